Background: an optimization exercise with open tools, aiming at small area, a short achievable clock period and few clock cycles. Do not read the settings as production practice.
Where RTL was checked, it was by simulation tests only, not by an equivalence proof against the original.
Order is by start time. A run may have started before the one above it ended, and the first run may already hold edits.
Not every run is shown, and edits may drop behaviour that the tests do not exercise.
No functional check of the RTL was part of runs 2, 4, 6 to 11 and 18.
Power and IR drop assume default switching activity.

### design.v
`timescale 1ns/10ps
module maze_router (
reset		,
start		,
clk         ,  
address     ,  
data_in        ,  
data_out,
cs          ,  
we          ,  
D); 
parameter DATA_WIDTH = 8 ;
parameter ADDR_WIDTH = 8 ;
localparam
INI=127, WAIT=126; 
input					reset		;
input 					start	;
input                  clk         ;
input [DATA_WIDTH-1:0]  data_in       ;
output                  cs          ;
output                  we          ;
output [DATA_WIDTH-1:0]  data_out       ;
output [ADDR_WIDTH-1:0] address     ;
output D;
reg cs,we;
reg [DATA_WIDTH-1:0]  data_out       ;
reg [ADDR_WIDTH-1:0] address     ;
reg D,flagr	;
reg [7:0] state;
reg [ADDR_WIDTH-1:0] sourceadd1,targadd1,sourceadd2,targadd2,servingadd,sourceadd,targadd;
reg [DATA_WIDTH-1:0] matrixa[63:0];
reg [DATA_WIDTH-1:0] matrixb[63:0];
reg nv;  
integer cnta,cntb,dst,dir;
reg [DATA_WIDTH-1:0]  temp;
always@(posedge clk)
begin
if(reset)
	begin
		state<=INI;
		D<=0;
		we<=0;
		cs<=1;
		address<=0;
	end
else
	begin
		case(state)
			INI: begin
					address<=0;
					D<=0;
					we<=0;
					cs<=0;
					state<=WAIT;
					cnta<=0;
					cntb<=0;
				  end
		   WAIT: begin
						if(start)
							begin
								state<=1;
							end
						D<=0;
						cs<=0;
					end
			1: begin		 
					we<=0;
					cs<=1;
					address<=128;
					state<=2;
				 end
			2: begin
					state<=3;
					cs<=0;
				end
			3: begin
					sourceadd1<=data_in;
					we<=1;
					cs<=1;
					data_out<=255;
					state<=4;
				end
			4: begin
					we<=0;
					cs<=1;
					address<=129;
					state<=5;
				end
			5: begin
					state<=6;
					cs<=0;
				end
			6: begin
					targadd1<=data_in;
					we<=1;
					cs<=1;
					data_out<=255;
					state<=7;
				end
			7: begin		 
					we<=0;
					cs<=1;
					address<=130;
					state<=8;
				 end
			8: begin
					state<=9;
					cs<=0;
				end
			9: begin
					sourceadd2<=data_in;
					we<=1;
					cs<=1;
					data_out<=255;
					state<=10;
				end
			10: begin
					we<=0;
					cs<=1;
					address<=131;
					state<=11;
				end
			11: begin
					state<=12;
					cs<=0;
				end
			12: begin
					targadd2<=data_in;
					we<=1;
					cs<=1;
					data_out<=255;
					state<=13;
				 end
			13: begin
					address<=sourceadd1;
					we<=1;
					cs<=1;
					data_out<=0;
					state<=14;
				 end
			14: begin
					address<=sourceadd2;
					we<=1;
					cs<=1;
					data_out<=255;
					state<=15;
				 end
			15: begin
					address<=targadd1;
					we<=1;
					cs<=1;
					data_out<=238;
					state<=16;
				 end
			16: begin
					address<=targadd2;
					we<=1;
					cs<=1;
					data_out<=255;
					sourceadd<=sourceadd1;
					targadd<=targadd1;
					flagr<=0;
					state<=17;
				 end
			17: begin
					servingadd<=sourceadd;
					address<=sourceadd;
					dst<=1;
					cnta<=0;
					state<=18;
					we<=0;
				 end
			18: begin
					if(servingadd[2:0]!=3'b000)
						begin
							address<=servingadd-1;
							we<=0;
							cs<=1;
							nv<=1;
						end
						else begin we<=0; nv<=0; end
					state<=19;
				 end
			19: begin
					state<=20;
					we<=0;
				 end
			20: begin
					if(nv && data_in==238)
						begin
							data_out<=dst;
							we<=1;
							cs<=1;
							matrixa[cnta[5:0]]<=address;
							cnta<=cnta+1;
						end
					else
						begin
							we<=0;
						end
					state<=21;
				 end
			21: begin
					if(servingadd[2:0]!=3'b111)
						begin
							address<=servingadd+1;
							we<=0;
							cs<=1;
							nv<=1;
						end
						else begin we<=0; nv<=0; end
					state<=22;
				 end
			22: begin
					state<=23;
				 end
			23: begin
					if(nv && data_in==238)
						begin
							data_out<=dst;
							we<=1;
							cs<=1;
							matrixa[cnta[5:0]]<=address;
							cnta<=cnta+1;
						end
					state<=24;
				 end
			24: begin
					if(servingadd[5:3]!=3'b000)
						begin
							address<=servingadd-8;
							we<=0;
							cs<=1;
							nv<=1;
						end
						else begin we<=0; nv<=0; end
					state<=25;
				 end
			25: begin
					state<=26;
				 end
			26: begin
					if(nv && data_in==238)
						begin
							data_out<=dst;
							we<=1;
							cs<=1;
							matrixa[cnta[5:0]]<=address;
							cnta<=cnta+1;
						end
					state<=27;
				 end
			27: begin
					if(servingadd[5:3]!=3'b111)
						begin
							address<=servingadd+8;
							we<=0;
							cs<=1;
							nv<=1;
						end
						else begin we<=0; nv<=0; end
					state<=28;
				 end
			28: begin
					state<=29;
				 end
			29: begin
					if(nv && data_in==238)
						begin
							data_out<=dst;
							we<=1;
							cs<=1;
							matrixa[cnta[5:0]]<=address;
							cnta<=cnta+1;
						end
					state<=30;
				 end
			30: begin
					if(servingadd[7:6]!=2'b00)
						begin
							address<=servingadd-64;
							we<=0;
							cs<=1;
							nv<=1;
						end
						else begin we<=0; nv<=0; end
					state<=31;
				 end
			31: begin
					state<=32;
				 end
			32: begin
					if(nv && data_in==238)
						begin
							data_out<=dst;
							we<=1;
							cs<=1;
							matrixa[cnta[5:0]]<=address;
							cnta<=cnta+1;
						end
					state<=33;
				 end
			33: begin
					if(servingadd[7:6]!=2'b11)
						begin
							address<=servingadd+64;
							we<=0;
							cs<=1;
							nv<=1;
						end
						else begin we<=0; nv<=0; end
					state<=34;
				 end
			34: begin
					state<=35;
				 end
			35: begin
					if(nv && data_in==238)
						begin
							data_out<=dst;
							we<=1;
							cs<=1;
							matrixa[cnta[5:0]]<=address;
							cnta<=cnta+1;
						end
					state<=125;
				 end
			125: begin
						dst<=dst+1;
						cntb<=0;
						cnta<=cnta-1;
						state<=36;
				  end
			36: begin
					servingadd<=matrixa[cnta[5:0]];
					we<=0;
					dir<=1;
					if(matrixa[cnta[5:0]]==targadd) 
						begin
							state<=45;
							dst<=dst-1;
							D<=0;
						end
					else
						begin
							state<=37;
						end
				 end
			37: begin
					case(dir)
						1: begin if(servingadd[2:0]!=3'b000)
							begin
								address<=servingadd-1;
								we<=0;
								cs<=1;
								nv<=1;
							end
							else begin we<=0; nv<=0; end
							end
						2: begin if(servingadd[2:0]!=3'b111)
							begin
								address<=servingadd+1;
								we<=0;
								cs<=1;
								nv<=1;
							end
							else begin we<=0; nv<=0; end
							end
						3: begin if(servingadd[5:3]!=3'b000)
							begin
								address<=servingadd-8;
								we<=0;
								cs<=1;
								nv<=1;
							end
							else begin we<=0; nv<=0; end
							end
						4: begin if(servingadd[5:3]!=3'b111)
							begin
								address<=servingadd+8;
								we<=0;
								cs<=1;
								nv<=1;
							end
							else begin we<=0; nv<=0; end
							end
						5: begin if(servingadd[7:6]!=2'b00)
							begin
								address<=servingadd-64;
								we<=0;
								cs<=1;
								nv<=1;
							end
							else begin we<=0; nv<=0; end
							end
						6: begin if(servingadd[7:6]!=2'b11)
							begin
								address<=servingadd+64;
								we<=0;
								cs<=1;
								nv<=1;
							end
							else begin we<=0; nv<=0; end
							cnta<=cnta-1;
							end
					endcase
					state<=38;
				 end
			38: begin
					state<=39;
					dir<=dir+1;
				 end
			39: begin
					if(nv && data_in==238)
						begin
							data_out<=dst;
							we<=1;
							cs<=1;
							matrixb[cntb[5:0]]<=address;
							cntb<=cntb+1;
						end
					if(cnta==-1)
						begin
							state<=40;
							D<=0;
							cnta<=0;
						end
					else if(dir==7)
						begin
							state<=36;
						end
					else
						begin
							state<=37;
						end
				 end
			40: begin
					state<=41;
					dst<=dst+1;
					cntb<=cntb-1;
					cnta<=0;
				 end
			41: begin
					servingadd<=matrixb[cntb[5:0]];
					we<=0;
					dir<=1;
					address<=matrixb[cntb[5:0]];
					if(matrixb[cntb[5:0]]==targadd) 
						begin
							state<=45;
							dst<=dst-1;
							D<=0;
						end
					else
						begin
							state<=42;
						end
				 end
			42: begin
					we<=0;
					cs<=1;
					case(dir)
						1: begin if(servingadd[2:0]!=3'b000)
							begin
								address<=servingadd-1;
								we<=0;
								cs<=1;
								nv<=1;
							end
							else begin we<=0; nv<=0; end
							end
						2: begin if(servingadd[2:0]!=3'b111)
							begin
								address<=servingadd+1;
								we<=0;
								cs<=1;
								nv<=1;
							end
							else begin we<=0; nv<=0; end
							end
						3: begin if(servingadd[5:3]!=3'b000)
							begin
								address<=servingadd-8;
								we<=0;
								cs<=1;
								nv<=1;
							end
							else begin we<=0; nv<=0; end
							end
						4: begin if(servingadd[5:3]!=3'b111)
							begin
								address<=servingadd+8;
								we<=0;
								cs<=1;
								nv<=1;
							end
							else begin we<=0; nv<=0; end
							end
						5: begin if(servingadd[7:6]!=2'b00)
							begin
								address<=servingadd-64;
								we<=0;
								cs<=1;
								nv<=1;
							end
							else begin we<=0; nv<=0; end
							end
						6: begin if(servingadd[7:6]!=2'b11)
							begin
								address<=servingadd+64;
								we<=0;
								cs<=1;
								nv<=1;
							end
							else begin we<=0; nv<=0; end
							cntb<=cntb-1;
							end
					endcase
					state<=43;
				 end
			43: begin
					state<=44;
					dir<=dir+1;
				 end
			44: begin
					if(nv && data_in==238)
						begin
							data_out<=dst;
							we<=1;
							cs<=1;
							matrixa[cnta[5:0]]<=address;
							cnta<=cnta+1;
						end
					if(cntb==-1)
						begin
							state<=125;
							cntb<=0;
							D<=0;
						end
					else if(dir==7)
						begin
							state<=41;
						end
					else
						begin
							state<=42;
						end
				 end
			45: begin
					servingadd<=targadd; 
					dir<=1;
					address<=dst;
					state<=46;
				 end
			46: begin
					we<=0;
					cs<=1;
					case(dir)
						1: begin if(servingadd[2:0]!=3'b000)
							begin
								address<=servingadd-1;
								nv<=1;
							end
							else nv<=0;
							end
						2: begin if(servingadd[2:0]!=3'b111)
							begin
								address<=servingadd+1;
								nv<=1;
							end
							else nv<=0;
							end
						3: begin if(servingadd[5:3]!=3'b000)
							begin
								address<=servingadd-8;
								nv<=1;
							end
							else nv<=0;
							end
						4: begin if(servingadd[5:3]!=3'b111)
							begin
								address<=servingadd+8;
								nv<=1;
							end
							else nv<=0;
							end
						5: begin if(servingadd[7:6]!=2'b00)
							begin
								address<=servingadd-64;
								nv<=1;
							end
							else nv<=0;
							end
						6: begin if(servingadd[7:6]!=2'b11)
							begin
								address<=servingadd+64;
								nv<=1;
							end
							else nv<=0;
							end
						default: nv<=0;
					endcase
					state<=47;
				end
			47: begin
					if(dst==1)
						begin
							state<=49;
							D<=0;
						end
					else
						begin
							state<=48;
						end
				 end
			48: begin
					if(nv && data_in==dst-1)
						begin
							servingadd<=address;
							we<=1;
							cs<=1;
							data_out<=0;
							if(flagr==1)
								begin
									data_out<=254;	 
								end
							dst<=dst-1;
							dir<=1;
						end
					else
						begin
							we<=0;
							dir<=dir+1;
						end
					state<=46;
					end
				49: begin
						address<=targadd;
						we<=1;
						cs<=1;
						data_out<=0;
						state<=50;
					end
				50:begin
						address<=0;
						we<=0;
						cs<=1;
						state<=51;
					end
				51:begin
						state<=52;
						we<=0;
					end
				52:begin
						if(flagr && data_in==254)
						begin
							data_out<=17;
							we<=1;
							cs<=1;
						end
						else if(data_in!=0 && data_in!=255)
						begin
							data_out<=238;
							we<=1;
							cs<=1;
						end
						state<=53;
					end
				53:begin
						address<=address+1;
						we<=0;
						cs<=1;
						if(address==255)
							begin
								state<=54;
								address<=flagr;
								D<=0;
							end
						else
							begin
								state<=51;
								D<=0;
							end
					end
				54: begin
						if(flagr)
							begin
								state<=56;
								D<=0;
							end
						else
							begin
								address<=sourceadd2;
								sourceadd<=sourceadd2;
								targadd<=targadd2;
								flagr<=1;
								data_out<=254; 
								we<=1;
								cs<=1;
								state<=55;
							end
					 end
				55: begin
						address<=targadd2;
						we<=1;
						cs<=1;
						data_out<=238;
						state<=17;
					end
				56: begin
						address<=targadd2;
						we<=1;
						cs<=1;
						data_out<=17;
						state<=57;
						D<=0;
					end
				57:
					begin
						cs<=0;
						D<=1;
					end
			endcase
		end	   
end	
endmodule  
### run.sh
#!/bin/bash
# synth_recipe.tcl (not shown) runs the flow's synth.tcl, then flattens the netlist and writes it again
# the make line also repeats each setting of config.mk as NAME=value (left out here)
make -C /OpenROAD-flow-scripts/flow DESIGN_CONFIG=/design/flow/config.mk WORK_HOME=/design/flow/orfs CLKGATE_MAP_FILE= SYNTH_SCRIPT=/design/flow/synth_recipe.tcl finish
### config.mk
export PLATFORM = sky130hd
export DESIGN_NAME = maze_router
export DESIGN_NICKNAME = maze_router
export VERILOG_FILES = /design/flow/design.v
export SDC_FILE = /design/flow/constraint.sdc
export NUM_CORES = 4
export LEC_CHECK = 0
export CAP_MARGIN = 20
export CORE_MARGIN = 2
export CORE_UTILIZATION = 40
export PLACE_DENSITY = 0.6
export SLEW_MARGIN = 20
### constraint.sdc
create_clock -name core_clock -period 6.5 [get_ports {clk}]
set_input_delay 1.3000 -clock core_clock [delete_from_list [all_inputs] [get_ports {clk}]]
set_output_delay 1.3000 -clock core_clock [all_outputs]
set_load 0.01 [all_outputs]
==> summary.txt, run 1 <==
- Grt ovf: 0
- Core footprint: ~0.15 mm2
- NumNets Final: 4234
- Most used DFF post-synth: edfxtp_1
- Syn. warnings: 1
- WP depth: 17
- Synthesis-to-finish area growth: 11.85%
- Final hold vios: 0
- H-tree depth: 4
- Final Max Slew Viols: 0
- Crit share post-route: roughly four fifths
- Die Y: 386.1 um
- Hold WC Path Type: flop to flop
- Max-slew headroom: 24.99%
- # rows: 140
- Global-route wire length before repair: roughly 240000 um
- Synthesized cell area: approximately 0.058 mm2
- Cell Pwr Density: between 300 and 400 mW/mm2
- Crit-path cells: nand2b_1 > a2bb2oi_1 > o22ai_1 > a22oi_2 > buf_6 > buf_4 > ha_1 > and2_1 > nor2b_1 > a221oi_1 > nor3b_1 > a2111oi_0 > nor2_1 > nand3_1 > o21ai_0 > or4_1 > o211ai_1
- Status: finished clean
- RSZ-0062 raised after global routing: no
- Starting Density: 40.21%
- Max VDD drop: 0.3424 mV
- WL per Instance: around 27 um
- Vias in the first global route: 35899
- DIE AREA: around 0.15 mm2
- Largest net degree at the start of global routing: between 90 and 100
- Syn_area_per_cell: approximately 14 um2
- Max-cap viol count: 0
- # setup viols final: 0
- Mapped Cells: 4131
- Fraction of layout cells with a size suffix above 1: approximately 15%
- Latest clock arrival within the worst-skew pair: around 0.78 ns
- Post-synth EDFFs: 1218
- Post-CTS setup buffer count: 0
- Critical Path End Type: flop
- Clk_skew: approximately 0.034 ns
- Initial antenna violation count: 1
- Via-to-Cell Ratio: between 6 and 7
- Largest delay share family, worst path: compound AO/OA/AOI/OAI gates
- Leakage: 20.87 nW
- Reg clk slew, reported paths: approximately 0.06 ns
- #FFs+latches synth: between 1000 and 1500
- Final ANT Viol Nets: 0
- Crit start category: flop
- Gpl congestion: between 0.9 and 1
- WP buf/inv: 2
- Resized cells post-CTS: 0
- FF-to-FF path depth: 17
- Slowest CP cell: a22oi_2
- Via count: roughly 37000
- Fmax: approximately 0.19 GHz
- Seq/Total Area, Yosys: a little under two thirds
- Min Clock Period, post-route: ~5.3 ns
- Worst Tran Pin Value: around 1.1 ns
- Asr flop ratio synth: 0%
- Ports: 30
- DR iter-0 viols: about 4500
- Number of buffers created by CTS: roughly 140
- CTS Hold Bufs: 0
- Placed insts: 5920
- Crit Path Max Fanout: 17
- Final std cells w/o fill: approximately 6200
- Setup TNS: 0 ns
- Total wire length: between 150000 and 200000 um
- Syn nets: 4222
- Antenna fix cells: 0
- WS Path Type: flop to flop
- WP data required: around 7.1 ns
- Synth cell types: 91
- Die Width: ~390 um
- Port Buffers: 29
- # DRC: 0
- CTS max path bufs: 3
- Worst Hold Depth: 2
- CTS tree: done
- Power Total: roughly 26 mW
- Crit path DAT: between 5 and 6 ns
- 1st-pass router iterations: 8
- Total GRT Usage: 21.85%
- Delay of the slowest cell on the worst path: ~0.7 ns
- HPWL after DPL: approximately 110000 um
- Root Driver: clkbuf_16
- # clock sinks: between 1000 and 1500
area by class of cell:
type                            count  area [um2]
Inverter                           50       187.7
Clock buffer                      178        3725
Sequential cell                  1248       37230
Multi-Input combinational cell   2578       20020
Tap cell                         1917        2399
Clock inverter                     69       596.8
Timing Repair Buffer              128        1144
Fill cell                       12696       79910
cell usage after synthesis, types with 66 or more instances:
library cell / n / area share [%]
edfxtp_1: 1218 / 63
mux2i_1: 79 / 1.4
nor3_1: 77 / 0.66
xnor2_1: 82 / 1.2
nand3_1: 100 / 0.86
mux4_2: 250 / 9.6
o21ai_0: 117 / 1.0
nor2_1: 421 / 2.7
xor2_1: 66 / 0.99
clkbuf_1: 166 / 1.1
nand2_1: 326 / 2.1
a21oi_1: 166 / 1.4
ha_1: 78 / 1.7
stage by stage:
stage | area [um2] | worst slack (ns) | hold WS (ns) | util, %
after global routing | 65300 | 0.7492 | 0.5723 | 44.97
after global placement | 60930 | 0.9430 | 0.5339 | 41.96
after detailed placement | 60950 | 1.156 | 0.5475 | 41.97
after floorplan | 58380 | 0.3272 | 0.5096 | -
final | 65300 | 1.194 | 0.5652 | 44.97
after CTS | 65270 | 1.277 | 0.5656 | 44.95
layout by cell type, fill, tap and decap left out, types with 66 or more instances in the layout:
master	n
mux4_2	250
ha_1	78
edfxtp_1	1218
mux2i_1	79
nand2_1	326
buf_4	89
nor3_1	72
clkbuf_16	139
o21ai_0	117
nand3_1	99
xnor2_1	82
xor2_1	66
nor2_1	419
a21oi_1	164
worst min-delay path, stage by stage, from the launching register on:
cell	delay (ns)
dfxtp_1	0.34
nor2_1	0.12
a211oi_1	0.06
metal layers:
metal  up-vias  part of all wire [%]  GRT usage (%)
met4         2                   2.9          6.478
met5         -                0.0079              0
met2      1717                    46          33.90
met3       309                   8.5          4.502
met1     18893                    42          31.04
li1      16306                     -              -
logic make-up after synthesis:
| logic type | count (synthesis) | share of synthesized area, % |
|---|---|---|
| mux | 352 | 11.56 |
| xor+xnor | 148 | 2.220 |
| compound gates | 706 | 8.053 |
| buf+inv | 305 | 2.169 |
| simple gates | 1292 | 10.58 |
| fa+ha+maj | 80 | 1.740 |
| flops | 1248 | 63.67 |
report_power, final:
part           switching, mW  leakage (nW)  internal, mW  total (mW)
sequential             0.818          11.5          9.64        10.5
clock                   3.24          2.09          4.24        7.48
combinational           4.95          7.32          3.17        8.13
total                   9.01          20.9          17.1        26.1
state kept, by name, summed over array words and instances, names as in the netlist, 7 cells and up, named ones only:
name	count
matrixa	512
matrixb	512
cnta	32
cntb	32
dir	32
dst	32
address	8
data_out	8
servingadd	8
sourceadd1	8
sourceadd2	8
sourceadd	8
targadd1	8
targadd2	8
targadd	8
state	7
worst paths after layout:
kind | startpoint | endpoint | slack, ns
worst max-delay path | state[1] | cnta[31] | 1.19
worst min-delay path | D | D | 0.57
worst max register to register | state[1] | cnta[31] | 1.19
worst min register to register | D | D | 0.57
Testbench counts, summed over its fixed seeds: cycles 434,723.
==> run 2: changes to the inputs <==
==> design.v (replaced) <==
`timescale 1ns/10ps
module maze_router (
reset		,
start		,
clk         ,
address     ,
data_in     ,
data_out    ,
cs          ,
we          ,
D);
input        reset;
input        start;
input        clk;
input  [7:0] data_in;
output       cs;
output       we;
output [7:0] data_out;
output [7:0] address;
output       D;
reg       cs, we, D;
reg [7:0] data_out, address;
localparam [1:0] ST_FREE = 2'b00, ST_BLK = 2'b01, ST_R0 = 2'b10;
localparam [3:0] S_IDLE  = 4'd0,
                 S_SCAN  = 4'd1,    
                 S_DRAIN = 4'd2,    
                 S_BFS   = 4'd3,    
                 S_TRACE = 4'd4,    
                 S_CLR   = 4'd5,    
                 S_SRC2  = 4'd6,    
                 S_FIN   = 4'd7,    
                 S_DONE  = 4'd8,
                 S_GO2   = 4'd9;
reg [3:0] state;
reg       net2;
reg [7:0] s1a, t1a, s2a, t2a;       
reg [7:0] cur;                       
reg [2:0] dir;
reg [7:0] wv;                        
reg [3:0] sw;                        
reg       drain;
reg       pS1, pT2;
reg [7:0] a1;
reg       v1;
reg [255:0] st1, st0;
reg  [7:0] dx, dy;                   
reg  [3:0] dz;                       
reg        g1, g0;
reg        bfs_en, clr;
genvar n;
generate
for (n = 0; n < 256; n = n + 1) begin : g_cell
	wire nbr = ((n % 8) != 0 ? st1[(n % 8) != 0 ? n - 1 : n] : 1'b0)
	         | ((n % 8) != 7 ? st1[(n % 8) != 7 ? n + 1 : n] : 1'b0)
	         | (((n / 8) % 8) != 0 ? st1[((n / 8) % 8) != 0 ? n - 8 : n] : 1'b0)
	         | (((n / 8) % 8) != 7 ? st1[((n / 8) % 8) != 7 ? n + 8 : n] : 1'b0)
	         | ((n / 64) != 0 ? st1[(n / 64) != 0 ? n - 64 : n] : 1'b0)
	         | ((n / 64) != 3 ? st1[(n / 64) != 3 ? n + 64 : n] : 1'b0);
	wire sel = dx[n % 8] & dy[(n / 8) % 8] & dz[n / 64];
	wire en  = sel | (clr & st1[n]) | (bfs_en & nbr & ~st1[n] & ~st0[n]);
	always @(posedge clk)
		if (en) begin
			st1[n] <= g1;
			st0[n] <= g0;
		end
end
endgenerate
function [5:0] validdirs;
	input [7:0] c;
	validdirs = {c[7:6] != 2'd3, c[7:6] != 2'd0,
	             c[5:3] != 3'd7, c[5:3] != 3'd0,
	             c[2:0] != 3'd7, c[2:0] != 3'd0};
endfunction
function [2:0] nextdir;
	input [5:0] v;
	input [2:0] d;
	reg [5:0] m;
	begin
		case (d)
			3'd7: m = v;
			3'd0: m = v & 6'b111110;
			3'd1: m = v & 6'b111100;
			3'd2: m = v & 6'b111000;
			3'd3: m = v & 6'b110000;
			3'd4: m = v & 6'b100000;
			default: m = 6'b000000;
		endcase
		nextdir = m[0] ? 3'd0 : m[1] ? 3'd1 : m[2] ? 3'd2 :
		          m[3] ? 3'd3 : m[4] ? 3'd4 : m[5] ? 3'd5 : 3'd6;
	end
endfunction
function [7:0] nb;
	input [7:0] c;
	input [2:0] d;
	case (d)
		3'd0: nb = {c[7:3], c[2:0] - 3'd1};
		3'd1: nb = {c[7:3], c[2:0] + 3'd1};
		3'd2: nb = {c[7:6], c[5:3] - 3'd1, c[2:0]};
		3'd3: nb = {c[7:6], c[5:3] + 3'd1, c[2:0]};
		3'd4: nb = {c[7:6] - 2'd1, c[5:0]};
		default: nb = {c[7:6] + 2'd1, c[5:0]};
	endcase
endfunction
wire [7:0] naddr = (state == S_TRACE) ? nb(cur, dir) : cur;
wire       ls1   = st1[naddr];
wire       ls0   = st0[naddr];
wire       found = ls1 && (ls0 == wv[1]);
wire [2:0] ndir  = nextdir(validdirs(cur), dir);
wire [2:0] fdir  = nextdir(validdirs(naddr), 3'd7);
reg [7:0] swa, swd;
always @* begin
	case (sw[2:0])
		3'd0: begin swa = 8'd128; swd = 8'hFF; end
		3'd1: begin swa = 8'd129; swd = 8'hFF; end
		3'd2: begin swa = 8'd130; swd = 8'hFF; end
		3'd3: begin swa = 8'd131; swd = 8'hFF; end
		3'd4: begin swa = s1a;    swd = 8'h00; end
		3'd5: begin swa = t1a;    swd = 8'h00; end
		3'd6: begin swa = s2a;    swd = 8'h11; end
		default: begin swa = t2a; swd = 8'h11; end
	endcase
end
wire path_wr = (state == S_TRACE) && found;
wire sw_go   = drain && !sw[3] && !path_wr;
reg       nw_en;
reg [7:0] nw_addr;
reg [1:0] nw_val;
reg       n_bfs, n_clr;
always @(posedge clk) begin
	a1 <= address;
	v1 <= (state == S_SCAN);
	nw_en   = 1'b0;
	nw_addr = cur;
	nw_val  = ST_BLK;
	n_bfs   = 1'b0;
	n_clr   = 1'b0;
	if (reset) begin
		state <= S_IDLE;
		D     <= 1'b0;
		cs    <= 1'b0;
		we    <= 1'b0;
		drain <= 1'b0;
		v1    <= 1'b0;
	end else begin
		cs <= 1'b0;
		we <= 1'b0;
		if (v1) begin
			nw_en   = 1'b1;
			nw_addr = a1;
			if (a1[7:2] == 6'b100000)           nw_val = ST_BLK;
			else if (a1 == s1a)                 nw_val = ST_R0;
			else if (a1 == t1a)                 nw_val = ST_FREE;
			else if (a1 == s2a || a1 == t2a)    nw_val = ST_BLK;
			else if (data_in == 8'hEE)          nw_val = ST_FREE;
			else                                nw_val = ST_BLK;
			if (a1 == 8'd128) s1a <= data_in;
			if (a1 == 8'd129) t1a <= data_in;
			if (a1 == 8'd130) s2a <= data_in;
			if (a1 == 8'd131) t2a <= data_in;
		end
		if (sw_go) begin
			cs       <= 1'b1;
			we       <= 1'b1;
			address  <= swa;
			data_out <= swd;
			sw       <= sw + 4'd1;
		end
		case (state)
			S_IDLE: begin
				net2  <= 1'b0;
				drain <= 1'b0;
				sw    <= 4'd0;
				if (start) begin
					state   <= S_SCAN;
					cs      <= 1'b1;
					address <= 8'd128;
				end
			end
			S_SCAN: begin
				cs      <= 1'b1;
				address <= address + 8'd1;
				if (address == 8'd127) begin
					cs    <= 1'b0;
					state <= S_DRAIN;
				end
			end
			S_DRAIN: begin
				drain <= 1'b1;
				if (!v1) begin
					state <= S_BFS;
					n_bfs = 1'b1;
					wv    <= 8'd1;
					cur   <= t1a;
				end
			end
			S_BFS: begin
				wv <= wv + 8'd1;
				if (ls1) begin
					wv  <= wv - 8'd2;      
					dir <= fdir;
					if (!net2) begin
						nw_en   = 1'b1;
						nw_addr = t1a;
						nw_val  = ST_BLK;
						pS1 <= 1'b1;
						pT2 <= 1'b1;
					end
					if (wv == 8'd2) state <= net2 ? S_FIN : S_CLR;
					else            state <= S_TRACE;
				end else if (wv == 8'd255) begin
					state <= S_FIN;
				end else begin
					n_bfs = 1'b1;
				end
			end
			S_TRACE: begin
				if (found) begin
					cs       <= 1'b1;
					we       <= 1'b1;
					address  <= naddr;
					data_out <= net2 ? 8'h11 : 8'h00;
					nw_en    = 1'b1;
					nw_addr  = naddr;
					nw_val   = ST_BLK;
					cur      <= naddr;
					dir      <= fdir;
					wv       <= wv - 8'd1;
					if (wv == 8'd1) state <= net2 ? S_FIN : S_CLR;
				end else begin
					if (pS1) begin
						nw_en   = 1'b1;
						nw_addr = s1a;
						nw_val  = ST_BLK;
						pS1 <= 1'b0;
					end else if (pT2) begin
						nw_en   = 1'b1;
						nw_addr = t2a;
						nw_val  = ST_FREE;
						pT2 <= 1'b0;
					end
					dir <= ndir;
					if (ndir == 3'd6) state <= S_FIN;
				end
			end
			S_CLR: begin
				if (pS1) begin
					nw_en   = 1'b1;
					nw_addr = s1a;
					nw_val  = ST_BLK;
					pS1 <= 1'b0;
				end else if (pT2) begin
					nw_en   = 1'b1;
					nw_addr = t2a;
					nw_val  = ST_FREE;
					pT2 <= 1'b0;
				end else begin
					n_clr = 1'b1;
					state <= S_SRC2;
				end
			end
			S_SRC2: begin
				nw_en   = 1'b1;
				nw_addr = s2a;
				nw_val  = ST_R0;
				net2  <= 1'b1;
				cur   <= t2a;
				wv    <= 8'd1;
				state <= S_GO2;
			end
			S_GO2: begin
				n_bfs = 1'b1;
				state <= S_BFS;
			end
			S_FIN: begin
				if (sw[3]) begin
					D     <= 1'b1;
					state <= S_DONE;
				end
			end
			S_DONE: begin
				D <= 1'b1;
			end
			default: state <= S_IDLE;
		endcase
	end
	bfs_en <= n_bfs;
	clr    <= n_clr;
	dx     <= 8'd1 << nw_addr[2:0];
	dy     <= 8'd1 << nw_addr[5:3];
	dz     <= nw_en ? (4'd1 << nw_addr[7:6]) : 4'd0;
	if (n_bfs)      {g1, g0} <= {1'b1, n_clr ? 1'b0 : (state == S_BFS ? wv[1] ^ wv[0] : 1'b0)};
	else if (n_clr) {g1, g0} <= ST_FREE;
	else            {g1, g0} <= nw_val;
end
endmodule
==> run 2 against run 1 <==
  * Still clean on timing, DRC and antenna
  * Area after synthesis shrank 34%
  * Utilization shrank 0.76 points
  * Total power fell by 39%
  * Largest power group unchanged
==> summary.txt, run 2 <==
- Max-cap viol count: 0 (unchanged)
- Max VDD drop: 0.2509 mV (was 0.3424 mV)
- Final ANT Viol Nets: 0 (unchanged)
- Ports: 30 (unchanged)
- CTS max path bufs: 3 (unchanged)
- Final std cells w/o fill: 4964 (was 6168)
- Vias in the first global route: 33554 (was 35899)
- Fmax: 0.1561 GHz (was 0.1885 GHz)
- Asr flop ratio synth: 0% (unchanged)
- Reg clk slew, reported paths: 0.06 ns (about the same)
- Syn nets: 3860 (was 4222)
- # rows: 114 (was 140)
- WS Path Type: flop to flop (unchanged)
- Initial antenna violation count: 3 (was 1)
- WL per Instance: 33.94 um (was 26.62 um)
- Mapped Cells: 3834 (was 4131)
- Worst R2R Setup Slack: 0.09 ns (was 1.19 ns)
- WP data required: 7.02 ns (was 7.11 ns)
- Critical Path End Type: flop (unchanged)
- Seq/Total Area, Yosys: 47.56% (was 63.67%)
- NumNets Final: 3656 (was 4234)
- HPWL after DPL: 110300 um (was 107800 um)
- 1st-pass router iterations: 9 (was 8)
- Most used DFF post-synth: edfxtp_1 (unchanged)
- Crit start category: flop (unchanged)
- Setup TNS: 0 ns (unchanged)
- Util after Layout: 44.21% (was 44.97%)
- Die Y: 315.2 um (was 386.1 um)
- Worst Tran Pin Value: 1.217 ns (was 1.116 ns)
- Number of buffers created by CTS: 75 (was 137)
- Resized cells post-CTS: 0 (unchanged)
- Final hold vios: 0 (unchanged)
- Most frequent cells in the layout: 586 x edfxtp_1, 303 x nand2_1, 296 x nor4_1 (was 1218 x edfxtp_1, 419 x nor2_1, 326 x nand2_1)
- Via count: 36596 (was 37227)
- Top cell type's share of synthesized area: 45.44% (was 62.64%)
- # clock sinks: 627 (was 1248)
- Final Max Slew Viols: 0 (unchanged)
- Crit path DAT: 6.93 ns (was 5.92 ns)
- Syn_area_per_cell: 10.10 um2 (was 14.13 um2)
- Port Buffers: 29 (unchanged)
- CTS Hold Bufs: 0 (unchanged)
- CTS tree: done (unchanged)
- # setup viols final: 0 (unchanged)
- # DRC: 0 (unchanged)
- Post-synth EDFFs: 586 (was 1218)
- Gpl congestion: 1.055 (was 0.9709)
- Starting Density: 40.22% (was 40.21%)
- Synth cell types: 93 (was 91)
- Crit Path Max Fanout: 15 (was 17)
- Hold WS: 0.5222 ns (was 0.5652 ns)
- Max-slew headroom: 18.84% (was 24.99%)
- DIE AREA: 0.09933 mm2 (was 0.1490 mm2)
- Most common cell after layout, fill and taps aside: edfxtp_1 (unchanged)
- Grt ovf: 0 (unchanged)
- Crit share post-route: 98.57% (was 81.62%)
- Synth cell count leaders: 586 x edfxtp_1, 336 x clkbuf_1, 305 x nand2_1 (was 1218 x edfxtp_1, 421 x nor2_1, 326 x nand2_1)
- Min Clock Period, post-route: 6.407 ns (was 5.306 ns)
- Clk_skew: 0.03932 ns (was 0.03422 ns)
- Leakage: 13.62 nW (was 20.87 nW)
- Die Width: 315.2 um (was 386.1 um)
- H-tree depth: 3 (was 4)
- Largest net degree at the start of global routing: 172 (was 97)
- Synthesized cell area: 0.03873 mm2 (was 0.05838 mm2)
- RSZ-0062 raised after global routing: no (unchanged)
- Largest area contributor in the netlist: edfxtp_1 (unchanged)
- Global-route wire length before repair: 243300 um (was 242800 um)
- Root Driver: clkbuf_16 (unchanged)
- Cell Pwr Density: 371.7 mW/mm2 (was 399.1 mW/mm2)
- Core footprint: 0.09628 mm2 (was 0.1452 mm2)
- DR iter-0 viols: 6646 (was 4515)
- Area contributors post-synth: edfxtp_1 45%, nor4_1 4.8%, mux2i_1 4.5% (was edfxtp_1 63%, mux4_2 9.6%, nor2_1 2.7%)
- Fraction of layout cells with a size suffix above 1: 11.32% (was 14.87%)
- Via-to-Cell Ratio: 7.372 (was 6.036)
- Placed insts: 4829 (was 5920)
- Status: finished clean (unchanged)
- Post-CTS setup buffer count: 0 (unchanged)
- Total wire length: 168500 um (was 164200 um)
- #FFs+latches synth: 627 (was 1248)
- Most common cell in the netlist: edfxtp_1 (unchanged)
- Hold WC Path Type: flop to flop (unchanged)
- Total GRT Usage: 32.91% (was 21.85%)
- Latest clock arrival within the worst-skew pair: 0.67 ns (was 0.78 ns)
- Critical path startpoint: cur[0] (was state[1])
- Min-delay src: drain (was D)
- R2r startpoint: cur[0] (was state[1])
- Synthesis-to-finish area growth: 9.905% (was 11.85%)
- Syn. warnings: 1 (unchanged)
run 2: cells by family (layout without fill, tap and decap cells):
kind of cell | Yosys count | count (layout) | share of synthesized area (%)
compound gates | 1138 | 1138 | 21.59
fa+ha+maj | 15 | 15 | 0.5234
simple gates | 1274 | 1274 | 16.46
xor+xnor | 54 | 54 | 1.241
flops | 627 | 627 | 47.56
buf+inv | 472 | 323 | 4.843
mux | 254 | 254 | 7.783
other cells | 0 | 3 | 0
run 2: report_power, final:
part | switching, mW | total (mW) | internal [mW]
logic | 3.83 | 5.56 | 1.73
clock network | 1.79 | 4.35 | 2.57
registers | 0.741 | 5.91 | 5.17
run 2: per-layer routing:
layer  vias to the layer above  track usage, %  wire length, um
li1                      15015               -                -
met1                     18015           45.67            65850
met2                      3007           47.10            70630
met3                       557           9.518            22740
met4                         2           15.37             9211
met5                         -               0               13
run 2: worst paths after layout:
| kind | endpoint | cells after the start |
|---|---|---|
| hold reg to reg | drain | 2 |
| setup / recovery | dy[3] | 15 |
| setup reg to reg | dy[3] | 15 |
| hold / removal | drain | 2 |
run 2: final cells by class:
type | instances | area (um2)
Clock inverter | 43 | 478.0
Clock buffer | 89 | 1982
Multi-Input combinational cell | 2735 | 18550
Inverter | 27 | 108.9
Timing Repair Buffer | 164 | 1404
Tap cell | 1276 | 1597
Antenna cell | 3 | 7.507
Fill cell | 9007 | 53720
Sequential cell | 627 | 18440
run 2: stage by stage:
step | setup slack (ns) | cell area (um2) | power [mW]
finish | 0.09307 | 42560 | 15.82
global route | 0.1101 | 42560 | 16.21
CTS | 0.4704 | 42550 | 15.53
detailed placement | 0.5162 | 40090 | 11.21
global placement | 0.4437 | 40090 | 11.20
floorplan | 0.2106 | 38730 | 8.984
run 2: critical path: stages, from the launching register on:
cell and delay (ns):
edfxtp_1 0.40, clkinv_1 0.13, fa_4 1.02, or3_1 0.29, a2bb2oi_2 0.68, buf_4 0.30, a221oi_1 0.08, o41a_1 0.43
o22ai_1 0.72, a22o_1 0.30, a211oi_1 0.12, or4_4 0.68, mux2i_1 0.17, a2111oi_0 0.65, buf_4 0.24, nor4_1 0.05
==> run 3: changes to the inputs <==
--- a/design.v
+++ b/design.v
@@ -19,7 +19,9 @@
 output [7:0] address;
 output       D;
 reg       cs, we, D;
-reg [7:0] data_out, address;
+reg [7:0] address;
+reg       do_a, do_b;                
+assign data_out = {do_a, do_a, do_a, do_b, do_a, do_a, do_a, do_b};
 localparam [1:0] ST_FREE = 2'b00, ST_BLK = 2'b01, ST_R0 = 2'b10;
 localparam [3:0] S_IDLE  = 4'd0,
                  S_SCAN  = 4'd1,    
@@ -28,18 +30,24 @@
                  S_TRACE = 4'd4,    
                  S_CLR   = 4'd5,    
                  S_SRC2  = 4'd6,    
-                 S_FIN   = 4'd7,    
-                 S_DONE  = 4'd8,
-                 S_GO2   = 4'd9;
+                 S_GO2   = 4'd7,    
+                 S_FIN   = 4'd8,    
+                 S_DONE  = 4'd9;
 reg [3:0] state;
 reg       net2;
 reg [7:0] s1a, t1a, s2a, t2a;       
-reg [7:0] cur;                       
-reg [2:0] dir;
 reg [7:0] wv;                        
 reg [3:0] sw;                        
 reg       drain;
-reg       pS1, pT2;
+reg       pS1, pT2;                  
+reg [7:0] cur;                       
+reg [5:0] cmask;                     
+reg [2:0] dir;                       
+reg [7:0] naddr;                     
+reg [7:0] laddr;                     
+reg [2:0] ldir;
+reg       lval;                      
+reg       ls1, ls0;                  
 reg [7:0] a1;
 reg       v1;
 reg [255:0] st1, st0;
@@ -71,23 +79,21 @@
 	             c[5:3] != 3'd7, c[5:3] != 3'd0,
 	             c[2:0] != 3'd7, c[2:0] != 3'd0};
 endfunction
-function [2:0] nextdir;
-	input [5:0] v;
+function [2:0] firstdir;
+	input [5:0] m;
+	firstdir = m[0] ? 3'd0 : m[1] ? 3'd1 : m[2] ? 3'd2 :
+	           m[3] ? 3'd3 : m[4] ? 3'd4 : m[5] ? 3'd5 : 3'd6;
+endfunction
+function [5:0] after;
 	input [2:0] d;
-	reg [5:0] m;
-	begin
-		case (d)
-			3'd7: m = v;
-			3'd0: m = v & 6'b111110;
-			3'd1: m = v & 6'b111100;
-			3'd2: m = v & 6'b111000;
-			3'd3: m = v & 6'b110000;
-			3'd4: m = v & 6'b100000;
-			default: m = 6'b000000;
-		endcase
-		nextdir = m[0] ? 3'd0 : m[1] ? 3'd1 : m[2] ? 3'd2 :
-		          m[3] ? 3'd3 : m[4] ? 3'd4 : m[5] ? 3'd5 : 3'd6;
-	end
+	case (d)
+		3'd0: after = 6'b111110;
+		3'd1: after = 6'b111100;
+		3'd2: after = 6'b111000;
+		3'd3: after = 6'b110000;
+		3'd4: after = 6'b100000;
+		default: after = 6'b000000;
+	endcase
 endfunction
 function [7:0] nb;
 	input [7:0] c;
@@ -101,27 +107,39 @@
 		default: nb = {c[7:6] + 2'd1, c[5:0]};
 	endcase
 endfunction
-wire [7:0] naddr = (state == S_TRACE) ? nb(cur, dir) : cur;
-wire       ls1   = st1[naddr];
-wire       ls0   = st0[naddr];
-wire       found = ls1 && (ls0 == wv[1]);
-wire [2:0] ndir  = nextdir(validdirs(cur), dir);
-wire [2:0] fdir  = nextdir(validdirs(naddr), 3'd7);
-reg [7:0] swa, swd;
+function [5:0] backdir;
+	input [2:0] d;
+	case (d)
+		3'd0: backdir = 6'b000010;
+		3'd1: backdir = 6'b000001;
+		3'd2: backdir = 6'b001000;
+		3'd3: backdir = 6'b000100;
+		3'd4: backdir = 6'b100000;
+		default: backdir = 6'b010000;
+	endcase
+endfunction
+wire       found  = (state == S_TRACE) && lval && ls1 && (ls0 == wv[1]);
+wire [5:0] fmask  = validdirs(laddr) & ~backdir(ldir);
+wire [2:0] fdir   = firstdir(fmask);
+wire [7:0] fnaddr = nb(laddr, fdir);
+wire [5:0] nmask  = cmask & after(dir);
+wire [2:0] ndir   = firstdir(nmask);
+wire [7:0] nnaddr = nb(cur, ndir);
+wire [2:0] tdir   = firstdir(validdirs(cur));
+reg [7:0] swa;
 always @* begin
 	case (sw[2:0])
-		3'd0: begin swa = 8'd128; swd = 8'hFF; end
-		3'd1: begin swa = 8'd129; swd = 8'hFF; end
-		3'd2: begin swa = 8'd130; swd = 8'hFF; end
-		3'd3: begin swa = 8'd131; swd = 8'hFF; end
-		3'd4: begin swa = s1a;    swd = 8'h00; end
-		3'd5: begin swa = t1a;    swd = 8'h00; end
-		3'd6: begin swa = s2a;    swd = 8'h11; end
-		default: begin swa = t2a; swd = 8'h11; end
+		3'd0: swa = 8'd128;
+		3'd1: swa = 8'd129;
+		3'd2: swa = 8'd130;
+		3'd3: swa = 8'd131;
+		3'd4: swa = s1a;
+		3'd5: swa = t1a;
+		3'd6: swa = s2a;
+		default: swa = t2a;
 	endcase
 end
-wire path_wr = (state == S_TRACE) && found;
-wire sw_go   = drain && !sw[3] && !path_wr;
+wire sw_go = drain && !sw[3] && !found;
 reg       nw_en;
 reg [7:0] nw_addr;
 reg [1:0] nw_val;
@@ -129,8 +147,13 @@
 always @(posedge clk) begin
 	a1 <= address;
 	v1 <= (state == S_SCAN);
+	ls1   <= st1[naddr];
+	ls0   <= st0[naddr];
+	laddr <= naddr;
+	ldir  <= dir;
+	lval  <= 1'b0;
 	nw_en   = 1'b0;
-	nw_addr = cur;
+	nw_addr = laddr;
 	nw_val  = ST_BLK;
 	n_bfs   = 1'b0;
 	n_clr   = 1'b0;
@@ -159,11 +182,12 @@
 			if (a1 == 8'd131) t2a <= data_in;
 		end
 		if (sw_go) begin
-			cs       <= 1'b1;
-			we       <= 1'b1;
-			address  <= swa;
-			data_out <= swd;
-			sw       <= sw + 4'd1;
+			cs      <= 1'b1;
+			we      <= 1'b1;
+			address <= swa;
+			do_a    <= (sw[2] == 1'b0);
+			do_b    <= (sw[2] == 1'b0) || (sw[1] == 1'b1);
+			sw      <= sw + 4'd1;
 		end
 		case (state)
 			S_IDLE: begin
@@ -186,18 +210,21 @@
 			end
 			S_DRAIN: begin
 				drain <= 1'b1;
+				cur   <= t1a;
+				naddr <= t1a;
 				if (!v1) begin
 					state <= S_BFS;
 					n_bfs = 1'b1;
 					wv    <= 8'd1;
-					cur   <= t1a;
 				end
 			end
 			S_BFS: begin
-				wv <= wv + 8'd1;
-				if (ls1) begin
-					wv  <= wv - 8'd2;      
-					dir <= fdir;
+				wv    <= wv + 8'd1;
+				naddr <= nb(cur, tdir);
+				dir   <= tdir;
+				cmask <= validdirs(cur);
+				if (ls1 && wv != 8'd1) begin
+					wv <= wv - 8'd3;      
 					if (!net2) begin
 						nw_en   = 1'b1;
 						nw_addr = t1a;
@@ -205,26 +232,31 @@
 						pS1 <= 1'b1;
 						pT2 <= 1'b1;
 					end
-					if (wv == 8'd2) state <= net2 ? S_FIN : S_CLR;
+					if (wv == 8'd3) state <= net2 ? S_FIN : S_CLR;
 					else            state <= S_TRACE;
 				end else if (wv == 8'd255) begin
 					state <= S_FIN;
 				end else begin
 					n_bfs = 1'b1;
+					naddr <= cur;
 				end
 			end
 			S_TRACE: begin
 				if (found) begin
-					cs       <= 1'b1;
-					we       <= 1'b1;
-					address  <= naddr;
-					data_out <= net2 ? 8'h11 : 8'h00;
-					nw_en    = 1'b1;
-					nw_addr  = naddr;
-					nw_val   = ST_BLK;
-					cur      <= naddr;
-					dir      <= fdir;
-					wv       <= wv - 8'd1;
+					cs      <= 1'b1;
+					we      <= 1'b1;
+					address <= laddr;
+					do_a    <= 1'b0;
+					do_b    <= net2;
+					nw_en   = 1'b1;
+					nw_addr = laddr;
+					nw_val  = ST_BLK;
+					cur     <= laddr;
+					cmask   <= fmask;
+					naddr   <= fnaddr;
+					dir     <= fdir;
+					lval    <= 1'b0;
+					wv      <= wv - 8'd1;
 					if (wv == 8'd1) state <= net2 ? S_FIN : S_CLR;
 				end else begin
 					if (pS1) begin
@@ -238,8 +270,9 @@
 						nw_val  = ST_FREE;
 						pT2 <= 1'b0;
 					end
-					dir <= ndir;
-					if (ndir == 3'd6) state <= S_FIN;
+					lval  <= (dir != 3'd6);
+					naddr <= nnaddr;
+					dir   <= ndir;
 				end
 			end
 			S_CLR: begin
@@ -264,6 +297,7 @@
 				nw_val  = ST_R0;
 				net2  <= 1'b1;
 				cur   <= t2a;
+				naddr <= t2a;
 				wv    <= 8'd1;
 				state <= S_GO2;
 			end
@@ -288,7 +322,7 @@
 	dx     <= 8'd1 << nw_addr[2:0];
 	dy     <= 8'd1 << nw_addr[5:3];
 	dz     <= nw_en ? (4'd1 << nw_addr[7:6]) : 4'd0;
-	if (n_bfs)      {g1, g0} <= {1'b1, n_clr ? 1'b0 : (state == S_BFS ? wv[1] ^ wv[0] : 1'b0)};
+	if (n_bfs)      {g1, g0} <= {1'b1, state == S_BFS ? wv[1] ^ wv[0] : 1'b0};
 	else if (n_clr) {g1, g0} <= ST_FREE;
 	else            {g1, g0} <= nw_val;
 end
==> run 3 against run 2 <==
  * The layout now fails its checks (slew limit)
  * Clock skew rose by 0.0031 ns
  * Utilization fell by 0.15 points
  * Count of clock-buffer cells in the layout did not move
  * Total power fell by 23%
==> summary.txt, run 3 <==
- Logic pwr share: 20.3% (was 35.1%)
- Via count: 29657 (was 36596)
- Core footprint: 0.08865 mm2 (was 0.09628 mm2)
- Final Cell Area: 0.03905 mm2 (was 0.04256 mm2)
- R2r startpoint: naddr[0] (was cur[0])
- Largest delay share family, worst path: buffers and inverters (was compound AO/OA/AOI/OAI gates)
- Reg-to-Reg End: ls0 (was dy[3])
- Min Clock Period, post-route: 3.452 ns (was 6.407 ns)
- Ports: 30 (unchanged)
- Via-to-Cell Ratio: 6.970 (was 7.372)
- WP data required: 6.99 ns (was 7.02 ns)
- Clock network power share: 33.9% (was 27.5%)
- Worst Slack Setup Final: 3.048 ns (was 0.09307 ns)
- Synthesis-to-finish area growth: 8.802% (was 9.905%)
- Util after Layout: 44.06% (was 44.21%)
- # DRC: 0 (unchanged)
- # clock sinks: 648 (was 627)
- Final std cells w/o fill: 4255 (was 4964)
- Leakage: 12.25 nW (was 13.62 nW)
- Most frequent CP cell: nand2_1 (was buf_4)
- Slowest CP cell: nand2_1 (was fa_4)
- Top cell type's share of synthesized area: 49.61% (was 45.44%)
- H-tree depth: 3 (unchanged)
- Reg clk slew, reported paths: 0.06 ns (about the same)
- Grt ovf: 0 (unchanged)
- Synth cell count leaders: 593 x edfxtp_1, 262 x nor4_1, 252 x nor2_1 (was 586 x edfxtp_1, 336 x clkbuf_1, 305 x nand2_1)
- Syn. warnings: 1 (unchanged)
- CTS max path bufs: 3 (unchanged)
- Initial antenna violation count: 1 (was 3)
- Setup TNS: 0 ns (unchanged)
- # rows: 109 (was 114)
- HPWL after DPL: 78500 um (was 110300 um)
- Seq pwr share: 45.8% (was 37.3%)
- Post-CTS setup buffer count: 0 (unchanged)
- Max VDD drop: 0.2224 mV (was 0.2509 mV)
- Critical Path End Type: flop (unchanged)
- Vias in the first global route: 28250 (was 33554)
- Worst R2R Setup Slack: 3.06 ns (was 0.09 ns)
- Final ANT Viol Nets: 0 (unchanged)
- Post-DP Area: 0.03671 mm2 (was 0.04009 mm2)
- Crit start category: input pin (was flop)
- Max-cap viol count: 0 (unchanged)
- Hold WC Path Type: flop to flop (unchanged)
- Crit Path Max Fanout: 30 (was 15)
- Synthesized cell area: 0.03589 mm2 (was 0.03873 mm2)
- NetSw: 3.873 mW (was 6.360 mW)
- Die Width: 303.6 um (was 315.2 um)
- Final Max Slew Viols: 47 (was 0)
- Syn nets: 3228 (was 3860)
- Mapped Cells: 3195 (was 3834)
- Asr flop ratio synth: 0% (unchanged)
- Worst Hold Depth: 0 (was 2)
- Worst Tran Pin Value: 1.523 ns (was 1.217 ns)
- Post-synth EDFFs: 593 (was 586)
- Total wire length: 126800 um (was 168500 um)
- Crit share post-route: 53.11% (was 98.57%)
- Root Driver: clkbuf_16 (unchanged)
- Syn_area_per_cell: 11.23 um2 (was 10.10 um2)
- Number of buffers created by CTS: 72 (was 75)
- Hold WS: 0.4261 ns (was 0.5222 ns)
- Crit path DAT: 3.94 ns (was 6.93 ns)
- Worst hold path endpoint: ldir[0] (was drain)
- Int Power: 8.276 mW (was 9.461 mW)
- Min-delay src: dir[0] (was drain)
- Starting Density: 40.49% (was 40.22%)
- # setup viols final: 0 (unchanged)
- Total GRT Usage: 27.05% (was 32.91%)
- Most common cell in the netlist: edfxtp_1 (unchanged)
- Largest area contributor in the netlist: edfxtp_1 (unchanged)
- Largest net degree at the start of global routing: 233 (was 172)
- DIE AREA: 0.09215 mm2 (was 0.09933 mm2)
- Reasons for failing layout checks: slew limit
- RSZ-0062 raised after global routing: no (unchanged)
- Gpl congestion: 0.9259 (was 1.055)
- WP buf/inv: 3 (unchanged)
- FF-to-FF path depth: 8 (was 15)
- NumNets Final: 3069 (was 3656)
- Fraction of layout cells with a size suffix above 1: 10.78% (was 11.32%)
- Delay of the slowest cell on the worst path: 0.70 ns (was 1.02 ns)
- Die Y: 303.6 um (was 315.2 um)
- Crit-path cells: clkdlybuf4s50_1 > buf_4 > clkinv_1 > nand2_1 > nand2_1 > o21ai_1 > nor2_1 (was clkinv_1 > fa_4 > or3_1 > a2bb2oi_2 > buf_4 > a221oi_1 > o41a_1 > o22ai_1 > a22o_1 > a211oi_1 > or4_4 > mux2i_1 > a2111oi_0 > buf_4 > nor4_1)
- Port Buffers: 29 (unchanged)
- Most used DFF post-synth: edfxtp_1 (unchanged)
- Power Total: 12.15 mW (was 15.82 mW)
- #FFs+latches synth: 648 (was 627)
- Placement Setup Slack: 2.510 ns (was 0.5162 ns)
- Most common cell after layout, fill and taps aside: edfxtp_1 (unchanged)
- Most frequent cells in the layout: 593 x edfxtp_1, 262 x nor4_1, 252 x nor2_1 (was 586 x edfxtp_1, 303 x nand2_1, 296 x nor4_1)
- Status: finished with violations (was finished clean)
- Latest clock arrival within the worst-skew pair: 0.64 ns (was 0.67 ns)
- WL per Instance: 29.80 um (was 33.94 um)
- Fmax: 0.2897 GHz (was 0.1561 GHz)
- Synth cell types: 88 (was 93)
- Area contributors post-synth: edfxtp_1 50%, mux4_2 5.0%, nor4_1 4.6% (was edfxtp_1 45%, nor4_1 4.8%, mux2i_1 4.5%)
- Clk_skew: 0.04245 ns (was 0.03932 ns)
- CTS tree: done (unchanged)
- 1st-pass router iterations: 5 (was 9)
- Seq/Total Area, Yosys: 52.68% (was 47.56%)
- WS Path Type: input pin to flop (was flop to flop)
- DR iter-0 viols: 4033 (was 6646)
- Placed insts: 4125 (was 4829)
- Final hold vios: 0 (unchanged)
- CTS Hold Bufs: 0 (unchanged)
- Global-route wire length before repair: 188200 um (was 243300 um)
- Cell Pwr Density: 311.1 mW/mm2 (was 371.7 mW/mm2)
- Resized cells post-CTS: 0 (unchanged)
- Sw Ratio: 31.88% (was 40.20%)
- Max-slew headroom: -1.559% (was 18.84%)
run 3: final cells by class:
class / count / area, um2
multi-input combinational: 2207 / 15540
inverter: 35 / 138.9
clock buffer: 89 / 1969
fill: 8310 / 49590
tap: 1165 / 1458
timing repair buffer: 72 / 664.4
clock inverter: 38 / 356.6
sequential: 648 / 18930
antenna: 1 / 2.502
run 3: how the worst max path moves through the flow:
stage          slack (ns)      to      from  cells past startpoint
6_report             3.05   dx[4]     reset                      7
5_1_grt              2.85     ls0  naddr[0]                      8
4_1_cts              2.99     ls0  naddr[0]                      8
3_5_place_dp         2.51   dx[0]     reset                      7
3_3_place_gp         2.54   dx[0]     reset                      7
2_1_floorplan        2.27  st0[0]        g0                      0
run 3: cells by family after synthesis:
group / share of synthesized area [%]
buf+inv: 4.050
compound gates: 16.83
fa+ha+maj: 0.8087
flops: 52.68
mux: 9.073
simple gates: 15.30
xor+xnor: 1.269
run 3: per-layer routing:
metal	GRT usage, %	wire length [um]	vias up
li1	-	-	12569
met1	38.85	52220	14805
met2	38.65	54310	1959
met3	6.818	14500	322
met4	11.64	5749	2
met5	0	11	-
run 3: power by group through the flow:
stage          Combinational [mW]  Sequential [mW]  Clock, mW
2_1_floorplan                1.67             5.45          0
3_3_place_gp                 2.40             5.63          0
3_5_place_dp                 2.40             5.63          0
4_1_cts                      2.41             5.54       4.16
5_1_grt                      2.62             5.58       4.32
6_report                     2.47             5.56       4.12
Testbench counts for the RTL of run 3, summed over its fixed seeds: cycles 25,591.
==> run 4: changes to the inputs <==
--- a/design.v
+++ b/design.v
@@ -44,15 +44,16 @@
 reg [5:0] cmask;                     
 reg [2:0] dir;                       
 reg [7:0] naddr;                     
+reg [15:0] rl, rh;                   
 reg [7:0] laddr;                     
 reg [2:0] ldir;
 reg       lval;                      
 reg       ls1, ls0;                  
-reg [7:0] a1;
 reg       v1;
+wire [7:0] a1 = address - 8'd1;
 reg [255:0] st1, st0;
-reg  [7:0] dx, dy;                   
-reg  [3:0] dz;                       
+reg [15:0] dl;                       
+reg [15:0] dh;                       
 reg        g1, g0;
 reg        bfs_en, clr;
 genvar n;
@@ -64,7 +65,7 @@
 	         | (((n / 8) % 8) != 7 ? st1[((n / 8) % 8) != 7 ? n + 8 : n] : 1'b0)
 	         | ((n / 64) != 0 ? st1[(n / 64) != 0 ? n - 64 : n] : 1'b0)
 	         | ((n / 64) != 3 ? st1[(n / 64) != 3 ? n + 64 : n] : 1'b0);
-	wire sel = dx[n % 8] & dy[(n / 8) % 8] & dz[n / 64];
+	wire sel = dl[n % 16] & dh[n / 16];
 	wire en  = sel | (clr & st1[n]) | (bfs_en & nbr & ~st1[n] & ~st0[n]);
 	always @(posedge clk)
 		if (en) begin
@@ -72,6 +73,11 @@
 			st0[n] <= g0;
 		end
 end
+wire [15:0] rd1, rd0;
+for (n = 0; n < 16; n = n + 1) begin : g_rd
+	assign rd1[n] = |(rl & st1[16 * n +: 16]);
+	assign rd0[n] = |(rl & st0[16 * n +: 16]);
+end
 endgenerate
 function [5:0] validdirs;
 	input [7:0] c;
@@ -125,7 +131,8 @@
 wire [5:0] nmask  = cmask & after(dir);
 wire [2:0] ndir   = firstdir(nmask);
 wire [7:0] nnaddr = nb(cur, ndir);
-wire [2:0] tdir   = firstdir(validdirs(cur));
+wire [5:0] tmask  = validdirs(cur);
+wire [2:0] tdir   = firstdir(tmask);
 reg [7:0] swa;
 always @* begin
 	case (sw[2:0])
@@ -144,19 +151,24 @@
 reg [7:0] nw_addr;
 reg [1:0] nw_val;
 reg       n_bfs, n_clr;
+reg [7:0] n_naddr;
 always @(posedge clk) begin
-	a1 <= address;
 	v1 <= (state == S_SCAN);
-	ls1   <= st1[naddr];
-	ls0   <= st0[naddr];
+	ls1   <= |(rh & rd1);
+	ls0   <= |(rh & rd0);
 	laddr <= naddr;
 	ldir  <= dir;
 	lval  <= 1'b0;
+	n_naddr = naddr;
 	nw_en   = 1'b0;
 	nw_addr = laddr;
 	nw_val  = ST_BLK;
 	n_bfs   = 1'b0;
 	n_clr   = 1'b0;
+	address <= swa;
+	do_a    <= (sw[2] == 1'b0);
+	do_b    <= (sw[2] == 1'b0) || (sw[1] == 1'b1);
+	D       <= 1'b0;
 	if (reset) begin
 		state <= S_IDLE;
 		D     <= 1'b0;
@@ -184,9 +196,6 @@
 		if (sw_go) begin
 			cs      <= 1'b1;
 			we      <= 1'b1;
-			address <= swa;
-			do_a    <= (sw[2] == 1'b0);
-			do_b    <= (sw[2] == 1'b0) || (sw[1] == 1'b1);
 			sw      <= sw + 4'd1;
 		end
 		case (state)
@@ -211,7 +220,7 @@
 			S_DRAIN: begin
 				drain <= 1'b1;
 				cur   <= t1a;
-				naddr <= t1a;
+				n_naddr = t1a;
 				if (!v1) begin
 					state <= S_BFS;
 					n_bfs = 1'b1;
@@ -220,9 +229,9 @@
 			end
 			S_BFS: begin
 				wv    <= wv + 8'd1;
-				naddr <= nb(cur, tdir);
+				n_naddr = nb(cur, tdir);
 				dir   <= tdir;
-				cmask <= validdirs(cur);
+				cmask <= tmask;
 				if (ls1 && wv != 8'd1) begin
 					wv <= wv - 8'd3;      
 					if (!net2) begin
@@ -238,7 +247,7 @@
 					state <= S_FIN;
 				end else begin
 					n_bfs = 1'b1;
-					naddr <= cur;
+					n_naddr = cur;
 				end
 			end
 			S_TRACE: begin
@@ -253,7 +262,7 @@
 					nw_val  = ST_BLK;
 					cur     <= laddr;
 					cmask   <= fmask;
-					naddr   <= fnaddr;
+					n_naddr = fnaddr;
 					dir     <= fdir;
 					lval    <= 1'b0;
 					wv      <= wv - 8'd1;
@@ -270,9 +279,9 @@
 						nw_val  = ST_FREE;
 						pT2 <= 1'b0;
 					end
-					lval  <= (dir != 3'd6);
-					naddr <= nnaddr;
-					dir   <= ndir;
+					lval    <= (dir != 3'd6);
+					n_naddr = nnaddr;
+					dir     <= ndir;
 				end
 			end
 			S_CLR: begin
@@ -297,7 +306,7 @@
 				nw_val  = ST_R0;
 				net2  <= 1'b1;
 				cur   <= t2a;
-				naddr <= t2a;
+				n_naddr = t2a;
 				wv    <= 8'd1;
 				state <= S_GO2;
 			end
@@ -317,11 +326,13 @@
 			default: state <= S_IDLE;
 		endcase
 	end
+	naddr <= n_naddr;
+	rl    <= 16'd1 << n_naddr[3:0];
+	rh    <= 16'd1 << n_naddr[7:4];
 	bfs_en <= n_bfs;
 	clr    <= n_clr;
-	dx     <= 8'd1 << nw_addr[2:0];
-	dy     <= 8'd1 << nw_addr[5:3];
-	dz     <= nw_en ? (4'd1 << nw_addr[7:6]) : 4'd0;
+	dl     <= 16'd1 << nw_addr[3:0];
+	dh     <= nw_en ? (16'd1 << nw_addr[7:4]) : 16'd0;
 	if (n_bfs)      {g1, g0} <= {1'b1, state == S_BFS ? wv[1] ^ wv[0] : 1'b0};
 	else if (n_clr) {g1, g0} <= ST_FREE;
 	else            {g1, g0} <= nw_val;
--- a/config.mk
+++ b/config.mk
@@ -9,4 +9,5 @@
 export CORE_MARGIN = 2
 export CORE_UTILIZATION = 40
 export PLACE_DENSITY = 0.6
+export SETUP_SLACK_MARGIN = 3.9
 export SLEW_MARGIN = 20
==> run 4 against run 3 <==
  * The run now finishes clean
  * Final cell count shrank 1.6%
  * Count of clock-buffer cells in the layout rose by 7
  * Maximum frequency is 24% higher
  * Area after synthesis fell by 2.8%
  * Design area grew 3.5%
  * First-iteration DRC count up 37%
  * Highest routed layer unchanged
==> summary.txt, run 4 <==
- Final Max Slew Viols: 0 (was 47)
- Total wire length: 152100 um (was 126800 um)
- Syn_area_per_cell: 11.50 um2 (was 11.23 um2)
- NumNets Final: 3000 (was 3069)
- Leakage: 12.14 nW (was 12.25 nW)
- Die Y: 299.4 um (was 303.6 um)
- Setup TNS: 0 ns (unchanged)
- Via count: 31940 (was 29657)
- Synth cell types: 95 (was 88)
- Total GRT Usage: 32.57% (was 27.05%)
- Worst Tran Pin Value: 1.118 ns (was 1.523 ns)
- Final ANT Viol Nets: 0 (unchanged)
- Max VDD drop: 0.3306 mV (was 0.2224 mV)
- Final hold vios: 0 (unchanged)
- Reg clk slew, reported paths: 0.06 ns (about the same)
- Core footprint: 0.08662 mm2 (was 0.08865 mm2)
- Via-to-Cell Ratio: 7.625 (was 6.970)
- DR iter-0 viols: 5511 (was 4033)
- Syn. warnings: 1 (unchanged)
- Largest family of logic cells by synthesized area: compound AO/OA/AOI/OAI gates (unchanged)
- Most common cell after layout, fill and taps aside: edfxtp_1 (unchanged)
- DIE AREA: 0.08961 mm2 (was 0.09215 mm2)
- Synthesis-to-finish area growth: 15.80% (was 8.802%)
- Util after Layout: 46.65% (was 44.06%)
- RSZ-0062 raised after global routing: yes (was no)
- HPWL after DPL: 90420 um (was 78500 um)
- Most used DFF post-synth: edfxtp_1 (unchanged)
- Area contributors post-synth: edfxtp_1 49%, a22oi_1 6.8%, dfxtp_1 6.3% (was edfxtp_1 50%, mux4_2 5.0%, nor4_1 4.6%)
- Mux cell area share after synthesis: 0.5486% (was 9.073%)
- Global-route wire length before repair: 216300 um (was 188200 um)
- Crit start category: flop (was input pin)
- Status: finished clean (was finished with violations)
- CTS tree: done (unchanged)
- Crit path DAT: 3.36 ns (was 3.94 ns)
- Compound-cell area share of the yosys netlist: 23.69% (was 16.83%)
- Synth cell count leaders: 575 x edfxtp_1, 318 x a22oi_1, 254 x clkbuf_1 (was 593 x edfxtp_1, 262 x nor4_1, 252 x nor2_1)
- Largest area contributor in the netlist: edfxtp_1 (unchanged)
- CTS Hold Bufs: 0 (unchanged)
- Worst R2R Setup Slack: 3.70 ns (was 3.06 ns)
- WS Path Type: flop to flop (was input pin to flop)
- Post-synth EDFFs: 575 (was 593)
- Seq/Total Area, Yosys: 55.74% (was 52.68%)
- Mapped Cells: 3035 (was 3195)
- Xor and xnor area share after synthesis: 1.381% (was 1.269%)
- Asr flop ratio synth: 0% (unchanged)
- Latest clock arrival within the worst-skew pair: 0.66 ns (was 0.64 ns)
- Top cell type's share of synthesized area: 49.48% (was 49.61%)
- WL per Instance: 36.31 um (was 29.80 um)
- Synthesized cell area: 0.03489 mm2 (was 0.03589 mm2)
- #FFs+latches synth: 684 (was 648)
- Die Width: 299.4 um (was 303.6 um)
- Simple-Gate Fraction of Synth Area: 13.37% (was 15.30%)
- Crit Path Max Fanout: 5 (was 30)
- H-tree depth: 3 (unchanged)
- Ports: 30 (unchanged)
- Gpl congestion: 0.9563 (was 0.9259)
- Crit share post-route: 43.00% (was 53.11%)
- Number of buffers created by CTS: 79 (was 72)
- # setup viols final: 0 (unchanged)
- Port Buffers: 29 (unchanged)
- Hold WC Path Type: flop to flop (unchanged)
- Vias in the first global route: 30720 (was 28250)
- 1st-pass router iterations: 8 (was 5)
- Post-synthesis adder-cell area fraction: 0.9753% (was 0.8087%)
- Largest net degree at the start of global routing: 220 (was 233)
- Min Clock Period, post-route: 2.795 ns (was 3.452 ns)
- Grt ovf: 0 (unchanged)
- Root Driver: clkbuf_16 (unchanged)
- Cell Pwr Density: 400.1 mW/mm2 (was 311.1 mW/mm2)
- Critical Path End Type: flop (unchanged)
- Initial antenna violation count: 6 (was 1)
- WP data required: 7.06 ns (was 6.99 ns)
- Fmax: 0.3578 GHz (was 0.2897 GHz)
- Syn nets: 3072 (was 3228)
- Most frequent cells in the layout: 575 x edfxtp_1, 316 x a22oi_1, 201 x o41ai_1 (was 593 x edfxtp_1, 262 x nor4_1, 252 x nor2_1)
- CTS max path bufs: 3 (unchanged)
- Clk_skew: 0.03574 ns (was 0.04245 ns)
- Most common cell in the netlist: edfxtp_1 (unchanged)
- Max-slew headroom: 25.50% (was -1.559%)
- # clock sinks: 684 (was 648)
- # DRC: 0 (unchanged)
- Starting Density: 40.28% (was 40.49%)
- Fraction of layout cells with a size suffix above 1: 18.86% (was 10.78%)
- # rows: 108 (was 109)
- Max-cap viol count: 0 (unchanged)
## run 4: changes by cell type in the layout (fill, tap and decap cells not counted), moves of 69 or more
cell      previous run  this run
a21oi_1            165        60
o41ai_1             17       201
a22o_1              13        83
mux2i_1            115        15
buf_4               37       113
mux4_2              80         0
a221oi_1            18        89
nor4_1             262       193
a22oi_1             32       316
nand2_1            211        47
o21ai_0            123        49
nor2_1             252       178
a32oi_1             99         3
nand3_1            146        41
## run 4: worst paths after layout
check | startpoint | end | depth (start not counted)
worst min-delay path | naddr[6] | laddr[6] | 0
worst max register to register | laddr[1] | rh[5] | 9
worst min register to register | naddr[6] | laddr[6] | 0
worst max-delay path | laddr[1] | rh[5] | 9
## run 4: worst max-delay path: stages (launching register included)
cell and delay (ns):
dfxtp_4 0.35, or4_4 0.53, a211o_4 0.36, nor2b_4 0.12, fa_2 0.46, o311ai_4 0.24
a21oi_2 0.06, a21oi_2 0.26, nand2_2 0.15, nor3_2 0.19
## run 4: repair_timing
action	CTS	global route
pin swaps	39	57
hold endpoints to repair	0	0
gates resized for setup	228	128
setup buffers	64	38
setup endpoints to repair	163	366
gates cloned	4	0
## run 4: logic make-up after synthesis
logic type / after synthesis
xor+xnor: 55
fa+ha+maj: 26
buf+inv: 351
compound gates: 1049
flops: 684
mux: 19
simple gates: 851
## run 4: layer usage
metal | track usage (%) | vias to the layer above | wire length [um]
met5 | 0 | - | 12
met4 | 19.49 | 2 | 10130
met3 | 10.96 | 699 | 22120
met2 | 46.63 | 2899 | 64140
met1 | 42.69 | 15767 | 55720
li1 | - | 12573 | -
## run 4: area by class of cell
type                            count  area [um2]
Clock inverter                     49       479.2
Timing Repair Buffer              163        1431
Multi-Input combinational cell   2001       15080
Tap cell                         1155        1445
Fill cell                        7694       46210
Timing Repair inverter              1       7.507
Sequential cell                   684       19580
Antenna cell                        7       17.52
Inverter                           33       143.9
Clock buffer                       96        2221
## run 4: report_power, final
group          total (mW)  switching, mW  leakage [nW]  internal, mW
registers            6.44           1.03          6.05          5.41
clock network        4.68           1.89          1.32          2.79
logic                5.05           3.25          4.77          1.80
## run 4: per-stage QoR
| step | instances | setup slack, ns | hold WS, ns | total power, mW | instance area, um2 |
|---|---|---|---|---|---|
| 2_1_floorplan | 3035 | 3.795 | 0.3226 | 8.590 | 35020 |
| 3_3_place_gp | 3931 | 2.696 | 0.3418 | 10.39 | 35690 |
| 3_5_place_dp | 3931 | 2.673 | 0.3462 | 10.43 | 35690 |
| 4_1_cts | 4144 | 3.716 | 0.3389 | 15.53 | 39560 |
| 5_1_grt | 4183 | 3.643 | 0.3356 | 16.52 | 40390 |
| 6_report | 4189 | 3.705 | 0.3440 | 16.17 | 40410 |
==> run 5: changes to the inputs <==
==> design.v: back to that of run 3 <==
--- a/config.mk
+++ b/config.mk
@@ -5,9 +5,10 @@
 export SDC_FILE = /design/flow/constraint.sdc
 export NUM_CORES = 4
 export LEC_CHECK = 0
+export ABC_CLOCK_PERIOD_IN_PS = 2800
 export CAP_MARGIN = 20
 export CORE_MARGIN = 2
 export CORE_UTILIZATION = 40
 export PLACE_DENSITY = 0.6
-export SETUP_SLACK_MARGIN = 3.9
+export SETUP_SLACK_MARGIN = 3.7
 export SLEW_MARGIN = 20
==> run 5 against run 4 <==
  * Maximum frequency fell by 0.98%
  * Sequential power fell by 14%
  * Total power fell by 23%
  * Final cell count rose by 2.5%
  * Sequential cell count fell by 36
  * Via count fell by 6.3%
  * Global-route usage fell by 5.0 points
  * Utilization fell by 1.9 points
  * Clock skew fell by 0.0028 ns
  * Register-to-register slack barely moved
  * Sequential share of layout area fell by 0.70 points
  * Largest cell class unchanged
  * Largest power group unchanged
  * Highest routed layer unchanged
==> summary.txt, run 5 <==
- FF-to-FF path depth: 8 (was 9)
- DR iter-0 viols: 4562 (was 5511)
- WP depth: 2 (was 9)
- Critical Path End Type: output port (was flop)
- Largest net degree at the start of global routing: 173 (was 220)
- Asr flop ratio synth: 0% (unchanged)
- Fraction of layout cells with a size suffix above 1: 12.92% (was 18.86%)
- # clock sinks: 648 (was 684)
- Root Driver: clkbuf_16 (unchanged)
- Total wire length: 128500 um (was 152100 um)
- Final ANT Viol Nets: 0 (unchanged)
- Worst Tran Pin Value: 1.104 ns (was 1.118 ns)
- 1st-pass router iterations: 6 (was 8)
- Number of buffers created by CTS: 73 (was 79)
- Largest delay share family, worst path: flip-flops (was simple AND/OR/NAND/NOR gates)
- Via-to-Cell Ratio: 6.972 (was 7.625)
- Latest clock arrival within the worst-skew pair: 0.65 ns (was 0.66 ns)
- Gpl congestion: 0.9142 (was 0.9563)
- Max VDD drop: 0.2444 mV (was 0.3306 mV)
- Starting Density: 40.49% (was 40.28%)
- Seq/Total Area, Yosys: 52.68% (was 55.74%)
- DIE AREA: 0.09215 mm2 (was 0.08961 mm2)
- Final hold vios: 0 (unchanged)
- Most common cell after layout, fill and taps aside: edfxtp_1 (unchanged)
- Setup TNS: 0 ns (unchanged)
- Placement Setup Slack: 2.490 ns (was 2.673 ns)
- WL per Instance: 29.93 um (was 36.31 um)
- Worst hold path endpoint: ldir[0] (was laddr[6])
- Total GRT Usage: 27.59% (was 32.57%)
- CTS max path bufs: 3 (unchanged)
- Reg-to-Reg End: ls0 (was rh[5])
- Clk_skew: 0.03297 ns (was 0.03574 ns)
- Synth cell types: 88 (was 95)
- Slowest CP cell: edfxtp_1 (was or4_4)
- Antenna fix cells: 0 (was 7)
- Crit path DAT: 1.52 ns (was 3.36 ns)
- Via count: 29931 (was 31940)
- Synthesis-to-finish area growth: 10.43% (was 15.80%)
- Die Y: 303.6 um (was 299.4 um)
- Worst Hold Depth: 0 (unchanged)
- R2r startpoint: naddr[0] (was laddr[1])
- Util after Layout: 44.71% (was 46.65%)
- Crit Path Max Fanout: 4 (was 5)
- CTS tree: done (unchanged)
- Grt ovf: 0 (unchanged)
- Most common cell in the netlist: edfxtp_1 (unchanged)
- Final Max Slew Viols: 0 (unchanged)
- Min-delay src: dir[0] (was naddr[6])
- Leakage: 12.56 nW (was 12.14 nW)
- Post-synth EDFFs: 593 (was 575)
- Max-cap viol count: 0 (unchanged)
- WP data required: 5.20 ns (was 7.06 ns)
- Worst Slack Setup Final: 3.677 ns (was 3.705 ns)
- Top cell type's share of synthesized area: 49.61% (was 49.48%)
- Die Width: 303.6 um (was 299.4 um)
- Worst R2R Setup Slack: 3.69 ns (was 3.70 ns)
- Global-route wire length before repair: 192600 um (was 216300 um)
- Area contributors post-synth: edfxtp_1 50%, mux4_2 5.0%, nor4_1 4.6% (was edfxtp_1 49%, a22oi_1 6.8%, dfxtp_1 6.3%)
- Crit-path cells: buf_4 > dlygate4sd2_1 (was or4_4 > a211o_4 > nor2b_4 > fa_2 > o311ai_4 > a21oi_2 > a21oi_2 > nand2_2 > nor3_2)
- Max-slew headroom: 26.41% (was 25.50%)
- # DRC: 0 (unchanged)
- Mapped Cells: 3195 (was 3035)
- Most frequent cells in the layout: 593 x edfxtp_1, 260 x nor4_1, 248 x nor2_1 (was 575 x edfxtp_1, 316 x a22oi_1, 201 x o41ai_1)
- RSZ-0062 raised after global routing: yes (unchanged)
- Crit share post-route: 43.43% (was 43.00%)
- Status: finished clean (unchanged)
- # setup viols final: 0 (unchanged)
- Delay of the slowest cell on the worst path: 0.45 ns (was 0.53 ns)
- #FFs+latches synth: 648 (was 684)
- Vias in the first global route: 28761 (was 30720)
- HPWL after DPL: 79120 um (was 90420 um)
- Reg clk slew, reported paths: 0.06 ns (about the same)
- Initial antenna violation count: 0 (was 6)
- Hold WC Path Type: flop to flop (unchanged)
- Hold WS: 0.4313 ns (was 0.3440 ns)
- Most used DFF post-synth: edfxtp_1 (unchanged)
- Largest area contributor in the netlist: edfxtp_1 (unchanged)
- Syn nets: 3228 (was 3072)
- Cell Pwr Density: 312.1 mW/mm2 (was 400.1 mW/mm2)
- Syn_area_per_cell: 11.23 um2 (was 11.50 um2)
- Synth cell count leaders: 593 x edfxtp_1, 262 x nor4_1, 252 x nor2_1 (was 575 x edfxtp_1, 318 x a22oi_1, 254 x clkbuf_1)
- WS Path Type: flop to output port (was flop to flop)
- # rows: 109 (was 108)
- H-tree depth: 3 (unchanged)
- Min Clock Period, post-route: 2.823 ns (was 2.795 ns)
- NumNets Final: 3104 (was 3000)
- Fmax: 0.3542 GHz (was 0.3578 GHz)
- Synthesized cell area: 0.03589 mm2 (was 0.03489 mm2)
- Syn. warnings: 1 (unchanged)
- WP buf/inv: 2 (was 0)
- Core footprint: 0.08865 mm2 (was 0.08662 mm2)
- Crit start category: flop (unchanged)
- Ports: 30 (unchanged)
- Port Buffers: 29 (unchanged)
==> run 5: changes by cell type after synthesis, moves of 64 or more <==
cell      previous run  this run
nand2_1             65       211
nand3_1             41       146
a21oi_1             71       165
nor4_1             198       262
a32oi_1              3        99
mux2i_1             18       115
a221oi_1            96        18
o41ai_1            201        17
mux4_2               0        80
a22o_1              83        13
a22oi_1            318        32
or4_1               77         8
==> run 5: worst max-delay path by stage <==
| stage | start | slack [ns] | to |
|---|---|---|---|
| floorplan | reset | 3.81 | cur[0] |
| global placement | reset | 2.51 | dx[5] |
| detailed placement | reset | 2.49 | dz[1] |
| CTS | do_a | 3.63 | data_out[2] |
| global route | naddr[0] | 3.62 | ls0 |
| finish | do_a | 3.68 | data_out[6] |
==> run 5: what timing repair did <==
item / CTS / global route
pin swaps: 3 / 1
resized for setup: 40 / 28
setup buffers: 25 / 6
hold buffers: 0 / 0
endpoints found under the setup margin: 218 / 83
cloned: 3 / 0
==> run 5: per-stage QoR <==
| stage | cell area, um2 | std cells | power (mW) |
|---|---|---|---|
| 6_report | 39640 | 4293 | 12.37 |
| 5_1_grt | 39640 | 4293 | 12.77 |
| 4_1_cts | 39500 | 4287 | 12.31 |
| 3_5_place_dp | 36750 | 4127 | 8.028 |
| 3_3_place_gp | 36740 | 4126 | 8.021 |
| 2_1_floorplan | 35910 | 3195 | 7.086 |
==> run 5: routing by layer <==
layer | GRT usage [%] | part of all wire [%]
met1 | 40.19 | 41
met2 | 39.98 | 44
met3 | 6.018 | 12
met4 | 10.57 | 3.7
met5 | 0.6211 | 0.061
==> run 5: kinds of logic (layout without fill, tap and decap cells) <==
group,Yosys count,after routing,share of synthesized area (%)
xor gates and xnor gates,52,52,1.269
AOI/OAI and AO/OA,814,814,16.83
and+or+nand+nor,1097,1098,15.30
adders and majority gates,22,22,0.8087
buffers and inverters,340,272,4.050
DFF,648,648,52.68
muxes,222,222,9.073
==> run 5: power by group <==
part / switching, mW / internal [mW]
sequential: 0.461 / 5.05
combinational: 1.72 / 0.890
clock: 1.82 / 2.43
total: 4.00 / 8.37
==> run 5: worst register-to-register path, delay by kind of cell, from the launching register on <==
family / cells / cell delay, ns
buf+inv: 2 / 0.54
flops: 1 / 0.38
simple gates: 3 / 1.17
compound gates: 3 / 0.69
==> run 5: cell type report <==
class / instances / area (um2)
fillers: 8243 / 49010
multi-input cells: 2208 / 15680
clock inverters: 38 / 375.4
inverters: 35 / 143.9
well taps: 1165 / 1458
clock buffers: 94 / 2031
repair buffers: 105 / 1013
flip-flops and latches: 648 / 18930
Testbench counts for the RTL of run 5, summed over its fixed seeds: cycles 25,591.
==> run 6: changes to the inputs <==
--- a/design.v
+++ b/design.v
@@ -44,15 +44,21 @@
 reg [5:0] cmask;                     
 reg [2:0] dir;                       
 reg [7:0] naddr;                     
+reg       nval;                      
+reg [15:0] rl, rh;                   
+reg [2:0] nxd;                       
+reg [7:0] nxa;                       
 reg [7:0] laddr;                     
-reg [2:0] ldir;
 reg       lval;                      
 reg       ls1, ls0;                  
-reg [7:0] a1;
+reg [5:0] lfm;                       
+reg [2:0] lfd, lsd;                  
+reg [7:0] lfn, lsn;                  
 reg       v1;
+wire [7:0] a1 = address - 8'd1;
 reg [255:0] st1, st0;
-reg  [7:0] dx, dy;                   
-reg  [3:0] dz;                       
+reg [15:0] dl;                       
+reg [15:0] dh;                       
 reg        g1, g0;
 reg        bfs_en, clr;
 genvar n;
@@ -64,7 +70,7 @@
 	         | (((n / 8) % 8) != 7 ? st1[((n / 8) % 8) != 7 ? n + 8 : n] : 1'b0)
 	         | ((n / 64) != 0 ? st1[(n / 64) != 0 ? n - 64 : n] : 1'b0)
 	         | ((n / 64) != 3 ? st1[(n / 64) != 3 ? n + 64 : n] : 1'b0);
-	wire sel = dx[n % 8] & dy[(n / 8) % 8] & dz[n / 64];
+	wire sel = dl[n % 16] & dh[n / 16];
 	wire en  = sel | (clr & st1[n]) | (bfs_en & nbr & ~st1[n] & ~st0[n]);
 	always @(posedge clk)
 		if (en) begin
@@ -72,6 +78,11 @@
 			st0[n] <= g0;
 		end
 end
+wire [15:0] rd1, rd0;
+for (n = 0; n < 16; n = n + 1) begin : g_rd
+	assign rd1[n] = |(rl & st1[16 * n +: 16]);
+	assign rd0[n] = |(rl & st0[16 * n +: 16]);
+end
 endgenerate
 function [5:0] validdirs;
 	input [7:0] c;
@@ -118,14 +129,18 @@
 		default: backdir = 6'b010000;
 	endcase
 endfunction
+function [2:0] seconddir;
+	input [5:0] m;
+	seconddir = firstdir(m & (m - 6'd1));
+endfunction
 wire       found  = (state == S_TRACE) && lval && ls1 && (ls0 == wv[1]);
-wire [5:0] fmask  = validdirs(laddr) & ~backdir(ldir);
-wire [2:0] fdir   = firstdir(fmask);
-wire [7:0] fnaddr = nb(laddr, fdir);
-wire [5:0] nmask  = cmask & after(dir);
-wire [2:0] ndir   = firstdir(nmask);
-wire [7:0] nnaddr = nb(cur, ndir);
-wire [2:0] tdir   = firstdir(validdirs(cur));
+wire [5:0] nfm    = validdirs(naddr) & ~backdir(dir);
+wire [2:0] nfd    = firstdir(nfm);
+wire [2:0] nsd    = seconddir(nfm);
+wire [2:0] nnd    = firstdir(cmask & after(nxd));
+wire [5:0] tmask  = validdirs(cur);
+wire [2:0] tdir   = firstdir(tmask);
+wire [2:0] tdir2  = seconddir(tmask);
 reg [7:0] swa;
 always @* begin
 	case (sw[2:0])
@@ -144,19 +159,28 @@
 reg [7:0] nw_addr;
 reg [1:0] nw_val;
 reg       n_bfs, n_clr;
+reg [7:0] n_naddr;
 always @(posedge clk) begin
-	a1 <= address;
 	v1 <= (state == S_SCAN);
-	ls1   <= st1[naddr];
-	ls0   <= st0[naddr];
+	ls1   <= |(rh & rd1);
+	ls0   <= |(rh & rd0);
 	laddr <= naddr;
-	ldir  <= dir;
 	lval  <= 1'b0;
+	lfm   <= nfm;
+	lfd   <= nfd;
+	lsd   <= nsd;
+	lfn   <= nb(naddr, nfd);
+	lsn   <= nb(naddr, nsd);
+	n_naddr = naddr;
 	nw_en   = 1'b0;
 	nw_addr = laddr;
 	nw_val  = ST_BLK;
 	n_bfs   = 1'b0;
 	n_clr   = 1'b0;
+	address <= swa;
+	do_a    <= (sw[2] == 1'b0);
+	do_b    <= (sw[2] == 1'b0) || (sw[1] == 1'b1);
+	D       <= 1'b0;
 	if (reset) begin
 		state <= S_IDLE;
 		D     <= 1'b0;
@@ -184,9 +208,6 @@
 		if (sw_go) begin
 			cs      <= 1'b1;
 			we      <= 1'b1;
-			address <= swa;
-			do_a    <= (sw[2] == 1'b0);
-			do_b    <= (sw[2] == 1'b0) || (sw[1] == 1'b1);
 			sw      <= sw + 4'd1;
 		end
 		case (state)
@@ -211,7 +232,7 @@
 			S_DRAIN: begin
 				drain <= 1'b1;
 				cur   <= t1a;
-				naddr <= t1a;
+				n_naddr = t1a;
 				if (!v1) begin
 					state <= S_BFS;
 					n_bfs = 1'b1;
@@ -220,9 +241,12 @@
 			end
 			S_BFS: begin
 				wv    <= wv + 8'd1;
-				naddr <= nb(cur, tdir);
+				n_naddr = nb(cur, tdir);
 				dir   <= tdir;
-				cmask <= validdirs(cur);
+				nval  <= 1'b1;
+				nxd   <= tdir2;
+				nxa   <= nb(cur, tdir2);
+				cmask <= tmask;
 				if (ls1 && wv != 8'd1) begin
 					wv <= wv - 8'd3;      
 					if (!net2) begin
@@ -238,7 +262,7 @@
 					state <= S_FIN;
 				end else begin
 					n_bfs = 1'b1;
-					naddr <= cur;
+					n_naddr = cur;
 				end
 			end
 			S_TRACE: begin
@@ -252,10 +276,12 @@
 					nw_addr = laddr;
 					nw_val  = ST_BLK;
 					cur     <= laddr;
-					cmask   <= fmask;
-					naddr   <= fnaddr;
-					dir     <= fdir;
-					lval    <= 1'b0;
+					cmask   <= lfm;
+					n_naddr = lfn;
+					dir     <= lfd;
+					nval    <= 1'b1;
+					nxd     <= lsd;
+					nxa     <= lsn;
 					wv      <= wv - 8'd1;
 					if (wv == 8'd1) state <= net2 ? S_FIN : S_CLR;
 				end else begin
@@ -270,9 +296,12 @@
 						nw_val  = ST_FREE;
 						pT2 <= 1'b0;
 					end
-					lval  <= (dir != 3'd6);
-					naddr <= nnaddr;
-					dir   <= ndir;
+					lval    <= nval;
+					n_naddr = nxa;
+					dir     <= nxd;
+					nval    <= (nxd != 3'd6);
+					nxd     <= nnd;
+					nxa     <= nb(cur, nnd);
 				end
 			end
 			S_CLR: begin
@@ -297,7 +326,7 @@
 				nw_val  = ST_R0;
 				net2  <= 1'b1;
 				cur   <= t2a;
-				naddr <= t2a;
+				n_naddr = t2a;
 				wv    <= 8'd1;
 				state <= S_GO2;
 			end
@@ -317,11 +346,13 @@
 			default: state <= S_IDLE;
 		endcase
 	end
+	naddr <= n_naddr;
+	rl    <= 16'd1 << n_naddr[3:0];
+	rh    <= 16'd1 << n_naddr[7:4];
 	bfs_en <= n_bfs;
 	clr    <= n_clr;
-	dx     <= 8'd1 << nw_addr[2:0];
-	dy     <= 8'd1 << nw_addr[5:3];
-	dz     <= nw_en ? (4'd1 << nw_addr[7:6]) : 4'd0;
+	dl     <= 16'd1 << nw_addr[3:0];
+	dh     <= nw_en ? (16'd1 << nw_addr[7:4]) : 16'd0;
 	if (n_bfs)      {g1, g0} <= {1'b1, state == S_BFS ? wv[1] ^ wv[0] : 1'b0};
 	else if (n_clr) {g1, g0} <= ST_FREE;
 	else            {g1, g0} <= nw_val;
==> flow/run.sh (new file) <==
#!/bin/bash
# Standard layout, except that the port buffers are buf_4 cells instead of
# the library's smallest (delay) buffer.
set -euo pipefail
export BUFFER_PORTS_ARGS="-buffer_cell sky130_fd_sc_hd__buf_4"
bash standard.sh > standard_flow.log 2>&1
==> standard.sh (new file) <==
#!/bin/bash
# synth_recipe.tcl (not shown) runs the flow's synth.tcl, then flattens the netlist and writes it again
# the make line also repeats each setting of config.mk as NAME=value (left out here)
make -C /OpenROAD-flow-scripts/flow DESIGN_CONFIG=/design/flow/config.mk WORK_HOME=/design/flow/orfs CLKGATE_MAP_FILE= SYNTH_SCRIPT=/design/flow/synth_recipe.tcl "${@:-finish}"
--- a/config.mk
+++ b/config.mk
@@ -5,10 +5,9 @@
 export SDC_FILE = /design/flow/constraint.sdc
 export NUM_CORES = 4
 export LEC_CHECK = 0
-export ABC_CLOCK_PERIOD_IN_PS = 2800
 export CAP_MARGIN = 20
 export CORE_MARGIN = 2
 export CORE_UTILIZATION = 40
 export PLACE_DENSITY = 0.6
-export SETUP_SLACK_MARGIN = 3.7
+export SETUP_SLACK_MARGIN = 4.0
 export SLEW_MARGIN = 20
removed: run.sh
==> run 6 against run 5 <==
  * Still clean on timing, DRC and antenna
  * Sequential power increased by about 20%
  * Count of clock-buffer cells in the layout rose by 13
  * Final cell count is 3.4% higher
  * Die area increased by 2.8%
  * Clock skew down 0.0024 ns
  * Synthesized cell count up 1.3%
  * Sequential cell count is 72 higher
  * Global-route usage rose by 4.2 points
  * Via count increased by 12%
  * Wire length up 22%
  * Utilization increased by 1.9 points
  * First-iteration DRC count up 37%
  * Critical path type is now flop to flop
==> summary.txt, run 6 <==
- Status: finished clean (unchanged)
- Hold WC Path Type: flop to flop (unchanged)
- CTS max path bufs: 3 (unchanged)
- Worst Slack Setup Final: 3.903 ns (was 3.677 ns)
- Reg-to-Reg End: ls0 (unchanged)
- Leakage: 13.10 nW (was 12.56 nW)
- Latest clock arrival within the worst-skew pair: 0.66 ns (was 0.65 ns)
- Final ANT Viol Nets: 0 (unchanged)
- CTS tree: done (unchanged)
- R2r startpoint: rl[14] (was naddr[0])
- Final Max Slew Viols: 0 (unchanged)
- Starting Density: 40.32% (was 40.49%)
- Root Driver: clkbuf_16 (unchanged)
- Largest area contributor in the netlist: edfxtp_1 (unchanged)
- Synth cell count leaders: 587 x edfxtp_1, 270 x a22oi_1, 252 x clkbuf_1 (was 593 x edfxtp_1, 262 x nor4_1, 252 x nor2_1)
- Crit share post-route: 39.96% (was 43.43%)
- CTS Hold Bufs: 0 (unchanged)
- Vias in the first global route: 31817 (was 28761)
- H-tree depth: 3 (unchanged)
- # rows: 111 (was 109)
- Mapped Cells: 3237 (was 3195)
- Via-to-Cell Ratio: 7.564 (was 6.972)
- DIE AREA: 0.09470 mm2 (was 0.09215 mm2)
- Worst Tran Pin Value: 1.160 ns (was 1.104 ns)
- Clk_skew: 0.03054 ns (was 0.03297 ns)
- Total GRT Usage: 31.79% (was 27.59%)
- # DRC: 0 (unchanged)
- Die Y: 307.7 um (was 303.6 um)
- Fraction of layout cells with a size suffix above 1: 18.35% (was 12.92%)
- Fmax: 0.3850 GHz (was 0.3542 GHz)
- Min-delay src: naddr[0] (was dir[0])
- Worst hold path endpoint: laddr[0] (was ldir[0])
- Most frequent cells in the layout: 587 x edfxtp_1, 268 x a22oi_1, 214 x nor2_1 (was 593 x edfxtp_1, 260 x nor4_1, 248 x nor2_1)
- Crit start category: flop (unchanged)
- Area contributors post-synth: edfxtp_1 48%, dfxtp_1 7.2%, a22oi_1 5.5% (was edfxtp_1 50%, mux4_2 5.0%, nor4_1 4.6%)
- Placed insts: 4159 (was 4127)
- Slowest CP cell: dfxtp_4 (was edfxtp_1)
- Syn. warnings: 1 (unchanged)
- WL per Instance: 35.28 um (was 29.93 um)
- Initial antenna violation count: 0 (unchanged)
- Port Buffers: 29 (unchanged)
- Core footprint: 0.09152 mm2 (was 0.08865 mm2)
- Crit path DAT: 3.06 ns (was 1.52 ns)
- Synthesized cell area: 0.03690 mm2 (was 0.03589 mm2)
- #FFs+latches synth: 720 (was 648)
- RSZ-0062 raised after global routing: yes (unchanged)
- Gpl congestion: 0.9780 (was 0.9142)
- Top cell type's share of synthesized area: 47.77% (was 49.61%)
- Most common cell after layout, fill and taps aside: edfxtp_1 (unchanged)
- Synthesis-to-finish area growth: 15.60% (was 10.43%)
- Max-cap viol count: 0 (unchanged)
- Critical Path End Type: flop (was output port)
- Util after Layout: 46.61% (was 44.71%)
- Crit-path cells: buf_6 > a22o_1 > a221oi_2 > nand4_1 > a22o_1 > a221oi_1 > nand4_1 (was buf_4 > dlygate4sd2_1)
- Worst Hold Depth: 0 (unchanged)
- DR iter-0 viols: 6240 (was 4562)
- Global-route wire length before repair: 224000 um (was 192600 um)
- Crit Path Max Fanout: 17 (was 4)
- Max VDD drop: 0.3438 mV (was 0.2444 mV)
- Most common cell in the netlist: edfxtp_1 (unchanged)
- Final std cells w/o fill: 4441 (was 4293)
- Asr flop ratio synth: 0% (unchanged)
- HPWL after DPL: 93600 um (was 79120 um)
- 1st-pass router iterations: 10 (was 6)
- WP data required: 6.96 ns (was 5.20 ns)
- Grt ovf: 0 (unchanged)
- Via count: 33590 (was 29931)
- Syn_area_per_cell: 11.40 um2 (was 11.23 um2)
- Max-slew headroom: 22.56% (was 26.41%)
- Synth cell types: 98 (was 88)
- Total wire length: 156700 um (was 128500 um)
- Die Width: 307.7 um (was 303.6 um)
- Cell Pwr Density: 375.9 mW/mm2 (was 312.1 mW/mm2)
- Setup TNS: 0 ns (unchanged)
- Min Clock Period, post-route: 2.597 ns (was 2.823 ns)
- # setup viols final: 0 (unchanged)
- FF-to-FF path depth: 7 (was 8)
- Seq/Total Area, Yosys: 54.98% (was 52.68%)
- Most used DFF post-synth: edfxtp_1 (unchanged)
- NumNets Final: 3240 (was 3104)
- Number of buffers created by CTS: 80 (was 73)
- Reg clk slew, reported paths: 0.06 ns (about the same)
- Worst R2R Setup Slack: 3.90 ns (was 3.69 ns)
- Post-synth EDFFs: 587 (was 593)
- Placement Setup Slack: 2.798 ns (was 2.490 ns)
- Ports: 30 (unchanged)
- Critical path startpoint: rl[14] (was do_a)
- WS Path Type: flop to flop (was flop to output port)
- Delay of the slowest cell on the worst path: 0.46 ns (was 0.45 ns)
- Largest net degree at the start of global routing: 168 (was 173)
- # clock sinks: 720 (was 648)
- Syn nets: 3282 (was 3228)
- Final hold vios: 0 (unchanged)
[run 6: changes by cell type after synthesis, sizes merged, moves of 52 or more]
cell | before | now
dfxtp | 55 | 133
a32oi | 99 | 1
or4 | 8 | 71
nor4 | 263 | 206
a21oi | 165 | 82
mux4 | 80 | 0
o41ai | 17 | 184
nand3 | 146 | 45
a22o | 13 | 100
mux2i | 115 | 22
o21ai | 128 | 76
nand2 | 211 | 86
a221oi | 27 | 111
a22oi | 33 | 270
[run 6: through the flow]
stage | area (um2) | power [mW] | hold WS [ns]
after CTS | 41330 | 15.31 | 0.3944
final | 42660 | 16.03 | 0.4045
after global placement | 37750 | 10.51 | 0.3712
after detailed placement | 37750 | 10.56 | 0.3660
after global routing | 42650 | 16.44 | 0.4110
after floorplan | 37030 | 8.810 | 0.3519
[run 6: power breakdown]
part           total [mW]  switching, mW  internal (mW)
Sequential           6.63          0.943           5.69
Combinational        5.00           3.13           1.87
Clock                4.40           1.91           2.49
Total                16.0           5.98           10.0
[run 6: layer usage]
layer	GRT usage (%)	up-vias	part of all wire (%)
met5	0	-	0
met4	15.27	0	6.2
met3	9.531	663	14
met2	46.98	3117	43
met1	42.54	16413	37
li1	-	13397	-
[run 6: area by class of cell]
cell class	instances	area (um2)
Fill cell	8159	48870
Sequential cell	720	20390
Multi-Input combinational cell	2143	16330
Clock buffer	107	2271
Timing Repair Buffer	201	1757
Tap cell	1186	1484
Clock inverter	34	210.2
Inverter	49	207.7
Antenna cell	1	2.502
[run 6: worst max-delay path by stage]
stage	to	slack, ns	cells after the start
after floorplan	rh[1]	3.97	7
after global placement	dh[9]	2.94	8
after detailed placement	dh[8]	2.80	8
after CTS	g0	3.92	8
after global routing	rl[13]	3.84	10
final	ls0	3.90	7
[run 6: what timing repair did]
action,4_1_cts,5_1_grt
pin swaps,31,71
gates cloned,2,0
setup buffers,74,63
endpoints found under the setup margin,367,339
gates resized for setup,129,176
[run 6: kinds of logic (layout without fill, tap and decap cells)]
logic type,after synthesis,count (layout),synth area share [%]
AND/OR/NAND/NOR,915,916,13.68
adder cells (fa/ha/maj),38,38,1.261
AO/OA/AOI/OAI,1100,1101,23.69
other,0,1,0
multiplexers,25,25,0.6883
XOR/XNOR,63,63,1.685
flip-flops,720,720,54.98
buffers and inverters,376,391,4.011
[run 6: critical path: cells and delay by family (launching register included)]
kind | cells | cell delay (ns)
flip-flops | 1 | 0.46
buffers and inverters | 1 | 0.25
AND/OR/NAND/NOR | 2 | 0.67
AO/OA/AOI/OAI | 4 | 0.99
==> run 7: changes to the inputs <==
--- a/design.v
+++ b/design.v
@@ -44,21 +44,15 @@
 reg [5:0] cmask;                     
 reg [2:0] dir;                       
 reg [7:0] naddr;                     
-reg       nval;                      
-reg [15:0] rl, rh;                   
-reg [2:0] nxd;                       
-reg [7:0] nxa;                       
 reg [7:0] laddr;                     
+reg [2:0] ldir;
 reg       lval;                      
 reg       ls1, ls0;                  
-reg [5:0] lfm;                       
-reg [2:0] lfd, lsd;                  
-reg [7:0] lfn, lsn;                  
+reg [7:0] a1;
 reg       v1;
-wire [7:0] a1 = address - 8'd1;
 reg [255:0] st1, st0;
-reg [15:0] dl;                       
-reg [15:0] dh;                       
+reg  [7:0] dx, dy;                   
+reg  [3:0] dz;                       
 reg        g1, g0;
 reg        bfs_en, clr;
 genvar n;
@@ -70,7 +64,7 @@
 	         | (((n / 8) % 8) != 7 ? st1[((n / 8) % 8) != 7 ? n + 8 : n] : 1'b0)
 	         | ((n / 64) != 0 ? st1[(n / 64) != 0 ? n - 64 : n] : 1'b0)
 	         | ((n / 64) != 3 ? st1[(n / 64) != 3 ? n + 64 : n] : 1'b0);
-	wire sel = dl[n % 16] & dh[n / 16];
+	wire sel = dx[n % 8] & dy[(n / 8) % 8] & dz[n / 64];
 	wire en  = sel | (clr & st1[n]) | (bfs_en & nbr & ~st1[n] & ~st0[n]);
 	always @(posedge clk)
 		if (en) begin
@@ -78,11 +72,6 @@
 			st0[n] <= g0;
 		end
 end
-wire [15:0] rd1, rd0;
-for (n = 0; n < 16; n = n + 1) begin : g_rd
-	assign rd1[n] = |(rl & st1[16 * n +: 16]);
-	assign rd0[n] = |(rl & st0[16 * n +: 16]);
-end
 endgenerate
 function [5:0] validdirs;
 	input [7:0] c;
@@ -129,18 +118,14 @@
 		default: backdir = 6'b010000;
 	endcase
 endfunction
-function [2:0] seconddir;
-	input [5:0] m;
-	seconddir = firstdir(m & (m - 6'd1));
-endfunction
 wire       found  = (state == S_TRACE) && lval && ls1 && (ls0 == wv[1]);
-wire [5:0] nfm    = validdirs(naddr) & ~backdir(dir);
-wire [2:0] nfd    = firstdir(nfm);
-wire [2:0] nsd    = seconddir(nfm);
-wire [2:0] nnd    = firstdir(cmask & after(nxd));
-wire [5:0] tmask  = validdirs(cur);
-wire [2:0] tdir   = firstdir(tmask);
-wire [2:0] tdir2  = seconddir(tmask);
+wire [5:0] fmask  = validdirs(laddr) & ~backdir(ldir);
+wire [2:0] fdir   = firstdir(fmask);
+wire [7:0] fnaddr = nb(laddr, fdir);
+wire [5:0] nmask  = cmask & after(dir);
+wire [2:0] ndir   = firstdir(nmask);
+wire [7:0] nnaddr = nb(cur, ndir);
+wire [2:0] tdir   = firstdir(validdirs(cur));
 reg [7:0] swa;
 always @* begin
 	case (sw[2:0])
@@ -159,19 +144,14 @@
 reg [7:0] nw_addr;
 reg [1:0] nw_val;
 reg       n_bfs, n_clr;
-reg [7:0] n_naddr;
 always @(posedge clk) begin
+	a1 <= address;
 	v1 <= (state == S_SCAN);
-	ls1   <= |(rh & rd1);
-	ls0   <= |(rh & rd0);
+	ls1   <= st1[naddr];
+	ls0   <= st0[naddr];
 	laddr <= naddr;
+	ldir  <= dir;
 	lval  <= 1'b0;
-	lfm   <= nfm;
-	lfd   <= nfd;
-	lsd   <= nsd;
-	lfn   <= nb(naddr, nfd);
-	lsn   <= nb(naddr, nsd);
-	n_naddr = naddr;
 	nw_en   = 1'b0;
 	nw_addr = laddr;
 	nw_val  = ST_BLK;
@@ -181,14 +161,7 @@
 	do_a    <= (sw[2] == 1'b0);
 	do_b    <= (sw[2] == 1'b0) || (sw[1] == 1'b1);
 	D       <= 1'b0;
-	if (reset) begin
-		state <= S_IDLE;
-		D     <= 1'b0;
-		cs    <= 1'b0;
-		we    <= 1'b0;
-		drain <= 1'b0;
-		v1    <= 1'b0;
-	end else begin
+	begin
 		cs <= 1'b0;
 		we <= 1'b0;
 		if (v1) begin
@@ -232,7 +205,7 @@
 			S_DRAIN: begin
 				drain <= 1'b1;
 				cur   <= t1a;
-				n_naddr = t1a;
+				naddr <= t1a;
 				if (!v1) begin
 					state <= S_BFS;
 					n_bfs = 1'b1;
@@ -241,12 +214,9 @@
 			end
 			S_BFS: begin
 				wv    <= wv + 8'd1;
-				n_naddr = nb(cur, tdir);
+				naddr <= nb(cur, tdir);
 				dir   <= tdir;
-				nval  <= 1'b1;
-				nxd   <= tdir2;
-				nxa   <= nb(cur, tdir2);
-				cmask <= tmask;
+				cmask <= validdirs(cur);
 				if (ls1 && wv != 8'd1) begin
 					wv <= wv - 8'd3;      
 					if (!net2) begin
@@ -262,7 +232,7 @@
 					state <= S_FIN;
 				end else begin
 					n_bfs = 1'b1;
-					n_naddr = cur;
+					naddr <= cur;
 				end
 			end
 			S_TRACE: begin
@@ -276,12 +246,10 @@
 					nw_addr = laddr;
 					nw_val  = ST_BLK;
 					cur     <= laddr;
-					cmask   <= lfm;
-					n_naddr = lfn;
-					dir     <= lfd;
-					nval    <= 1'b1;
-					nxd     <= lsd;
-					nxa     <= lsn;
+					cmask   <= fmask;
+					naddr   <= fnaddr;
+					dir     <= fdir;
+					lval    <= 1'b0;
 					wv      <= wv - 8'd1;
 					if (wv == 8'd1) state <= net2 ? S_FIN : S_CLR;
 				end else begin
@@ -296,12 +264,9 @@
 						nw_val  = ST_FREE;
 						pT2 <= 1'b0;
 					end
-					lval    <= nval;
-					n_naddr = nxa;
-					dir     <= nxd;
-					nval    <= (nxd != 3'd6);
-					nxd     <= nnd;
-					nxa     <= nb(cur, nnd);
+					lval  <= (dir != 3'd6);
+					naddr <= nnaddr;
+					dir   <= ndir;
 				end
 			end
 			S_CLR: begin
@@ -326,7 +291,7 @@
 				nw_val  = ST_R0;
 				net2  <= 1'b1;
 				cur   <= t2a;
-				n_naddr = t2a;
+				naddr <= t2a;
 				wv    <= 8'd1;
 				state <= S_GO2;
 			end
@@ -346,15 +311,23 @@
 			default: state <= S_IDLE;
 		endcase
 	end
-	naddr <= n_naddr;
-	rl    <= 16'd1 << n_naddr[3:0];
-	rh    <= 16'd1 << n_naddr[7:4];
 	bfs_en <= n_bfs;
 	clr    <= n_clr;
-	dl     <= 16'd1 << nw_addr[3:0];
-	dh     <= nw_en ? (16'd1 << nw_addr[7:4]) : 16'd0;
+	dx     <= 8'd1 << nw_addr[2:0];
+	dy     <= 8'd1 << nw_addr[5:3];
+	dz     <= nw_en ? (4'd1 << nw_addr[7:6]) : 4'd0;
 	if (n_bfs)      {g1, g0} <= {1'b1, state == S_BFS ? wv[1] ^ wv[0] : 1'b0};
 	else if (n_clr) {g1, g0} <= ST_FREE;
 	else            {g1, g0} <= nw_val;
+	if (reset) begin
+		state  <= S_IDLE;
+		D      <= 1'b0;
+		cs     <= 1'b0;
+		we     <= 1'b0;
+		drain  <= 1'b0;
+		v1     <= 1'b0;
+		bfs_en <= 1'b0;
+		clr    <= 1'b0;
+	end
 end
 endmodule
--- a/config.mk
+++ b/config.mk
@@ -9,5 +9,5 @@
 export CORE_MARGIN = 2
 export CORE_UTILIZATION = 40
 export PLACE_DENSITY = 0.6
-export SETUP_SLACK_MARGIN = 4.0
+export SETUP_SLACK_MARGIN = 3.8
 export SLEW_MARGIN = 20
==> run 7 against run 6 <==
  * Still clean
  * Clock power down 3%
  * Final cell count down 3.2%
  * Register-to-register slack worse by 0.10 ns
  * Utilization down 1.8 points
  * Setup slack worse by 0.10 ns
  * Sequential power down 11%
  * Sequential share of layout area down 0.33 points
  * Critical endpoint unchanged
  * Largest cell class unchanged
  * Largest power group unchanged
==> summary.txt, run 7 <==
- Status: finished clean (unchanged)
- Placed insts: 4119 (was 4159)
- Compound-cell area share of the yosys netlist: 16.69% (was 23.69%)
- Mux cell area share after synthesis: 8.970% (was 0.6883%)
- Largest area contributor in the netlist: edfxtp_1 (unchanged)
- Via count: 30453 (was 33590)
- Via-to-Cell Ratio: 7.084 (was 7.564)
- Synth cell count leaders: 579 x edfxtp_1, 301 x nor2_1, 238 x clkbuf_1 (was 587 x edfxtp_1, 270 x a22oi_1, 252 x clkbuf_1)
- Setup TNS: 0 ns (unchanged)
- Cell Pwr Density: 351.0 mW/mm2 (was 375.9 mW/mm2)
- # DRC: 0 (unchanged)
- Mapped Cells: 3208 (was 3237)
- Post-synth EDFFs: 579 (was 587)
- WL per Instance: 30.99 um (was 35.28 um)
- HPWL after DPL: 80070 um (was 93600 um)
- Crit path DAT: 3.25 ns (was 3.06 ns)
- Leakage: 12.64 nW (was 13.10 nW)
- Grt ovf: 0 (unchanged)
- Top cell type's share of synthesized area: 48.69% (was 47.77%)
- H-tree depth: 3 (unchanged)
- Root Driver: clkbuf_16 (unchanged)
- DR iter-0 viols: 4780 (was 6240)
- Final ANT Viol Nets: 0 (unchanged)
- Vias in the first global route: 28593 (was 31817)
- Total GRT Usage: 28.02% (was 31.79%)
- RSZ-0062 raised after global routing: yes (unchanged)
- Syn. warnings: 1 (unchanged)
- Most used DFF post-synth: edfxtp_1 (unchanged)
- Min Clock Period, post-route: 2.702 ns (was 2.597 ns)
- Crit Path Max Fanout: 6 (was 17)
- Crit share post-route: 41.56% (was 39.96%)
- # clock sinks: 648 (was 720)
- CTS max path bufs: 3 (unchanged)
- Global-route wire length before repair: 194600 um (was 224000 um)
- Max-cap viol count: 0 (unchanged)
- # setup viols final: 0 (unchanged)
- #FFs+latches synth: 648 (was 720)
- Post-synthesis adder-cell area fraction: 0.8130% (was 1.261%)
- Synthesized cell area: 0.03571 mm2 (was 0.03690 mm2)
- Most common cell in the netlist: edfxtp_1 (unchanged)
- Simple-Gate Fraction of Synth Area: 15.44% (was 13.68%)
- Syn nets: 3241 (was 3282)
- Largest family of logic cells by synthesized area: compound AO/OA/AOI/OAI gates (unchanged)
- Most frequent CP cell: buf_4
- DIE AREA: 0.09167 mm2 (was 0.09470 mm2)
- Port Buffers: 29 (unchanged)
- Seq/Total Area, Yosys: 52.56% (was 54.98%)
- Final std cells w/o fill: 4299 (was 4441)
- Max VDD drop: 0.3168 mV (was 0.3438 mV)
- Fmax: 0.3701 GHz (was 0.3850 GHz)
- Starting Density: 40.40% (was 40.32%)
- # rows: 109 (was 111)
- Ports: 30 (unchanged)
- Die Width: 302.8 um (was 307.7 um)
- Initial antenna violation count: 1 (was 0)
- Hold WC Path Type: flop to flop (unchanged)
- Gpl congestion: 0.9067 (was 0.9780)
- Clk_skew: 0.02654 ns (was 0.03054 ns)
- Most frequent cells in the layout: 579 x edfxtp_1, 298 x nor2_1, 229 x nor4_1 (was 587 x edfxtp_1, 268 x a22oi_1, 214 x nor2_1)
- Post-DP Area: 0.03639 mm2 (was 0.03775 mm2)
- Syn_area_per_cell: 11.13 um2 (was 11.40 um2)
- Asr flop ratio synth: 0% (unchanged)
- Core footprint: 0.08837 mm2 (was 0.09152 mm2)
- Die Y: 302.8 um (was 307.7 um)
- Crit-path cells: buf_4 > buf_4 > nor2_1 > a22oi_1 > a31oi_1 > a21o_1 > o32ai_1 > a211oi_1 (was buf_6 > a22o_1 > a221oi_2 > nand4_1 > a22o_1 > a221oi_1 > nand4_1)
- Worst Tran Pin Value: 1.233 ns (was 1.160 ns)
- Most common cell after layout, fill and taps aside: edfxtp_1 (unchanged)
- Final Cell Area: 0.03964 mm2 (was 0.04266 mm2)
- Final hold vios: 0 (unchanged)
- Synth cell types: 87 (was 98)
- CTS tree: done (unchanged)
- Number of buffers created by CTS: 73 (was 80)
- Final Max Slew Viols: 0 (unchanged)
- Critical Path End Type: flop (unchanged)
- Delay of the slowest cell on the worst path: 0.65 ns (was 0.46 ns)
- 1st-pass router iterations: 8 (was 10)
- NumNets Final: 3112 (was 3240)
- WS Path Type: flop to flop (unchanged)
- Xor and xnor area share after synthesis: 1.346% (was 1.685%)
- Largest net degree at the start of global routing: 214 (was 168)
- Slowest CP cell: nor2_1 (was dfxtp_4)
- Latest clock arrival within the worst-skew pair: 0.63 ns (was 0.66 ns)
- Reg clk slew, reported paths: 0.06 ns (about the same)
- WP data required: 7.04 ns (was 6.96 ns)
- Fraction of layout cells with a size suffix above 1: 13.38% (was 18.35%)
- Max-slew headroom: 17.83% (was 22.56%)
- Crit start category: flop (unchanged)
- Synthesis-to-finish area growth: 11.02% (was 15.60%)
- Area contributors post-synth: edfxtp_1 49%, mux4_2 5.1%, nor4_1 4.1% (was edfxtp_1 48%, dfxtp_1 7.2%, a22oi_1 5.5%)
- Total wire length: 133200 um (was 156700 um)
## run 7: cell count changes in the layout (fill, tap and decap cells not counted), moves of 70 or more
cell / change
a22oi_1: -239
o41ai_1: -162
nand2_1: +120
a32oi_1: +117
mux2i_1: +108
a221oi_1: -95
a22o_1: -92
nand3_1: +86
nor2_1: +84
mux4_2: +81
o21ai_0: +77
a21oi_1: +70
## run 7: logic make-up (layout without fill, tap and decap cells)
family / Yosys count / count (layout)
AO/OA/AOI/OAI: 804 / 804
XOR/XNOR: 54 / 54
adder cells (fa/ha/maj): 22 / 22
buffers and inverters: 353 / 274
flip-flops: 648 / 648
multiplexers: 218 / 218
other: 0 / 2
AND/OR/NAND/NOR: 1109 / 1112
## run 7: worst paths after layout
path / start / endpoint / slack (ns) / cells past startpoint
worst max register to register: naddr[2] / ls0 / 3.80 / 8
worst max-delay path: naddr[2] / ls0 / 3.80 / 8
worst min-delay path: address[3] / a1[3] / 0.40 / 0
worst min register to register: address[3] / a1[3] / 0.40 / 0
## run 7: through the flow
stage	power (mW)	hold WS [ns]	utilization, %	worst slack (ns)
2_1_floorplan	7.905	0.3462	-	3.848
3_3_place_gp	9.254	0.3957	41.18	2.960
3_5_place_dp	9.263	0.3954	41.18	2.832
4_1_cts	13.64	0.4039	44.34	3.802
5_1_grt	14.26	0.4205	44.85	3.698
6_report	13.91	0.4013	44.86	3.798
## run 7: what timing repair did
item	in CTS	in global routing
hold buffers	0	0
setup endpoints to repair	342	56
gates cloned	6	5
pin swaps	4	10
resized for setup	31	46
setup buffers	18	21
## run 7: critical path: cells and delay by family, from the launching register on
family | cells | cell delay, ns
AOI/OAI and AO/OA | 5 | 1.08
buffers and inverters | 2 | 0.37
DFF | 1 | 0.51
and+or+nand+nor | 1 | 0.65
## run 7: area by class of cell
cell class              count  area [um2]
clock buffers              91        1998
inverters                  36       146.4
repair buffers            110        1097
multi-input cells        2210       15720
diodes                      2       5.005
clock inverters            37       400.4
flip-flops and latches    648       18820
well taps                1165        1458
fillers                  8143       48730
## run 7: power by group
group	internal, mW	total (mW)	switching [mW]
clock	2.50	4.25	1.75
sequential	5.19	5.89	0.703
combinational	1.24	3.77	2.53
total	8.92	13.9	4.99
## run 7: layer usage
| metal | global-route usage [%] | vias up | share of wire [%] |
|---|---|---|---|
| met1 | 40.66 | 15141 | 40 |
| met5 | 0 | - | 0 |
| met2 | 41.23 | 2355 | 43 |
| met3 | 5.471 | 315 | 12 |
| met4 | 11.05 | 0 | 4.0 |
| li1 | - | 12642 | - |
==> run 8: changes to the inputs <==
==> run.sh (new file) <==
#!/bin/bash
# synth_recipe.tcl (not shown) runs the flow's synth.tcl, then flattens the netlist and writes it again
# the make line also repeats each setting of config.mk as NAME=value (left out here)
make -C /OpenROAD-flow-scripts/flow DESIGN_CONFIG=/design/flow/config.mk WORK_HOME=/design/flow/orfs CLKGATE_MAP_FILE= SYNTH_SCRIPT=/design/flow/synth_recipe.tcl finish
--- a/config.mk
+++ b/config.mk
@@ -8,6 +8,8 @@
 export CAP_MARGIN = 20
 export CORE_MARGIN = 2
 export CORE_UTILIZATION = 40
+export CTS_BUF_LIST = sky130_fd_sc_hd__clkbuf_8
+export CTS_CLUSTER_SIZE = 30
 export PLACE_DENSITY = 0.6
-export SETUP_SLACK_MARGIN = 3.8
+export SETUP_SLACK_MARGIN = 3.7
 export SLEW_MARGIN = 20
removed: flow/run.sh
removed: standard.sh
==> run 8 against run 7 <==
  * Critical endpoint is now naddr[4]
  * Synthesized cell count unchanged
  * Total power down 4.3%
  * Still clean on timing, DRC and antenna
  * Die area unchanged
  * Utilization down 0.38 points
  * Setup slack worse by 0.080 ns
  * Critical path type unchanged
  * Largest cell class unchanged
  * Maximum frequency down 2.9%
  * Combinational power down 2%
==> summary.txt, run 8 <==
- Port Buffers: 29 (unchanged)
- Syn_area_per_cell: 11.13 um2 (unchanged)
- DR iter-0 viols: 4381 (was 4780)
- Area contributors post-synth: edfxtp_1 49%, mux4_2 5.1%, nor4_1 4.1% (unchanged)
- CTS Hold Bufs: 0 (unchanged)
- Setup TNS: 0 ns (unchanged)
- Largest net degree at the start of global routing: 210 (was 214)
- Final ANT Viol Nets: 0 (unchanged)
- DIE AREA: 0.09167 mm2 (unchanged)
- Clock network power share: 28.5% (was 30.5%)
- Synthesized cell area: 0.03571 mm2 (unchanged)
- Status: finished clean (unchanged)
- Ports: 30 (unchanged)
- Crit start category: flop (unchanged)
- Core footprint: 0.08837 mm2 (unchanged)
- Starting Density: 40.40% (unchanged)
- Most common cell after layout, fill and taps aside: edfxtp_1 (unchanged)
- Cell Pwr Density: 338.6 mW/mm2 (was 351.0 mW/mm2)
- Critical Path End Type: flop (unchanged)
- Via-to-Cell Ratio: 6.963 (was 7.084)
- Syn nets: 3241 (unchanged)
- Power Total: 13.31 mW (was 13.91 mW)
- # rows: 109 (unchanged)
- CTS tree: done (unchanged)
- #FFs+latches synth: 648 (unchanged)
- Die Width: 302.8 um (unchanged)
- Latest clock arrival within the worst-skew pair: 0.78 ns (was 0.63 ns)
- Crit path DAT: 3.28 ns (was 3.25 ns)
- Synthesis-to-finish area growth: 10.07% (was 11.02%)
- Seq/Total Area, Yosys: 52.56% (unchanged)
- WS Path Type: flop to flop (unchanged)
- Fmax: 0.3594 GHz (was 0.3701 GHz)
- 1st-pass router iterations: 8 (unchanged)
- Final Max Slew Viols: 0 (unchanged)
- Clk_skew: 0.05385 ns (was 0.02654 ns)
- # DRC: 0 (unchanged)
- Hold WC Path Type: flop to flop (unchanged)
- NetSw: 4.935 mW (was 4.989 mW)
- Max VDD drop: 0.3571 mV (was 0.3168 mV)
- Max-slew headroom: 14.38% (was 17.83%)
- Most frequent cells in the layout: 579 x edfxtp_1, 301 x nor2_1, 233 x nor4_1 (was 579 x edfxtp_1, 298 x nor2_1, 229 x nor4_1)
- Initial antenna violation count: 3 (was 1)
- Die Y: 302.8 um (unchanged)
- Grt ovf: 0 (unchanged)
- Asr flop ratio synth: 0% (unchanged)
- Post-synth EDFFs: 579 (unchanged)
- Leakage: 12.62 nW (was 12.64 nW)
- Number of buffers created by CTS: 112 (was 73)
- Sw Ratio: 37.09% (was 35.86%)
- Worst Tran Pin Value: 1.284 ns (was 1.233 ns)
- Fillers: 8309 (was 8143)
- Most used DFF post-synth: edfxtp_1 (unchanged)
- Synth cell count leaders: 579 x edfxtp_1, 301 x nor2_1, 238 x clkbuf_1 (unchanged)
- Via count: 30393 (was 30453)
- # setup viols final: 0 (unchanged)
- Gpl congestion: 0.9366 (was 0.9067)
- WL per Instance: 29.93 um (was 30.99 um)
- Syn. warnings: 1 (unchanged)
- Fraction of layout cells with a size suffix above 1: 13.35% (was 13.38%)
- HPWL after DPL: 81440 um (was 80070 um)
- Root Driver: clkbuf_8 (was clkbuf_16)
- Global-route wire length before repair: 193700 um (was 194600 um)
- Min Clock Period, post-route: 2.782 ns (was 2.702 ns)
- Most common cell in the netlist: edfxtp_1 (unchanged)
- Final hold vios: 0 (unchanged)
- Top cell type's share of synthesized area: 48.69% (unchanged)
- RSZ-0062 raised after global routing: yes (unchanged)
- H-tree depth: 3 (unchanged)
- Vias in the first global route: 28822 (was 28593)
- Synth cell types: 87 (unchanged)
- Reg clk slew, reported paths: 0.06 ns (about the same)
- Largest area contributor in the netlist: edfxtp_1 (unchanged)
- NumNets Final: 3137 (was 3112)
- WP data required: 7.00 ns (was 7.04 ns)
- Mapped Cells: 3208 (unchanged)
- Max-cap viol count: 0 (unchanged)
- Crit share post-route: 42.80% (was 41.56%)
- CTS max path bufs: 3 (unchanged)
- Worst R2R Setup Slack: 3.72 ns (was 3.80 ns)
- # clock sinks: 648 (unchanged)
- Int Power: 8.372 mW (was 8.924 mW)
- Logic pwr share: 27.7% (was 27.1%)
- Total wire length: 130600 um (was 133200 um)
- Crit Path Max Fanout: 10 (was 6)
- Seq pwr share: 43.8% (was 42.3%)
- Total GRT Usage: 27.84% (was 28.02%)
run 8: cell counts after synthesis:
No cell type changed its count.
run 8: per-layer routing:
metal	global-route usage, %	part of all wire (%)
met1	40.41	41
met2	40.28	43
met3	6.108	12
met4	11.29	4.3
met5	0	0
run 8: critical path: stages, from the launching register on:
cell and delay (ns):
dfxtp_1 0.68, nor3_1 0.15, nand2b_1 0.15, a21boi_4 0.11
inv_1 0.07, nor2_1 0.05, fa_1 0.49, a21oi_1 0.09
a222oi_1 0.48, o221ai_1 0.23
run 8: through the flow:
stage	std cells	setup WS (ns)	utilization [%]	hold WS [ns]	cell area, um2
after floorplan	3208	3.848	-	0.3462	35710
after detailed placement	4123	2.895	41.30	0.3906	36500
final	4365	3.718	44.47	0.3906	39300
after global routing	4365	3.667	44.47	0.4021	39300
after CTS	4345	3.685	44.11	0.3982	38980
after global placement	4123	2.965	41.30	0.4031	36500
run 8: logic make-up (layout without fill, tap and decap cells):
logic type,Yosys count,count (layout),share of synthesized area (%)
AO/OA/AOI/OAI,804,804,16.69
XOR/XNOR,54,54,1.346
adder cells (fa/ha/maj),22,22,0.8130
buffers and inverters,353,342,4.184
flip-flops,648,648,52.56
multiplexers,218,218,8.970
other,0,1,0
AND/OR/NAND/NOR,1109,1111,15.44
run 8: what timing repair did:
item	CTS	global route
gates resized for setup	53	42
setup endpoints to repair	81	43
cloned	4	1
buffers inserted	9	18
pin swaps	3	6
run 8: worst paths after layout:
path         startpoint  endpoint  depth (start not counted)
min          address[3]     a1[3]                          0
max            laddr[2]  naddr[4]                          9
min reg2reg  address[3]     a1[3]                          0
max reg2reg    laddr[2]  naddr[4]                          9
run 8: layout make-up:
cell class                      count  area (um2)  share of cell area [%]
Multi-Input combinational cell   2209       15660                   39.85
Antenna cell                        1       2.502                0.006367
Tap cell                         1165        1458                   3.709
Timing Repair Buffer               97       993.5                   2.528
Inverter                           36       142.6                  0.3629
Clock buffer                      120        1652                   4.202
Clock inverter                     89       578.1                   1.471
Sequential cell                   648       18810                   47.87
run 8: power groups by stage:
stage               registers (mW)  logic, mW  clock network (mW)
floorplan                     5.60       2.31                   0
global placement              5.90       3.40                   0
detailed placement            5.89       3.40                   0
CTS                           5.80       3.49                3.83
global route                  5.86       3.85                4.01
finish                        5.83       3.69                3.79
==> run 9: changes to the inputs <==
--- a/design.v
+++ b/design.v
@@ -50,7 +50,7 @@
 reg       ls1, ls0;                  
 reg [7:0] a1;
 reg       v1;
-reg [255:0] st1, st0;
+wire [255:0] st1, st0;
 reg  [7:0] dx, dy;                   
 reg  [3:0] dz;                       
 reg        g1, g0;
@@ -64,13 +64,21 @@
 	         | (((n / 8) % 8) != 7 ? st1[((n / 8) % 8) != 7 ? n + 8 : n] : 1'b0)
 	         | ((n / 64) != 0 ? st1[(n / 64) != 0 ? n - 64 : n] : 1'b0)
 	         | ((n / 64) != 3 ? st1[(n / 64) != 3 ? n + 64 : n] : 1'b0);
-	wire sel = dx[n % 8] & dy[(n / 8) % 8] & dz[n / 64];
-	wire en  = sel | (clr & st1[n]) | (bfs_en & nbr & ~st1[n] & ~st0[n]);
-	always @(posedge clk)
-		if (en) begin
-			st1[n] <= g1;
-			st0[n] <= g0;
-		end
+	if (n >= 128 && n < 132) begin : g_pin
+		assign st1[n] = 1'b0;
+		assign st0[n] = 1'b1;
+	end else begin : g_map
+		reg  q1, q0;
+		wire sel = dx[n % 8] & dy[(n / 8) % 8] & dz[n / 64];
+		wire en  = sel | (clr & q1) | (bfs_en & nbr & ~q1 & ~q0);
+		always @(posedge clk)
+			if (en) begin
+				q1 <= g1;
+				q0 <= g0;
+			end
+		assign st1[n] = q1;
+		assign st0[n] = q0;
+	end
 end
 endgenerate
 function [5:0] validdirs;
@@ -98,14 +106,24 @@
 function [7:0] nb;
 	input [7:0] c;
 	input [2:0] d;
-	case (d)
-		3'd0: nb = {c[7:3], c[2:0] - 3'd1};
-		3'd1: nb = {c[7:3], c[2:0] + 3'd1};
-		3'd2: nb = {c[7:6], c[5:3] - 3'd1, c[2:0]};
-		3'd3: nb = {c[7:6], c[5:3] + 3'd1, c[2:0]};
-		3'd4: nb = {c[7:6] - 2'd1, c[5:0]};
-		default: nb = {c[7:6] + 2'd1, c[5:0]};
-	endcase
+	reg [2:0] xm, xp, ym, yp;
+	reg [1:0] zm, zp;
+	begin
+		xm = {c[2] ^ ~(c[1] | c[0]), c[1] ~^ c[0], ~c[0]};
+		xp = {c[2] ^ (c[1] & c[0]), c[1] ^ c[0], ~c[0]};
+		ym = {c[5] ^ ~(c[4] | c[3]), c[4] ~^ c[3], ~c[3]};
+		yp = {c[5] ^ (c[4] & c[3]), c[4] ^ c[3], ~c[3]};
+		zm = {c[7] ~^ c[6], ~c[6]};
+		zp = {c[7] ^ c[6], ~c[6]};
+		case (d)
+			3'd0: nb = {c[7:3], xm};
+			3'd1: nb = {c[7:3], xp};
+			3'd2: nb = {c[7:6], ym, c[2:0]};
+			3'd3: nb = {c[7:6], yp, c[2:0]};
+			3'd4: nb = {zm, c[5:0]};
+			default: nb = {zp, c[5:0]};
+		endcase
+	end
 endfunction
 function [5:0] backdir;
 	input [2:0] d;
==> flow/run.sh (new file) <==
#!/bin/bash
# Standard layout, except that the port buffers are buf_4 cells instead of
# the library's smallest (delay) buffer.
set -euo pipefail
export BUFFER_PORTS_ARGS="-buffer_cell sky130_fd_sc_hd__buf_4"
bash standard.sh > standard_flow.log 2>&1
==> standard.sh (new file) <==
#!/bin/bash
# synth_recipe.tcl (not shown) runs the flow's synth.tcl, then flattens the netlist and writes it again
# the make line also repeats each setting of config.mk as NAME=value (left out here)
make -C /OpenROAD-flow-scripts/flow DESIGN_CONFIG=/design/flow/config.mk WORK_HOME=/design/flow/orfs CLKGATE_MAP_FILE= SYNTH_SCRIPT=/design/flow/synth_recipe.tcl "${@:-finish}"
--- a/config.mk
+++ b/config.mk
@@ -8,8 +8,6 @@
 export CAP_MARGIN = 20
 export CORE_MARGIN = 2
 export CORE_UTILIZATION = 40
-export CTS_BUF_LIST = sky130_fd_sc_hd__clkbuf_8
-export CTS_CLUSTER_SIZE = 30
 export PLACE_DENSITY = 0.6
-export SETUP_SLACK_MARGIN = 3.7
+export SETUP_SLACK_MARGIN = 3.85
 export SLEW_MARGIN = 20
removed: run.sh
==> run 9 against run 8 <==
  * Non-clock buffer count increased by 16
  * Sequential power up 3.8%
  * Area after synthesis is 2.1% lower
  * Maximum frequency is 2.1% lower
  * Design area down 0.56%
  * Setup slack worse by 0.059 ns
  * Clock power is 11% higher
  * Sequential cell count down 8
  * Global-route usage grew 1.2 points
  * Synthesized cell count shrank 3.4%
  * Largest power group unchanged
  * Highest routed layer is now met5
==> summary.txt, run 9 <==
- Status: finished clean (unchanged)
- Synth cell types: 89 (was 87)
- DIE AREA: 0.08980 mm2 (was 0.09167 mm2)
- Max-cap viol count: 0 (unchanged)
- Via count: 30250 (was 30393)
- Power Total: 14.28 mW (was 13.31 mW)
- WL per Instance: 32.04 um (was 29.93 um)
- Area contributors post-synth: edfxtp_1 49%, mux4_2 5.2%, nor4_1 4.7% (was edfxtp_1 49%, mux4_2 5.1%, nor4_1 4.1%)
- NumNets Final: 3034 (was 3137)
- Clk_skew: 0.02330 ns (was 0.05385 ns)
- Final ANT Viol Nets: 0 (unchanged)
- Leakage: 12.51 nW (was 12.62 nW)
- #FFs+latches synth: 640 (was 648)
- Global-route wire length before repair: 198100 um (was 193700 um)
- Min Clock Period, post-route: 2.842 ns (was 2.782 ns)
- Worst R2R Setup Slack: 3.66 ns (was 3.72 ns)
- Port Buffers: 29 (unchanged)
- # rows: 108 (was 109)
- R2r startpoint: naddr[0] (was laddr[2])
- Latest clock arrival within the worst-skew pair: 0.64 ns (was 0.78 ns)
- Synthesized cell area: 0.03497 mm2 (was 0.03571 mm2)
- Worst Slack Setup Final: 3.658 ns (was 3.718 ns)
- Vias in the first global route: 28659 (was 28822)
- Crit start category: flop (unchanged)
- Worst Tran Pin Value: 1.110 ns (was 1.284 ns)
- DR iter-0 viols: 5321 (was 4381)
- Most common cell after layout, fill and taps aside: edfxtp_1 (unchanged)
- M2 GR Usage: 42.06% (was 40.28%)
- Min-delay src: address[1] (was address[3])
- Synth cell count leaders: 571 x edfxtp_1, 263 x nor4_1, 237 x nor2_1 (was 579 x edfxtp_1, 301 x nor2_1, 238 x clkbuf_1)
- WP data required: 7.00 ns (about the same)
- Critical Path End Type: flop (unchanged)
- Mapped Cells: 3098 (was 3208)
- Gpl congestion: 0.9517 (was 0.9366)
- H-tree depth: 3 (unchanged)
- Final hold vios: 0 (unchanged)
- CTS max path bufs: 3 (unchanged)
- Crit path DAT: 3.34 ns (was 3.28 ns)
- Grt peak-use layer: met2 (was met1)
- Util after Layout: 45.05% (was 44.47%)
- Top cell type's share of synthesized area: 49.04% (was 48.69%)
- Worst hold path endpoint: a1[1] (was a1[3])
- Final Max Slew Viols: 0 (unchanged)
- Int Power: 9.063 mW (was 8.372 mW)
- 1st-pass router iterations: 8 (unchanged)
- Syn nets: 3135 (was 3241)
- Largest net degree at the start of global routing: 212 (was 210)
- Initial antenna violation count: 2 (was 3)
- Most common cell in the netlist: edfxtp_1 (unchanged)
- CTS tree: done (unchanged)
- Asr flop ratio synth: 0% (unchanged)
- Reg-to-Reg End: ls0 (was naddr[4])
- Crit Path Max Fanout: 5 (was 10)
- Total GRT Usage: 29.09% (was 27.84%)
- Die Width: 299.7 um (was 302.8 um)
- # clock sinks: 640 (was 648)
- Post-synth EDFFs: 571 (was 579)
- NetSw: 5.215 mW (was 4.935 mW)
- Hold WS: 0.4009 ns (was 0.3906 ns)
- # DRC: 0 (unchanged)
- HPWL after DPL: 84110 um (was 81440 um)
- Hold WC Path Type: flop to flop (unchanged)
- Die Y: 299.7 um (was 302.8 um)
- Fraction of layout cells with a size suffix above 1: 13.89% (was 13.35%)
- GR Layer Usage met1: 40.97% (was 40.41%)
- Setup TNS: 0 ns (unchanged)
- Root Driver: clkbuf_16 (was clkbuf_8)
- WS Path Type: flop to flop (unchanged)
- Grt ovf: 0 (unchanged)
- Fmax: 0.3519 GHz (was 0.3594 GHz)
- Number of buffers created by CTS: 75 (was 112)
- # setup viols final: 0 (unchanged)
- Seq/Total Area, Yosys: 52.99% (was 52.56%)
- Most used DFF post-synth: edfxtp_1 (unchanged)
- Crit share post-route: 43.72% (was 42.80%)
- Total wire length: 134900 um (was 130600 um)
- Clock network power share: 29.5% (was 28.5%)
- Via-to-Cell Ratio: 7.187 (was 6.963)
- Placement Setup Slack: 2.746 ns (was 2.895 ns)
- Reg clk slew, reported paths: 0.06 ns (about the same)
- Cell Pwr Density: 365.3 mW/mm2 (was 338.6 mW/mm2)
- Syn. warnings: 1 (unchanged)
- Sw Ratio: 36.53% (was 37.09%)
- Ports: 30 (unchanged)
- Routing usage on met3: 7.342% (was 6.108%)
- Max VDD drop: 0.3369 mV (was 0.3571 mV)
- Seq pwr share: 42.4% (was 43.8%)
- FF-to-FF path depth: 10 (was 9)
- Synthesis-to-finish area growth: 11.77% (was 10.07%)
- Core footprint: 0.08675 mm2 (was 0.08837 mm2)
- Logic pwr share: 28.1% (was 27.7%)
- Worst Hold Depth: 0 (unchanged)
- Max-slew headroom: 25.98% (was 14.38%)
- Most frequent cells in the layout: 571 x edfxtp_1, 261 x nor4_1, 233 x nor2_1 (was 579 x edfxtp_1, 301 x nor2_1, 233 x nor4_1)
- Largest area contributor in the netlist: edfxtp_1 (unchanged)
- Starting Density: 40.31% (was 40.40%)
- RSZ-0062 raised after global routing: yes (unchanged)
- Syn_area_per_cell: 11.29 um2 (was 11.13 um2)
==> run 9: cell count changes after synthesis, sizes merged, moves of 21 or more <==
cell | before | now
a211o | 65 | 44
a21oi | 147 | 177
a221oi | 4 | 29
nor3 | 104 | 82
o22ai | 34 | 12
nor4 | 236 | 263
a32oi | 118 | 93
nor2 | 302 | 239
==> run 9: per-stage QoR <==
stage,std cells,cell area (um2)
detailed placement,4032,35760
global placement,4030,35700
CTS,4181,38620
global route,4208,39080
floorplan,3098,34970
finish,4209,39080
==> run 9: metal layers <==
metal | up-vias | wire length (um)
met5 | - | 13
met4 | 2 | 7182
met3 | 513 | 17900
met2 | 2562 | 57690
met1 | 14825 | 52070
li1 | 12348 | -
==> run 9: timing repair <==
item	in CTS	in global routing
buffers inserted	10	24
resized for setup	56	55
gates cloned	6	2
pin swaps	2	6
endpoints found under the setup margin	88	100
hold buffers	0	0
==> run 9: power groups by stage <==
| stage | Combinational, mW | Sequential (mW) | Clock (mW) |
|---|---|---|---|
| 2_1_floorplan | 2.29 | 5.80 | 0 |
| 3_3_place_gp | 3.42 | 6.10 | 0 |
| 3_5_place_dp | 3.47 | 6.10 | 0 |
| 6_report | 4.02 | 6.05 | 4.21 |
| 4_1_cts | 3.68 | 6.01 | 4.25 |
| 5_1_grt | 4.13 | 6.08 | 4.41 |
==> run 9: cell type report <==
type / count / area (um2)
diodes: 1 / 2.502
clock buffers: 103 / 2082
clock inverters: 30 / 309.0
fillers: 7968 / 47670
inverters: 44 / 195.2
multi-input cells: 2122 / 15240
flip-flops and latches: 640 / 18560
well taps: 1155 / 1445
repair buffers: 113 / 1237
repair inverters: 1 / 7.507
==> run 9: kinds of logic after synthesis <==
| logic type | count (synthesis) | synth area share [%] |
|---|---|---|
| adders and majority gates | 26 | 0.9304 |
| and+or+nand+nor | 1037 | 14.98 |
| AOI/OAI and AO/OA | 807 | 16.94 |
| xor gates and xnor gates | 50 | 1.274 |
| DFF | 640 | 52.99 |
| buffers and inverters | 336 | 4.215 |
| muxes | 202 | 8.677 |
==> run 9: worst max path at each step <==
| stage | from | end | slack (ns) | cells after the start |
|---|---|---|---|---|
| 2_1_floorplan | start | state[1] | 3.80 | 8 |
| 3_3_place_gp | naddr[3] | ls1 | 2.48 | 6 |
| 3_5_place_dp | naddr[3] | ls0 | 2.75 | 6 |
| 4_1_cts | wv[1] | state[1] | 3.84 | 7 |
| 5_1_grt | naddr[0] | ls0 | 3.73 | 11 |
| 6_report | naddr[0] | ls0 | 3.66 | 10 |
==> run 9: critical path, cell delays in order (launching register included) <==
cell      delay [ns]
edfxtp_1        0.42
buf_6           0.15
buf_8           0.14
buf_16          0.15
buf_12          0.13
buf_12          0.12
mux4_2          0.48
o21ai_0         0.49
a211oi_1        0.22
o32ai_1         0.24
o22ai_1         0.14
==> run 10: changes to the inputs <==
--- a/config.mk
+++ b/config.mk
@@ -8,6 +8,8 @@
 export CAP_MARGIN = 20
 export CORE_MARGIN = 2
 export CORE_UTILIZATION = 40
+export CTS_BUF_LIST = sky130_fd_sc_hd__clkbuf_8
+export CTS_CLUSTER_SIZE = 30
 export PLACE_DENSITY = 0.6
 export SETUP_SLACK_MARGIN = 3.85
 export SLEW_MARGIN = 20
==> run 10 against run 9 <==
  * Synthesized cell count is the same
  * Critical path type unchanged
  * Count of clock-buffer cells in the layout grew 14
  * Global-route usage is essentially flat
  * Sequential cell count is the same
  * Maximum frequency grew 5.1%
  * Final cell count grew 1.5%
  * Utilization shrank 0.51 points
  * Area after synthesis is the same
  * Still clean
  * Die area is the same
  * First-iteration DRC count grew 0.43%
  * Largest cell class unchanged
  * Sequential share of layout area grew 0.59 points
  * Critical endpoint unchanged
==> summary.txt, run 10 <==
- Area contributors post-synth: edfxtp_1 49%, mux4_2 5.2%, nor4_1 4.7% (unchanged)
- R2r startpoint: naddr[3] (was naddr[0])
- Hold WC Path Type: flop to flop (unchanged)
- Latest clock arrival within the worst-skew pair: 0.79 ns (was 0.64 ns)
- Crit-path cells: buf_4 > clkinvlp_4 > a221oi_1 > o21ai_0 > a221oi_2 > nor3_1 > o22ai_1 (was buf_6 > buf_8 > buf_16 > buf_12 > buf_12 > mux4_2 > o21ai_0 > a211oi_1 > o32ai_1 > o22ai_1)
- Top cell type's share of synthesized area: 49.04% (unchanged)
- Grt ovf: 0 (unchanged)
- Worst Tran Pin Value: 1.112 ns (was 1.110 ns)
- Number of buffers created by CTS: 113 (was 75)
- Min Clock Period, post-route: 2.703 ns (was 2.842 ns)
- Crit Path Max Fanout: 12 (was 5)
- WS Path Type: flop to flop (unchanged)
- Port Buffers: 29 (unchanged)
- HPWL after DPL: 84110 um (unchanged)
- WP data required: 7.21 ns (was 7.00 ns)
- Power Total: 13.67 mW (was 14.28 mW)
- Final ANT Viol Nets: 0 (unchanged)
- DR iter-0 viols: 5344 (was 5321)
- Via-to-Cell Ratio: 7.100 (was 7.187)
- Placed insts: 4032 (unchanged)
- Worst hold path endpoint: a1[1] (unchanged)
- Status: finished clean (unchanged)
- RSZ-0062 raised after global routing: yes (unchanged)
- Crit share post-route: 41.59% (was 43.72%)
- Asr flop ratio synth: 0% (unchanged)
- Reg clk slew, reported paths: 0.06 ns (about the same)
- Post-synth EDFFs: 571 (unchanged)
- CTS max path bufs: 3 (unchanged)
- Syn nets: 3135 (unchanged)
- # rows: 108 (unchanged)
- # DRC: 0 (unchanged)
- Worst Slack Setup Final: 3.797 ns (was 3.658 ns)
- Synth cell count leaders: 571 x edfxtp_1, 263 x nor4_1, 237 x nor2_1 (unchanged)
- Min-delay src: address[1] (unchanged)
- Worst R2R Setup Slack: 3.80 ns (was 3.66 ns)
- Seq/Total Area, Yosys: 52.99% (unchanged)
- Worst Hold Depth: 0 (unchanged)
- Largest net degree at the start of global routing: 212 (unchanged)
- Max-cap viol count: 0 (unchanged)
- Max VDD drop: 0.4110 mV (was 0.3369 mV)
- Final Max Slew Viols: 0 (unchanged)
- Max-slew headroom: 25.89% (was 25.98%)
- Cell Pwr Density: 353.8 mW/mm2 (was 365.3 mW/mm2)
- CTS tree: done (unchanged)
- Routing usage on met3: 7.335% (was 7.342%)
- Starting Density: 40.31% (unchanged)
- Most common cell after layout, fill and taps aside: edfxtp_1 (unchanged)
- Final hold vios: 0 (unchanged)
- Total wire length: 134900 um (about the same)
- Most used DFF post-synth: edfxtp_1 (unchanged)
- Die Y: 299.7 um (unchanged)
- M2 GR Usage: 42.12% (was 42.06%)
- NumNets Final: 3057 (was 3034)
- Syn. warnings: 1 (unchanged)
- Synthesis-to-finish area growth: 10.51% (was 11.77%)
- Total GRT Usage: 29.05% (was 29.09%)
- Clk_skew: 0.06315 ns (was 0.02330 ns)
- Fraction of layout cells with a size suffix above 1: 14.57% (was 13.89%)
- Delay of the slowest cell on the worst path: 0.61 ns (was 0.49 ns)
- Gpl congestion: 0.9517 (unchanged)
- Reg-to-Reg End: ls0 (unchanged)
- GR Layer Usage met1: 40.76% (was 40.97%)
- # setup viols final: 0 (unchanged)
- Synthesized cell area: 0.03497 mm2 (unchanged)
- H-tree depth: 3 (unchanged)
- # clock sinks: 640 (unchanged)
- Largest area contributor in the netlist: edfxtp_1 (unchanged)
- Final std cells w/o fill: 4273 (was 4209)
- Most common cell in the netlist: edfxtp_1 (unchanged)
- Fmax: 0.3699 GHz (was 0.3519 GHz)
- WL per Instance: 31.57 um (was 32.04 um)
- Initial antenna violation count: 2 (unchanged)
- Setup TNS: 0 ns (unchanged)
- Most frequent cells in the layout: 571 x edfxtp_1, 263 x nor4_1, 233 x nor2_1 (was 571 x edfxtp_1, 261 x nor4_1, 233 x nor2_1)
- Syn_area_per_cell: 11.29 um2 (unchanged)
- Global-route wire length before repair: 197900 um (was 198100 um)
- Mapped Cells: 3098 (unchanged)
- #FFs+latches synth: 640 (unchanged)
- Vias in the first global route: 28948 (was 28659)
- Slowest CP cell: a221oi_1 (was o21ai_0)
- Crit start category: flop (unchanged)
- 1st-pass router iterations: 9 (was 8)
- FF-to-FF path depth: 7 (was 10)
- Ports: 30 (unchanged)
- Via count: 30339 (was 30250)
- CTS Hold Bufs: 0 (unchanged)
- Critical Path End Type: flop (unchanged)
- Leakage: 12.45 nW (was 12.51 nW)
- Largest delay share family, worst path: compound AO/OA/AOI/OAI gates (unchanged)
- Root Driver: clkbuf_8 (was clkbuf_16)
- Util after Layout: 44.54% (was 45.05%)
- DIE AREA: 0.08980 mm2 (unchanged)
- Grt peak-use layer: met2 (unchanged)
- Die Width: 299.7 um (unchanged)
- Placement Setup Slack: 2.746 ns (unchanged)
- Synth cell types: 89 (unchanged)
- WP buf/inv: 2 (was 5)
- Crit path DAT: 3.41 ns (was 3.34 ns)
- Core footprint: 0.08675 mm2 (unchanged)
==> run 10: cell types whose count changed in the layout (fill, tap and decap cells not counted), moves of 9 or more <==
cell,before,now
clkbuf_1,19,0
clkbuf_16,79,4
buf_4,85,75
clkinv_1,10,35
dfxtp_1,53,44
clkbuf_8,5,117
inv_1,40,73
==> run 10: worst max path at each step <==
stage                     cells after the start  endpoint  slack [ns]      from
after floorplan                               8  state[1]        3.80     start
after global placement                        6       ls1        2.48  naddr[3]
after detailed placement                      6       ls0        2.75  naddr[3]
after CTS                                     8       ls0        3.77  naddr[0]
after global routing                          7       ls0        3.81  naddr[3]
final                                         7       ls0        3.80  naddr[3]
==> run 10: logic make-up (layout without fill, tap and decap cells) <==
| group | after synthesis | after routing | synth area share [%] |
|---|---|---|---|
| other | 0 | 1 | 0 |
| AO/OA/AOI/OAI | 807 | 807 | 16.94 |
| AND/OR/NAND/NOR | 1037 | 1037 | 14.98 |
| buffers and inverters | 336 | 355 | 4.215 |
| flip-flops | 640 | 640 | 52.99 |
| adder cells (fa/ha/maj) | 26 | 26 | 0.9304 |
| multiplexers | 202 | 202 | 8.677 |
| XOR/XNOR | 50 | 50 | 1.274 |
==> run 10: per-stage QoR <==
| stage | cell area (um2) | hold slack (ns) |
|---|---|---|
| after global routing | 38640 | 0.3873 |
| after CTS | 38350 | 0.3807 |
| final | 38640 | 0.3864 |
| after floorplan | 34970 | 0.3680 |
| after detailed placement | 35760 | 0.3679 |
| after global placement | 35700 | 0.3590 |
==> run 10: worst register-to-register path, cell delays in order (launching register included) <==
cell        delay, ns
edfxtp_1         0.35
buf_4            0.16
clkinvlp_4       0.44
a221oi_1         0.61
o21ai_0          0.33
a221oi_2         0.50
nor3_1           0.09
o22ai_1          0.14
==> run 10: metal layers <==
layer,up-vias,part of all wire [%]
met4,2,5.0
met5,-,0.0096
met1,14832,39
li1,12437,-
met3,453,14
met2,2615,43
==> run 10: area by class of cell <==
type	instances	area (um2)
Timing Repair inverter	1	7.507
Timing Repair Buffer	98	1059
Antenna cell	1	2.502
Fill cell	8051	48110
Inverter	44	195.2
Clock inverter	95	540.5
Multi-Input combinational cell	2122	15200
Tap cell	1155	1445
Clock buffer	117	1610
Sequential cell	640	18580
==> run 10: what timing repair did <==
action                                  4_1_cts  5_1_grt
pin swaps                                     2        5
cloned                                        4        4
buffers inserted                             13        6
gates resized for setup                      64       44
endpoints found under the setup margin      102      111
==> run 10: report_power, final <==
part	switching (mW)	internal (mW)	total [mW]
Clock	1.82	1.87	3.69
Combinational	2.66	1.27	3.93
Sequential	0.757	5.29	6.05
==> run 11: changes to the inputs <==
--- a/design.v
+++ b/design.v
@@ -40,6 +40,7 @@
 reg [3:0] sw;                        
 reg       drain;
 reg       pS1, pT2;                  
+reg       pm;                        
 reg [7:0] cur;                       
 reg [5:0] cmask;                     
 reg [2:0] dir;                       
@@ -165,6 +166,7 @@
 always @(posedge clk) begin
 	a1 <= address;
 	v1 <= (state == S_SCAN);
+	pm    <= 1'b0;
 	ls1   <= st1[naddr];
 	ls0   <= st0[naddr];
 	laddr <= naddr;
@@ -254,15 +256,28 @@
 				end
 			end
 			S_TRACE: begin
+				if (pm) begin
+					nw_en   = 1'b1;
+					nw_addr = cur;
+					nw_val  = ST_BLK;
+				end else if (pS1) begin
+					nw_en   = 1'b1;
+					nw_addr = s1a;
+					nw_val  = ST_BLK;
+					pS1 <= 1'b0;
+				end else if (pT2) begin
+					nw_en   = 1'b1;
+					nw_addr = t2a;
+					nw_val  = ST_FREE;
+					pT2 <= 1'b0;
+				end
 				if (found) begin
 					cs      <= 1'b1;
 					we      <= 1'b1;
 					address <= laddr;
 					do_a    <= 1'b0;
 					do_b    <= net2;
-					nw_en   = 1'b1;
-					nw_addr = laddr;
-					nw_val  = ST_BLK;
+					pm      <= 1'b1;
 					cur     <= laddr;
 					cmask   <= fmask;
 					naddr   <= fnaddr;
@@ -271,24 +286,17 @@
 					wv      <= wv - 8'd1;
 					if (wv == 8'd1) state <= net2 ? S_FIN : S_CLR;
 				end else begin
-					if (pS1) begin
-						nw_en   = 1'b1;
-						nw_addr = s1a;
-						nw_val  = ST_BLK;
-						pS1 <= 1'b0;
-					end else if (pT2) begin
-						nw_en   = 1'b1;
-						nw_addr = t2a;
-						nw_val  = ST_FREE;
-						pT2 <= 1'b0;
-					end
 					lval  <= (dir != 3'd6);
 					naddr <= nnaddr;
 					dir   <= ndir;
 				end
 			end
 			S_CLR: begin
-				if (pS1) begin
+				if (pm) begin
+					nw_en   = 1'b1;
+					nw_addr = cur;
+					nw_val  = ST_BLK;
+				end else if (pS1) begin
 					nw_en   = 1'b1;
 					nw_addr = s1a;
 					nw_val  = ST_BLK;
--- a/config.mk
+++ b/config.mk
@@ -11,5 +11,5 @@
 export CTS_BUF_LIST = sky130_fd_sc_hd__clkbuf_8
 export CTS_CLUSTER_SIZE = 30
 export PLACE_DENSITY = 0.6
-export SETUP_SLACK_MARGIN = 3.85
+export SETUP_SLACK_MARGIN = 3.95
 export SLEW_MARGIN = 20
==> run 11 against run 10 <==
  * Non-clock buffer count up 23
  * Still clean
  * Highest routed layer unchanged
  * Clock skew rose by 0.038 ns
  * Via count down 0.49%
  * Sequential cell count increased by 1
  * First-iteration DRC count is 11% lower
  * Utilization up 0.71 points
  * Area after synthesis rose by 0.78%
  * Largest power group unchanged
  * Count of clock-buffer cells in the layout is 7 higher
  * Worst hold slack improved by 0.073 ns
  * Sequential power fell by 4.0%
  * Critical path depth rose by 1
==> summary.txt, run 11 <==
- Status: finished clean (unchanged)
- Via-to-Cell Ratio: 7.098 (was 7.100)
- Total wire length: 134900 um (about the same)
- Core footprint: 0.08702 mm2 (was 0.08675 mm2)
- Clk_skew: 0.1015 ns (was 0.06315 ns)
- DR iter-0 viols: 4734 (was 5344)
- RSZ-0062 raised after global routing: yes (unchanged)
- Fillers: 8032 (was 8051)
- Largest net degree at the start of global routing: 143 (was 212)
- Worst Slack Setup Final: 3.744 ns (was 3.797 ns)
- Largest area contributor in the netlist: edfxtp_1 (unchanged)
- Most common cell after layout, fill and taps aside: edfxtp_1 (unchanged)
- Most common cell in the netlist: edfxtp_1 (unchanged)
- WL per Instance: 31.71 um (was 31.57 um)
- Max VDD drop: 0.1868 mV (was 0.4110 mV)
- Synthesized cell area: 0.03524 mm2 (was 0.03497 mm2)
- Initial antenna violation count: 3 (was 2)
- Max-cap viol count: 0 (unchanged)
- Latest clock arrival within the worst-skew pair: 0.83 ns (was 0.79 ns)
- CTS Hold Bufs: 0 (unchanged)
- WP data required: 7.09 ns (was 7.21 ns)
- # clock sinks: 641 (was 640)
- Grt peak-use layer: met2 (unchanged)
- Post-DP Area: 0.03580 mm2 (was 0.03576 mm2)
- Total GRT Usage: 28.99% (was 29.05%)
- Asr flop ratio synth: 0% (unchanged)
- Syn_area_per_cell: 11.46 um2 (was 11.29 um2)
- # setup viols final: 0 (unchanged)
- Cell Pwr Density: 348.4 mW/mm2 (was 353.8 mW/mm2)
- Crit start category: flop (unchanged)
- Global-route wire length before repair: 199000 um (was 197900 um)
- Crit share post-route: 42.41% (was 41.59%)
- HPWL after DPL: 82740 um (was 84110 um)
- Top cell type's share of synthesized area: 48.66% (was 49.04%)
- Area contributors post-synth: edfxtp_1 49%, mux4_2 5.9%, nor4_1 4.5% (was edfxtp_1 49%, mux4_2 5.2%, nor4_1 4.7%)
- Most frequent cells in the layout: 571 x edfxtp_1, 255 x nor4_1, 221 x nor2_1 (was 571 x edfxtp_1, 263 x nor4_1, 233 x nor2_1)
- Hold WC Path Type: flop to flop (unchanged)
- Area of the multi-input gates: 0.01546 mm2 (was 0.01520 mm2)
- Post-synth EDFFs: 571 (unchanged)
- Routing usage on met3: 8.074% (was 7.335%)
- Die Y: 300.8 um (was 299.7 um)
- Crit Path Max Fanout: 29 (was 12)
- Crit path DAT: 3.35 ns (was 3.41 ns)
- GR Layer Usage met1: 40.95% (was 40.76%)
- Port Buffers: 29 (unchanged)
- # rows: 108 (unchanged)
- Register area: 0.01861 mm2 (was 0.01858 mm2)
- # DRC: 0 (unchanged)
- Syn. warnings: 1 (unchanged)
- Most used DFF post-synth: edfxtp_1 (unchanged)
- Final Cell Area: 0.03938 mm2 (was 0.03864 mm2)
- Synth cell count leaders: 571 x edfxtp_1, 255 x nor4_1, 226 x nor2_1 (was 571 x edfxtp_1, 263 x nor4_1, 237 x nor2_1)
- 1st-pass router iterations: 6 (was 9)
- Min Clock Period, post-route: 2.756 ns (was 2.703 ns)
- Placement Setup Slack: 2.924 ns (was 2.746 ns)
- Final Max Slew Viols: 0 (unchanged)
- Die Width: 300.8 um (was 299.7 um)
- Final ANT Viol Nets: 0 (unchanged)
- Ports: 30 (unchanged)
- NumNets Final: 3042 (was 3057)
- Worst Tran Pin Value: 1.140 ns (was 1.112 ns)
- Seq/Total Area, Yosys: 52.64% (was 52.99%)
- H-tree depth: 3 (unchanged)
- Mapped Cells: 3076 (was 3098)
- Reg clk slew, reported paths: 0.07 ns (was 0.06 ns)
- WS Path Type: flop to flop (unchanged)
- Grt ovf: 0 (unchanged)
- M2 GR Usage: 42.25% (was 42.12%)
- Number of buffers created by CTS: 110 (was 113)
- Via count: 30189 (was 30339)
- Vias in the first global route: 29148 (was 28948)
- Util after Layout: 45.25% (was 44.54%)
- Starting Density: 40.49% (was 40.31%)
- Final hold vios: 0 (unchanged)
- Critical Path End Type: flop (unchanged)
- Synthesis-to-finish area growth: 11.75% (was 10.51%)
- Max-slew headroom: 23.99% (was 25.89%)
- Synth cell types: 103 (was 89)
- Gpl congestion: 1.002 (was 0.9517)
- Fraction of layout cells with a size suffix above 1: 17.02% (was 14.57%)
- Setup TNS: 0 ns (unchanged)
- DIE AREA: 0.09048 mm2 (was 0.08980 mm2)
- Root Driver: clkbuf_8 (unchanged)
- #FFs+latches synth: 641 (was 640)
- CTS tree: done (unchanged)
- Leakage: 12.59 nW (was 12.45 nW)
- Syn nets: 3113 (was 3135)
- CTS max path bufs: 3 (unchanged)
- Hold WS: 0.4593 ns (was 0.3864 ns)
- Fmax: 0.3628 GHz (was 0.3699 GHz)
==> run 11: cell type report <==
type	count	area share (%)
timing repair buffer	121	3.289
antenna	1	0.006355
multi-input combinational	2092	39.26
clock buffer	124	4.334
inverter	39	0.4258
tap	1155	3.670
clock inverter	80	1.754
sequential	641	47.26
==> run 11: cell families (layout without fill, tap and decap cells) <==
family	count (synthesis)	count (layout)	share of synthesized area, %
AND/OR/NAND/NOR	1045	1045	15.21
AO/OA/AOI/OAI	779	779	16.61
flip-flops	641	641	52.64
buffers and inverters	343	364	4.602
multiplexers	191	191	8.749
XOR/XNOR	51	51	1.268
adder cells (fa/ha/maj)	26	26	0.9232
other	0	1	0
==> run 11: layer usage <==
metal  part of all wire, %  wire length, um
met3                    14            18620
met1                    39            52450
met4                   3.7             4954
met2                    44            58810
met5                 0.014               19
==> run 11: report_power, final <==
group | switching [mW] | total (mW) | internal (mW)
logic | 2.57 | 3.84 | 1.28
clock network | 1.83 | 4.07 | 2.24
registers | 0.626 | 5.81 | 5.19
==> run 11: worst max-delay path, stage by stage, from the launching register on <==
cell       delay [ns]
edfxtp_1         0.34
buf_6            0.29
nor2b_4          0.31
buf_4            0.27
nand2_1          0.23
o2111ai_2        0.24
o211ai_1         0.20
o2bb2ai_2        0.22
a311oi_4         0.42
==> run 11: what timing repair did <==
item                       4_1_cts  5_1_grt
cloned                           7        0
buffers inserted                22       24
setup endpoints to repair      285      226
gates resized for setup         88       65
pin swaps                        6       15
hold endpoints to repair         0        0
==> run 11: worst paths after layout <==
| path | startpoint | endpoint | slack [ns] | cells past startpoint |
|---|---|---|---|---|
| worst min-delay path | dir[0] | ldir[0] | 0.46 | 0 |
| worst max-delay path | naddr[2] | ls1 | 3.74 | 8 |
| worst max register to register | naddr[2] | ls1 | 3.74 | 8 |
| worst min register to register | dir[0] | ldir[0] | 0.46 | 0 |
==> run 11: per-stage QoR <==
| step | power [mW] | instances |
|---|---|---|
| detailed placement | 9.105 | 3995 |
| finish | 13.72 | 4253 |
| CTS | 13.42 | 4228 |
| floorplan | 7.816 | 3076 |
| global placement | 9.081 | 3995 |
| global route | 14.08 | 4253 |
==> run 12: changes to the inputs <==
--- a/design.v
+++ b/design.v
@@ -48,7 +48,9 @@
 reg [7:0] laddr;                     
 reg [2:0] ldir;
 reg       lval;                      
-reg       ls1, ls0;                  
+reg [3:0] lq1, lq0;                  
+wire      ls1 = lq1[laddr[7:6]];     
+wire      ls0 = lq0[laddr[7:6]];
 reg [7:0] a1;
 reg       v1;
 wire [255:0] st1, st0;
@@ -167,8 +169,8 @@
 	a1 <= address;
 	v1 <= (state == S_SCAN);
 	pm    <= 1'b0;
-	ls1   <= st1[naddr];
-	ls0   <= st0[naddr];
+	lq1   <= {st1[{2'd3, naddr[5:0]}], st1[{2'd2, naddr[5:0]}], st1[{2'd1, naddr[5:0]}], st1[{2'd0, naddr[5:0]}]};
+	lq0   <= {st0[{2'd3, naddr[5:0]}], st0[{2'd2, naddr[5:0]}], st0[{2'd1, naddr[5:0]}], st0[{2'd0, naddr[5:0]}]};
 	laddr <= naddr;
 	ldir  <= dir;
 	lval  <= 1'b0;
--- a/config.mk
+++ b/config.mk
@@ -7,9 +7,9 @@
 export LEC_CHECK = 0
 export CAP_MARGIN = 20
 export CORE_MARGIN = 2
-export CORE_UTILIZATION = 40
+export CORE_UTILIZATION = 50
 export CTS_BUF_LIST = sky130_fd_sc_hd__clkbuf_8
 export CTS_CLUSTER_SIZE = 30
-export PLACE_DENSITY = 0.6
+export PLACE_DENSITY = 0.65
 export SETUP_SLACK_MARGIN = 3.95
 export SLEW_MARGIN = 20
==> run 12 against run 11 <==
  * Register-to-register slack gained 0.15 ns
  * Sequential power shrank 2%
  * Area after synthesis shrank 1.2%
  * Final cell count shrank 8.2%
  * Clock skew shrank 0.046 ns
  * Critical path type unchanged
  * Global-route usage grew 5.0 points
  * Sequential share of layout area grew 1.2 points
  * Combinational power shrank 16%
  * Wire length shrank 6.6%
==> summary.txt, run 12 <==
- Gpl congestion: 0.9458 (was 1.002)
- Final Cell Area: 0.03865 mm2 (was 0.03938 mm2)
- #FFs+latches synth: 647 (was 641)
- Most used DFF post-synth: edfxtp_1 (unchanged)
- # rows: 96 (was 108)
- Syn_area_per_cell: 11.94 um2 (was 11.46 um2)
- Asr flop ratio synth: 0% (unchanged)
- CTS tree: done (unchanged)
- DR iter-0 viols: 4452 (was 4734)
- Total GRT Usage: 34.03% (was 28.99%)
- CTS Hold Bufs: 0 (unchanged)
- Fillers: 5698 (was 8032)
- Leakage: 12.41 nW (was 12.59 nW)
- H-tree depth: 3 (unchanged)
- Largest area contributor in the netlist: edfxtp_1 (unchanged)
- DIE AREA: 0.07176 mm2 (was 0.09048 mm2)
- Starting Density: 50.59% (was 40.49%)
- RSZ-0062 raised after global routing: yes (unchanged)
- Most frequent cells in the layout: 571 x edfxtp_1, 234 x nor2_1, 210 x nand2_1, 210 x nor4_1, 166 x mux4_2 (was 571 x edfxtp_1, 255 x nor4_1, 221 x nor2_1)
- Min Clock Period, post-route: 2.607 ns (was 2.756 ns)
- Die Y: 267.9 um (was 300.8 um)
- # setup viols final: 0 (unchanged)
- Critical Path End Type: flop (unchanged)
- WL per Instance: 32.28 um (was 31.71 um)
- Largest net degree at the start of global routing: 173 (was 143)
- 1st-pass router iterations: 9 (was 6)
- Met2 Wirelength: 56740 um (was 58810 um)
- Area contributors post-synth: edfxtp_1 49%, mux4_2 11%, dfxtp_1 4.4% (was edfxtp_1 49%, mux4_2 5.9%, nor4_1 4.5%)
- WP data required: 7.08 ns (was 7.09 ns)
- Total wire length: 126000 um (was 134900 um)
- Placement Setup Slack: 2.648 ns (was 2.924 ns)
- Root Driver: clkbuf_8 (unchanged)
- Die Width: 267.9 um (was 300.8 um)
- Post-synth EDFFs: 571 (unchanged)
- Synth cell count leaders: 571 x edfxtp_1, 234 x nor2_1, 224 x clkbuf_1 (was 571 x edfxtp_1, 255 x nor4_1, 226 x nor2_1)
- NumNets Final: 2920 (was 3042)
- Clk_skew: 0.05515 ns (was 0.1015 ns)
- Via-to-Cell Ratio: 7.462 (was 7.098)
- Syn nets: 2952 (was 3113)
- Hold WS: 0.3442 ns (was 0.4593 ns)
- # clock sinks: 647 (was 641)
- Fraction of layout cells with a size suffix above 1: 18.34% (was 17.02%)
- Wl on met1: 46230 um (was 52450 um)
- Cell Pwr Density: 319.0 mW/mm2 (was 348.4 mW/mm2)
- Seq/Total Area, Yosys: 53.62% (was 52.64%)
- Port Buffers: 29 (unchanged)
- Latest clock arrival within the worst-skew pair: 0.75 ns (was 0.83 ns)
- Core footprint: 0.06883 mm2 (was 0.08702 mm2)
- Max VDD drop: 0.2057 mV (was 0.1868 mV)
- Crit share post-route: 40.10% (was 42.41%)
- Top cell type's share of synthesized area: 49.25% (was 48.66%)
- Worst Tran Pin Value: 1.062 ns (was 1.140 ns)
- Util after Layout: 56.16% (was 45.25%)
- FF-to-FF path depth: 6 (was 8)
- Syn. warnings: 1 (unchanged)
- Fmax: 0.3836 GHz (was 0.3628 GHz)
- Via count: 29126 (was 30189)
- Vias in the first global route: 27872 (was 29148)
- Ports: 30 (unchanged)
- Reg clk slew, reported paths: 0.06 ns (was 0.07 ns)
- Hold WC Path Type: flop to flop (unchanged)
- Initial antenna violation count: 4 (was 3)
- Met3 wire len: 16820 um (was 18620 um)
- Final Max Slew Viols: 0 (unchanged)
- Post-DP Area: 0.03542 mm2 (was 0.03580 mm2)
- Setup TNS: 0 ns (unchanged)
- Mapped Cells: 2915 (was 3076)
- Crit Path Max Fanout: 5 (was 29)
- Synthesized cell area: 0.03482 mm2 (was 0.03524 mm2)
- Max-slew headroom: 29.21% (was 23.99%)
- Final hold vios: 0 (unchanged)
- Synth cell types: 83 (was 103)
- Global-route wire length before repair: 183800 um (was 199000 um)
- Final ANT Viol Nets: 0 (unchanged)
- Worst Hold Depth: 0 (unchanged)
- Crit start category: flop (unchanged)
- Synthesis-to-finish area growth: 11.02% (was 11.75%)
- WS Path Type: flop to flop (unchanged)
- CTS max path bufs: 3 (unchanged)
- Most common cell in the netlist: edfxtp_1 (unchanged)
- Number of buffers created by CTS: 110 (unchanged)
- Most common cell after layout, fill and taps aside: edfxtp_1 (unchanged)
- Max-cap viol count: 0 (unchanged)
- Status: finished clean (unchanged)
- # DRC: 0 (unchanged)
- Worst Slack Setup Final: 3.893 ns (was 3.744 ns)
- Max Used Layer: met5 (unchanged)
- Crit path DAT: 3.19 ns (was 3.35 ns)
- HPWL after DPL: 75960 um (was 82740 um)
- Grt ovf: 0 (unchanged)
==> run 12: cell types whose count changed after synthesis, sizes merged, moves of 11 or more <==
cell and delta:
buf -28, a211oi -19, nor4 -45, o21ai +19, a21oi -32, nand2 +12
mux4 +73, nor2b -11, mux2i -68, o221ai -26, a221oi -17
==> run 12: through the flow <==
| step | cells | power [mW] |
|---|---|---|
| 5_1_grt | 3903 | 12.66 |
| 6_report | 3903 | 12.33 |
| 2_1_floorplan | 2915 | 7.357 |
| 3_5_place_dp | 3635 | 8.511 |
| 4_1_cts | 3860 | 12.02 |
| 3_3_place_gp | 3635 | 8.481 |
==> run 12: final timing paths <==
path              startpoint        to  slack [ns]
setup / recovery    naddr[0]    lq0[3]        3.89
hold / removal      naddr[7]  laddr[7]        0.34
setup reg to reg    naddr[0]    lq0[3]        3.89
hold reg to reg     naddr[7]  laddr[7]        0.34
==> run 12: cells by family (layout without fill, tap and decap cells) <==
group                    after synthesis  count (layout)  synth area share, %
AO/OA/AOI/OAI                        708             708                15.21
XOR/XNOR                              52              52                1.308
adder cells (fa/ha/maj)               26              26               0.9344
buffers and inverters                315             370                3.605
flip-flops                           647             647                53.62
multiplexers                         197             197                11.67
other                                  0               1                    0
AND/OR/NAND/NOR                      970             971                13.66
==> run 12: power breakdown <==
part           total [mW]  switching (mW)  internal, mW
Sequential           5.72           0.553          5.16
Clock                3.41            1.74          1.67
Combinational        3.21            2.04          1.17
==> run 12: what timing repair did <==
| action | CTS | global route |
|---|---|---|
| pin swaps | 6 | 13 |
| setup endpoints to repair | 194 | 194 |
| gates resized for setup | 86 | 35 |
| setup buffers | 20 | 27 |
| gates cloned | 5 | 14 |
==> run 12: metal layers <==
layer / global-route usage [%] / vias to the layer above
li1: - / 11876
met1: 46.39 / 14342
met2: 51.85 / 2451
met3: 8.494 / 453
met4: 15.01 / 4
met5: 0 / -
==> run 12: layout make-up <==
cell class / instances / area, um2 / share of cell area [%]
timing repair buffer: 130 / 1506 / 3.897
antenna: 1 / 2.502 / 0.006474
sequential: 647 / 18730 / 48.46
clock buffer: 118 / 1624 / 4.202
clock inverter: 82 / 352.8 / 0.9128
tap: 931 / 1165 / 3.014
inverter: 40 / 162.7 / 0.4208
multi-input combinational: 1954 / 15110 / 39.08
==> run 12: worst max-delay path: stages, from the launching register on <==
cell and delay, ns:
edfxtp_1 0.38, buf_6 0.13, buf_12 0.15, buf_16 0.15, mux4_2 0.55, mux4_2 0.61
mux4_2 0.49
Testbench counts for the RTL of run 12, summed over its fixed seeds: cycles 25,669.
==> run 13: changes to the inputs <==
--- a/config.mk
+++ b/config.mk
@@ -7,9 +7,9 @@
 export LEC_CHECK = 0
 export CAP_MARGIN = 20
 export CORE_MARGIN = 2
-export CORE_UTILIZATION = 50
+export CORE_UTILIZATION = 40
 export CTS_BUF_LIST = sky130_fd_sc_hd__clkbuf_8
 export CTS_CLUSTER_SIZE = 30
-export PLACE_DENSITY = 0.65
+export PLACE_DENSITY = 0.6
 export SETUP_SLACK_MARGIN = 3.95
 export SLEW_MARGIN = 20
==> run 13 against run 12 <==
  * Global-route usage decreased by 6.1 points
  * Die area increased by 25%
  * First-iteration DRC count decreased by 3.1%
  * Critical endpoint is now lq0[2]
  * Register-to-register slack about the same
  * Worst hold slack got worse by 0.014 ns
  * Synthesized cell count unchanged
  * Area after synthesis unchanged
==> summary.txt, run 13 <==
- Number of buffers created by CTS: 114 (was 110)
- Worst setup path endpoint: lq0[2] (was lq0[3])
- DR iter-0 viols: 4315 (was 4452)
- Die Y: 299.0 um (was 267.9 um)
- Clk_skew: 0.07079 ns (was 0.05515 ns)
- Fillers: 7952 (was 5698)
- Via-to-Cell Ratio: 7.037 (was 7.462)
- RSZ-0062 raised after global routing: yes (unchanged)
- Sw Ratio: 35.03% (was 35.13%)
- Most frequent cells in the layout: 571 x edfxtp_1, 233 x nor2_1, 209 x nor4_1 (was 571 x edfxtp_1, 234 x nor2_1, 210 x nand2_1, 210 x nor4_1, 166 x mux4_2)
- Setup TNS: 0 ns (unchanged)
- Worst Hold Depth: 0 (unchanged)
- Ports: 30 (unchanged)
- DIE AREA: 0.08942 mm2 (was 0.07176 mm2)
- WS Path Type: flop to flop (unchanged)
- R2r startpoint: naddr[0] (unchanged)
- WP data required: 7.14 ns (was 7.08 ns)
- Crit Path Max Fanout: 6 (was 5)
- Min Clock Period, post-route: 2.619 ns (was 2.607 ns)
- WL per Instance: 30.99 um (was 32.28 um)
- Seq pwr share: 45.7% (was 46.4%)
- Synth cell types: 83 (unchanged)
- HPWL after DPL: 77630 um (was 75960 um)
- Vias in the first global route: 28172 (was 27872)
- Util after Layout: 45.25% (was 56.16%)
- Placed insts: 3856 (was 3635)
- Syn. warnings: 1 (unchanged)
- Final Cell Area: 0.03914 mm2 (was 0.03865 mm2)
- Most common cell in the netlist: edfxtp_1 (unchanged)
- Gpl congestion: 0.9288 (was 0.9458)
- Core footprint: 0.08648 mm2 (was 0.06883 mm2)
- Placement Setup Slack: 2.568 ns (was 2.648 ns)
- Fmax: 0.3818 GHz (was 0.3836 GHz)
- Syn_area_per_cell: 11.94 um2 (unchanged)
- #FFs+latches synth: 647 (unchanged)
- # clock sinks: 647 (unchanged)
- Slowest CP cell: mux4_2 (unchanged)
- CTS tree: done (unchanged)
- NumNets Final: 2921 (was 2920)
- 1st-pass router iterations: 8 (was 9)
- # DRC: 0 (unchanged)
- NetSw: 4.406 mW (was 4.332 mW)
- Latest clock arrival within the worst-skew pair: 0.81 ns (was 0.75 ns)
- Area contributors post-synth: edfxtp_1 49%, mux4_2 11%, dfxtp_1 4.4% (unchanged)
- Max-cap viol count: 0 (unchanged)
- Mapped Cells: 2915 (unchanged)
- Synthesized cell area: 0.03482 mm2 (unchanged)
- Hold WS: 0.3300 ns (was 0.3442 ns)
- Final hold vios: 0 (unchanged)
- Port Buffers: 29 (unchanged)
- Post-synth EDFFs: 571 (unchanged)
- Final ANT Viol Nets: 0 (unchanged)
- Die Width: 299.0 um (was 267.9 um)
- Starting Density: 40.26% (was 50.59%)
- Most used DFF post-synth: edfxtp_1 (unchanged)
- H-tree depth: 3 (unchanged)
- Worst R2R Setup Slack: 3.88 ns (was 3.89 ns)
- Delay of the slowest cell on the worst path: 0.53 ns (was 0.61 ns)
- Largest net degree at the start of global routing: 191 (was 173)
- Final std cells w/o fill: 4138 (was 3903)
- Grt ovf: 0 (unchanged)
- # rows: 108 (was 96)
- Clock network power share: 28.9% (was 27.6%)
- CTS max path bufs: 3 (unchanged)
- Seq/Total Area, Yosys: 53.62% (unchanged)
- Root Driver: clkbuf_8 (unchanged)
- Int Power: 8.171 mW (was 8.000 mW)
- Max VDD drop: 0.2497 mV (was 0.2057 mV)
- Logic pwr share: 25.4% (was 26.0%)
- Crit start category: flop (unchanged)
- Crit-path cells: buf_6 > buf_12 > buf_12 > buf_12 > buf_16 > mux4_2 > mux4_2 > mux4_2 (was buf_6 > buf_12 > buf_16 > mux4_2 > mux4_2 > mux4_2)
- Asr flop ratio synth: 0% (unchanged)
- Max-slew headroom: 28.07% (was 29.21%)
- Crit path DAT: 3.26 ns (was 3.19 ns)
- Status: finished clean (unchanged)
- Total wire length: 128200 um (was 126000 um)
- Syn nets: 2952 (unchanged)
- Via count: 29120 (was 29126)
- Synth cell count leaders: 571 x edfxtp_1, 234 x nor2_1, 224 x clkbuf_1 (unchanged)
- FF-to-FF path depth: 8 (was 6)
- Largest area contributor in the netlist: edfxtp_1 (unchanged)
- Top cell type's share of synthesized area: 49.25% (unchanged)
- Fraction of layout cells with a size suffix above 1: 18.99% (was 18.34%)
- Hold WC Path Type: flop to flop (unchanged)
- CTS Hold Bufs: 0 (unchanged)
- Crit share post-route: 40.30% (was 40.10%)
- Synthesis-to-finish area growth: 12.41% (was 11.02%)
- Worst Tran Pin Value: 1.079 ns (was 1.062 ns)
- Reg clk slew, reported paths: 0.06 ns (about the same)
- Leakage: 12.47 nW (was 12.41 nW)
- Power Total: 12.58 mW (was 12.33 mW)
- Total GRT Usage: 27.95% (was 34.03%)
- Critical path startpoint: naddr[0] (unchanged)
- Final Max Slew Viols: 0 (unchanged)
- Global-route wire length before repair: 190200 um (was 183800 um)
- # setup viols final: 0 (unchanged)
- Worst Slack Setup Final: 3.881 ns (was 3.893 ns)
- Initial antenna violation count: 3 (was 4)
- Post-DP Area: 0.03570 mm2 (was 0.03542 mm2)
- Cell Pwr Density: 321.4 mW/mm2 (was 319.0 mW/mm2)
- Reg-to-Reg End: lq0[2] (was lq0[3])
- Critical Path End Type: flop (unchanged)
- Most common cell after layout, fill and taps aside: edfxtp_1 (unchanged)
run 13: changes by cell type in the layout (fill, tap and decap cells not counted), moves of 3 or more:
cell / change
nand2_1: -3
buf_4: -12
inv_1: +4
clkbuf_8: +5
nor2b_2: -3
clkbuf_16: -10
buf_6: +11
dfxtp_1: -4
nand2_2: +4
buf_16: +3
run 13: worst min path at each step:
stage	from	endpoint	slack [ns]
after global routing	naddr[6]	laddr[6]	0.34
after CTS	naddr[6]	laddr[6]	0.32
after global placement	naddr[6]	laddr[6]	0.33
after detailed placement	naddr[6]	laddr[6]	0.33
final	naddr[6]	laddr[6]	0.33
after floorplan	naddr[6]	laddr[6]	0.32
run 13: what timing repair did:
action                     in CTS  in global routing
buffers inserted               36                 17
setup endpoints to repair     319                 99
pin swaps                       5                 11
gates resized for setup       109                 39
gates cloned                   11                  2
run 13: worst max-delay path, delay by kind of cell, from the launching register on:
kind / cells / cell delay [ns]
multiplexers: 3 / 1.48
buffers and inverters: 5 / 0.67
flip-flops: 1 / 0.34
run 13: cells by family (layout without fill, tap and decap cells):
kind of cell / after synthesis / in the layout / share of synthesized area (%)
other cells: 0 / 3 / 0
mux: 197 / 197 / 11.67
compound gates: 708 / 708 / 15.21
xor+xnor: 52 / 52 / 1.308
fa+ha+maj: 26 / 26 / 0.9344
flops: 647 / 647 / 53.62
buf+inv: 315 / 378 / 3.605
simple gates: 970 / 972 / 13.66
run 13: routing by layer:
metal / track usage, % / wire [um]
met1: 37.57 / 48340
met4: 13.11 / 6676
met3: 6.117 / 14550
met5: 0 / 13
met2: 43.31 / 58650
run 13: power groups by stage:
stage | registers, mW | clock network [mW] | logic, mW
floorplan | 5.57 | 0 | 1.79
global placement | 5.81 | 0 | 2.69
detailed placement | 5.81 | 0 | 2.71
CTS | 5.72 | 3.68 | 2.99
global route | 5.77 | 3.85 | 3.32
finish | 5.75 | 3.63 | 3.19
run 13: layout make-up:
class | count | area [um2] | share of cell area, %
sequential | 647 | 18740 | 47.89
multi-input combinational | 1955 | 15190 | 38.82
clock buffer | 123 | 1693 | 4.326
tap | 1155 | 1445 | 3.693
timing repair buffer | 126 | 1433 | 3.661
clock inverter | 89 | 459.2 | 1.173
inverter | 40 | 162.7 | 0.4156
antenna | 3 | 7.507 | 0.01918
==> run 14: changes to the inputs <==
--- a/config.mk
+++ b/config.mk
@@ -7,9 +7,9 @@
 export LEC_CHECK = 0
 export CAP_MARGIN = 20
 export CORE_MARGIN = 2
-export CORE_UTILIZATION = 40
-export CTS_BUF_LIST = sky130_fd_sc_hd__clkbuf_8
-export CTS_CLUSTER_SIZE = 30
-export PLACE_DENSITY = 0.6
+export CORE_UTILIZATION = 50
+export CTS_BUF_LIST = sky130_fd_sc_hd__clkbuf_4 sky130_fd_sc_hd__clkbuf_8
+export CTS_CLUSTER_SIZE = 20
+export PLACE_DENSITY = 0.65
 export SETUP_SLACK_MARGIN = 3.95
 export SLEW_MARGIN = 20
==> run 14 against run 13 <==
  * Still clean on timing, DRC and antenna
  * Count of clock-buffer cells in the layout rose by 26
  * Utilization is 11 points higher
  * Final cell count down 6.0%
  * Clock power is essentially flat
  * Sequential share of layout area is 0.64 points higher
  * Die area down 20%
  * Worst hold slack improved by 0.015 ns
  * Critical path type unchanged
  * Largest power group unchanged
  * Highest routed layer unchanged
==> summary.txt, run 14 <==
- Seq/Total Area, Yosys: 53.62% (unchanged)
- CTS tree: done (unchanged)
- Fillers: 5695 (was 7952)
- Reg clk slew, reported paths: 0.06 ns (about the same)
- # rows: 96 (was 108)
- Core footprint: 0.06883 mm2 (was 0.08648 mm2)
- Area contributors post-synth: edfxtp_1 49%, mux4_2 11%, dfxtp_1 4.4% (unchanged)
- Asr flop ratio synth: 0% (unchanged)
- Crit start category: flop (unchanged)
- Max-slew headroom: 23.80% (was 28.07%)
- Max-cap viol count: 0 (unchanged)
- Final ANT Viol Nets: 0 (unchanged)
- Most frequent cells in the layout: 571 x edfxtp_1, 234 x nor2_1, 209 x nand2_1, 209 x nor4_1, 166 x mux4_2 (was 571 x edfxtp_1, 233 x nor2_1, 209 x nor4_1)
- Final Max Slew Viols: 0 (unchanged)
- Largest net degree at the start of global routing: 173 (was 191)
- #FFs+latches synth: 647 (unchanged)
- Most used DFF post-synth: edfxtp_1 (unchanged)
- Worst Tran Pin Value: 1.143 ns (was 1.079 ns)
- Ports: 30 (unchanged)
- Port Buffers: 29 (unchanged)
- # setup viols final: 0 (unchanged)
- Critical Path End Type: flop (unchanged)
- Latest clock arrival within the worst-skew pair: 0.75 ns (was 0.81 ns)
- WS Path Type: flop to flop (unchanged)
- # DRC: 0 (unchanged)
- Slowest CP cell: mux4_2 (unchanged)
- Root Driver: clkbuf_8 (unchanged)
- Final hold vios: 0 (unchanged)
- Initial antenna violation count: 3 (unchanged)
- Post-synth EDFFs: 571 (unchanged)
- Total GRT Usage: 34.03% (was 27.95%)
- Number of buffers created by CTS: 110 (was 114)
- Synthesis-to-finish area growth: 10.87% (was 12.41%)
- Most common cell in the netlist: edfxtp_1 (unchanged)
- Mapped Cells: 2915 (unchanged)
- H-tree depth: 3 (unchanged)
- Largest area contributor in the netlist: edfxtp_1 (unchanged)
- Most common cell after layout, fill and taps aside: edfxtp_1 (unchanged)
- DIE AREA: 0.07176 mm2 (was 0.08942 mm2)
- NumNets Final: 2906 (was 2921)
- Crit path DAT: 3.21 ns (was 3.26 ns)
- Gpl congestion: 0.9458 (was 0.9288)
- # clock sinks: 647 (unchanged)
- Die Y: 267.9 um (was 299.0 um)
- Most frequent CP cell: mux4_2
- Fmax: 0.3805 GHz (was 0.3818 GHz)
- Synth cell count leaders: 571 x edfxtp_1, 234 x nor2_1, 224 x clkbuf_1 (unchanged)
- Top cell type's share of synthesized area: 49.25% (unchanged)
- HPWL after DPL: 75960 um (was 77630 um)
- Crit share post-route: 40.43% (was 40.30%)
- Global-route wire length before repair: 183900 um (was 190200 um)
- Synth cell types: 83 (unchanged)
- Synthesized cell area: 0.03482 mm2 (unchanged)
- Power Total: 12.49 mW (was 12.58 mW)
- Starting Density: 50.59% (was 40.26%)
- Setup TNS: 0 ns (unchanged)
- WP data required: 7.08 ns (was 7.14 ns)
- Via-to-Cell Ratio: 7.438 (was 7.037)
- Syn nets: 2952 (unchanged)
- Leakage: 12.28 nW (was 12.47 nW)
- DR iter-0 viols: 4410 (was 4315)
- Vias in the first global route: 27878 (was 28172)
- 1st-pass router iterations: 8 (unchanged)
- Delay of the slowest cell on the worst path: 0.58 ns (was 0.53 ns)
- WL per Instance: 32.13 um (was 30.99 um)
- Crit Path Max Fanout: 5 (was 6)
- Status: finished clean (unchanged)
- Syn_area_per_cell: 11.94 um2 (unchanged)
- Crit-path cells: buf_6 > buf_12 > clkbuf_16 > mux4_2 > mux4_2 > mux4_2 (was buf_6 > buf_12 > buf_12 > buf_12 > buf_16 > mux4_2 > mux4_2 > mux4_2)
- Clk_skew: 0.06186 ns (was 0.07079 ns)
- Min Clock Period, post-route: 2.628 ns (was 2.619 ns)
- CTS max path bufs: 3 (unchanged)
- Via count: 28926 (was 29120)
- RSZ-0062 raised after global routing: yes (unchanged)
- Total wire length: 125000 um (was 128200 um)
- Grt ovf: 0 (unchanged)
- Syn. warnings: 1 (unchanged)
- Cell Pwr Density: 323.5 mW/mm2 (was 321.4 mW/mm2)
- Max VDD drop: 0.2039 mV (was 0.2497 mV)
- Die Width: 267.9 um (was 299.0 um)
- Fraction of layout cells with a size suffix above 1: 19.11% (was 18.99%)
- Hold WC Path Type: flop to flop (unchanged)
run 14: cell type report:
cell class	count	area [um2]	area share, %
timing repair buffer	116	1297	3.361
tap	931	1165	3.018
clock inverter	50	257.7	0.6677
multi-input combinational	1954	15120	39.18
inverter	40	162.7	0.4214
sequential	647	18730	48.53
antenna	2	5.005	0.01297
clock buffer	149	1857	4.810
run 14: logic make-up (layout without fill, tap and decap cells):
| logic type | count (synthesis) | in the layout | synth area share (%) |
|---|---|---|---|
| adders and majority gates | 26 | 26 | 0.9344 |
| AOI/OAI and AO/OA | 708 | 708 | 15.21 |
| and+or+nand+nor | 970 | 971 | 13.66 |
| DFF | 647 | 647 | 53.62 |
| muxes | 197 | 197 | 11.67 |
| xor gates and xnor gates | 52 | 52 | 1.308 |
| other | 0 | 2 | 0 |
| buffers and inverters | 315 | 355 | 3.605 |
run 14: through the flow:
stage	worst slack, ns	cell area [um2]	instances	util (%)	hold slack, ns
floorplan	3.968	34830	2915	-	0.3233
global placement	2.733	35420	3635	51.46	0.3273
detailed placement	2.648	35420	3635	51.46	0.3301
CTS	3.890	38090	3859	55.34	0.3428
global route	3.870	38600	3888	56.08	0.3627
finish	3.872	38600	3889	56.08	0.3453
run 14: final timing paths:
path	slack, ns	cells past startpoint	endpoint	startpoint
worst max-delay path	3.87	6	lq0[3]	naddr[0]
worst min-delay path	0.35	0	laddr[7]	naddr[7]
worst max register to register	3.87	6	lq0[3]	naddr[0]
worst min register to register	0.35	0	laddr[7]	naddr[7]
run 14: per-layer routing:
metal	GRT usage [%]	part of all wire (%)	vias up
li1	-	-	11845
met1	46.11	37	14236
met2	52.09	45	2433
met3	8.650	13	408
met4	14.90	4.6	4
met5	0	0.020	-
run 14: where the power goes:
group	total (mW)	switching, mW	internal (mW)
Combinational	3.15	2.02	1.12
Sequential	5.71	0.552	5.16
Clock	3.62	1.74	1.89
Total	12.5	4.31	8.17
run 14: timing repair:
action                                  4_1_cts  5_1_grt
setup buffers                                20       20
gates resized for setup                      84       29
cloned                                        5        7
pin swaps                                     6       10
hold buffers                                  0        0
endpoints found under the setup margin      191      182
run 14: worst max-delay path, delay by kind of cell (launching register included):
family / cells / cell delay, ns
buffers and inverters: 3 / 0.48
flip-flops: 1 / 0.43
multiplexers: 3 / 1.59
==> run 15: changes to the inputs <==
--- a/design.v
+++ b/design.v
@@ -167,7 +167,7 @@
 reg       n_bfs, n_clr;
 always @(posedge clk) begin
 	a1 <= address;
-	v1 <= (state == S_SCAN);
+	v1 <= (state == S_SCAN) || (state == S_IDLE && start);
 	pm    <= 1'b0;
 	lq1   <= {st1[{2'd3, naddr[5:0]}], st1[{2'd2, naddr[5:0]}], st1[{2'd1, naddr[5:0]}], st1[{2'd0, naddr[5:0]}]};
 	lq0   <= {st0[{2'd3, naddr[5:0]}], st0[{2'd2, naddr[5:0]}], st0[{2'd1, naddr[5:0]}], st0[{2'd0, naddr[5:0]}]};
@@ -207,13 +207,14 @@
 		end
 		case (state)
 			S_IDLE: begin
-				net2  <= 1'b0;
-				drain <= 1'b0;
-				sw    <= 4'd0;
+				net2    <= 1'b0;
+				drain   <= 1'b0;
+				sw      <= 4'd0;
+				cs      <= 1'b1;
+				address <= 8'd128;
 				if (start) begin
 					state   <= S_SCAN;
-					cs      <= 1'b1;
-					address <= 8'd128;
+					address <= 8'd129;
 				end
 			end
 			S_SCAN: begin
@@ -348,10 +349,11 @@
 	else if (n_clr) {g1, g0} <= ST_FREE;
 	else            {g1, g0} <= nw_val;
 	if (reset) begin
-		state  <= S_IDLE;
-		D      <= 1'b0;
-		cs     <= 1'b0;
-		we     <= 1'b0;
+		state   <= S_IDLE;
+		D       <= 1'b0;
+		cs      <= 1'b1;              
+		we      <= 1'b0;
+		address <= 8'd128;
 		drain  <= 1'b0;
 		v1     <= 1'b0;
 		bfs_en <= 1'b0;
--- a/config.mk
+++ b/config.mk
@@ -8,8 +8,9 @@
 export CAP_MARGIN = 20
 export CORE_MARGIN = 2
 export CORE_UTILIZATION = 50
-export CTS_BUF_LIST = sky130_fd_sc_hd__clkbuf_4 sky130_fd_sc_hd__clkbuf_8
-export CTS_CLUSTER_SIZE = 20
+export CTS_BUF_LIST = sky130_fd_sc_hd__clkbuf_16
+export CTS_CLUSTER_DIAMETER = 90
+export CTS_CLUSTER_SIZE = 30
 export PLACE_DENSITY = 0.65
 export SETUP_SLACK_MARGIN = 3.95
 export SLEW_MARGIN = 20
==> run 15 against run 14 <==
  * Sequential share of layout area rose by 1.5 points
  * Critical path depth is 2 higher
  * Design area decreased by 3.2%
  * Count of clock-buffer cells in the layout down 116
  * Total power is 9.2% higher
  * Largest cell class unchanged
==> summary.txt, run 15 <==
- DR iter-0 viols: 4785 (was 4410)
- Fillers: 5921 (was 5695)
- WS Path Type: flop to flop (unchanged)
- Mapped Cells: 2925 (was 2915)
- Largest area contributor in the netlist: edfxtp_1 (unchanged)
- WP data required: 6.89 ns (was 7.08 ns)
- CTS max path bufs: 3 (unchanged)
- Final ANT Viol Nets: 0 (unchanged)
- NumNets Final: 2817 (was 2906)
- Seq/Total Area, Yosys: 53.29% (was 53.62%)
- Synth cell types: 89 (was 83)
- Total GRT Usage: 34.42% (was 34.03%)
- Hold WC Path Type: flop to flop (unchanged)
- Fmax: 0.3957 GHz (was 0.3805 GHz)
- Final hold vios: 0 (unchanged)
- Via-to-Cell Ratio: 7.691 (was 7.438)
- CTS tree: done (unchanged)
- Reg clk slew, reported paths: 0.11 ns (was 0.06 ns)
- Die Y: 268.7 um (was 267.9 um)
- Largest net degree at the start of global routing: 115 (was 173)
- Starting Density: 50.29% (was 50.59%)
- Syn_area_per_cell: 11.98 um2 (was 11.94 um2)
- Number of buffers created by CTS: 30 (was 110)
- Latest clock arrival within the worst-skew pair: 0.66 ns (was 0.75 ns)
- Port Buffers: 29 (unchanged)
- Synthesized cell area: 0.03503 mm2 (was 0.03482 mm2)
- Ports: 30 (unchanged)
- Fraction of layout cells with a size suffix above 1: 15.55% (was 19.11%)
- Min Clock Period, post-route: 2.527 ns (was 2.628 ns)
- Initial antenna violation count: 2 (was 3)
- Global-route wire length before repair: 186800 um (was 183900 um)
- Die Width: 268.7 um (was 267.9 um)
- Most frequent cells in the layout: 571 x edfxtp_1, 273 x nor4_1, 202 x nor2_1 (was 571 x edfxtp_1, 234 x nor2_1, 209 x nand2_1, 209 x nor4_1, 166 x mux4_2)
- Syn nets: 2962 (was 2952)
- Asr flop ratio synth: 0% (unchanged)
- # clock sinks: 647 (unchanged)
- Gpl congestion: 0.9300 (was 0.9458)
- # DRC: 0 (unchanged)
- Final std cells w/o fill: 3744 (was 3889)
- Clk_skew: 0.03807 ns (was 0.06186 ns)
- WL per Instance: 33.58 um (was 32.13 um)
- Crit Path Max Fanout: 5 (unchanged)
- Cell Pwr Density: 364.8 mW/mm2 (was 323.5 mW/mm2)
- #FFs+latches synth: 647 (unchanged)
- Leakage: 11.42 nW (was 12.28 nW)
- Critical Path End Type: flop (unchanged)
- Via count: 28795 (was 28926)
- Most used DFF post-synth: edfxtp_1 (unchanged)
- Post-synth EDFFs: 571 (unchanged)
- Final Max Slew Viols: 0 (unchanged)
- Area contributors post-synth: edfxtp_1 49%, mux4_2 10%, nor4_1 4.9% (was edfxtp_1 49%, mux4_2 11%, dfxtp_1 4.4%)
- HPWL after DPL: 78270 um (was 75960 um)
- Grt ovf: 0 (unchanged)
- Synthesis-to-finish area growth: 6.704% (was 10.87%)
- Crit share post-route: 38.88% (was 40.43%)
- Worst Tran Pin Value: 1.155 ns (was 1.143 ns)
- 1st-pass router iterations: 8 (unchanged)
- Most common cell after layout, fill and taps aside: edfxtp_1 (unchanged)
- Top cell type's share of synthesized area: 48.95% (was 49.25%)
- # rows: 97 (was 96)
- DIE AREA: 0.07219 mm2 (was 0.07176 mm2)
- Most common cell in the netlist: edfxtp_1 (unchanged)
- Synth cell count leaders: 571 x edfxtp_1, 274 x nor4_1, 223 x clkbuf_1 (was 571 x edfxtp_1, 234 x nor2_1, 224 x clkbuf_1)
- Crit start category: flop (unchanged)
- Syn. warnings: 1 (unchanged)
- Max-slew headroom: 23.00% (was 23.80%)
- Root Driver: clkbuf_16 (was clkbuf_8)
- Setup TNS: 0 ns (unchanged)
- Status: finished clean (unchanged)
- Max-cap viol count: 0 (unchanged)
- Max VDD drop: 0.2917 mV (was 0.2039 mV)
- Core footprint: 0.06966 mm2 (was 0.06883 mm2)
- Placed insts: 3657 (was 3635)
- Crit path DAT: 2.92 ns (was 3.21 ns)
- # setup viols final: 0 (unchanged)
- Vias in the first global route: 27533 (was 27878)
- H-tree depth: 1 (was 3)
- RSZ-0062 raised after global routing: yes (unchanged)
- Total wire length: 125700 um (was 125000 um)
[run 15: metal layers]
metal | track usage (%) | share of wire, %
met3 | 6.594 | 12
met5 | 0 | 0.010
met2 | 53.59 | 46
met1 | 47.18 | 37
met4 | 15.29 | 5.5
[run 15: repair_timing]
item,4_1_cts,5_1_grt
hold endpoints to repair,0,0
hold buffers,0,0
cloned,5,0
endpoints found under the setup margin,295,188
resized for setup,44,37
pin swaps,5,5
setup buffers,14,12
[run 15: logic make-up after synthesis]
logic type,after synthesis,synth area share [%]
multiplexers,189,11.08
adder cells (fa/ha/maj),26,0.9286
AND/OR/NAND/NOR,1000,14.73
flip-flops,647,53.29
buffers and inverters,307,3.632
XOR/XNOR,56,1.422
AO/OA/AOI/OAI,700,14.92
[run 15: where the power goes]
| part | leakage [nW] | internal (mW) | switching [mW] |
|---|---|---|---|
| clock | 0.545 | 1.02 | 1.47 |
| sequential | 5.75 | 5.33 | 0.775 |
| combinational | 5.13 | 1.88 | 3.16 |
[run 15: cell type report]
class	count	area, um2	area share (%)
Clock inverter	22	235.2	0.6293
Tap cell	940	1176	3.146
Clock buffer	33	825.8	2.209
Timing Repair Buffer	97	959.7	2.567
Sequential cell	647	18700	50.04
Inverter	33	132.6	0.3548
Antenna cell	1	2.502	0.006695
Multi-Input combinational cell	1971	15340	41.05
[run 15: metrics by stage]
stage | utilization, % | power [mW] | instance area, um2 | hold WS [ns] | setup WS (ns)
4_1_cts | 53.34 | 13.38 | 37160 | 0.3401 | 3.925
6_report | 53.66 | 13.64 | 37380 | 0.3371 | 3.973
2_1_floorplan | - | 9.006 | 35040 | 0.3233 | 4.050
5_1_grt | 53.65 | 14.02 | 37380 | 0.3377 | 3.846
3_3_place_gp | 51.13 | 10.67 | 35620 | 0.3327 | 3.062
3_5_place_dp | 51.14 | 10.69 | 35630 | 0.3281 | 2.951
[run 15: path summary, 6_finish.rpt]
check | startpoint | end | slack (ns) | cells after the start
worst min-delay path | naddr[7] | laddr[7] | 0.34 | 0
worst min register to register | naddr[7] | laddr[7] | 0.34 | 0
worst max register to register | cur[3] | naddr[4] | 3.97 | 8
worst max-delay path | cur[3] | naddr[4] | 3.97 | 8
[run 15: worst max-delay path, cell delays in order, from the launching register on]
cell       delay [ns]
edfxtp_1         0.54
inv_1            0.15
ha_1             0.22
ha_1             0.30
o221ai_4         0.30
xnor2_1          0.16
nor2_1           0.08
a222oi_1         0.36
o2111ai_1        0.15
Testbench counts for the RTL of run 15, summed over its fixed seeds: cycles 25,589.
==> run 16: changes to the inputs <==
--- a/config.mk
+++ b/config.mk
@@ -9,8 +9,8 @@
 export CORE_MARGIN = 2
 export CORE_UTILIZATION = 50
 export CTS_BUF_LIST = sky130_fd_sc_hd__clkbuf_16
-export CTS_CLUSTER_DIAMETER = 90
-export CTS_CLUSTER_SIZE = 30
+export CTS_CLUSTER_DIAMETER = 110
+export CTS_CLUSTER_SIZE = 24
 export PLACE_DENSITY = 0.65
 export SETUP_SLACK_MARGIN = 3.95
 export SLEW_MARGIN = 20
==> run 16 against run 15 <==
  * Still clean
  * Sequential cell count did not move
  * Sequential power is essentially flat
  * Via count is essentially flat
  * Count of clock-buffer cells in the layout decreased by 2
  * Setup slack improved by 0.00061 ns
  * Critical path depth down 2
  * Area after synthesis unchanged
  * Synthesized cell count unchanged
  * Die area is the same
  * Sequential share of layout area is 0.22 points higher
==> summary.txt, run 16 <==
- Critical path startpoint: naddr[0] (was cur[3])
- Fraction of layout cells with a size suffix above 1: 15.14% (was 15.55%)
- Area contributors post-synth: edfxtp_1 49%, mux4_2 10%, nor4_1 4.9% (unchanged)
- Ports: 30 (unchanged)
- NumNets Final: 2826 (was 2817)
- Core footprint: 0.06966 mm2 (unchanged)
- CTS tree: done (unchanged)
- Max VDD drop: 0.2484 mV (was 0.2917 mV)
- Crit start category: flop (unchanged)
- Asr flop ratio synth: 0% (unchanged)
- Root Driver: clkbuf_16 (unchanged)
- Total GRT Usage: 34.44% (was 34.42%)
- Max-cap viol count: 0 (unchanged)
- Cell Pwr Density: 360.0 mW/mm2 (was 364.8 mW/mm2)
- Via count: 28771 (was 28795)
- Worst setup path endpoint: lq1[2] (was naddr[4])
- Top cell type's share of synthesized area: 48.95% (unchanged)
- Clk_skew: 0.02038 ns (was 0.03807 ns)
- Initial antenna violation count: 2 (unchanged)
- WL per Instance: 33.52 um (was 33.58 um)
- # DRC: 0 (unchanged)
- Synthesis-to-finish area growth: 6.247% (was 6.704%)
- Most common cell in the netlist: edfxtp_1 (unchanged)
- Hold WC Path Type: flop to flop (unchanged)
- Global-route wire length before repair: 186900 um (was 186800 um)
- 1st-pass router iterations: 8 (unchanged)
- Most common cell after layout, fill and taps aside: edfxtp_1 (unchanged)
- Most frequent cells in the layout: 571 x edfxtp_1, 274 x nor4_1, 202 x nor2_1 (was 571 x edfxtp_1, 273 x nor4_1, 202 x nor2_1)
- Fillers: 5934 (was 5921)
- Post-DP Area: 0.03563 mm2 (unchanged)
- Setup TNS: 0 ns (unchanged)
- Final Max Slew Viols: 0 (unchanged)
- CTS max path bufs: 3 (unchanged)
- Final hold vios: 0 (unchanged)
- Crit Path Max Fanout: 13 (was 5)
- Largest net degree at the start of global routing: 115 (unchanged)
- WP data required: 7.04 ns (was 6.89 ns)
- Worst Tran Pin Value: 1.127 ns (was 1.155 ns)
- Final ANT Viol Nets: 0 (unchanged)
- R2r startpoint: naddr[0] (was cur[3])
- # clock sinks: 647 (unchanged)
- # setup viols final: 0 (unchanged)
- Post-synth EDFFs: 571 (unchanged)
- Max-slew headroom: 24.86% (was 23.00%)
- Total wire length: 125800 um (was 125700 um)
- Latest clock arrival within the worst-skew pair: 0.66 ns (about the same)
- Vias in the first global route: 27512 (was 27533)
- Reg-to-Reg End: lq1[2] (was naddr[4])
- Synth cell types: 89 (unchanged)
- Crit path DAT: 3.07 ns (was 2.92 ns)
- Syn. warnings: 1 (unchanged)
- Port Buffers: 29 (unchanged)
- Starting Density: 50.29% (unchanged)
- Syn_area_per_cell: 11.98 um2 (unchanged)
- WS Path Type: flop to flop (unchanged)
- Reg clk slew, reported paths: 0.10 ns (was 0.11 ns)
- RSZ-0062 raised after global routing: yes (unchanged)
- HPWL after DPL: 78270 um (unchanged)
- Die Y: 268.7 um (unchanged)
- Min Clock Period, post-route: 2.527 ns (about the same)
- Leakage: 11.42 nW (about the same)
- Worst Hold Depth: 0 (unchanged)
- #FFs+latches synth: 647 (unchanged)
- Largest area contributor in the netlist: edfxtp_1 (unchanged)
- DR iter-0 viols: 4827 (was 4785)
- Mapped Cells: 2925 (unchanged)
- Status: finished clean (unchanged)
- Final Cell Area: 0.03722 mm2 (was 0.03738 mm2)
- Number of buffers created by CTS: 31 (was 30)
- Die Width: 268.7 um (unchanged)
- FF-to-FF path depth: 6 (was 8)
- Crit share post-route: 38.87% (was 38.88%)
- Fmax: 0.3958 GHz (was 0.3957 GHz)
- Synthesized cell area: 0.03503 mm2 (unchanged)
- Worst R2R Setup Slack: 3.97 ns (about the same)
- Via-to-Cell Ratio: 7.664 (was 7.691)
- Grt ovf: 0 (unchanged)
- Gpl congestion: 0.9300 (unchanged)
- Seq/Total Area, Yosys: 53.29% (unchanged)
- Synth cell count leaders: 571 x edfxtp_1, 274 x nor4_1, 223 x clkbuf_1 (unchanged)
- DIE AREA: 0.07219 mm2 (unchanged)
- Syn nets: 2962 (unchanged)
- Critical Path End Type: flop (unchanged)
- H-tree depth: 1 (unchanged)
- # rows: 97 (unchanged)
- Most used DFF post-synth: edfxtp_1 (unchanged)
run 16: cell counts after synthesis:
No cell type changed its count.
run 16: cell families (layout without fill, tap and decap cells):
kind of cell / after synthesis / in the layout / synth area share, %
AND/OR/NAND/NOR: 1000 / 1000 / 14.73
AO/OA/AOI/OAI: 700 / 700 / 14.92
flip-flops: 647 / 647 / 53.29
buffers and inverters: 307 / 195 / 3.632
multiplexers: 189 / 189 / 11.08
XOR/XNOR: 56 / 56 / 1.422
adder cells (fa/ha/maj): 26 / 26 / 0.9286
other: 0 / 1 / 0
run 16: layer usage:
layer	GRT usage, %	vias to the layer above	part of all wire [%]
met3	6.831	439	12
met1	46.97	14236	37
li1	-	11722	-
met5	0	-	0.010
met4	16.16	2	5.4
met2	53.31	2372	46
run 16: how the worst min path moves through the flow:
stage	from	end	slack, ns
3_5_place_dp	naddr[7]	laddr[7]	0.33
3_3_place_gp	naddr[7]	laddr[7]	0.33
4_1_cts	naddr[7]	laddr[7]	0.35
6_report	naddr[7]	laddr[7]	0.36
2_1_floorplan	naddr[6]	laddr[6]	0.32
5_1_grt	naddr[7]	laddr[7]	0.36
run 16: area by class of cell:
cell class / instances / area, um2 / share of cell area (%)
clock inverter: 26 / 117.6 / 0.3160
timing repair buffer: 105 / 996.0 / 2.676
sequential: 647 / 18700 / 50.25
clock buffer: 31 / 775.7 / 2.084
antenna: 1 / 2.502 / 0.006723
multi-input combinational: 1971 / 15310 / 41.15
inverter: 33 / 132.6 / 0.3563
tap: 940 / 1176 / 3.160
run 16: where the power goes:
group          internal, mW  switching (mW)  total [mW]
clock network         0.880            1.38        2.26
logic                  1.87            3.16        5.03
registers              5.33           0.769        6.10
total                  8.08            5.32        13.4
run 16: critical path, stage by stage, from the launching register on:
cell and delay (ns):
edfxtp_1 0.48, buf_12 0.23, buf_16 0.21, mux4_2 0.51
mux4_2 0.58, a22oi_1 0.25, o21ai_1 0.12
run 16: repair_timing:
item / in CTS / in global routing
pin swaps: 4 / 5
gates cloned: 4 / 1
buffers inserted: 14 / 20
setup endpoints to repair: 301 / 181
hold buffers: 0 / 0
resized for setup: 47 / 29
run 16: through the flow:
step           utilization (%)  setup slack, ns  hold slack [ns]  std cells  total power, mW
3_3_place_gp             51.13            3.062           0.3327       3657            10.67
5_1_grt                  53.42            3.863           0.3572       3753            13.79
4_1_cts                  53.04            3.930           0.3495       3732            13.11
3_5_place_dp             51.14            2.951           0.3281       3657            10.69
2_1_floorplan                -            4.050           0.3233       2925            9.006
6_report                 53.43            3.973           0.3569       3754            13.40
==> run 17: changes to the inputs <==
--- a/config.mk
+++ b/config.mk
@@ -12,5 +12,5 @@
 export CTS_CLUSTER_DIAMETER = 110
 export CTS_CLUSTER_SIZE = 24
 export PLACE_DENSITY = 0.65
-export SETUP_SLACK_MARGIN = 3.95
+export SETUP_SLACK_MARGIN = 4.05
 export SLEW_MARGIN = 20
==> run 17 against run 16 <==
  * Combinational power up 6.4%
  * Synthesized cell count did not move
  * Critical path depth is 5 lower
  * Critical path type is now flop to output port
  * Register-to-register slack better by 0.07 ns
  * Clock power rose by 2%
  * Sequential power grew 1%
  * Non-clock buffer count increased by 33
  * Design area rose by 1.9%
  * Count of clock-buffer cells in the layout is the same
  * Total power rose by 3.3%
==> summary.txt, run 17 <==
- H-tree depth: 1 (unchanged)
- Via-to-Cell Ratio: 7.669 (was 7.664)
- Largest area contributor in the netlist: edfxtp_1 (unchanged)
- CTS Hold Bufs: 0 (unchanged)
- WP data required: 5.20 ns (was 7.04 ns)
- Core footprint: 0.06966 mm2 (unchanged)
- Max-slew headroom: 32.50% (was 24.86%)
- # clock sinks: 647 (unchanged)
- Synth cell count leaders: 571 x edfxtp_1, 274 x nor4_1, 223 x clkbuf_1 (unchanged)
- Top cell type's share of synthesized area: 48.95% (unchanged)
- Max VDD drop: 0.3177 mV (was 0.2484 mV)
- # setup viols final: 0 (unchanged)
- Logic pwr share: 38.7% (was 37.6%)
- Largest net degree at the start of global routing: 190 (was 115)
- Final Cell Area: 0.03794 mm2 (was 0.03722 mm2)
- Hold WC Path Type: flop to flop (unchanged)
- Mapped Cells: 2925 (unchanged)
- Synthesis-to-finish area growth: 8.315% (was 6.247%)
- Critical path startpoint: do_a (was naddr[0])
- Most common cell in the netlist: edfxtp_1 (unchanged)
- Global-route wire length before repair: 186600 um (was 186900 um)
- Asr flop ratio synth: 0% (unchanged)
- Grt ovf: 0 (unchanged)
- RSZ-0062 raised after global routing: yes (unchanged)
- Port Buffers: 29 (unchanged)
- Slowest CP cell: dfxtp_4 (was mux4_2)
- Most common cell after layout, fill and taps aside: edfxtp_1 (unchanged)
- #FFs+latches synth: 647 (unchanged)
- Root Driver: clkbuf_16 (unchanged)
- Final Max Slew Viols: 0 (unchanged)
- Die Y: 268.7 um (unchanged)
- Fraction of layout cells with a size suffix above 1: 17.36% (was 15.14%)
- # rows: 97 (unchanged)
- Number of buffers created by CTS: 31 (unchanged)
- Post-DP Area: 0.03563 mm2 (about the same)
- Seq pwr share: 44.7% (was 45.5%)
- Crit Path Max Fanout: 6 (was 13)
- Worst setup path endpoint: data_out[7] (was lq1[2])
- Crit-path cells: buf_6 (was buf_12 > buf_16 > mux4_2 > mux4_2 > a22oi_1 > o21ai_1)
- Most used DFF post-synth: edfxtp_1 (unchanged)
- Worst R2R Setup Slack: 4.04 ns (was 3.97 ns)
- CTS tree: done (unchanged)
- DIE AREA: 0.07219 mm2 (unchanged)
- Critical Path End Type: output port (was flop)
- Via count: 29042 (was 28771)
- Crit start category: flop (unchanged)
- Syn_area_per_cell: 11.98 um2 (unchanged)
- HPWL after DPL: 78870 um (was 78270 um)
- Clock network power share: 16.6% (was 16.9%)
- NumNets Final: 2859 (was 2826)
- WP depth: 1 (was 6)
- Crit share post-route: 38.91% (was 38.87%)
- Vias in the first global route: 27841 (was 27512)
- Reg-to-Reg End: g0 (was lq1[2])
- Post-synth EDFFs: 571 (unchanged)
- Syn. warnings: 1 (unchanged)
- CTS max path bufs: 3 (unchanged)
- Starting Density: 50.29% (unchanged)
- Status: finished clean (unchanged)
- Fillers: 5936 (was 5934)
- Syn nets: 2962 (unchanged)
- Die Width: 268.7 um (unchanged)
- Latest clock arrival within the worst-skew pair: 0.67 ns (was 0.66 ns)
- Final ANT Viol Nets: 0 (unchanged)
- Delay of the slowest cell on the worst path: 0.45 ns (was 0.58 ns)
- Total GRT Usage: 34.50% (was 34.44%)
- Setup TNS: 0 ns (unchanged)
- Synth cell types: 89 (unchanged)
- # DRC: 0 (unchanged)
- Min Clock Period, post-route: 2.529 ns (was 2.527 ns)
- FF-to-FF path depth: 10 (was 6)
- Cell Pwr Density: 364.8 mW/mm2 (was 360.0 mW/mm2)
- Total wire length: 128100 um (was 125800 um)
- Area contributors post-synth: edfxtp_1 49%, mux4_2 10%, nor4_1 4.9% (unchanged)
- Sw Ratio: 39.42% (was 39.67%)
- Hold WS: 0.3510 ns (was 0.3569 ns)
- Worst Tran Pin Value: 1.012 ns (was 1.127 ns)
- NetSw: 5.458 mW (was 5.315 mW)
- Seq/Total Area, Yosys: 53.29% (unchanged)
- Most frequent cells in the layout: 571 x edfxtp_1, 274 x nor4_1, 201 x nor2_1 (was 571 x edfxtp_1, 274 x nor4_1, 202 x nor2_1)
- Leakage: 11.74 nW (was 11.42 nW)
- Fmax: 0.3954 GHz (was 0.3958 GHz)
- 1st-pass router iterations: 9 (was 8)
- Synthesized cell area: 0.03503 mm2 (unchanged)
- Ports: 30 (unchanged)
- Register area: 0.01874 mm2 (was 0.01870 mm2)
- WS Path Type: flop to output port (was flop to flop)
- WL per Instance: 33.82 um (was 33.52 um)
- Largest delay share family, worst path: flip-flops (was multiplexers)
- Reg clk slew, reported paths: 0.12 ns (was 0.10 ns)
- R2r startpoint: wv[1] (was naddr[0])
- Final hold vios: 0 (unchanged)
- Max-cap viol count: 0 (unchanged)
- Crit path DAT: 1.23 ns (was 3.07 ns)
- DR iter-0 viols: 4984 (was 4827)
- Initial antenna violation count: 1 (was 2)
- Gpl congestion: 0.9332 (was 0.9300)
- Area of the multi-input gates: 0.01544 mm2 (was 0.01531 mm2)
- Clk_skew: 0.03670 ns (was 0.02038 ns)
- WP buf/inv: 1 (was 2)
- Util after Layout: 54.47% (was 53.43%)
- Int Power: 8.386 mW (was 8.085 mW)
-- run 17: cell counts after synthesis --
Identical to the previous run, type by type.
-- run 17: worst min path at each step --
stage                     startpoint        to  slack (ns)  cells after the start
after floorplan             naddr[6]  laddr[6]        0.32                      0
after global placement      naddr[7]  laddr[7]        0.33                      0
final                       naddr[7]  laddr[7]        0.35                      0
after global routing        naddr[6]  laddr[6]        0.37                      0
after detailed placement    naddr[6]  laddr[6]        0.33                      0
after CTS                   naddr[7]  laddr[7]        0.36                      0
-- run 17: cells by family after synthesis --
| logic type | after synthesis | share of synthesized area, % |
|---|---|---|
| AOI/OAI and AO/OA | 700 | 14.92 |
| xor gates and xnor gates | 56 | 1.422 |
| adders and majority gates | 26 | 0.9286 |
| buffers and inverters | 307 | 3.632 |
| DFF | 647 | 53.29 |
| muxes | 189 | 11.08 |
| and+or+nand+nor | 1000 | 14.73 |
-- run 17: timing repair --
action / CTS / global route
cloned: 5 / 10
pin swaps: 5 / 21
buffers inserted: 29 / 34
gates resized for setup: 91 / 50
endpoints found under the setup margin: 620 / 190
-- run 17: per-layer routing --
layer	vias to the layer above	wire, um	global-route usage (%)
met3	480	16540	6.977
met2	2485	58810	54.49
met4	4	7284	16.37
li1	11804	-	-
met5	-	83	0
met1	14269	45360	45.97
-- run 17: final cells by class --
| cell class | count | share of cell area (%) |
|---|---|---|
| antenna | 1 | 0.006595 |
| multi-input combinational | 1971 | 40.68 |
| sequential | 647 | 49.40 |
| tap | 940 | 3.100 |
| clock buffer | 31 | 2.044 |
| timing repair buffer | 138 | 4.020 |
| clock inverter | 26 | 0.3759 |
| inverter | 33 | 0.3726 |
-- run 17: power groups by stage --
stage	combinational [mW]	sequential, mW	clock (mW)
2_1_floorplan	3.18	5.81	0
3_3_place_gp	4.39	6.23	0
3_5_place_dp	4.44	6.24	0
4_1_cts	4.81	6.14	2.30
5_1_grt	5.57	6.23	2.44
6_report	5.35	6.19	2.30
-- run 17: metrics by stage --
stage          cells  power (mW)  setup WS, ns
2_1_floorplan   2925       8.987         4.062
3_3_place_gp    3651       10.63         3.030
3_5_place_dp    3651       10.67         2.903
4_1_cts         3742       13.26         3.961
5_1_grt         3786       14.24         3.961
6_report        3787       13.84         3.971
-- run 17: worst register-to-register path: stages, from the launching register on --
cell and delay [ns]:
edfxtp_1 0.43, inv_2 0.08, ha_1 0.13, or4b_4 0.53, o21ai_4 0.17, buf_12 0.14, buf_4 0.11, a31oi_1 0.13
or3_4 0.40, a31oi_4 0.14, nor2_1 0.07
==> run 18: changes to the inputs <==
--- a/design.v
+++ b/design.v
@@ -42,6 +42,8 @@
 reg       pS1, pT2;                  
 reg       pm;                        
 reg [7:0] cur;                       
+reg [4:0] mt;                        
+reg       tight;                     
 reg [5:0] cmask;                     
 reg [2:0] dir;                       
 reg [7:0] naddr;                     
@@ -139,14 +141,31 @@
 		default: backdir = 6'b010000;
 	endcase
 endfunction
+function [5:0] awaydirs;
+	input [7:0] c;
+	input [7:0] a;
+	awaydirs = {c[7:6] >= a[7:6], c[7:6] <= a[7:6],
+	            c[5:3] >= a[5:3], c[5:3] <= a[5:3],
+	            c[2:0] >= a[2:0], c[2:0] <= a[2:0]};
+endfunction
+function [4:0] absdiff3;
+	input [2:0] a;
+	input [2:0] b;
+	absdiff3 = (a >= b) ? {2'd0, a - b} : {2'd0, b - a};
+endfunction
+wire [7:0] sa     = net2 ? s2a : s1a;
 wire       found  = (state == S_TRACE) && lval && ls1 && (ls0 == wv[1]);
-wire [5:0] fmask  = validdirs(laddr) & ~backdir(ldir);
+wire [5:0] fmask  = validdirs(laddr) & ~backdir(ldir) & ~(tight ? awaydirs(laddr, sa) : 6'd0);
 wire [2:0] fdir   = firstdir(fmask);
 wire [7:0] fnaddr = nb(laddr, fdir);
 wire [5:0] nmask  = cmask & after(dir);
 wire [2:0] ndir   = firstdir(nmask);
 wire [7:0] nnaddr = nb(cur, ndir);
-wire [2:0] tdir   = firstdir(validdirs(cur));
+wire       ttight = (wv - 8'd2 == {3'd0, mt});
+wire [5:0] tmask  = validdirs(cur) & ~(ttight ? awaydirs(cur, sa) : 6'd0);
+wire [2:0] tdir   = firstdir(tmask);
+wire [4:0] tman   = absdiff3(cur[2:0], sa[2:0]) + absdiff3(cur[5:3], sa[5:3]) +
+                    absdiff3({1'b0, cur[7:6]}, {1'b0, sa[7:6]});
 reg [7:0] swa;
 always @* begin
 	case (sw[2:0])
@@ -239,7 +258,9 @@
 				wv    <= wv + 8'd1;
 				naddr <= nb(cur, tdir);
 				dir   <= tdir;
-				cmask <= validdirs(cur);
+				cmask <= tmask;
+				tight <= ttight;
+				if (wv == 8'd1) mt <= tman;
 				if (ls1 && wv != 8'd1) begin
 					wv <= wv - 8'd3;      
 					if (!net2) begin
--- a/config.mk
+++ b/config.mk
@@ -12,5 +12,5 @@
 export CTS_CLUSTER_DIAMETER = 110
 export CTS_CLUSTER_SIZE = 24
 export PLACE_DENSITY = 0.65
-export SETUP_SLACK_MARGIN = 4.05
+export SETUP_SLACK_MARGIN = 3.95
 export SLEW_MARGIN = 20
==> run 18 against run 17 <==
  * Total power is 0.90% lower
  * Sequential cell count increased by 6
  * Critical path depth increased by 13
  * Sequential power is 6.8% lower
  * Clock power rose by 7%
  * Combinational power rose by 3%
  * Setup slack worse by 0.91 ns
  * Sequential share of layout area is 2.5 points lower
  * Final cell count rose by 6.0%
  * Area after synthesis is 4.4% higher
  * Register-to-register slack lost 0.98 ns
  * Critical endpoint is now mt[2]
  * Largest power group unchanged
==> summary.txt, run 18 <==
- R2r startpoint: net2 (was wv[1])
- 1st-pass router iterations: 8 (was 9)
- Root Driver: clkbuf_16 (unchanged)
- Post-synth EDFFs: 577 (was 571)
- Seq/Total Area, Yosys: 51.55% (was 53.29%)
- Status: finished clean (unchanged)
- Reg-to-Reg End: mt[2] (was g0)
- FF-to-FF path depth: 14 (was 10)
- Fillers: 6018 (was 5936)
- Gpl congestion: 0.9554 (was 0.9332)
- Most common cell in the netlist: edfxtp_1 (unchanged)
- Max-slew headroom: 15.11% (was 32.50%)
- Crit start category: flop (unchanged)
- Vias in the first global route: 29520 (was 27841)
- WP data required: 6.88 ns (was 5.20 ns)
- Setup TNS: 0 ns (unchanged)
- Min Clock Period, post-route: 3.438 ns (was 2.529 ns)
- Cell Pwr Density: 340.6 mW/mm2 (was 364.8 mW/mm2)
- Most used DFF post-synth: edfxtp_1 (unchanged)
- Reg clk slew, reported paths: 0.11 ns (was 0.12 ns)
- Clock network power share: 17.9% (was 16.6%)
- Area contributors post-synth: edfxtp_1 47%, mux4_2 10%, nor4_1 4.4% (was edfxtp_1 49%, mux4_2 10%, nor4_1 4.9%)
- Max-cap viol count: 0 (unchanged)
- # clock sinks: 653 (was 647)
- # setup viols final: 0 (unchanged)
- Synthesized cell area: 0.03656 mm2 (was 0.03503 mm2)
- Antenna fix cells: 0 (was 1)
- NetSw: 5.340 mW (was 5.458 mW)
- Critical path startpoint: net2 (was do_a)
- Total wire length: 135800 um (was 128100 um)
- CTS max path bufs: 3 (unchanged)
- Die Width: 274.4 um (was 268.7 um)
- Util after Layout: 55.40% (was 54.47%)
- Final ANT Viol Nets: 0 (unchanged)
- WL per Instance: 33.84 um (was 33.82 um)
- Global-route wire length before repair: 200300 um (was 186600 um)
- Sw Ratio: 38.92% (was 39.42%)
- Fmax: 0.2909 GHz (was 0.3954 GHz)
- Most common cell after layout, fill and taps aside: edfxtp_1 (unchanged)
- Worst R2R Setup Slack: 3.06 ns (was 4.04 ns)
- Via-to-Cell Ratio: 7.699 (was 7.669)
- Syn nets: 3185 (was 2962)
- Synth cell types: 87 (was 89)
- Logic pwr share: 40.0% (was 38.7%)
- Most frequent cells in the layout: 577 x edfxtp_1, 254 x nor4_1, 227 x nor2_1 (was 571 x edfxtp_1, 274 x nor4_1, 201 x nor2_1)
- RSZ-0062 raised after global routing: yes (unchanged)
- Crit path DAT: 3.82 ns (was 1.23 ns)
- Max VDD drop: 0.2506 mV (was 0.3177 mV)
- Via count: 30904 (was 29042)
- Largest net degree at the start of global routing: 221 (was 190)
- Asr flop ratio synth: 0% (unchanged)
- Syn. warnings: 1 (unchanged)
- CTS tree: done (unchanged)
- Crit Path Max Fanout: 7 (was 6)
- Top cell type's share of synthesized area: 47.39% (was 48.95%)
- Worst setup path endpoint: mt[2] (was data_out[7])
- Leakage: 12.76 nW (was 11.74 nW)
- # rows: 99 (was 97)
- Grt ovf: 0 (unchanged)
- Total GRT Usage: 35.52% (was 34.50%)
- Latest clock arrival within the worst-skew pair: 0.62 ns (was 0.67 ns)
- Synthesis-to-finish area growth: 10.16% (was 8.315%)
- Crit share post-route: 52.89% (was 38.91%)
- Synth cell count leaders: 577 x edfxtp_1, 255 x nor4_1, 234 x nor2_1 (was 571 x edfxtp_1, 274 x nor4_1, 223 x clkbuf_1)
- Fraction of layout cells with a size suffix above 1: 18.56% (was 17.36%)
- Worst Tran Pin Value: 1.273 ns (was 1.012 ns)
- Seq pwr share: 42.1% (was 44.7%)
- Final std cells w/o fill: 4014 (was 3787)
- DR iter-0 viols: 5373 (was 4984)
- Die Y: 274.4 um (was 268.7 um)
- Final hold vios: 0 (unchanged)
- #FFs+latches synth: 653 (was 647)
- WS Path Type: flop to flop (was flop to output port)
- Ports: 30 (unchanged)
- # DRC: 0 (unchanged)
- HPWL after DPL: 83290 um (was 78870 um)
- NumNets Final: 3108 (was 2859)
- Core footprint: 0.07271 mm2 (was 0.06966 mm2)
- DIE AREA: 0.07531 mm2 (was 0.07219 mm2)
- Largest area contributor in the netlist: edfxtp_1 (unchanged)
- Int Power: 8.379 mW (was 8.386 mW)
- Critical Path End Type: flop (was output port)
- H-tree depth: 2 (was 1)
- Final Max Slew Viols: 0 (unchanged)
- Port Buffers: 29 (unchanged)
- Clk_skew: 0.02490 ns (was 0.03670 ns)
- Mapped Cells: 3113 (was 2925)
- Placed insts: 3860 (was 3651)
- Hold WC Path Type: flop to flop (unchanged)
- Syn_area_per_cell: 11.75 um2 (was 11.98 um2)
- Starting Density: 50.29% (about the same)
- Number of buffers created by CTS: 34 (was 31)
- Initial antenna violation count: 2 (was 1)
-- run 18: cell count changes after synthesis, sizes merged, moves of 11 or more --
cell     change
nor2        +31
mux2i       +11
xnor2       -21
or4         +13
a32oi       +16
xor2        +25
inv         +27
ha          +25
nand2       +17
nor3        +31
a22oi       -16
nor4        -20
a2111oi     -11
-- run 18: critical path: stages (launching register included) --
cell	delay (ns)
edfxtp_1	0.35
buf_6	0.18
buf_8	0.16
mux2i_4	0.25
inv_2	0.09
ha_4	0.16
fa_2	0.35
nand2_2	0.09
mux2_4	0.32
fa_1	0.46
inv_2	0.08
ha_4	0.12
inv_2	0.04
fa_2	0.52
inv_1	0.04
-- run 18: final cells by class --
class	count	area, um2	share of cell area, %
repair buffers	167	1827	4.535
multi-input cells	2122	17130	42.52
clock inverters	20	127.6	0.3168
flip-flops and latches	653	18880	46.88
clock buffers	35	875.8	2.174
inverters	58	240.2	0.5964
well taps	959	1200	2.979
-- run 18: repair_timing --
action / in CTS / in global routing
endpoints found under the setup margin: 105 / 108
resized for setup: 92 / 64
gates cloned: 13 / 1
setup buffers: 56 / 29
pin swaps: 18 / 22
hold buffers: 0 / 0
-- run 18: worst min-delay path by stage --
stage / startpoint / endpoint / cells after the start
4_1_cts: naddr[6] / laddr[6] / 0
6_report: naddr[6] / laddr[6] / 0
3_5_place_dp: naddr[6] / laddr[6] / 0
2_1_floorplan: naddr[6] / laddr[6] / 0
3_3_place_gp: naddr[6] / laddr[6] / 0
5_1_grt: naddr[6] / laddr[6] / 0
-- run 18: kinds of logic after synthesis --
group | after synthesis | share of synthesized area, %
XOR/XNOR | 60 | 1.458
AO/OA/AOI/OAI | 731 | 15.05
AND/OR/NAND/NOR | 1066 | 14.74
adder cells (fa/ha/maj) | 61 | 2.293
multiplexers | 203 | 11.25
flip-flops | 653 | 51.55
buffers and inverters | 339 | 3.665
-- run 18: per-layer routing --
layer,vias up,share of wire [%],GRT usage [%]
met3,476,13,8.661
met5,-,0.017,0
met1,15267,37,48.57
li1,12485,-,-
met4,4,4.9,14.62
met2,2672,45,54.47
-- run 18: through the flow --
stage               total power, mW  instance area (um2)  hold WS (ns)  setup WS, ns
floorplan                     8.671                36780        0.3233         3.224
global placement              10.24                37440        0.3446         2.454
detailed placement            10.28                37440        0.3319         2.349
CTS                           13.26                39710        0.3532         3.118
global route                  14.11                40280        0.3597         3.013
finish                        13.72                40280        0.3554         3.062
-- run 18: power groups by stage --
stage / combinational (mW) / clock (mW) / sequential, mW
global route: 5.72 / 2.60 / 5.79
finish: 5.49 / 2.45 / 5.77
global placement: 4.36 / 0 / 5.88
CTS: 5.06 / 2.46 / 5.74
floorplan: 3.07 / 0 / 5.60
detailed placement: 4.40 / 0 / 5.88
==> run 19: changes to the inputs <==
--- a/design.v
+++ b/design.v
@@ -42,8 +42,6 @@
 reg       pS1, pT2;                  
 reg       pm;                        
 reg [7:0] cur;                       
-reg [4:0] mt;                        
-reg       tight;                     
 reg [5:0] cmask;                     
 reg [2:0] dir;                       
 reg [7:0] naddr;                     
@@ -141,31 +139,14 @@
 		default: backdir = 6'b010000;
 	endcase
 endfunction
-function [5:0] awaydirs;
-	input [7:0] c;
-	input [7:0] a;
-	awaydirs = {c[7:6] >= a[7:6], c[7:6] <= a[7:6],
-	            c[5:3] >= a[5:3], c[5:3] <= a[5:3],
-	            c[2:0] >= a[2:0], c[2:0] <= a[2:0]};
-endfunction
-function [4:0] absdiff3;
-	input [2:0] a;
-	input [2:0] b;
-	absdiff3 = (a >= b) ? {2'd0, a - b} : {2'd0, b - a};
-endfunction
-wire [7:0] sa     = net2 ? s2a : s1a;
 wire       found  = (state == S_TRACE) && lval && ls1 && (ls0 == wv[1]);
-wire [5:0] fmask  = validdirs(laddr) & ~backdir(ldir) & ~(tight ? awaydirs(laddr, sa) : 6'd0);
+wire [5:0] fmask  = validdirs(laddr) & ~backdir(ldir);
 wire [2:0] fdir   = firstdir(fmask);
 wire [7:0] fnaddr = nb(laddr, fdir);
 wire [5:0] nmask  = cmask & after(dir);
 wire [2:0] ndir   = firstdir(nmask);
 wire [7:0] nnaddr = nb(cur, ndir);
-wire       ttight = (wv - 8'd2 == {3'd0, mt});
-wire [5:0] tmask  = validdirs(cur) & ~(ttight ? awaydirs(cur, sa) : 6'd0);
-wire [2:0] tdir   = firstdir(tmask);
-wire [4:0] tman   = absdiff3(cur[2:0], sa[2:0]) + absdiff3(cur[5:3], sa[5:3]) +
-                    absdiff3({1'b0, cur[7:6]}, {1'b0, sa[7:6]});
+wire [2:0] tdir   = firstdir(validdirs(cur));
 reg [7:0] swa;
 always @* begin
 	case (sw[2:0])
@@ -258,9 +239,7 @@
 				wv    <= wv + 8'd1;
 				naddr <= nb(cur, tdir);
 				dir   <= tdir;
-				cmask <= tmask;
-				tight <= ttight;
-				if (wv == 8'd1) mt <= tman;
+				cmask <= validdirs(cur);
 				if (ls1 && wv != 8'd1) begin
 					wv <= wv - 8'd3;      
 					if (!net2) begin
--- a/config.mk
+++ b/config.mk
@@ -12,5 +12,5 @@
 export CTS_CLUSTER_DIAMETER = 110
 export CTS_CLUSTER_SIZE = 24
 export PLACE_DENSITY = 0.65
-export SETUP_SLACK_MARGIN = 3.95
+export SETUP_SLACK_MARGIN = 4.15
 export SLEW_MARGIN = 20
==> run 19 against run 18 <==
  * Non-clock buffer count is 12 lower
  * Critical path depth is 5 lower
  * Sequential cell count is 6 lower
  * Clock skew is 0.025 ns higher
  * Worst hold slack better by 0.012 ns
  * Global-route usage is 0.14 points higher
  * Area after synthesis is 4.2% lower
  * Maximum frequency is 36% higher
  * Register-to-register slack better by 0.90 ns
  * Clock power is 7% lower
  * Sequential power is 6.9% higher
  * Count of clock-buffer cells in the layout is 4 lower
==> summary.txt, run 19 <==
- #FFs+latches synth: 647 (was 653)
- Reg clk slew, reported paths: 0.11 ns (about the same)
- Final ANT Viol Nets: 0 (unchanged)
- Synth cell count leaders: 571 x edfxtp_1, 274 x nor4_1, 223 x clkbuf_1 (was 577 x edfxtp_1, 255 x nor4_1, 234 x nor2_1)
- Syn_area_per_cell: 11.98 um2 (was 11.75 um2)
- Min-delay src: naddr[7] (was naddr[6])
- Worst Tran Pin Value: 1.228 ns (was 1.273 ns)
- WP data required: 7.03 ns (was 6.88 ns)
- Sw Ratio: 39.98% (was 38.92%)
- 1st-pass router iterations: 8 (unchanged)
- DR iter-0 viols: 4839 (was 5373)
- Crit Path Max Fanout: 4 (was 7)
- Int Power: 8.602 mW (was 8.379 mW)
- Most used DFF post-synth: edfxtp_1 (unchanged)
- Most common cell in the netlist: edfxtp_1 (unchanged)
- Clock network power share: 16.0% (was 17.9%)
- Hold WC Path Type: flop to flop (unchanged)
- Critical Path End Type: flop (unchanged)
- Post-synth EDFFs: 571 (was 577)
- Max-cap viol count: 0 (unchanged)
- FF-to-FF path depth: 9 (was 14)
- CTS max path bufs: 3 (unchanged)
- Status: finished clean (unchanged)
- H-tree depth: 1 (was 2)
- Initial antenna violation count: 2 (unchanged)
- HPWL after DPL: 78320 um (was 83290 um)
- Final Max Slew Viols: 0 (unchanged)
- Cell Pwr Density: 370.1 mW/mm2 (was 340.6 mW/mm2)
- Worst R2R Setup Slack: 3.96 ns (was 3.06 ns)
- RSZ-0062 raised after global routing: yes (unchanged)
- R2r startpoint: wv[1] (was net2)
- Setup TNS: 0 ns (unchanged)
- # DRC: 0 (unchanged)
- Seq/Total Area, Yosys: 53.29% (was 51.55%)
- WL per Instance: 34.53 um (was 33.84 um)
- Reg-to-Reg End: g0 (was mt[2])
- Fmax: 0.3943 GHz (was 0.2909 GHz)
- # setup viols final: 0 (unchanged)
- Worst setup path endpoint: g0 (was mt[2])
- DIE AREA: 0.07219 mm2 (was 0.07531 mm2)
- Gpl congestion: 0.9509 (was 0.9554)
- Synthesized cell area: 0.03503 mm2 (was 0.03656 mm2)
- Logic pwr share: 41.0% (was 40.0%)
- Total wire length: 131400 um (was 135800 um)
- Most frequent cells in the layout: 571 x edfxtp_1, 272 x nor4_1, 198 x nor2_1 (was 577 x edfxtp_1, 254 x nor4_1, 227 x nor2_1)
- Vias in the first global route: 28465 (was 29520)
- CTS tree: done (unchanged)
- Synthesis-to-finish area growth: 10.56% (was 10.16%)
- # rows: 97 (was 99)
- Area contributors post-synth: edfxtp_1 49%, mux4_2 10%, nor4_1 4.9% (was edfxtp_1 47%, mux4_2 10%, nor4_1 4.4%)
- Most common cell after layout, fill and taps aside: edfxtp_1 (unchanged)
- Starting Density: 50.29% (about the same)
- Mapped Cells: 2925 (was 3113)
- Power Total: 14.33 mW (was 13.72 mW)
- Largest area contributor in the netlist: edfxtp_1 (unchanged)
- Syn nets: 2962 (was 3185)
- Number of buffers created by CTS: 31 (was 34)
- Synth cell types: 89 (was 87)
- Core footprint: 0.06966 mm2 (was 0.07271 mm2)
- Largest net degree at the start of global routing: 221 (unchanged)
- Top cell type's share of synthesized area: 48.95% (was 47.39%)
- Grt ovf: 0 (unchanged)
- Asr flop ratio synth: 0% (unchanged)
- Max VDD drop: 0.3618 mV (was 0.2506 mV)
- Post-DP Area: 0.03566 mm2 (was 0.03744 mm2)
- Die Y: 268.7 um (was 274.4 um)
- Latest clock arrival within the worst-skew pair: 0.68 ns (was 0.62 ns)
- Seq pwr share: 43.1% (was 42.1%)
- Fillers: 5748 (was 6018)
- Crit start category: flop (unchanged)
- CTS Hold Bufs: 0 (unchanged)
- Port Buffers: 29 (unchanged)
- NumNets Final: 2877 (was 3108)
- Crit share post-route: 39.02% (was 52.89%)
- Critical path startpoint: wv[1] (was net2)
- # clock sinks: 647 (was 653)
- Total GRT Usage: 35.67% (was 35.52%)
- Min Clock Period, post-route: 2.536 ns (was 3.438 ns)
- Die Width: 268.7 um (was 274.4 um)
- Via count: 29487 (was 30904)
- Root Driver: clkbuf_16 (unchanged)
- NetSw: 5.731 mW (was 5.340 mW)
- Crit path DAT: 3.07 ns (was 3.82 ns)
- WS Path Type: flop to flop (unchanged)
- Syn. warnings: 1 (unchanged)
- Clk_skew: 0.04957 ns (was 0.02490 ns)
- Max-slew headroom: 18.16% (was 15.11%)
- Worst Hold Depth: 0 (unchanged)
- Leakage: 12.00 nW (was 12.76 nW)
- Global-route wire length before repair: 192500 um (was 200300 um)
- Final hold vios: 0 (unchanged)
- Final Cell Area: 0.03873 mm2 (was 0.04028 mm2)
- Fraction of layout cells with a size suffix above 1: 19.58% (was 18.56%)
- Antenna fix cells: 0 (unchanged)
- Ports: 30 (unchanged)
- Via-to-Cell Ratio: 7.750 (was 7.699)
[run 19: changes by cell type after synthesis, sizes merged, moves of 13 or more]
cell and delta:
nor3 -31, nor4 +20, xor2 -25, nand2 -17, or4 -13, ha -25, nor2 -31, inv -27
xnor2 +21, a32oi -16, a22oi +16
[run 19: stage by stage]
step	instances	utilization, %	worst slack, ns	hold slack, ns
after floorplan	2925	-	4.152	0.3233
after global placement	3648	51.16	3.102	0.3493
after detailed placement	3648	51.19	3.100	0.3294
after CTS	3776	54.61	3.985	0.3724
after global routing	3805	55.60	3.902	0.3901
final	3805	55.60	3.964	0.3677
[run 19: cells by family after synthesis]
kind of cell               Yosys count  share of synthesized area, %
AOI/OAI and AO/OA                  700                         14.92
xor gates and xnor gates            56                         1.422
adders and majority gates           26                        0.9286
buffers and inverters              307                         3.632
DFF                                647                         53.29
muxes                              189                         11.08
and+or+nand+nor                   1000                         14.73
[run 19: worst min-delay path by stage]
stage / end / slack, ns
floorplan: laddr[6] / 0.32
global placement: laddr[7] / 0.35
detailed placement: laddr[6] / 0.33
CTS: laddr[7] / 0.37
global route: laddr[7] / 0.39
finish: laddr[7] / 0.37
[run 19: what timing repair did]
action | CTS | global route
resized for setup | 151 | 86
setup endpoints to repair | 615 | 300
buffers inserted | 55 | 24
gates cloned | 15 | 5
pin swaps | 37 | 27
[run 19: layout make-up]
| class | count | area, um2 | area share, % |
|---|---|---|---|
| clock buffer | 31 | 775.7 | 2.003 |
| clock inverter | 27 | 131.4 | 0.3392 |
| inverter | 33 | 133.9 | 0.3457 |
| multi-input combinational | 1972 | 15870 | 40.97 |
| sequential | 647 | 18760 | 48.44 |
| tap | 940 | 1176 | 3.037 |
| timing repair buffer | 155 | 1886 | 4.868 |
[run 19: power by group through the flow]
stage               Sequential, mW  Combinational, mW  Clock (mW)
floorplan                     5.81               3.20           0
CTS                           6.13               5.30        2.28
global placement              6.22               4.41           0
global route                  6.19               6.08        2.41
detailed placement            6.22               4.47           0
finish                        6.17               5.87        2.29
[run 19: worst max-delay path, cell delays in order (launching register included)]
cell	delay (ns)
edfxtp_1	0.43
inv_2	0.10
ha_4	0.12
or4b_4	0.54
o21ai_4	0.29
buf_6	0.16
a31oi_4	0.11
or3_4	0.39
a31oi_4	0.15
nor2_1	0.10
[run 19: metal layers]
| metal | routed length (um) | track usage, % | vias up | part of all wire [%] |
|---|---|---|---|---|
| li1 | - | - | 11842 | - |
| met5 | 23 | 0 | - | 0.018 |
| met2 | 58860 | 55.34 | 2721 | 45 |
| met1 | 46620 | 47.91 | 14353 | 35 |
| met3 | 18020 | 7.598 | 567 | 14 |
| met4 | 7846 | 17.40 | 4 | 6.0 |
Testbench counts for the RTL of run 19, summed over its fixed seeds: cycles 25,589.

==> what the ideal ports hide <==
The flow's constraints put no driver on any port. The routed layouts listed below were extracted and timed again, unchanged, in two steps.
Step 1 sets driving cells, clkbuf_16 on the clock port and buf_2 on the other inputs (assumed; they add their load-dependent delay and slew).
Step 2 times the ports against the registers' clock, not the clock port: input delays grow and output delays shrink by t, the midpoint of the rising clock arrivals with the driver on.
a / b / c = ideal / step 1 / step 2; a / b = the first two.
run	t (ns)	slack for setup (ns)	clock arrival spread, ns	cell pins on the clock port's net
run 1	0.841	1.194 / 1.194 / 1.138	0.034 / 0.035	1
run 2	0.724	0.093 / 0.093 / 0.093	0.040 / 0.041	1
run 3	0.680	3.048 / 3.058 / 2.404	0.050 / 0.050	1
run 4	0.708	3.705 / 3.705 / 3.094	0.037 / 0.036	1
run 5	0.701	3.677 / 3.611 / 3.162	0.034 / 0.034	1
run 6	0.712	3.903 / 3.903 / 3.376	0.035 / 0.035	1
run 7	0.686	3.798 / 3.798 / 3.677	0.036 / 0.036	1
run 8	0.819	3.718 / 3.708 / 3.265	0.056 / 0.056	1
run 9	0.695	3.658 / 3.658 / 3.477	0.024 / 0.024	1
run 10	0.825	3.797 / 3.797 / 3.598	0.066 / 0.066	1
run 11	0.836	3.744 / 3.744 / 3.669	0.102 / 0.102	1
run 12	0.781	3.893 / 3.865 / 3.867	0.055 / 0.056	1
run 13	0.834	3.881 / 3.871 / 3.881	0.074 / 0.074	1
run 14	0.779	3.872 / 3.864 / 3.872	0.061 / 0.062	1
run 15	0.709	3.973 / 3.927 / 3.830	0.040 / 0.040	1
run 16	0.713	3.973 / 3.917 / 3.831	0.024 / 0.024	1
run 17	0.717	3.971 / 3.903 / 3.795	0.046 / 0.046	1
run 18	0.669	3.062 / 3.062 / 3.062	0.032 / 0.032	1
run 19	0.718	3.964 / 3.916 / 3.773	0.051 / 0.051	1
The setup slack of run 3, which loses most, moves by +0.010 ns with the drivers and by -0.644 ns with both steps.
